Source: an optimization exercise on an open RTL-to-GDS flow (aim: a short achievable clock period and few clock cycles). Production flows keep margins and buffers that such runs may drop. Where RTL was checked, it was by simulation tests only, not by an equivalence proof against the original. Runs are listed by start time; runs that overlapped did not see each other's results, and the first one shown may already differ from the original design. Some runs may be left out. An edit can pass the tests and still lose a function that they never use. Function not checked in runs 1 and 3: the RTL went through the layout flow alone. Power is estimated from default activity; no workload was simulated.

`design/flow/run.sh`:
```
#!/bin/bash
# synth_recipe.tcl (not shown) runs the flow's synth.tcl, then flattens the netlist and writes it again
# the make line also repeats each setting of config.mk as NAME=value (left out here)
make -C /OpenROAD-flow-scripts/flow DESIGN_CONFIG=/design/flow/config.mk WORK_HOME=/design/flow/orfs CLKGATE_MAP_FILE= SYNTH_SCRIPT=/design/flow/synth_recipe.tcl finish
```
`design/flow/config.mk`:
```
export PLATFORM = sky130hd
export DESIGN_NAME = cpu
export DESIGN_NICKNAME = cpu
export VERILOG_FILES = /design/flow/design.v
export SDC_FILE = /design/flow/constraint.sdc
export NUM_CORES = 4
export LEC_CHECK = 0
export CAP_MARGIN = 20
export CORE_MARGIN = 2
export CORE_UTILIZATION = 40
export SLEW_MARGIN = 20
```
`design/flow/constraint.sdc`:
```
create_clock -name core_clock -period 14.0 [get_ports {clk}]
set_input_delay 2.8000 -clock core_clock [delete_from_list [all_inputs] [get_ports {clk}]]
set_output_delay 2.8000 -clock core_clock [all_outputs]
set_load 0.01 [all_outputs]
```
`design/flow/design.v`:
```
`timescale 1ns / 1ps
module adder
    #(parameter width = 32)
    (input [width-1 : 0] a,
     input [width-1 : 0] b,
     output [width-1 : 0] s
    );
    assign s = a + b;
endmodule
`timescale 1ns / 1ps
module alu 
    #(parameter size = 32)
    (input [size-1:0] a,
    input [size-1:0] b,
    input [3:0] ALUctrl,
    output reg [size-1:0] result,
    output zero
    );    
    assign zero = (result == 0);
    always @(*) begin
        case (ALUctrl)
            4'b0000: result = a & b;
            4'b0001: result = a | b;
            4'b0010: result = a + b;
            4'b0110: result = a - b;
            4'b0111: result = a < b ? 1 : 0;
            4'b1100: result = ~(a | b);
            default: result = 0;
        endcase
    end
endmodule
`timescale 1ns / 1ps
module mux2_1 #(parameter size = 32) (input [size-1:0] a,
    input [size-1:0] b,
    input sel,
    output [size-1:0]out
    );
    assign out = sel ? b : a;
endmodule
`timescale 1ns / 1ps
module mux4_1(
    input [31:0] a, b, c,
    input [1:0] sel,
    output [31:0] out
    );
    assign out = (sel == 2'b10) ? a : (sel == 2'b01) ? b : c;
endmodule
`timescale 1ns / 1ps
module register #(parameter size = 32) (
    input load,
    input clk,
    input rst, clear,
    input [size-1:0] in,
    output reg [size-1:0] out
    );
    always @(posedge clk) begin
        if (rst)
            out <= 0;
        else if (clear)
            out <= 0;
        else if (load)
            out <= in;
    end
endmodule
`timescale 1ns / 1ps
module regfile (input clk,
    input we,
    input [4:0] read1, read2, write1,
    input [31:0] write_data1,
    output [31:0] data_out1, data_out2
    );
    reg [31:0] rf [31:0];
    assign data_out1 = read1 == 0 ? 0 : rf [read1];
    assign data_out2 = read2 == 0 ? 0 : rf [read2];
    always @(negedge clk) begin
        if (we) begin
            rf [write1] <= write_data1;
        end
    end
endmodule
`timescale 1ns / 1ps
module signext(input [31:0] instr,
    output reg [31:0] imm
    );
    always @(*) begin
        if (instr [6:5] == 2'b00) begin
            imm = {{20{instr[31]}}, instr [31:20]};     
        end
        else if (instr [6:5] == 2'b01) begin
            imm = {{20{instr[31]}}, instr [31:25], instr [11:7]};     
        end
        else if (instr [6:2] == 5'b1_1000) begin
            imm = {{20{instr[31]}}, instr [31], instr [7], instr [30:25], instr [11:8]};     
        end
        else if (instr [6:2] == 5'b1_1011 ) begin
            imm = {{12{instr[31]}}, instr [31], instr [19:12], instr [20], instr [30:21]};    
        end
        else
            imm = 32'h0000_0000;    
    end
endmodule
`timescale 1ns / 1ps
module alu_control (
    input [1:0] ALUOp,
    input funct7,   
    input [2:0] funct3,
    output reg [3:0] aluctrl
);
    always @(*) begin
        casez ({ALUOp,funct7,funct3})
            6'b00_????: aluctrl = 4'b0010;   
            6'b10_0000: aluctrl = 4'b0010;   
            6'b10_1000: aluctrl = 4'b0110;   
            6'b10_0111: aluctrl = 4'b0000;   
            6'b10_0110: aluctrl = 4'b0001;   
            default: aluctrl = 4'b0000;
        endcase
    end    
endmodule
module main_control (
    input [6:0] opcode,
    output reg [1:0] ALUOp,
    output reg RegWrite, MemRead, MemWrite, ALUSrc, MemtoReg, Branch, Jump
);
    always @(opcode) begin
        case (opcode)
            7'b011_0011: {ALUOp, RegWrite, MemRead, MemWrite, ALUSrc, MemtoReg, Branch, Jump} = 9'b1_0100_0000;  
            7'b001_0011: {ALUOp, RegWrite, MemRead, MemWrite, ALUSrc, MemtoReg, Branch, Jump} = 9'b0_0100_1000;  
            7'b000_0011: {ALUOp, RegWrite, MemRead, MemWrite, ALUSrc, MemtoReg, Branch, Jump} = 9'b0_0110_1100;  
            7'b010_0011: {ALUOp, RegWrite, MemRead, MemWrite, ALUSrc, MemtoReg, Branch, Jump} = 9'b0_0011_1000;  
            7'b110_0011: {ALUOp, RegWrite, MemRead, MemWrite, ALUSrc, MemtoReg, Branch, Jump} = 9'b0_1000_0010;  
            7'b110_1111: {ALUOp, RegWrite, MemRead, MemWrite, ALUSrc, MemtoReg, Branch, Jump} = 9'b0_1100_0001;  
            default: {ALUOp, RegWrite, MemRead, MemWrite, ALUSrc, MemtoReg, Branch, Jump} = 9'b0_0000_0000;
        endcase
    end
endmodule
module controller(
    input [31:0] instr,
    output [3:0] aluctrl,
    output RegWrite, MemRead, MemWrite, ALUSrc, MemtoReg, Branch, Jump
    );
    wire [1:0] op;
    main_control MainControlUnit(
    .opcode (instr [6:0]),
    .ALUOp (op),
    .RegWrite (RegWrite), .MemRead (MemRead), .MemWrite (MemWrite), .ALUSrc (ALUSrc), .MemtoReg (MemtoReg), .Branch (Branch), .Jump (Jump)
    );
    alu_control  ALUControlUnit(
    .ALUOp (op),
    .funct7 (instr [30]),  
    .funct3 (instr [14:12]),
    .aluctrl (aluctrl)
    ); 
endmodule
`timescale 1ns / 1ps
module branchForwarding (
    input [4:0] rs1, rs2, rd_EX, rd_MEM,
    input RegWrite_EX, MemRead_EX, RegWrite_MEM,
    output [1:0] branch_forwardA, branch_forwardB 
);
    assign branch_forwardA = (RegWrite_EX & !MemRead_EX & (rd_EX != 0) & (rs1 == rd_EX)) ? 2'b10 
                                                                           : (RegWrite_MEM & (rd_MEM != 0) & (rs1 == rd_MEM)) 
                                                                           ? 2'b01 : 2'b00;
    assign branch_forwardB = (RegWrite_EX & !MemRead_EX & (rd_EX != 0) & (rs2 == rd_EX)) ? 2'b10 
                                                                           : (RegWrite_MEM & (rd_MEM != 0) & (rs2 == rd_MEM)) ? 2'b01 : 2'b00;
endmodule
module branchhazardDetection (
    input [4:0] rs1, rs2, rd_ID, rd_EX,
    input Branch, MemRead, 
    output PCWrite, IDWrite, CtrlSrc
);
    assign PCWrite = Branch && (((rd_ID == rs1 || rd_ID == rs2) && (rd_ID != 0)) || (MemRead && (rd_EX == rs1 || rd_EX == rs2) && (rd_EX != 0))) ? 0 : 1;
    assign IDWrite = Branch && (((rd_ID == rs1 || rd_ID == rs2) && (rd_ID != 0)) || (MemRead && (rd_EX == rs1 || rd_EX == rs2) && (rd_EX != 0))) ? 0 : 1;
    assign CtrlSrc = Branch && (((rd_ID == rs1 || rd_ID == rs2) && (rd_ID != 0)) || (MemRead && (rd_EX == rs1 || rd_EX == rs2) && (rd_EX != 0))) ? 1 : 0;    
endmodule
`timescale 1ns / 1ps
module forwarding_unit (
    input [4:0] rs1, rs2, rd_EX, rd_MEM,
    input RegWrite_EX, RegWrite_MEM, 
    output [1:0] forwardA, forwardB
);
    assign forwardA = (RegWrite_EX & (rd_EX != 0) & (rs1 == rd_EX)) ? 2'b10 : (RegWrite_MEM & (rd_MEM != 0) & (rs1 == rd_MEM)) ? 2'b01 : 2'b00;
    assign forwardB = (RegWrite_EX & (rd_EX != 0) & (rs2 == rd_EX)) ? 2'b10 : (RegWrite_MEM & (rd_MEM != 0) & (rs2 == rd_MEM)) ? 2'b01 : 2'b00;
endmodule
module hazardDetection (
    input [4:0] rs1, rs2, rd,
    input MemRead,
    output PCWrite, IDWrite, CtrlSrc
);
    assign PCWrite = (MemRead && (rd == rs1 || rd == rs2)) ? 0 : 1;
    assign IDWrite = (MemRead && (rd == rs1 || rd == rs2)) ? 0 : 1;
    assign CtrlSrc = (MemRead && (rd == rs1 || rd == rs2)) ? 1 : 0;    
endmodule
`timescale 1ns / 1ps
module datapath(
    input clk,rst,
    input RegWrite, ALUSrc, MemtoReg, Branch, Jump, MemRead, MemWrite,
    input [3:0] aluctrl,
    input [31:0] instr, dread_mem,
    output datamem_en, datamem_we,   
    output [31:0] result_EX, instr_addr, rs2_EX, IR_IF    
    );
    wire [31:0] pc_increment4, pc_next, pc_branch, result, rs2;
    wire [31:0] imm, ALUSrca, ALUSrcb, dwrite_regfile;
    wire zero, PCSrc;
    wire [31:0] pc_IF;
    wire [31:0] read1_ID, read2_ID, imm_ID, pc_ID;
    wire [4:0] wdst_ID;
    wire [4:0] wdst_EX;
    wire [31:0] result_MEM, dread_mem_MEM;
    wire [4:0] wdst_MEM;
    wire [10:0] control_ID;
    wire [4:0] control_EX;
    wire [1:0] control_MEM;
    wire [4:0] rs1_ID, rs2_ID;
    wire [1:0] forwardA, forwardB;
    wire [31:0] ina, inb;
    wire PCWriteb, IDWriteb, CtrlSrcb;
    wire [10:0] control_out;
    wire IF_flush, redirect;
    wire [31:0] result_sel;
    wire PCWritea, IDWritea, CtrlSrca;
    wire [31:0] branch_rs1, branch_rs2;
    wire [1:0] branch_forwardA, branch_forwardB;
    mux2_1 mux2(
    .a(pc_increment4),
    .b(pc_branch),
    .sel(redirect),     
    .out(pc_next)
    );
    register pc (
    .clk(clk),
    .load(PCWritea && PCWriteb),
    .rst(rst),
    .clear(1'b0),
    .in(pc_next),
    .out(instr_addr)
    );
    adder #(32) adder1
    (.a(32'b1),
     .b(instr_addr),
     .s(pc_increment4)
    );
    assign redirect = (PCSrc || Jump) && PCWritea && PCWriteb;
    assign IF_flush = redirect;
    register IRIF (
    .clk(clk),
    .load(IDWritea && IDWriteb),
    .rst(rst),
    .clear(IF_flush),
    .in(instr),
    .out(IR_IF)
    );
    register pcIF (
    .clk(clk),
    .load(IDWritea && IDWriteb),
    .rst(rst),
    .clear(1'b0),
    .in(instr_addr),
    .out(pc_IF)
    );
    regfile regfile (
    .clk(clk),
    .we(control_MEM[0]),     
    .read1(IR_IF [19:15]), 
    .read2(IR_IF [24:20]), 
    .write1(wdst_MEM),
    .write_data1(dwrite_regfile),
    .data_out1(ALUSrca), 
    .data_out2(rs2)
    );
    signext signext 
    (.instr(IR_IF),
     .imm(imm)
    );
    branchForwarding branchForwarding(
    .rs1          ( IR_IF [19:15]   ),
    .rs2          ( IR_IF [24:20]   ),
    .rd_EX        ( wdst_EX        ),
    .rd_MEM       ( wdst_MEM       ),
    .RegWrite_EX  ( control_EX[0]  ),
    .MemRead_EX   (control_EX[3]),
    .RegWrite_MEM ( control_MEM[0] ),
    .branch_forwardA     ( branch_forwardA     ),
    .branch_forwardB     ( branch_forwardB     )
    );
    mux4_1 branch_muxA(
    .a   ( result_EX   ),
    .b   ( dwrite_regfile   ),
    .c   (  ALUSrca  ),
    .sel ( branch_forwardA ),
    .out  ( branch_rs1 )
    );
    mux4_1 branch_muxB(
    .a   ( result_EX   ),
    .b   ( dwrite_regfile   ),
    .c   (  rs2  ),
    .sel ( branch_forwardB ),
    .out  ( branch_rs2 )
    );
    branchhazardDetection branchhazardDetection(
    .rs1     ( IR_IF [19:15]     ),
    .rs2     ( IR_IF [24:20]     ),
    .rd_ID   ( wdst_ID   ),
    .rd_EX   ( wdst_EX   ),
    .Branch  (Branch),
    .MemRead ( control_EX[3] ),
    .PCWrite ( PCWritea ),
    .IDWrite ( IDWritea ),
    .CtrlSrc  ( CtrlSrca  )
    );
    assign PCSrc = Branch ? (branch_rs1 - branch_rs2 == 0) : 0;
    adder #(32) adder2   
    (.a(imm),
     .b(pc_IF),
     .s(pc_branch)
    );
    hazardDetection hazardDetection(
    .rs1     ( IR_IF [19:15] ),
    .rs2     ( IR_IF [24:20] ),
    .rd      ( wdst_ID      ),
    .MemRead ( control_ID[3] ),
    .PCWrite ( PCWriteb ),
    .IDWrite ( IDWriteb ),
    .CtrlSrc ( CtrlSrcb  )
    );
    mux2_1 #(11) muxbubble(
    .a({Jump, aluctrl, ALUSrc, Branch, MemRead, MemWrite, MemtoReg, RegWrite}),
    .b(11'b0),
    .sel(CtrlSrca || CtrlSrcb),     
    .out(control_out)
    );
    register read1ID (
    .clk(clk),
    .load(1'b1),
    .rst(rst),
    .clear(1'b0),
    .in(ALUSrca),
    .out(read1_ID)
    );
    register read2ID (
    .clk(clk),
    .load(1'b1),
    .rst(rst),
    .clear(1'b0),
    .in(rs2),
    .out(read2_ID)
    );
    register #(5) wdstID (
    .clk(clk),
    .load(1'b1),
    .rst(rst),
    .clear(Branch),   
    .in(IR_IF [11:7]),
    .out(wdst_ID)
    );
    register immID (
    .clk(clk),
    .load(1'b1),
    .rst(rst),
    .clear(1'b0),
    .in(imm),
    .out(imm_ID)
    );
    register pcID (
    .clk(clk),
    .load(1'b1),
    .rst(rst),
    .clear(1'b0),
    .in(pc_IF),
    .out(pc_ID)
    );
    register #(11) controlID (
    .clk(clk),
    .load(1'b1),
    .rst(rst),
    .clear(1'b0),
    .in(control_out),
    .out(control_ID)
    );
    register #(5) rs1ID (
    .clk(clk),
    .load(1'b1),
    .rst(rst),
    .clear(1'b0),
    .in(IR_IF [19:15]),
    .out(rs1_ID)
    );
    register #(5) rs2ID (
    .clk(clk),
    .load(1'b1),
    .rst(rst),
    .clear(1'b0),
    .in(IR_IF [24:20]),
    .out(rs2_ID)
    );
    mux2_1 mux1(
    .a(inb),
    .b(imm_ID),
    .sel(control_ID[5]),     
    .out(ALUSrcb)
    );
    alu #(32) alu
    (
    .a(ina),
    .b(ALUSrcb),
    .ALUctrl(control_ID[9:6]),    
    .result(result_sel),
    .zero(zero)
    );
    assign result = control_ID[10] ? pc_ID + 1 : result_sel;
    forwarding_unit forwarding_unit(
    .rs1          ( rs1_ID          ),
    .rs2          ( rs2_ID          ),
    .rd_EX        ( wdst_EX        ),
    .rd_MEM       ( wdst_MEM       ),
    .RegWrite_EX  ( control_EX[0]  ),
    .RegWrite_MEM ( control_MEM[0] ),
    .forwardA     ( forwardA     ),
    .forwardB     ( forwardB     )
    );
    mux4_1 muxA(
    .a   ( result_EX   ),
    .b   ( dwrite_regfile   ),
    .c   (  read1_ID  ),
    .sel ( forwardA ),
    .out  ( ina )
    );
    mux4_1 muxB(
    .a   ( result_EX   ),
    .b   ( dwrite_regfile   ),
    .c   (  read2_ID  ),
    .sel ( forwardB ),
    .out  ( inb )
    );
    register resultEX (
    .clk(clk),
    .load(1'b1),
    .rst(rst),
    .clear(1'b0),
    .in(result),
    .out(result_EX)
    );
    register rs2EX (
    .clk(clk),
    .load(1'b1),
    .rst(rst),
    .clear(1'b0),
    .in(inb),        
    .out(rs2_EX)
    );
    register #(5) wdstEX (
    .clk(clk),
    .load(1'b1),
    .rst(rst),
    .clear(1'b0),
    .in(wdst_ID),
    .out(wdst_EX)
    );
    register #(5) controlEX (
    .clk(clk),
    .load(1'b1),
    .rst(rst),
    .clear(1'b0),
    .in(control_ID[4:0]),
    .out(control_EX)
    );
    register resultMEM (
    .clk(clk),
    .load(1'b1),
    .rst(rst),
    .clear(1'b0),
    .in(result_EX),
    .out(result_MEM)
    );
    register #(5) wdstMEM (
    .clk(clk),
    .load(1'b1),
    .rst(rst),
    .clear(1'b0),
    .in(wdst_EX),
    .out(wdst_MEM)
    );
    register dread_memMEM (
    .clk(clk),
    .load(1'b1),
    .rst(rst),
    .clear(1'b0),
    .in(dread_mem),
    .out(dread_mem_MEM)
    );
    assign datamem_en = control_EX[3];
    assign datamem_we = control_EX[2];
    register #(2) controlMEM (
    .clk(clk),
    .load(1'b1),
    .rst(rst),
    .clear(1'b0),
    .in(control_EX[1:0]),
    .out(control_MEM)
    );
    mux2_1 mux3(
    .a(result_MEM),
    .b(dread_mem_MEM),
    .sel(control_MEM[1]),     
    .out(dwrite_regfile)
    );
endmodule
`timescale 1ns / 1ps
module cpu(
    input clk,rst,
    input [31:0] instr, dread_mem,
    output [31:0] result, instr_addr, rs2,
    output instrmem_en,datamem_en, datamem_we
    );
    assign instrmem_en = 1'b1;   
    wire RegWrite, ALUSrc, MemtoReg, Branch, Jump, mem_en, mem_we;
    wire [3:0] aluctrl;
    wire [31:0] IR;
    datapath datapath(
    .clk(clk),
    .rst(rst),
    .RegWrite(RegWrite), 
    .ALUSrc(ALUSrc), 
    .MemtoReg(MemtoReg), 
    .Branch(Branch),
    .Jump(Jump),
    .MemRead(mem_en), 
    .MemWrite(mem_we),
    .aluctrl(aluctrl),
    .instr(instr), 
    .dread_mem(dread_mem),
    .result_EX(result), 
    .instr_addr(instr_addr), 
    .rs2_EX(rs2),
    .IR_IF(IR),
    .datamem_en(datamem_en),
    .datamem_we(datamem_we)
    );
    controller controller(
    .instr(IR),
    .aluctrl(aluctrl),
    .RegWrite(RegWrite), 
    .MemRead(mem_en), 
    .MemWrite(mem_we),     
    .ALUSrc(ALUSrc), 
    .MemtoReg(MemtoReg), 
    .Branch(Branch),
    .Jump(Jump)
    );
endmodule
```
==> results.sh, run 1 <==
export IMPL_drv_slew=0
export IMPL_cp_start_kind="register"
export IMPL_clk_pin_slew_ns=0.06
export IMPL_criticalPathCategory="reg2reg"
export IMPL_syn_cell_area_um2=71500
export IMPL_wl_per_cell_um=26.9
export IMPL_cp_top_family="compound AO/OA/AOI/OAI gates"
export IMPL_cts_resized=0
export IMPL_die_width_um=427
export IMPL_relSlewSlack=0.281
export IMPL_reg2regPathDepth=22
export IMPL_viasPerCell=5.90
export IMPL_synth_top_area_share=0.430
export IMPL_post_route_drc_count=0
export IMPL_max_cap_violations=0
export IMPL_first_iter_violations=5664
export IMPL_clk_path_buf_depth=3
export IMPL_ys_types=90
export IMPL_yosys_area_top_type="edfxtp_1"
export IMPL_hold_path_class="reg2reg"
export IMPL_p_total_mw=11.4
export IMPL_drive_above_1_share=0.167
export IMPL_synthFlopType="edfxtp_1"
export IMPL_cpPeakStageDelay_ns=0.52
export IMPL_crit_fanout=16
export IMPL_dr_pass1_iters=9
export IMPL_num_vias=53200
export IMPL_die_h_um=427
export IMPL_grt_first_pass_wirelength_mm=350
export IMPL_async_reset_ff_frac=0
export IMPL_ys_warn_count=9
export IMPL_grt_ovfl_total=0
export IMPL_crit_required_ns=14.71
export IMPL_path_cells="mux4_2, mux4_2, o211ai_1, nor2_1, a21oi_1, o21ai_0, ha_1, a21oi_1, nor2_1, o21ai_0, nand3_1, a31oi_1, o21ai_0, xor2_1, a2111oi_0, buf_4, nor4b_4, buf_12, or2_1, buf_12, nor3_1, a2111oi_1"
export IMPL_cts_buffers_inserted=154
export IMPL_holdPathStages=1
export IMPL_final_setup_tns_ns=0
export IMPL_cp_end_kind="register"
export IMPL_syn_area_per_cell_um2=13.1
export IMPL_cts_max_level=4
export IMPL_initial_core_util=0.401
export IMPL_fillers=15900
export IMPL_rows=155
export IMPL_port_buffer_count=163
export IMPL_antenna_left=0
export IMPL_dp_cells=7694
export IMPL_worst_hold_slack_ns=0.448
export IMPL_cpMaxStageDelayCell="mux4_2"
export IMPL_ys_top_cells_by_area="edfxtp_1 (43%), mux4_2 (16%), dfxtp_1 (11%)"
export IMPL_synth_edf_count=1024
export IMPL_globalplace_congestion=0.941
export IMPL_grt_max_degree=116
export IMPL_grt_usage=0.263
export IMPL_crit_buf_inv=3
export IMPL_wl_mm=243
export IMPL_clk_latency_ns=0.84
export IMPL_ys_ff_latch=1404
export IMPL_cellLeakagePower_nw=32.7
export IMPL_root_buffer="clkbuf_16"
export IMPL_dp_hpwl_mm=150
export IMPL_final_hold_violation_count=0
export IMPL_status="no timing/DRC/antenna violations"
export IMPL_clock_sinks=1404
export IMPL_crit_top_cell="o21ai_0"
export IMPL_syn_num_nets=5670
export IMPL_syn_inst=5441
export IMPL_worstMarginPinSlew_ns=1.08
export IMPL_nNetsFinal=6752
export IMPL_cts_hold_buf=0
export IMPL_coreArea_um2=178000
export IMPL_cp_arrival_ns=14.02
export IMPL_finalSetupViolations=0
export IMPL_path_depth=22
export IMPL_grt_pass1_vias=54500
export IMPL_antenna_found_initial=1
export IMPL_cts_tree="done"
export IMPL_dieArea_um2=182000
export IMPL_top_level_ports=165
export IMPL_rsz0062_at_grt="false"
export IMPL_ir_worst_vdd_v=0.000138
export IMPL_powerDensity_nw_per_um2=134
export IMPL_final_cells=9009
export IMPL_postCtsSetupRepairBufs=0
export IMPL_clock_skew_ns=0.0668
export IMPL_ys_seq_area_frac=0.537
export IMPL_syn_to_final_growth_pct=19.3
layout by cell type (no fill, tap or decap), types with 21 or more instances in the layout:
master	instances
a221oi_1	39
edfxtp_1	1024
a21oi_2	32
clkinvlp_2	24
inv_1	1169
nand3_1	87
nor3_1	82
xor2_1	54
a211oi_1	25
nor2_1	287
o221ai_1	31
nor2_4	33
a21o_1	47
clkbuf_16	160
dfxtp_1	368
mux2_2	96
o211ai_1	29
nand2b_1	21
xnor2_1	94
nor4_1	42
buf_4	119
nor2b_1	189
o21ai_0	216
mux2i_1	219
clkdlybuf4s50_1	162
ha_1	160
a21oi_1	280
a22oi_1	57
mux4_2	494
a31oi_1	31
o21a_1	60
o22a_1	23
nand2_1	450
o22ai_1	54
registers in the layout, indices dropped and copies added (netlist names), 9 cells and up:
name	cells
datapath.pc.out	32
datapath.IRIF.out	32
datapath.resultMEM.out	32
datapath.immID.out	20
datapath.pcID.out	32
datapath.rs2EX.out	32
datapath.regfile.rf	1024
datapath.controlID.out	9
datapath.read2ID.out	32
datapath.dread_memMEM.out	32
datapath.resultEX.out	32
datapath.read1ID.out	32
datapath.pcIF.out	32
through the flow:
| step | worst slack [ns] | util | instance area (um^2) |
|---|---|---|---|
| global placement | 0.791 | 0.426 | 75900 |
| finish | 0.684 | 0.479 | 85300 |
| global route | 0.156 | 0.479 | 85300 |
| CTS | 0.761 | 0.478 | 85100 |
| detailed placement | 0.707 | 0.427 | 75900 |
| floorplan | 2.04 | - | 71500 |
layout make-up:
cell class | count | area [um^2] | share of cell area
inverters | 136 | 510 | 0.00599
clock inverters | 1137 | 5080 | 0.0596
repair buffers | 297 | 2850 | 0.0334
diodes | 2 | 5.00 | 0.0000587
clock buffers | 172 | 4110 | 0.0482
multi-input cells | 3506 | 31400 | 0.368
well taps | 2355 | 2950 | 0.0346
flip-flops and latches | 1404 | 38400 | 0.450
final timing paths:
| check | from | endpoint | slack [ns] |
|---|---|---|---|
| max | datapath.regfile.rf[14][5]$_DFFE_NP_ | datapath.pc.out[13]$_SDFFE_PP0P_ | 0.68 |
| min reg2reg | datapath.controlID.out[1]$_SDFF_PP0_ | datapath.controlEX.out[1]$_SDFF_PP0_ | 0.45 |
| min | datapath.controlID.out[1]$_SDFF_PP0_ | datapath.controlEX.out[1]$_SDFF_PP0_ | 0.45 |
| max reg2reg | datapath.regfile.rf[14][5]$_DFFE_NP_ | datapath.pc.out[13]$_SDFFE_PP0P_ | 0.68 |
synth_stat cells (87+ instances only):
master,n
mux4_2,494
inv_1,136
nor2b_1,191
edfxtp_1,1024
clkbuf_1,273
ha_1,160
o21ai_0,216
dfxtp_1,380
xnor2_1,94
mux2_2,96
nand2_1,451
mux2i_1,219
nor2_1,319
nand3_1,87
a21oi_1,280
logic make-up (layout without fill, tap and decap cells):
group           after synthesis  count (layout)  share of synthesized area
mux                         809             809                      0.202
other cells                   1               3                  0.0000525
compound gates             1051            1051                     0.0963
fa+ha+maj                   163             163                     0.0289
simple gates               1334            1334                     0.0889
flops                      1404            1404                      0.537
buf+inv                     531            1742                     0.0295
xor+xnor                    148             148                     0.0181
routing by layer:
layer,global-route usage,part of all wire
met4,0.121,0.038
met1,0.327,0.39
met2,0.435,0.49
met5,0,0
met3,0.0596,0.083
where the power goes:
part | switching, mW | internal, mW | leakage (nW)
logic | 0.793 | 0.525 | 12.0
clock network | 2.57 | 2.90 | 8.11
registers | 0.0769 | 4.53 | 12.6
total | 3.44 | 7.95 | 32.7
==> run 2, diff against run 1 <==
==> design/flow/design.v (replaced) <==
module regfile (
    input         clk,
    input         we,
    input  [4:0]  wa,
    input  [31:0] wd,
    input  [31:1] oh1, oh2,
    output [31:0] rd1, rd2
);
    reg [31:0] rf [1:31];
    integer w, r;
    always @(posedge clk)
        for (w = 1; w < 32; w = w + 1)
            if (we && wa == w) rf[w] <= wd;
    reg [31:0] a, b;
    always @(*) begin
        a = 32'd0; b = 32'd0;
        for (r = 1; r < 32; r = r + 1) begin
            a = a | (rf[r] & {32{oh1[r]}});
            b = b | (rf[r] & {32{oh2[r]}});
        end
    end
    assign rd1 = a;
    assign rd2 = b;
endmodule
module controller (
    input  [31:0] instr,
    output        is_r, is_addi, is_lw, is_sw, is_beq, is_jal,
    output        use1, use2, wr, same,
    output        op_sub, op_and, op_or,
    output [31:1] oh1, oh2,
    output [31:0] imm, boff
);
    wire [6:0] op = instr[6:0];
    wire [2:0] f3 = instr[14:12];
    assign is_r    = op == 7'b0110011;
    assign is_addi = op == 7'b0010011;
    assign is_lw   = op == 7'b0000011;
    assign is_sw   = op == 7'b0100011;
    assign is_beq  = op == 7'b1100011;
    assign is_jal  = op == 7'b1101111;
    assign use1 = is_r | is_addi | is_lw | is_sw | is_beq;
    assign use2 = is_r | is_beq;
    assign wr   = (is_r | is_addi | is_lw | is_jal) & (instr[11:7] != 5'd0);
    assign same = instr[19:15] == instr[24:20];
    assign op_sub = is_r & ({instr[30], f3} == 4'b1000);
    assign op_or  = is_r & ({instr[30], f3} == 4'b0110);
    assign op_and = is_r & ({instr[30], f3} != 4'b0000) & ({instr[30], f3} != 4'b1000)
                         & ({instr[30], f3} != 4'b0110);
    genvar i;
    generate
        for (i = 1; i < 32; i = i + 1) begin : g_oh
            assign oh1[i] = instr[19:15] == i;
            assign oh2[i] = instr[24:20] == i;
        end
    endgenerate
    assign imm  = is_sw ? {{20{instr[31]}}, instr[31:25], instr[11:7]}
                        : {{20{instr[31]}}, instr[31:20]};
    assign boff = is_jal ? {{12{instr[31]}}, instr[31], instr[19:12], instr[20], instr[30:21]}
                         : {{20{instr[31]}}, instr[31], instr[7], instr[30:25], instr[11:8]};
endmodule
module datapath (
    input         clk, rst,
    input  [31:0] instr, dread_mem,
    output [31:0] instr_addr, result, rs2,
    output        datamem_en, datamem_we
);
    reg  [31:0] pc_f;
    assign instr_addr = pc_f;
    wire        d_r, d_addi, d_lw, d_sw, d_beq, d_jal, d_use1, d_use2, d_wr, d_same;
    wire        d_sub, d_and, d_or;
    wire [31:1] d_oh1, d_oh2;
    wire [31:0] d_imm, d_boff;
    controller dec (
        .instr(instr),
        .is_r(d_r), .is_addi(d_addi), .is_lw(d_lw), .is_sw(d_sw), .is_beq(d_beq), .is_jal(d_jal),
        .use1(d_use1), .use2(d_use2), .wr(d_wr), .same(d_same),
        .op_sub(d_sub), .op_and(d_and), .op_or(d_or),
        .oh1(d_oh1), .oh2(d_oh2), .imm(d_imm), .boff(d_boff)
    );
    reg        btb_v   [0:15];
    reg [3:0]  btb_tag [0:15];
    reg [7:0]  btb_tgt [0:15];
    wire [3:0] bi = pc_f[3:0];
    wire       btb_hit = btb_v[bi] && btb_tag[bi] == pc_f[7:4];
    wire [31:0] pc_seq = pc_f + 32'd1;
    wire [31:0] pc_pred = btb_hit ? {pc_f[31:8], btb_tgt[bi]} : pc_seq;
    reg         x_v;
    reg         x_r, x_addi, x_lw, x_sw, x_beq, x_jal, x_use1, x_use2, x_wr, x_same;
    reg         x_sub, x_and, x_or;
    reg  [31:1] x_oh1, x_oh2;
    reg  [31:0] x_imm, x_boff, x_pc;
    reg  [4:0]  x_rs1, x_rs2, x_rd;
    reg         m_v, m_lw, m_wr;
    reg  [4:0]  m_rd;
    reg  [31:0] m_res, m_st;
    reg         m_en, m_we;
    assign result     = m_res;
    assign rs2        = m_st;
    assign datamem_en = m_en;
    assign datamem_we = m_we;
    wire [31:0] rf1, rf2;
    wire        rf_we = m_v & m_wr;
    wire [31:0] rf_wd = m_lw ? dread_mem : m_res;
    regfile regfile (
        .clk(clk), .we(rf_we), .wa(m_rd), .wd(rf_wd),
        .oh1(x_oh1), .oh2(x_oh2), .rd1(rf1), .rd2(rf2)
    );
    wire hit1 = m_v & m_wr & (m_rd == x_rs1);
    wire hit2 = m_v & m_wr & (m_rd == x_rs2);
    wire stall = x_v & m_lw & ((x_use1 & hit1) | (x_use2 & hit2));
    wire [31:0] a  = hit1 ? m_res : rf1;
    wire [31:0] b2 = hit2 ? m_res : rf2;
    wire [31:0] b  = x_r ? b2 : x_imm;
    wire [31:0] s_add = a + b;
    wire [31:0] s_sub = a - b;
    wire [31:0] link  = x_pc + 32'd1;
    wire [31:0] x_res = x_jal ? link :
                        x_and ? (a & b) :
                        x_or  ? (a | b) :
                        x_sub ? s_sub : s_add;
    wire [31:0] st_data = (hit2 & m_lw) ? dread_mem : b2;
    wire [31:0] target = x_pc + x_boff;
    wire        taken  = x_jal | (x_beq & (a == b2));
    wire        go     = x_v & ~stall;
    wire        tgt_ok = target == pc_f;
    wire        seq_ok = link == pc_f;
    wire        mispredict = go & (taken ? ~tgt_ok : ~seq_ok);
    wire [31:0] redirect_pc = taken ? target : link;
    wire        btb_wr = go & (x_jal | (x_beq & x_same));
    integer k;
    always @(posedge clk) begin
        if (rst) begin
            pc_f <= 32'd0;
            x_v  <= 1'b0;
            m_v  <= 1'b0;
            m_en <= 1'b0;
            m_we <= 1'b0;
            for (k = 0; k < 16; k = k + 1) btb_v[k] <= 1'b0;
        end else begin
            if (mispredict)  pc_f <= redirect_pc;
            else if (!stall) pc_f <= pc_pred;
            if (mispredict)  x_v <= 1'b0;
            else if (!stall) x_v <= 1'b1;
            m_v  <= go;
            m_en <= go & (x_lw | x_sw);
            m_we <= go & x_sw;
            if (btb_wr) btb_v[x_pc[3:0]] <= 1'b1;
        end
        if (!stall) begin
            x_r <= d_r; x_addi <= d_addi; x_lw <= d_lw; x_sw <= d_sw; x_beq <= d_beq; x_jal <= d_jal;
            x_use1 <= d_use1; x_use2 <= d_use2; x_wr <= d_wr; x_same <= d_same;
            x_sub <= d_sub; x_and <= d_and; x_or <= d_or;
            x_oh1 <= d_oh1; x_oh2 <= d_oh2; x_imm <= d_imm; x_boff <= d_boff;
            x_pc <= pc_f;
            x_rs1 <= instr[19:15]; x_rs2 <= instr[24:20]; x_rd <= instr[11:7];
        end
        if (btb_wr) begin
            btb_tag[x_pc[3:0]] <= x_pc[7:4];
            btb_tgt[x_pc[3:0]] <= target[7:0];
        end
        m_lw  <= x_lw;
        m_wr  <= x_wr;
        m_rd  <= x_rd;
        m_res <= x_res;
        m_st  <= st_data;
    end
endmodule
module cpu(
    input clk,rst,
    input [31:0] instr, dread_mem,
    output [31:0] result, instr_addr, rs2,
    output instrmem_en,datamem_en, datamem_we
    );
    assign instrmem_en = 1'b1;   
    datapath datapath (
        .clk(clk), .rst(rst),
        .instr(instr), .dread_mem(dread_mem),
        .instr_addr(instr_addr), .result(result), .rs2(rs2),
        .datamem_en(datamem_en), .datamem_we(datamem_we)
    );
endmodule
--- a/design/flow/config.mk
+++ b/design/flow/config.mk
@@ -6,4 +6,5 @@
 export NUM_CORES = 4
 export LEC_CHECK = 0
+export ABC_CLOCK_PERIOD_IN_PS = 4000
 export CAP_MARGIN = 20
 export CORE_MARGIN = 2
==> results.sh, run 2 <==
export IMPL_status="no timing/DRC/antenna violations"
export IMPL_r2r_end="datapath.m_res[29]$_DFF_P_"
export IMPL_grt_pass1_vias=51400
export IMPL_fmax_ghz=0.125
export IMPL_dieArea_um2=170000
export IMPL_yosys_area_top_type="edfxtp_1"
export IMPL_die_h_um=412
export IMPL_async_reset_ff_frac=0
export IMPL_clk_latency_ns=0.83
export IMPL_post_route_period_util=0.572
export IMPL_drive_above_1_share=0.125
export IMPL_grt_max_degree=84
export IMPL_regMostFlops="datapath.regfile.rf"
export IMPL_initial_core_util=0.403
export IMPL_dr_pass1_iters=13
export IMPL_clock_skew_ns=0.0503
export IMPL_holdPathStages=0
export IMPL_max_cap_violations=0
export IMPL_ys_top_cells_by_area="edfxtp_1 (60%), a22oi_1 (9.5%), dfxtp_1 (3.8%)"
export IMPL_synth_top_area_share=0.600
export IMPL_ys_seq_area_frac=0.638
export IMPL_synth_most_common_cell="edfxtp_1"
export IMPL_die_width_um=412
export IMPL_first_iter_violations=12100
export IMPL_yosys_top_cells_count="edfxtp_1 (1330), a22oi_1 (838), nor2_1 (385)"
export IMPL_clock_sinks=1457
export IMPL_path_cells="xnor2_1, nand2_2, or3_4, a31oi_1, mux2i_1, nand3_1, nor4_1, inv_1, nor2_1, a21oi_1, xor2_1, ha_1, nand2_1, o31ai_1, a311o_1, a211oi_1, o31ai_1, a311oi_1, or3_1, a31o_2, a21oi_1"
export IMPL_cp_top_family="simple AND/OR/NAND/NOR gates"
export IMPL_relSlewSlack=0.0994
export IMPL_cellLeakagePower_nw=24.5
export IMPL_crit_buf_inv=1
export IMPL_reg2regPathDepth=21
export IMPL_rsz0062_at_grt="false"
export IMPL_syn_inst=4973
export IMPL_final_hold_violation_count=0
export IMPL_ys_ff_latch=1457
export IMPL_mostFrequentLayoutCell="edfxtp_1"
export IMPL_clk_pin_slew_ns=0.06
export IMPL_antenna_found_initial=14
export IMPL_wl_mm=313
export IMPL_largest_reg_flops=992
export IMPL_globalplace_congestion=0.985
export IMPL_nNetsFinal=5265
export IMPL_cp_arrival_ns=8.73
export IMPL_clk_path_buf_depth=3
export IMPL_drv_slew=0
export IMPL_post_route_drc_count=0
export IMPL_syn_num_nets=5118
export IMPL_final_setup_tns_ns=0
export IMPL_criticalPathCategory="reg2reg"
export IMPL_finalSetupViolations=0
export IMPL_ir_worst_vdd_v=0.000127
export IMPL_ys_warn_count=3
export IMPL_cts_max_level=4
export IMPL_layout_common_cells="edfxtp_1 (1330), a22oi_1 (838), nor2_1 (347)"
export IMPL_grt_first_pass_wirelength_mm=421
export IMPL_num_vias=55400
export IMPL_cp_end_kind="register"
export IMPL_synthFlopType="edfxtp_1"
export IMPL_worstMarginPinSlew_ns=1.34
export IMPL_hp_start="datapath.x_rd[3]$_DFFE_PN_"
export IMPL_ys_types=93
export IMPL_fin_crit_ns=8.01
export IMPL_coreArea_um2=165000
export IMPL_powerDensity_nw_per_um2=147
export IMPL_cpMaxStageDelayCell="or3_4"
export IMPL_rr_startpoint="datapath.m_rd[4]$_DFF_P_"
export IMPL_hold_path_class="reg2reg"
export IMPL_root_buffer="clkbuf_16"
export IMPL_p_total_mw=11.3
export IMPL_wl_per_cell_um=42.0
export IMPL_rows=149
export IMPL_viasPerCell=7.43
export IMPL_min_to="datapath.m_rd[3]$_DFF_P_"
export IMPL_synth_edf_count=1330
export IMPL_crit_required_ns=14.72
export IMPL_grt_usage=0.359
export IMPL_syn_to_final_growth_pct=15.2
export IMPL_port_buffer_count=163
export IMPL_postCtsSetupRepairBufs=0
export IMPL_cts_hold_buf=0
export IMPL_cts_buffers_inserted=157
export IMPL_cts_resized=0
export IMPL_dp_hpwl_mm=177
export IMPL_syn_area_per_cell_um2=13.4
export IMPL_top_level_ports=165
export IMPL_cp_start_kind="register"
export IMPL_cpPeakStageDelay_ns=0.89
export IMPL_grt_ovfl_total=0
export IMPL_ff2ff_setup_slack_ns=5.99
export IMPL_antenna_left=0
export IMPL_cts_tree="done"
export IMPL_syn_cell_area_um2=66500
export IMPL_crit_fanout=33
==> run 2: cell types whose count changed in the layout (fill, tap and decap cells not counted), sizes merged, moves of 173 or more <==
cell	delta
mux2i	-195
nand2	-325
inv	-1136
dfxtp	-253
nand4	+202
a21oi	-173
a22oi	+781
nor2b	-174
mux4	-429
edfxtp	+306
==> run 2: area by class of cell <==
type	instances	area (um^2)
multi-input combinational	3118	22900
sequential	1457	42500
clock inverter	89	1120
clock buffer	203	4220
inverter	49	189
antenna	15	37.5
timing repair buffer	337	2960
tap	2189	2740
fill	14500	88300
==> run 2: report_power, final <==
group	leakage, nW	internal, mW	switching (mW)	total (mW)
clock	2.59	2.49	1.85	4.34
combinational	8.53	0.481	1.02	1.51
sequential	13.4	5.21	0.243	5.45
==> run 2: kinds of logic after synthesis <==
family,count (synthesis),share of synthesized area
and+or+nand+nor,1162,0.0874
xor gates and xnor gates,244,0.0347
DFF,1457,0.638
adders and majority gates,79,0.0151
other,1,0.0000564
buffers and inverters,398,0.0233
AOI/OAI and AO/OA,1464,0.162
muxes,168,0.0390
==> run 2: how the worst max path moves through the flow <==
| stage | from | to | slack (ns) | cells past startpoint |
|---|---|---|---|---|
| CTS | datapath.m_rd[1]$_DFF_P_ | datapath.m_res[31]$_DFF_P_ | 6.33 | 22 |
| finish | datapath.m_rd[4]$_DFF_P_ | datapath.m_res[29]$_DFF_P_ | 5.99 | 21 |
| floorplan | datapath.m_rd[1]$_DFF_P_ | register | 7.29 | 14 |
| detailed placement | datapath.m_rd[4]$_DFF_P_ | datapath.m_res[31]$_DFF_P_ | 6.38 | 22 |
| global route | datapath.m_rd[4]$_DFF_P_ | datapath.m_res[29]$_DFF_P_ | 5.83 | 21 |
| global placement | datapath.m_rd[2]$_DFF_P_ | datapath.m_res[31]$_DFF_P_ | 5.95 | 22 |
==> run 2: through the flow <==
step,util,cells,cell area [um^2],worst slack (ns),hold slack [ns]
6_report,0.465,7457,76700,5.99,0.349
5_1_grt,0.465,7442,76600,5.83,0.364
4_1_cts,0.464,7440,76600,6.33,0.351
3_5_place_dp,0.432,7148,71200,6.38,0.338
3_3_place_gp,0.431,7144,71100,5.95,0.332
2_1_floorplan,-,4973,66500,7.29,0.323
==> run 2: per-layer routing <==
metal / global-route usage / share of wire / up-vias
li1: - / - / 20600
met1: 0.433 / 0.34 / 26800
met2: 0.498 / 0.40 / 6040
met3: 0.187 / 0.17 / 2027
met4: 0.236 / 0.092 / 16
met5: 0.00989 / 0.00067 / -
Testbench counts for the RTL of run 2, summed over its fixed seeds: cycles 24,440.
==> run 3, diff against run 2 <==
--- a/design/flow/design.v
+++ b/design/flow/design.v
@@ -78,11 +78,14 @@
         .oh1(d_oh1), .oh2(d_oh2), .imm(d_imm), .boff(d_boff)
     );
-    reg        btb_v   [0:15];
-    reg [3:0]  btb_tag [0:15];
-    reg [7:0]  btb_tgt [0:15];
-    wire [3:0] bi = pc_f[3:0];
-    wire       btb_hit = btb_v[bi] && btb_tag[bi] == pc_f[7:4];
-    wire [31:0] pc_seq = pc_f + 32'd1;
-    wire [31:0] pc_pred = btb_hit ? {pc_f[31:8], btb_tgt[bi]} : pc_seq;
+    wire        f_beq   = instr[6:0] == 7'b1100011;
+    wire        f_taken = (instr[6:0] == 7'b1101111) |
+                          (f_beq & (instr[31] | (instr[19:15] == instr[24:20])));
+    wire [7:0]  f_off   = instr[2] ? instr[28:21] : {instr[28:25], instr[11:8]};
+    wire [7:0]  f_tlo   = pc_f[7:0] + f_off;
+    wire [31:0] pc_seq  = pc_f + 32'd1;
+    wire        fw      = x_v & x_wr;
+    wire        f_f1    = fw & (x_rd == instr[19:15]);
+    wire        f_f2    = fw & (x_rd == instr[24:20]);
+    wire [31:0] pc_pred = f_taken ? {pc_f[31:8], f_tlo} : pc_seq;
     reg         x_v;
     reg         x_r, x_addi, x_lw, x_sw, x_beq, x_jal, x_use1, x_use2, x_wr, x_same;
@@ -91,4 +94,5 @@
     reg  [31:0] x_imm, x_boff, x_pc;
     reg  [4:0]  x_rs1, x_rs2, x_rd;
+    reg         x_f1, x_f2;      
     reg         m_v, m_lw, m_wr;
     reg  [4:0]  m_rd;
@@ -106,9 +110,15 @@
         .oh1(x_oh1), .oh2(x_oh2), .rd1(rf1), .rd2(rf2)
     );
-    wire hit1 = m_v & m_wr & (m_rd == x_rs1);
-    wire hit2 = m_v & m_wr & (m_rd == x_rs2);
-    wire stall = x_v & m_lw & ((x_use1 & hit1) | (x_use2 & hit2));
-    wire [31:0] a  = hit1 ? m_res : rf1;
-    wire [31:0] b2 = hit2 ? m_res : rf2;
+    wire [31:1] x_rs1oh, x_rs2oh;
+    genvar gi;
+    generate
+        for (gi = 1; gi < 32; gi = gi + 1) begin : g_oh
+            assign x_rs1oh[gi] = x_rs1 == gi;
+            assign x_rs2oh[gi] = x_rs2 == gi;
+        end
+    endgenerate
+    wire stall = x_v & m_lw & ((x_use1 & x_f1) | (x_use2 & x_f2));
+    wire [31:0] a  = rf1 | (m_res & {32{x_f1}});
+    wire [31:0] b2 = rf2 | (m_res & {32{x_f2}});
     wire [31:0] b  = x_r ? b2 : x_imm;
     wire [31:0] s_add = a + b;
@@ -119,5 +129,5 @@
                         x_or  ? (a | b) :
                         x_sub ? s_sub : s_add;
-    wire [31:0] st_data = (hit2 & m_lw) ? dread_mem : b2;
+    wire [31:0] st_data = (x_f2 & m_lw) ? dread_mem : b2;
     wire [31:0] target = x_pc + x_boff;
     wire        taken  = x_jal | (x_beq & (a == b2));
@@ -127,6 +137,4 @@
     wire        mispredict = go & (taken ? ~tgt_ok : ~seq_ok);
     wire [31:0] redirect_pc = taken ? target : link;
-    wire        btb_wr = go & (x_jal | (x_beq & x_same));
-    integer k;
     always @(posedge clk) begin
         if (rst) begin
@@ -136,5 +144,4 @@
             m_en <= 1'b0;
             m_we <= 1'b0;
-            for (k = 0; k < 16; k = k + 1) btb_v[k] <= 1'b0;
         end else begin
             if (mispredict)  pc_f <= redirect_pc;
@@ -145,5 +152,15 @@
             m_en <= go & (x_lw | x_sw);
             m_we <= go & x_sw;
-            if (btb_wr) btb_v[x_pc[3:0]] <= 1'b1;
+        end
+        if (stall) begin
+            if (x_f1) x_oh1 <= x_rs1oh;
+            if (x_f2) x_oh2 <= x_rs2oh;
+            x_f1  <= 1'b0;
+            x_f2  <= 1'b0;
+        end else begin
+            x_f1  <= f_f1;
+            x_f2  <= f_f2;
+            x_oh1 <= d_oh1 & ~{31{f_f1}};
+            x_oh2 <= d_oh2 & ~{31{f_f2}};
         end
         if (!stall) begin
@@ -151,11 +168,7 @@
             x_use1 <= d_use1; x_use2 <= d_use2; x_wr <= d_wr; x_same <= d_same;
             x_sub <= d_sub; x_and <= d_and; x_or <= d_or;
-            x_oh1 <= d_oh1; x_oh2 <= d_oh2; x_imm <= d_imm; x_boff <= d_boff;
+            x_imm <= d_imm; x_boff <= d_boff;
             x_pc <= pc_f;
             x_rs1 <= instr[19:15]; x_rs2 <= instr[24:20]; x_rd <= instr[11:7];
-        end
-        if (btb_wr) begin
-            btb_tag[x_pc[3:0]] <= x_pc[7:4];
-            btb_tgt[x_pc[3:0]] <= target[7:0];
         end
         m_lw  <= x_lw;
==> design/flow/flow/run.sh (new file) <==
#!/bin/bash
set -euo pipefail
cd "$(dirname "$0")/.."
bash standard.sh SETUP_SLACK_MARGIN=9.7 finish > make_finish.log 2>&1
==> design/flow/standard.sh (new file) <==
#!/bin/bash
# synth_recipe.tcl (not shown) runs the flow's synth.tcl, then flattens the netlist and writes it again
# the make line also repeats each setting of config.mk as NAME=value (left out here)
make -C /OpenROAD-flow-scripts/flow DESIGN_CONFIG=/design/flow/config.mk WORK_HOME=/design/flow/orfs CLKGATE_MAP_FILE= SYNTH_SCRIPT=/design/flow/synth_recipe.tcl "${@:-finish}"
removed: design/flow/run.sh
==> results.sh, run 3 <==
export IMPL_port_buffer_count=163
export IMPL_ir_worst_vdd_v=0.000138
export IMPL_final_hold_violation_count=0
export IMPL_grt_max_degree=65
export IMPL_mostFrequentLayoutCell="edfxtp_1"
export IMPL_rsz0062_at_grt="true"
export IMPL_clk_pin_slew_ns=0.06
export IMPL_viasPerCell=7.58
export IMPL_hold_path_class="reg2reg"
export IMPL_coreArea_um2=146000
export IMPL_syn_num_nets=4806
export IMPL_rows=140
export IMPL_fin_crit_ns=5.48
export IMPL_ys_seq_area_frac=0.617
export IMPL_clk_path_buf_depth=3
export IMPL_cp_end_kind="register"
export IMPL_syn_cell_area_um2=58800
export IMPL_wl_per_cell_um=43.8
export IMPL_worstMarginPinSlew_ns=1.22
export IMPL_ys_warn_count=3
export IMPL_relSlewSlack=0.189
export IMPL_dieArea_um2=150000
export IMPL_crit_fanout=32
export IMPL_nNetsFinal=5293
export IMPL_synth_most_common_cell="edfxtp_1"
export IMPL_cp_start_kind="register"
export IMPL_dr_pass1_iters=13
export IMPL_globalplace_congestion=0.963
export IMPL_syn_area_per_cell_um2=12.6
export IMPL_layout_common_cells="edfxtp_1 (1137), a22oi_1 (981), buf_4 (355)"
export IMPL_num_vias=54500
export IMPL_clock_skew_ns=0.0626
export IMPL_synth_top_area_share=0.580
export IMPL_die_width_um=388
export IMPL_max_cap_violations=0
export IMPL_cts_max_level=4
export IMPL_cts_hold_buf=0
export IMPL_top_level_ports=165
export IMPL_clk_latency_ns=0.82
export IMPL_ys_top_cells_by_area="edfxtp_1 (58%), a22oi_1 (13%), dfxtp_1 (3.7%)"
export IMPL_hp_start="datapath.x_lw$_DFFE_PN_"
export IMPL_grt_first_pass_wirelength_mm=418
export IMPL_yosys_area_top_type="edfxtp_1"
export IMPL_finalSetupViolations=0
export IMPL_crit_required_ns=14.64
export IMPL_fillers=12400
export IMPL_ys_types=90
export IMPL_synthFlopType="edfxtp_1"
export IMPL_antenna_found_initial=29
export IMPL_root_buffer="clkbuf_16"
export IMPL_dp_slack_ns=7.81
export IMPL_regMostFlops="datapath.regfile.rf"
export IMPL_syn_to_final_growth_pct=25.7
export IMPL_antenna_left=0
export IMPL_wl_mm=315
export IMPL_grt_usage=0.404
export IMPL_drv_slew=0
export IMPL_rr_startpoint="datapath.x_oh2[13]$_DFFE_PP_"
export IMPL_post_route_drc_count=0
export IMPL_cts_buffers_inserted=137
export IMPL_powerDensity_nw_per_um2=139
export IMPL_grt_ovfl_total=0
export IMPL_yosys_top_cells_count="edfxtp_1 (1137), a22oi_1 (1019), clkbuf_1 (303)"
export IMPL_dp_hpwl_mm=163
export IMPL_fmax_ghz=0.183
export IMPL_cts_tree="done"
export IMPL_final_setup_tns_ns=0
export IMPL_setup_ws_ns=8.52
export IMPL_async_reset_ff_frac=0
export IMPL_post_route_period_util=0.391
export IMPL_clock_sinks=1246
export IMPL_criticalPathCategory="reg2reg"
export IMPL_synth_edf_count=1137
export IMPL_cellLeakagePower_nw=25.0
export IMPL_largest_reg_flops=992
export IMPL_drive_above_1_share=0.222
export IMPL_die_h_um=388
export IMPL_status="no timing/DRC/antenna violations"
export IMPL_syn_inst=4656
export IMPL_initial_core_util=0.403
export IMPL_cp_startpoint="datapath.x_oh2[13]$_DFFE_PP_"
export IMPL_cp_arrival_ns=6.11
export IMPL_grt_pass1_vias=50000
export IMPL_first_iter_violations=11500
export IMPL_ys_ff_latch=1246
==> run 3: cell count changes after synthesis, sizes merged, moves of 63 or more <==
cell	before	now
nand4	221	291
a22oi	838	1019
mux4	65	0
nor2	386	199
edfxtp	1330	1137
o22ai	1	64
a222oi	65	0
==> run 3: cell families after synthesis <==
| logic type | count (synthesis) | share of synthesized area |
|---|---|---|
| AO/OA/AOI/OAI | 1582 | 0.194 |
| flip-flops | 1246 | 0.617 |
| AND/OR/NAND/NOR | 1032 | 0.0941 |
| buffers and inverters | 399 | 0.0261 |
| XOR/XNOR | 233 | 0.0361 |
| adder cells (fa/ha/maj) | 84 | 0.0182 |
| multiplexers | 79 | 0.0145 |
| other | 1 | 0.0000637 |
==> run 3: worst max-delay path, stage by stage (launching register included) <==
cell	delay [ns]
edfxtp_1	0.42
buf_12	0.20
a22oi_1	0.22
nand4_1	0.15
nor4_2	0.34
buf_4	0.28
a21o_1	0.17
and4_4	0.24
and4_4	0.26
nand3_4	0.10
nor2_4	0.11
a21oi_2	0.06
xor2_1	0.14
ha_1	0.31
nand2_1	0.07
nor2_2	0.13
nand2_1	0.07
a211o_1	0.29
a31oi_4	0.22
o21ai_2	0.09
a211oi_2	0.25
o31ai_2	0.10
a21oi_2	0.18
nor3_1	0.09
or4_1	0.50
a21oi_1	0.14
o22ai_1	0.08
==> run 3: path summary, 6_finish.rpt <==
path | endpoint | slack [ns] | cells past startpoint
worst max-delay path | datapath.m_res[30]$_DFF_P_ | 8.52 | 26
worst min-delay path | datapath.m_lw$_DFF_P_ | 0.40 | 0
worst max register to register | datapath.m_res[30]$_DFF_P_ | 8.52 | 26
worst min register to register | datapath.m_lw$_DFF_P_ | 0.40 | 0
==> run 3: what timing repair did <==
| action | in CTS | in global routing |
|---|---|---|
| endpoints found under the setup margin | 187 | 94 |
| pin swaps | 94 | 54 |
| resized for setup | 673 | 80 |
| cloned | 30 | 3 |
| buffers inserted | 248 | 50 |
| hold endpoints to repair | 0 | 0 |
==> run 3: layout make-up <==
class	count	area, um^2	share of cell area
Antenna cell	21	52.6	0.000710
Clock inverter	75	952	0.0129
Multi-Input combinational cell	3011	22900	0.309
Sequential cell	1246	36600	0.494
Timing Repair Buffer	675	7220	0.0976
Inverter	72	273	0.00369
Tap cell	1917	2400	0.0324
Clock buffer	173	3670	0.0496
==> run 3: stage by stage <==
step / instance area [um^2] / total power [mW] / instances / utilization / hold slack [ns]
after global routing: 73900 / 10.5 / 7176 / 0.507 / 0.420
after CTS: 73200 / 10.1 / 7115 / 0.501 / 0.403
after floorplan: 59500 / 5.43 / 4656 / - / 0.349
after detailed placement: 63700 / 6.20 / 6589 / 0.437 / 0.384
after global placement: 63700 / 6.19 / 6589 / 0.437 / 0.377
final: 74000 / 10.3 / 7190 / 0.507 / 0.397
==> run 3: power by group <==
group | internal (mW) | total, mW | leakage [nW] | switching [mW]
logic | 0.634 | 1.82 | 11.2 | 1.19
clock network | 2.14 | 3.75 | 2.23 | 1.61
registers | 4.53 | 4.73 | 11.6 | 0.201
total | 7.31 | 10.3 | 25.0 | 3.00
==> run 3: routing by layer <==
metal  wire (um)  GRT usage
met3       57500      0.227
met1      103000      0.475
met4       30300      0.266
met2      123000      0.559
met5         520     0.0258
==> run 4, diff against run 3 <==
==> design/flow/design.v (replaced) <==
module adder (
    input  [31:0] a, b,
    input         cin,
    output [31:0] s
);
    wire [32:0] g0 = {a & b, cin};
    wire [32:0] t0 = {a | b, cin};
    wire [32:0] g1, t1, g2, t2, g3, t3, g4, t4, g5;
    genvar i;
    generate
        for (i = 0; i < 33; i = i + 1) begin : g_tree
            if (i >= 1) begin : l1
                assign g1[i] = g0[i] | (t0[i] & g0[i-1]);
                assign t1[i] = t0[i] & t0[i-1];
            end else begin : l1p
                assign g1[i] = g0[i]; assign t1[i] = t0[i];
            end
            if (i >= 2) begin : l2
                assign g2[i] = g1[i] | (t1[i] & g1[i-2]);
                assign t2[i] = t1[i] & t1[i-2];
            end else begin : l2p
                assign g2[i] = g1[i]; assign t2[i] = t1[i];
            end
            if (i >= 4) begin : l3
                assign g3[i] = g2[i] | (t2[i] & g2[i-4]);
                assign t3[i] = t2[i] & t2[i-4];
            end else begin : l3p
                assign g3[i] = g2[i]; assign t3[i] = t2[i];
            end
            if (i >= 8) begin : l4
                assign g4[i] = g3[i] | (t3[i] & g3[i-8]);
                assign t4[i] = t3[i] & t3[i-8];
            end else begin : l4p
                assign g4[i] = g3[i]; assign t4[i] = t3[i];
            end
            if (i >= 16) begin : l5
                assign g5[i] = g4[i] | (t4[i] & g4[i-16]);
            end else begin : l5p
                assign g5[i] = g4[i];
            end
        end
    endgenerate
    assign s = (a ^ b) ^ g5[31:0];
endmodule
module regfile (
    input         clk,
    input         we,
    input  [4:0]  wa,
    input  [31:0] wd,
    input  [31:1] oh1, oh2,
    output [31:0] rd1, rd2
);
    reg [31:0] rf [1:31];
    integer w, r;
    always @(posedge clk)
        for (w = 1; w < 32; w = w + 1)
            if (we && wa == w) rf[w] <= wd;
    reg [31:0] a, b;
    always @(*) begin
        a = 32'd0; b = 32'd0;
        for (r = 1; r < 32; r = r + 1) begin
            a = a | (rf[r] & {32{oh1[r]}});
            b = b | (rf[r] & {32{oh2[r]}});
        end
    end
    assign rd1 = a;
    assign rd2 = b;
endmodule
module controller (
    input  [31:0] instr,
    output        is_r, is_addi, is_lw, is_sw, is_beq, is_jal,
    output        use1, use2, wr, same,
    output        op_sub, op_and, op_or,
    output [31:1] oh1, oh2,
    output [31:0] imm, boff
);
    wire [6:0] op = instr[6:0];
    wire [2:0] f3 = instr[14:12];
    assign is_r    = op == 7'b0110011;
    assign is_addi = op == 7'b0010011;
    assign is_lw   = op == 7'b0000011;
    assign is_sw   = op == 7'b0100011;
    assign is_beq  = op == 7'b1100011;
    assign is_jal  = op == 7'b1101111;
    assign use1 = is_r | is_addi | is_lw | is_sw | is_beq;
    assign use2 = is_r | is_beq;
    assign wr   = (is_r | is_addi | is_lw | is_jal) & (instr[11:7] != 5'd0);
    assign same = instr[19:15] == instr[24:20];
    assign op_sub = is_r & ({instr[30], f3} == 4'b1000);
    assign op_or  = is_r & ({instr[30], f3} == 4'b0110);
    assign op_and = is_r & ({instr[30], f3} != 4'b0000) & ({instr[30], f3} != 4'b1000)
                         & ({instr[30], f3} != 4'b0110);
    genvar i;
    generate
        for (i = 1; i < 32; i = i + 1) begin : g_oh
            assign oh1[i] = instr[19:15] == i;
            assign oh2[i] = instr[24:20] == i;
        end
    endgenerate
    assign imm  = is_sw ? {{20{instr[31]}}, instr[31:25], instr[11:7]}
                        : {{20{instr[31]}}, instr[31:20]};
    assign boff = is_jal ? {{12{instr[31]}}, instr[31], instr[19:12], instr[20], instr[30:21]}
                         : {{20{instr[31]}}, instr[31], instr[7], instr[30:25], instr[11:8]};
endmodule
module datapath (
    input         clk, rst,
    input  [31:0] instr, dread_mem,
    output [31:0] instr_addr, result, rs2,
    output        datamem_en, datamem_we
);
    reg  [31:0] pc_f;
    reg         d_v;
    reg         d_r, d_lw, d_sw, d_beq, d_jal, d_use1, d_use2, d_wr;
    reg         d_sub, d_and, d_or;
    reg  [31:1] d_oh1, d_oh2;
    reg  [31:0] d_imm, d_boff, d_pc;
    reg  [4:0]  d_rd;
    reg         d_fw1, d_fw2;    
    reg         d_bp1, d_bp2;    
    reg         x_v;
    reg         x_r, x_lw, x_sw, x_beq, x_jal, x_wr;
    reg         x_sub, x_and, x_or;
    reg  [31:0] x_a, x_b, x_imm, x_link, x_tgt;
    reg  [4:0]  x_rd;
    reg         x_f1, x_f2;      
    reg         x_tgt_ok, x_seq_ok;
    reg         m_v, m_lw, m_wr;
    reg  [4:0]  m_rd;
    reg  [31:0] m_res, m_st;
    reg         m_en, m_we;
    assign instr_addr = pc_f;
    assign result     = m_res;
    assign rs2        = m_st;
    assign datamem_en = m_en;
    assign datamem_we = m_we;
    wire        f_r, f_addi, f_lw, f_sw, f_beq, f_jal, f_use1, f_use2, f_wr, f_same;
    wire        f_sub, f_and, f_or;
    wire [31:1] f_oh1, f_oh2;
    wire [31:0] f_imm, f_boff;
    controller dec (
        .instr(instr),
        .is_r(f_r), .is_addi(f_addi), .is_lw(f_lw), .is_sw(f_sw), .is_beq(f_beq), .is_jal(f_jal),
        .use1(f_use1), .use2(f_use2), .wr(f_wr), .same(f_same),
        .op_sub(f_sub), .op_and(f_and), .op_or(f_or),
        .oh1(f_oh1), .oh2(f_oh2), .imm(f_imm), .boff(f_boff)
    );
    wire        f_taken = f_jal | (f_beq & (instr[31] | f_same));
    wire [7:0]  f_off   = instr[2] ? instr[28:21] : {instr[28:25], instr[11:8]};
    wire [7:0]  f_tlo   = pc_f[7:0] + f_off;
    wire [31:0] pc_pred = f_taken ? {pc_f[31:8], f_tlo} : pc_f + 32'd1;
    wire        f_fw1 = d_v & d_wr & (d_rd == instr[19:15]);
    wire        f_fw2 = d_v & d_wr & (d_rd == instr[24:20]);
    wire        f_bp1 = x_v & x_wr & (x_rd == instr[19:15]);
    wire        f_bp2 = x_v & x_wr & (x_rd == instr[24:20]);
    wire [31:0] rf1, rf2;
    wire        rf_we = m_v & m_wr;
    wire [31:0] m_val = m_lw ? dread_mem : m_res;
    regfile regfile (
        .clk(clk), .we(rf_we), .wa(m_rd), .wd(m_val),
        .oh1(d_oh1), .oh2(d_oh2), .rd1(rf1), .rd2(rf2)
    );
    wire [31:0] d_a = d_bp1 ? m_val : rf1;
    wire [31:0] d_b = d_bp2 ? m_val : rf2;
    wire        stall = d_v & x_v & x_lw & ((d_use1 & d_fw1) | (d_use2 & d_fw2));
    wire [31:0] d_link = d_pc + 32'd1;
    wire [31:0] d_tgt  = d_pc + d_boff;
    wire [31:0] a  = x_f1 ? m_res : x_a;
    wire [31:0] b2 = x_f2 ? m_res : x_b;
    wire [31:0] b  = x_r ? b2 : x_imm;
    wire [31:0] s_add, s_sub;
    adder add_u (.a(a), .b(b),  .cin(1'b0), .s(s_add));
    adder sub_u (.a(a), .b(~b), .cin(1'b1), .s(s_sub));
    wire [31:0] x_res = x_jal ? x_link :
                        x_and ? (a & b) :
                        x_or  ? (a | b) :
                        x_sub ? s_sub : s_add;
    wire [31:0] st_data = (x_f2 & m_lw) ? dread_mem : b2;
    wire        taken = x_jal | (x_beq & (a == b2));
    wire        mispredict = x_v & (taken ? ~x_tgt_ok : ~x_seq_ok);
    wire [31:0] redirect_pc = taken ? x_tgt : x_link;
    wire        d_go = d_v & ~stall & ~mispredict;
    always @(posedge clk) begin
        if (rst) begin
            pc_f <= 32'd0;
            d_v  <= 1'b0;
            x_v  <= 1'b0;
            m_v  <= 1'b0;
            m_en <= 1'b0;
            m_we <= 1'b0;
        end else begin
            if (mispredict)  pc_f <= redirect_pc;
            else if (!stall) pc_f <= pc_pred;
            if (mispredict)  d_v <= 1'b0;
            else if (!stall) d_v <= 1'b1;
            x_v  <= d_go;
            m_v  <= x_v;
            m_en <= x_v & (x_lw | x_sw);
            m_we <= x_v & x_sw;
        end
        if (stall) begin
            d_bp1 <= d_fw1;
            d_bp2 <= d_fw2;
            d_fw1 <= 1'b0;
            d_fw2 <= 1'b0;
        end else begin
            d_r <= f_r; d_lw <= f_lw; d_sw <= f_sw; d_beq <= f_beq; d_jal <= f_jal;
            d_use1 <= f_use1; d_use2 <= f_use2; d_wr <= f_wr;
            d_sub <= f_sub; d_and <= f_and; d_or <= f_or;
            d_oh1 <= f_oh1; d_oh2 <= f_oh2; d_imm <= f_imm; d_boff <= f_boff;
            d_pc <= pc_f; d_rd <= instr[11:7];
            d_fw1 <= f_fw1; d_fw2 <= f_fw2; d_bp1 <= f_bp1; d_bp2 <= f_bp2;
        end
        x_r <= d_r; x_lw <= d_lw; x_sw <= d_sw; x_beq <= d_beq; x_jal <= d_jal; x_wr <= d_wr;
        x_sub <= d_sub; x_and <= d_and; x_or <= d_or;
        x_a <= d_a; x_b <= d_b; x_imm <= d_imm; x_link <= d_link; x_tgt <= d_tgt;
        x_rd <= d_rd; x_f1 <= d_fw1; x_f2 <= d_fw2;
        x_tgt_ok <= d_tgt == pc_f;
        x_seq_ok <= d_link == pc_f;
        m_lw  <= x_lw;
        m_wr  <= x_wr;
        m_rd  <= x_rd;
        m_res <= x_res;
        m_st  <= st_data;
    end
endmodule
module cpu(
    input clk,rst,
    input [31:0] instr, dread_mem,
    output [31:0] result, instr_addr, rs2,
    output instrmem_en,datamem_en, datamem_we
    );
    assign instrmem_en = 1'b1;   
    datapath datapath (
        .clk(clk), .rst(rst),
        .instr(instr), .dread_mem(dread_mem),
        .instr_addr(instr_addr), .result(result), .rs2(rs2),
        .datamem_en(datamem_en), .datamem_we(datamem_we)
    );
endmodule
==> results.sh, run 4 <==
export IMPL_top_level_ports=165
export IMPL_hold_path_class="reg2reg"
export IMPL_finish_instance_area_um2=74400
export IMPL_min_to="datapath.x_and$_DFF_P_"
export IMPL_wl_mm=287
export IMPL_post_route_period_util=0.310
export IMPL_port_buffer_count=163
export IMPL_max_cap_violations=0
export IMPL_num_vias=53500
export IMPL_regMostFlops="datapath.regfile.rf"
export IMPL_syn_to_final_growth_pct=15.8
export IMPL_cpMaxStageDelayCell="mux2i_1"
export IMPL_antenna_left=0
export IMPL_grt_pass1_vias=49800
export IMPL_antenna_found_initial=7
export IMPL_status="no timing/DRC/antenna violations"
export IMPL_initial_core_util=0.402
export IMPL_ys_types=86
export IMPL_rows=147
export IMPL_synth_edf_count=1127
export IMPL_ys_seq_area_frac=0.611
export IMPL_viasPerCell=7.16
export IMPL_ff2ff_setup_slack_ns=9.80
export IMPL_cp_top_family="buffers and inverters"
export IMPL_cp_start_kind="primary input"
export IMPL_cts_tree="done"
export IMPL_dp_cells=7160
export IMPL_powerDensity_nw_per_um2=146
export IMPL_clk_pin_slew_ns=0.06
export IMPL_fmax_ghz=0.230
export IMPL_post_route_drc_count=0
export IMPL_final_cells=7478
export IMPL_final_core_util=0.465
export IMPL_coreArea_um2=160000
export IMPL_crit_fanout=31
export IMPL_root_buffer="clkbuf_16"
export IMPL_rsz0062_at_grt="true"
export IMPL_rr_startpoint="datapath.x_f2$_DFF_P_"
export IMPL_setup_ws_ns=9.66
export IMPL_cp_arrival_ns=4.69
export IMPL_largest_reg_flops=992
export IMPL_yosys_top_cells_count="edfxtp_1 (1127), a221oi_1 (325), a22oi_1 (322)"
export IMPL_wl_per_cell_um=38.4
export IMPL_dp_hpwl_mm=168
export IMPL_cts_buffers_inserted=145
export IMPL_first_iter_violations=10400
export IMPL_grt_usage=0.340
export IMPL_crit_buf_inv=2
export IMPL_cellLeakagePower_nw=26.0
export IMPL_die_h_um=405
export IMPL_die_width_um=405
export IMPL_fin_crit_ns=4.34
export IMPL_worstMarginPinSlew_ns=1.32
export IMPL_grt_first_pass_wirelength_mm=390
export IMPL_relSlewSlack=0.112
export IMPL_synthFlopType="edfxtp_1"
export IMPL_grt_max_degree=85
export IMPL_syn_num_nets=5322
export IMPL_holdPathStages=0
export IMPL_clk_latency_ns=0.83
export IMPL_ys_warn_count=3
export IMPL_synth_top_area_share=0.527
export IMPL_async_reset_ff_frac=0
export IMPL_mostFrequentLayoutCell="edfxtp_1"
export IMPL_dpl_cell_area_um2=68700
export IMPL_reg2regPathDepth=14
export IMPL_final_hold_violation_count=0
export IMPL_crit_required_ns=14.35
export IMPL_dieArea_um2=164000
export IMPL_synth_most_common_cell="edfxtp_1"
export IMPL_layout_common_cells="edfxtp_1 (1127), a221oi_1 (324), a22oi_1 (322)"
export IMPL_cp_end_kind="register"
export IMPL_globalplace_congestion=0.962
export IMPL_path_cells="clkdlybuf4s50_1, mux2i_1, inv_1"
export IMPL_cts_hold_buf=0
export IMPL_r2r_end="datapath.m_res[24]$_DFF_P_"
export IMPL_clk_path_buf_depth=3
export IMPL_worst_hold_slack_ns=0.339
export IMPL_nNetsFinal=5499
export IMPL_ys_ff_latch=1397
export IMPL_hp_start="datapath.d_and$_DFFE_PN_"
export IMPL_dp_slack_ns=7.91
export IMPL_clock_skew_ns=0.0503
export IMPL_yosys_area_top_type="edfxtp_1"
export IMPL_dr_pass1_iters=9
export IMPL_p_total_mw=10.9
export IMPL_syn_inst=5087
export IMPL_drv_slew=0
export IMPL_ir_worst_vdd_v=0.000136
export IMPL_finalSetupViolations=0
export IMPL_cts_max_level=4
export IMPL_syn_cell_area_um2=64300
export IMPL_syn_area_per_cell_um2=12.6
export IMPL_criticalPathCategory="in2reg"
export IMPL_final_setup_tns_ns=0
export IMPL_grt_ovfl_total=0
export IMPL_drive_above_1_share=0.125
export IMPL_cpPeakStageDelay_ns=0.76
export IMPL_ys_top_cells_by_area="edfxtp_1 (53%), dfxtp_1 (8.4%), a221oi_1 (4.4%)"
export IMPL_clock_sinks=1397
[run 4: cell type report]
type                            count  area [um^2]
Fill cell                       14300        85600
Sequential cell                  1397        39500
Multi-Input combinational cell   3186        23700
Clock buffer                      192         3960
Timing Repair Buffer              359         3130
Tap cell                         2086         2610
Clock inverter                     71          805
Inverter                          175          662
Antenna cell                       12         30.0
[run 4: power breakdown]
group	switching (mW)	total (mW)	internal (mW)
clock network	1.71	3.96	2.25
logic	1.19	1.71	0.511
registers	0.193	5.23	5.04
total	3.10	10.9	7.80
[run 4: cell families (layout without fill, tap and decap cells)]
family | Yosys count | count (layout) | synth area share
xor+xnor | 240 | 240 | 0.0336
fa+ha+maj | 169 | 169 | 0.0333
other cells | 1 | 13 | 0.0000584
flops | 1397 | 1397 | 0.611
compound gates | 1605 | 1605 | 0.189
buf+inv | 505 | 797 | 0.0308
mux | 150 | 150 | 0.0236
simple gates | 1020 | 1021 | 0.0788
[run 4: what timing repair did]
action / 4_1_cts / 5_1_grt
pin swaps: 9 / 21
endpoints found under the setup margin: 197 / 97
setup buffers: 23 / 17
gates resized for setup: 354 / 86
gates cloned: 3 / 0
[run 4: worst max path at each step]
stage                                                 end  depth (start not counted)                   from  slack (ns)
floorplan                   datapath.pc_f[7]$_SDFFE_PP0P_                         14               instr[2]        8.91
global placement           datapath.pc_f[31]$_SDFFE_PP0P_                         11              instr[19]        7.89
detailed placement         datapath.pc_f[24]$_SDFFE_PP0P_                         11              instr[19]        7.91
CTS                            datapath.m_res[31]$_DFF_P_                         14  datapath.x_f1$_DFF_P_        9.69
global route                datapath.pc_f[7]$_SDFFE_PP0P_                         14               instr[2]        9.55
finish              datapath.regfile.rf[16][11]$_DFFE_PP_                          3          dread_mem[11]        9.66
[run 4: per-layer routing]
metal	wire length, um	track usage	vias to the layer above
met5	58	0	-
met4	19400	0.184	6
met3	48200	0.136	1249
met2	113000	0.456	5277
met1	107000	0.465	26400
li1	-	-	20600
[run 4: worst register-to-register path: stages, from the launching register on]
cell and delay [ns]:
dfxtp_4 0.45, buf_16 0.27, mux2i_1 0.34, a21o_1 0.20, inv_1 0.07, ha_1 0.23
or3_1 0.45, nand3b_1 0.21, or2_2 0.32, a311oi_4 0.34, nor3_1 0.18, o311ai_0 0.46
o221ai_1 0.23, xnor2_1 0.17, o221ai_1 0.11
Testbench counts for the RTL of run 4, summed over its fixed seeds: cycles 24,284.
==> run 5, diff against run 4 <==
--- a/design/flow/design.v
+++ b/design/flow/design.v
@@ -42,4 +42,17 @@
     endgenerate
     assign s = (a ^ b) ^ g5[31:0];
+endmodule
+module alu (
+    input  [31:0] a, b, link,
+    input         sub, op_and, op_or, jal,
+    output        zero
+);
+    wire [31:0] bb = sub ? ~b : b;
+    wire [31:0] c  = {a[30:0] | bb[30:0], sub};
+    wire        z_sum  = &(~(a ^ bb ^ c));
+    wire        z_and  = ~|(a & b);
+    wire        z_or   = ~|(a | b);
+    wire        z_link = ~|link;
+    assign zero = jal ? z_link : op_and ? z_and : op_or ? z_or : z_sum;
 endmodule
 module regfile (
@@ -117,4 +130,5 @@
     reg  [4:0]  d_rd;
     reg         d_fw1, d_fw2;    
+    reg         d_z1, d_z2, d_same;   
     reg         d_bp1, d_bp2;    
     reg         x_v;
@@ -124,5 +138,5 @@
     reg  [4:0]  x_rd;
     reg         x_f1, x_f2;      
-    reg         x_tgt_ok, x_seq_ok;
+    reg         x_tgt_ok, x_seq_ok, x_chk;
     reg         m_v, m_lw, m_wr;
     reg  [4:0]  m_rd;
@@ -165,4 +179,8 @@
     wire [31:0] d_link = d_pc + 32'd1;
     wire [31:0] d_tgt  = d_pc + d_boff;
+    wire        d_tgt_ok = d_tgt == pc_f;
+    wire        d_seq_ok = d_link == pc_f;
+    wire        d_early = d_same | (d_fw1 & d_z2) | (d_fw2 & d_z1);
+    wire        d_chk   = d_v & ~stall & (d_jal | (d_beq & d_early));
     wire [31:0] a  = x_f1 ? m_res : x_a;
     wire [31:0] b2 = x_f2 ? m_res : x_b;
@@ -176,8 +194,18 @@
                         x_sub ? s_sub : s_add;
     wire [31:0] st_data = (x_f2 & m_lw) ? dread_mem : b2;
-    wire        taken = x_jal | (x_beq & (a == b2));
-    wire        mispredict = x_v & (taken ? ~x_tgt_ok : ~x_seq_ok);
-    wire [31:0] redirect_pc = taken ? x_tgt : x_link;
-    wire        d_go = d_v & ~stall & ~mispredict;
+    wire        taken = x_beq & (a == b2);
+    wire        x_mis = x_chk & (taken ? ~x_tgt_ok : ~x_seq_ok);
+    wire [31:0] x_redirect = taken ? x_tgt : x_link;
+    wire        zero_x;
+    alu cmp_u (
+        .a(a), .b(b), .link(x_link),
+        .sub(x_sub), .op_and(x_and), .op_or(x_or), .jal(x_jal), .zero(zero_x)
+    );
+    wire        d_taken = d_jal | d_same | zero_x;
+    wire        d_mis = d_chk & (d_taken ? ~d_tgt_ok : ~d_seq_ok);
+    wire [31:0] d_redirect = d_taken ? d_tgt : d_link;
+    wire        mispredict = x_mis | d_mis;
+    wire [31:0] redirect_pc = x_mis ? x_redirect : d_redirect;
+    wire        d_go = d_v & ~stall & ~x_mis;
     always @(posedge clk) begin
         if (rst) begin
@@ -210,4 +238,5 @@
             d_pc <= pc_f; d_rd <= instr[11:7];
             d_fw1 <= f_fw1; d_fw2 <= f_fw2; d_bp1 <= f_bp1; d_bp2 <= f_bp2;
+            d_z1 <= instr[19:15] == 5'd0; d_z2 <= instr[24:20] == 5'd0; d_same <= f_same;
         end
         x_r <= d_r; x_lw <= d_lw; x_sw <= d_sw; x_beq <= d_beq; x_jal <= d_jal; x_wr <= d_wr;
@@ -215,6 +244,7 @@
         x_a <= d_a; x_b <= d_b; x_imm <= d_imm; x_link <= d_link; x_tgt <= d_tgt;
         x_rd <= d_rd; x_f1 <= d_fw1; x_f2 <= d_fw2;
-        x_tgt_ok <= d_tgt == pc_f;
-        x_seq_ok <= d_link == pc_f;
+        x_tgt_ok <= d_tgt_ok;
+        x_seq_ok <= d_seq_ok;
+        x_chk    <= d_go & d_beq & ~d_early;
         m_lw  <= x_lw;
         m_wr  <= x_wr;
==> results.sh, run 5 <==
export IMPL_status="no timing/DRC/antenna violations"
export IMPL_post_route_drc_count=0
export IMPL_grt_ovfl_total=0
export IMPL_fin_crit_ns=4.49
export IMPL_coreArea_um2=170000
export IMPL_cpMaxStageDelayCell="or4_4"
export IMPL_clock_sinks=1401
export IMPL_synth_edf_count=1130
export IMPL_cts_tree="done"
export IMPL_cpPeakStageDelay_ns=0.59
export IMPL_clk_path_buf_depth=3
export IMPL_drive_above_1_share=0.188
export IMPL_fmax_ghz=0.223
export IMPL_powerDensity_nw_per_um2=137
export IMPL_holdPathStages=0
export IMPL_post_route_period_util=0.321
export IMPL_multi_input_area_um2=29300
export IMPL_max_cap_violations=0
export IMPL_syn_num_nets=6041
export IMPL_crit_buf_inv=6
export IMPL_clk_latency_ns=0.85
export IMPL_synthFlopType="edfxtp_1"
export IMPL_rsz0062_at_grt="true"
export IMPL_globalplace_congestion=0.968
export IMPL_grt_max_degree=74
export IMPL_die_width_um=418
export IMPL_async_reset_ff_frac=0
export IMPL_num_vias=61400
export IMPL_ys_warn_count=3
export IMPL_syn_to_final_growth_pct=21.0
export IMPL_ys_ff_latch=1401
export IMPL_synth_most_common_cell="edfxtp_1"
export IMPL_antenna_left=0
export IMPL_dieArea_um2=175000
export IMPL_dp_hpwl_mm=190
export IMPL_nNetsFinal=6406
export IMPL_ir_worst_vdd_v=0.000115
export IMPL_synth_top_area_share=0.495
export IMPL_initial_core_util=0.404
export IMPL_die_h_um=418
export IMPL_path_cells="buf_12, buf_12, buf_6, mux2i_4, inv_2, ha_4, nor4_4, nand4_1, or4_4, a21oi_2, a21o_2, buf_12, or4b_4, nor4_4, or2_4, or2_4, nor2_4, buf_6, o211ai_1, a41oi_1"
export IMPL_dpl_cell_area_um2=73100
export IMPL_syn_cell_area_um2=68500
export IMPL_cts_hold_buf=0
export IMPL_regMostFlops="datapath.regfile.rf"
export IMPL_worstMarginPinSlew_ns=1.35
export IMPL_area_sequential_um2=39600
export IMPL_cp_top_family="simple AND/OR/NAND/NOR gates"
export IMPL_wl_per_cell_um=39.4
export IMPL_clock_skew_ns=0.0642
export IMPL_dr_pass1_iters=9
export IMPL_antenna_found_initial=20
export IMPL_rows=151
export IMPL_clk_pin_slew_ns=0.07
export IMPL_grt_pass1_vias=57000
export IMPL_wl_mm=335
export IMPL_cellLeakagePower_nw=29.0
export IMPL_syn_inst=5775
export IMPL_cts_buffers_inserted=148
export IMPL_criticalPathCategory="reg2reg"
export IMPL_final_setup_tns_ns=0
export IMPL_cp_start_kind="register"
export IMPL_relSlewSlack=0.0958
export IMPL_cp_end_kind="register"
export IMPL_reg2regPathDepth=20
export IMPL_grt_usage=0.369
export IMPL_grt_first_pass_wirelength_mm=451
export IMPL_viasPerCell=7.24
export IMPL_fillers=15100
export IMPL_largest_reg_flops=992
export IMPL_ys_types=97
export IMPL_cts_max_level=4
export IMPL_cp_arrival_ns=5.22
export IMPL_drv_slew=0
export IMPL_layout_common_cells="edfxtp_1 (1130), buf_4 (350), a22oi_1 (338)"
export IMPL_hold_path_class="reg2reg"
export IMPL_yosys_top_cells_count="edfxtp_1 (1130), a21oi_1 (346), a221oi_1 (344)"
export IMPL_final_hold_violation_count=0
export IMPL_path_depth=20
export IMPL_crit_top_cell="buf_12"
export IMPL_finalSetupViolations=0
export IMPL_crit_fanout=6
export IMPL_syn_area_per_cell_um2=11.9
export IMPL_port_buffer_count=163
export IMPL_finish_instance_area_um2=82900
export IMPL_ys_seq_area_frac=0.575
export IMPL_first_iter_violations=12100
export IMPL_root_buffer="clkbuf_16"
export IMPL_yosys_area_top_type="edfxtp_1"
export IMPL_mostFrequentLayoutCell="edfxtp_1"
export IMPL_crit_required_ns=14.72
export IMPL_top_level_ports=165
export IMPL_ys_top_cells_by_area="edfxtp_1 (50%), dfxtp_1 (7.9%), a221oi_1 (4.4%)"
## run 5: through the flow
stage / power [mW] / instances / utilization / setup slack (ns) / hold WS (ns)
after floorplan: 6.12 / 5775 / - / 8.98 / 0.323
after global placement: 7.03 / 7948 / 0.431 / 7.26 / 0.327
after detailed placement: 7.04 / 7949 / 0.431 / 7.11 / 0.327
after CTS: 11.2 / 8424 / 0.481 / 9.61 / 0.341
after global routing: 11.6 / 8475 / 0.488 / 9.40 / 0.349
final: 11.4 / 8487 / 0.489 / 9.51 / 0.341
## run 5: worst paths after layout
| path | startpoint | endpoint | slack (ns) |
|---|---|---|---|
| min reg2reg | datapath.d_lw$_DFFE_PN_ | datapath.x_lw$_DFF_P_ | 0.34 |
| min | datapath.d_lw$_DFFE_PN_ | datapath.x_lw$_DFF_P_ | 0.34 |
| max | datapath.x_f1$_DFF_P_ | datapath.pc_f[12]$_SDFFE_PP0P_ | 9.51 |
| max reg2reg | datapath.x_f1$_DFF_P_ | datapath.pc_f[12]$_SDFFE_PP0P_ | 9.51 |
## run 5: area by class of cell
class                           count  area share
Tap cell                         2218      0.0335
Clock buffer                      187      0.0490
Multi-Input combinational cell   3772       0.353
Timing Repair inverter              2    0.000181
Sequential cell                  1401       0.478
Antenna cell                       12    0.000362
Clock inverter                     80     0.00993
Timing Repair Buffer              591      0.0658
Inverter                          224      0.0103
## run 5: cell families after synthesis
group                      synth area share
AOI/OAI and AO/OA                     0.199
DFF                                   0.575
and+or+nand+nor                      0.0946
buffers and inverters                0.0340
xor gates and xnor gates             0.0394
adders and majority gates            0.0369
muxes                                0.0214
other                             0.0000547
## run 5: report_power, final
group          switching, mW  internal [mW]  total [mW]
logic                   1.45          0.684        2.13
clock network           1.80           2.23        4.03
registers              0.173           5.04        5.21
total                   3.42           7.95        11.4
## run 5: timing repair
item	CTS	global route
setup buffers	193	48
resized for setup	674	175
pin swaps	81	118
cloned	15	2
endpoints found under the setup margin	198	86
## run 5: per-layer routing
layer  vias up  GRT usage  share of wire
met5         -    0.00194        0.00037
met2      6123      0.499           0.39
met1     30200      0.496           0.36
met3      1417      0.153           0.17
li1      23600          -              -
met4        18      0.200          0.072
Testbench counts for the RTL of run 5, summed over its fixed seeds: cycles 23,559.
==> run 6, diff against run 5 <==
--- a/design/flow/design.v
+++ b/design/flow/design.v
@@ -1,45 +1,27 @@
-module adder (
-    input  [31:0] a, b,
-    input         cin,
-    output [31:0] s
-);
-    wire [32:0] g0 = {a & b, cin};
-    wire [32:0] t0 = {a | b, cin};
-    wire [32:0] g1, t1, g2, t2, g3, t3, g4, t4, g5;
-    genvar i;
+module adder #(parameter W = 32) (
+    input  [W-1:0] a, b,
+    input          cin,
+    output [W-1:0] s
+);
+    localparam L = W <= 2 ? 1 : W <= 4 ? 2 : W <= 8 ? 3 : W <= 16 ? 4 : W <= 32 ? 5 : 6;
+    wire [W:0] g [0:L];
+    wire [W:0] t [0:L];
+    assign g[0] = {a & b, cin};
+    assign t[0] = {a | b, cin};
+    genvar l, i;
     generate
-        for (i = 0; i < 33; i = i + 1) begin : g_tree
-            if (i >= 1) begin : l1
-                assign g1[i] = g0[i] | (t0[i] & g0[i-1]);
-                assign t1[i] = t0[i] & t0[i-1];
-            end else begin : l1p
-                assign g1[i] = g0[i]; assign t1[i] = t0[i];
+        for (l = 0; l < L; l = l + 1) begin : g_lvl
+            for (i = 0; i <= W; i = i + 1) begin : g_bit
+                if (i >= (1 << l)) begin : g_op
+                    assign g[l+1][i] = g[l][i] | (t[l][i] & g[l][i - (1 << l)]);
+                    assign t[l+1][i] = t[l][i] & t[l][i - (1 << l)];
+                end else begin : g_pass
+                    assign g[l+1][i] = g[l][i];
+                    assign t[l+1][i] = t[l][i];
+                end
             end
-            if (i >= 2) begin : l2
-                assign g2[i] = g1[i] | (t1[i] & g1[i-2]);
-                assign t2[i] = t1[i] & t1[i-2];
-            end else begin : l2p
-                assign g2[i] = g1[i]; assign t2[i] = t1[i];
-            end
-            if (i >= 4) begin : l3
-                assign g3[i] = g2[i] | (t2[i] & g2[i-4]);
-                assign t3[i] = t2[i] & t2[i-4];
-            end else begin : l3p
-                assign g3[i] = g2[i]; assign t3[i] = t2[i];
-            end
-            if (i >= 8) begin : l4
-                assign g4[i] = g3[i] | (t3[i] & g3[i-8]);
-                assign t4[i] = t3[i] & t3[i-8];
-            end else begin : l4p
-                assign g4[i] = g3[i]; assign t4[i] = t3[i];
-            end
-            if (i >= 16) begin : l5
-                assign g5[i] = g4[i] | (t4[i] & g4[i-16]);
-            end else begin : l5p
-                assign g5[i] = g4[i];
-            end
         end
     endgenerate
-    assign s = (a ^ b) ^ g5[31:0];
+    assign s = (a ^ b) ^ g[L][W-1:0];
 endmodule
 module alu (
@@ -160,6 +142,8 @@
     );
     wire        f_taken = f_jal | (f_beq & (instr[31] | f_same));
-    wire [7:0]  f_off   = instr[2] ? instr[28:21] : {instr[28:25], instr[11:8]};
-    wire [7:0]  f_tlo   = pc_f[7:0] + f_off;
+    wire [7:0]  f_tj, f_tb;
+    adder #(8) tj_u (.a(pc_f[7:0]), .b(instr[28:21]), .cin(1'b0), .s(f_tj));
+    adder #(8) tb_u (.a(pc_f[7:0]), .b({instr[28:25], instr[11:8]}), .cin(1'b0), .s(f_tb));
+    wire [7:0]  f_tlo   = instr[2] ? f_tj : f_tb;
     wire [31:0] pc_pred = f_taken ? {pc_f[31:8], f_tlo} : pc_f + 32'd1;
     wire        f_fw1 = d_v & d_wr & (d_rd == instr[19:15]);
==> results.sh, run 6 <==
export IMPL_grt_max_degree=97
export IMPL_hp_start="datapath.d_and$_DFFE_PN_"
export IMPL_fillers=14700
export IMPL_synth_top_area_share=0.502
export IMPL_top_level_ports=165
export IMPL_synth_edf_count=1130
export IMPL_regMostFlops="datapath.regfile.rf"
export IMPL_async_reset_ff_frac=0
export IMPL_ys_seq_area_frac=0.582
export IMPL_final_setup_tns_ns=0
export IMPL_layout_common_cells="edfxtp_1 (1130), a22o_1 (326), a221oi_1 (326)"
export IMPL_dr_pass1_iters=9
export IMPL_ys_ff_latch=1401
export IMPL_criticalPathCategory="reg2reg"
export IMPL_dp_slack_ns=6.72
export IMPL_holdPathStages=0
export IMPL_first_iter_violations=11400
export IMPL_ys_types=113
export IMPL_clk_path_buf_depth=3
export IMPL_min_to="datapath.x_and$_DFF_P_"
export IMPL_rows=150
export IMPL_synthFlopType="edfxtp_1"
export IMPL_max_cap_violations=0
export IMPL_final_hold_violation_count=0
export IMPL_drv_slew=0
export IMPL_cp_start_kind="register"
export IMPL_drive_above_1_share=0.184
export IMPL_rr_startpoint="datapath.x_f2$_DFF_P_"
export IMPL_dp_hpwl_mm=192
export IMPL_worstMarginPinSlew_ns=1.24
export IMPL_crit_top_cell="buf_12"
export IMPL_viasPerCell=7.24
export IMPL_syn_inst=5538
export IMPL_syn_to_final_growth_pct=20.5
export IMPL_clock_skew_ns=0.0437
export IMPL_synth_most_common_cell="edfxtp_1"
export IMPL_crit_buf_inv=6
export IMPL_initial_core_util=0.403
export IMPL_grt_first_pass_wirelength_mm=446
export IMPL_grt_pass1_vias=55800
export IMPL_cts_max_level=4
export IMPL_mostFrequentLayoutCell="edfxtp_1"
export IMPL_cellLeakagePower_nw=28.7
export IMPL_crit_required_ns=14.68
export IMPL_yosys_top_cells_count="edfxtp_1 (1130), a221oi_1 (333), a22o_1 (326)"
export IMPL_ir_worst_vdd_v=0.0000895
export IMPL_port_buffer_count=163
export IMPL_syn_cell_area_um2=67600
export IMPL_dieArea_um2=172000
export IMPL_clk_latency_ns=0.83
export IMPL_path_cells="buf_8, buf_12, buf_12, mux2i_2, a21oi_2, xnor2_1, ha_1, xnor2_1, nor4_1, nand4_1, o311ai_4, or4_4, buf_12, buf_4, buf_16, mux2_2, o31ai_2, o22ai_1, a31o_1"
export IMPL_grt_ovfl_total=0
export IMPL_cts_buffers_inserted=151
export IMPL_num_vias=59600
export IMPL_largest_reg_flops=992
export IMPL_post_route_drc_count=0
export IMPL_cpPeakStageDelay_ns=0.49
export IMPL_antenna_found_initial=26
export IMPL_die_width_um=415
export IMPL_r2r_end="datapath.pc_f[21]$_SDFFE_PP0P_"
export IMPL_nNetsFinal=6161
export IMPL_die_h_um=415
export IMPL_status="no timing/DRC/antenna violations"
export IMPL_cp_arrival_ns=5.29
export IMPL_wl_mm=330
export IMPL_clock_sinks=1401
export IMPL_fmax_ghz=0.217
export IMPL_coreArea_um2=168000
export IMPL_cpMaxStageDelayCell="dfxtp_4"
export IMPL_cts_tree="done"
export IMPL_grt_usage=0.369
export IMPL_rsz0062_at_grt="true"
export IMPL_setup_ws_ns=9.39
export IMPL_post_route_period_util=0.329
export IMPL_hold_path_class="reg2reg"
export IMPL_multi_input_area_um2=28300
export IMPL_globalplace_congestion=0.988
export IMPL_root_buffer="clkbuf_16"
export IMPL_area_sequential_um2=39600
export IMPL_cp_end_kind="register"
export IMPL_reg2regPathDepth=19
export IMPL_fin_crit_ns=4.61
export IMPL_syn_area_per_cell_um2=12.2
export IMPL_wl_per_cell_um=40.1
export IMPL_ys_top_cells_by_area="edfxtp_1 (50%), dfxtp_1 (8.0%), a221oi_1 (4.3%)"
export IMPL_cp_top_family="compound AO/OA/AOI/OAI gates"
export IMPL_clk_pin_slew_ns=0.06
export IMPL_crit_fanout=6
export IMPL_syn_num_nets=5818
export IMPL_ff2ff_setup_slack_ns=9.39
export IMPL_powerDensity_nw_per_um2=139
export IMPL_relSlewSlack=0.170
export IMPL_yosys_area_top_type="edfxtp_1"
export IMPL_antenna_left=0
export IMPL_ys_warn_count=5
export IMPL_finalSetupViolations=0
run 6: worst max-delay path by stage:
stage	start	to	slack, ns	cells after the start
floorplan	instr[22]	datapath.pc_f[7]$_SDFFE_PP0P_	9.20	15
global placement	datapath.x_f2$_DFF_P_	datapath.pc_f[18]$_SDFFE_PP0P_	6.80	20
detailed placement	datapath.x_f2$_DFF_P_	datapath.pc_f[18]$_SDFFE_PP0P_	6.72	20
CTS	datapath.x_f2$_DFF_P_	datapath.pc_f[29]$_SDFFE_PP0P_	9.55	22
global route	datapath.x_f2$_DFF_P_	datapath.pc_f[28]$_SDFFE_PP0P_	9.32	23
finish	datapath.x_f2$_DFF_P_	datapath.pc_f[21]$_SDFFE_PP0P_	9.39	19
run 6: power by group:
part           internal, mW  leakage [nW]  total (mW)  switching, mW
sequential             5.03          12.9        5.23          0.204
clock                  2.39          2.49        4.17           1.78
combinational         0.603          13.4        1.92           1.32
total                  8.03          28.7        11.3           3.30
run 6: cell families after synthesis:
kind of cell,count (synthesis),share of synthesized area
adders and majority gates,214,0.0400
buffers and inverters,553,0.0325
xor gates and xnor gates,306,0.0416
DFF,1401,0.582
muxes,171,0.0256
and+or+nand+nor,1153,0.0863
AOI/OAI and AO/OA,1739,0.192
other,1,0.0000555
run 6: layer usage:
layer | global-route usage | part of all wire | up-vias
met3 | 0.164 | 0.18 | 1655
met1 | 0.482 | 0.35 | 29000
met5 | 0.00250 | 0.00085 | -
met2 | 0.501 | 0.39 | 6172
met4 | 0.216 | 0.077 | 32
li1 | - | - | 22700
run 6: stage by stage:
step,hold WS [ns],util,power (mW),std cells,cell area (um^2)
floorplan,0.323,-,6.06,5538,67900
global placement,0.324,0.432,6.94,7751,72400
detailed placement,0.329,0.432,6.95,7751,72400
CTS,0.345,0.482,11.2,8185,80800
global route,0.352,0.486,11.6,8209,81500
finish,0.342,0.486,11.3,8224,81500
run 6: timing repair:
| item | in CTS | in global routing |
|---|---|---|
| pin swaps | 102 | 47 |
| gates cloned | 16 | 0 |
| buffers inserted | 141 | 22 |
| setup endpoints to repair | 165 | 82 |
| hold buffers | 0 | 0 |
| resized for setup | 750 | 109 |
run 6: layout make-up:
type,count,area share
Sequential cell,1401,0.486
Multi-Input combinational cell,3589,0.347
Timing Repair Buffer,539,0.0604
Clock buffer,193,0.0510
Tap cell,2204,0.0338
Clock inverter,84,0.0119
Inverter,198,0.00952
Antenna cell,15,0.000460
Timing Repair inverter,1,0.0000614
run 6: worst reg2reg max path, stage by stage, from the launching register on:
cell,delay [ns]
dfxtp_4,0.49
buf_8,0.18
buf_12,0.13
buf_12,0.13
mux2i_2,0.28
a21oi_2,0.14
xnor2_1,0.15
ha_1,0.31
xnor2_1,0.14
nor4_1,0.29
nand4_1,0.22
o311ai_4,0.48
or4_4,0.23
buf_12,0.12
buf_4,0.13
buf_16,0.12
mux2_2,0.33
o31ai_2,0.27
o22ai_1,0.16
a31o_1,0.21
Testbench counts for the RTL of run 6, summed over its fixed seeds: cycles 23,559.
==> run 7, diff against run 6 <==
--- a/design/flow/design.v
+++ b/design/flow/design.v
@@ -114,4 +114,5 @@
     reg         d_z1, d_z2, d_same;   
     reg         d_bp1, d_bp2;    
+    reg         d_bw1, d_bw2;    
     reg         x_v;
     reg         x_r, x_lw, x_sw, x_beq, x_jal, x_wr;
@@ -125,4 +126,7 @@
     reg  [31:0] m_res, m_st;
     reg         m_en, m_we;
+    reg         w_wr;
+    reg  [4:0]  w_rd;
+    reg  [31:0] w_val;
     assign instr_addr = pc_f;
     assign result     = m_res;
@@ -146,18 +150,20 @@
     adder #(8) tb_u (.a(pc_f[7:0]), .b({instr[28:25], instr[11:8]}), .cin(1'b0), .s(f_tb));
     wire [7:0]  f_tlo   = instr[2] ? f_tj : f_tb;
-    wire [31:0] pc_pred = f_taken ? {pc_f[31:8], f_tlo} : pc_f + 32'd1;
+    wire [31:0] pc_seq  = pc_f + 32'd1;
+    wire [31:0] pc_pred = {pc_seq[31:8], f_taken ? f_tlo : pc_seq[7:0]};
     wire        f_fw1 = d_v & d_wr & (d_rd == instr[19:15]);
     wire        f_fw2 = d_v & d_wr & (d_rd == instr[24:20]);
     wire        f_bp1 = x_v & x_wr & (x_rd == instr[19:15]);
     wire        f_bp2 = x_v & x_wr & (x_rd == instr[24:20]);
+    wire        f_bw1 = m_v & m_wr & (m_rd == instr[19:15]);
+    wire        f_bw2 = m_v & m_wr & (m_rd == instr[24:20]);
     wire [31:0] rf1, rf2;
-    wire        rf_we = m_v & m_wr;
     wire [31:0] m_val = m_lw ? dread_mem : m_res;
     regfile regfile (
-        .clk(clk), .we(rf_we), .wa(m_rd), .wd(m_val),
+        .clk(clk), .we(w_wr), .wa(w_rd), .wd(w_val),
         .oh1(d_oh1), .oh2(d_oh2), .rd1(rf1), .rd2(rf2)
     );
-    wire [31:0] d_a = d_bp1 ? m_val : rf1;
-    wire [31:0] d_b = d_bp2 ? m_val : rf2;
+    wire [31:0] d_a = d_bp1 ? m_val : d_bw1 ? w_val : rf1;
+    wire [31:0] d_b = d_bp2 ? m_val : d_bw2 ? w_val : rf2;
     wire        stall = d_v & x_v & x_lw & ((d_use1 & d_fw1) | (d_use2 & d_fw2));
     wire [31:0] d_link = d_pc + 32'd1;
@@ -180,5 +186,4 @@
     wire        taken = x_beq & (a == b2);
     wire        x_mis = x_chk & (taken ? ~x_tgt_ok : ~x_seq_ok);
-    wire [31:0] x_redirect = taken ? x_tgt : x_link;
     wire        zero_x;
     alu cmp_u (
@@ -188,7 +193,12 @@
     wire        d_taken = d_jal | d_same | zero_x;
     wire        d_mis = d_chk & (d_taken ? ~d_tgt_ok : ~d_seq_ok);
-    wire [31:0] d_redirect = d_taken ? d_tgt : d_link;
     wire        mispredict = x_mis | d_mis;
-    wire [31:0] redirect_pc = x_mis ? x_redirect : d_redirect;
+    wire [31:0] pc_keep = stall ? pc_f : pc_pred;
+    wire [31:0] pc_dt   = (d_chk & ~d_tgt_ok) ? d_tgt  : pc_keep;
+    wire [31:0] pc_dn   = (d_chk & ~d_seq_ok) ? d_link : pc_keep;
+    wire [31:0] pc_d    = (d_jal | d_same | zero_x) ? pc_dt : pc_dn;
+    wire [31:0] pc_xt   = (x_chk & ~x_tgt_ok) ? x_tgt  : pc_d;
+    wire [31:0] pc_xn   = (x_chk & ~x_seq_ok) ? x_link : pc_d;
+    wire [31:0] pc_next = taken ? pc_xt : pc_xn;
     wire        d_go = d_v & ~stall & ~x_mis;
     always @(posedge clk) begin
@@ -197,14 +207,17 @@
             d_v  <= 1'b0;
             x_v  <= 1'b0;
+            x_chk <= 1'b0;
             m_v  <= 1'b0;
+            w_wr <= 1'b0;
             m_en <= 1'b0;
             m_we <= 1'b0;
         end else begin
-            if (mispredict)  pc_f <= redirect_pc;
-            else if (!stall) pc_f <= pc_pred;
+            pc_f <= pc_next;
             if (mispredict)  d_v <= 1'b0;
             else if (!stall) d_v <= 1'b1;
             x_v  <= d_go;
+            x_chk <= d_go & d_beq & ~d_early;
             m_v  <= x_v;
+            w_wr <= m_v & m_wr;
             m_en <= x_v & (x_lw | x_sw);
             m_we <= x_v & x_sw;
@@ -213,4 +226,6 @@
             d_bp1 <= d_fw1;
             d_bp2 <= d_fw2;
+            d_bw1 <= d_bp1;
+            d_bw2 <= d_bp2;
             d_fw1 <= 1'b0;
             d_fw2 <= 1'b0;
@@ -222,4 +237,5 @@
             d_pc <= pc_f; d_rd <= instr[11:7];
             d_fw1 <= f_fw1; d_fw2 <= f_fw2; d_bp1 <= f_bp1; d_bp2 <= f_bp2;
+            d_bw1 <= f_bw1; d_bw2 <= f_bw2;
             d_z1 <= instr[19:15] == 5'd0; d_z2 <= instr[24:20] == 5'd0; d_same <= f_same;
         end
@@ -230,5 +246,4 @@
         x_tgt_ok <= d_tgt_ok;
         x_seq_ok <= d_seq_ok;
-        x_chk    <= d_go & d_beq & ~d_early;
         m_lw  <= x_lw;
         m_wr  <= x_wr;
@@ -236,4 +251,6 @@
         m_res <= x_res;
         m_st  <= st_data;
+        w_rd  <= m_rd;
+        w_val <= m_val;
     end
 endmodule
==> results.sh, run 7 <==
export IMPL_coreArea_um2=172000
export IMPL_grt_max_degree=95
export IMPL_viasPerCell=7.18
export IMPL_largest_reg_flops=992
export IMPL_first_iter_violations=11400
export IMPL_status="no timing/DRC/antenna violations"
export IMPL_initial_core_util=0.403
export IMPL_rows=152
export IMPL_dp_hpwl_mm=190
export IMPL_drive_above_1_share=0.202
export IMPL_mostFrequentLayoutCell="edfxtp_1"
export IMPL_ys_seq_area_frac=0.580
export IMPL_relSlewSlack=0.0494
export IMPL_grt_first_pass_wirelength_mm=447
export IMPL_root_buffer="clkbuf_16"
export IMPL_criticalPathCategory="reg2reg"
export IMPL_post_route_period_util=0.330
export IMPL_die_width_um=420
export IMPL_cts_buffers_inserted=150
export IMPL_regMostFlops="datapath.regfile.rf"
export IMPL_cellLeakagePower_nw=28.9
export IMPL_cts_hold_buf=0
export IMPL_dr_pass1_iters=10
export IMPL_syn_inst=5684
export IMPL_crit_fanout=6
export IMPL_cts_tree="done"
export IMPL_die_h_um=420
export IMPL_holdPathStages=0
export IMPL_synthFlopType="edfxtp_1"
export IMPL_p_total_mw=11.7
export IMPL_antenna_left=0
export IMPL_num_vias=60700
export IMPL_powerDensity_nw_per_um2=139
export IMPL_synth_edf_count=1130
export IMPL_syn_num_nets=5964
export IMPL_nNetsFinal=6285
export IMPL_fin_crit_ns=4.61
export IMPL_layout_common_cells="edfxtp_1 (1130), a22oi_1 (344), buf_4 (332)"
export IMPL_ir_worst_vdd_v=0.000109
export IMPL_clk_latency_ns=0.83
export IMPL_dp_cells=7949
export IMPL_clk_path_buf_depth=3
export IMPL_globalplace_congestion=0.966
export IMPL_hold_path_class="reg2reg"
export IMPL_grt_ovfl_total=0
export IMPL_syn_to_final_growth_pct=21.0
export IMPL_cp_start_kind="register"
export IMPL_ys_types=101
export IMPL_max_cap_violations=0
export IMPL_syn_area_per_cell_um2=12.2
export IMPL_grt_usage=0.365
export IMPL_final_setup_tns_ns=0
export IMPL_crit_required_ns=14.69
export IMPL_syn_cell_area_um2=69200
export IMPL_cp_end_kind="register"
export IMPL_drv_slew=0
export IMPL_rsz0062_at_grt="true"
export IMPL_fmax_ghz=0.217
export IMPL_ys_ff_latch=1441
export IMPL_wl_mm=333
export IMPL_top_level_ports=165
export IMPL_clk_pin_slew_ns=0.06
export IMPL_finalSetupViolations=0
export IMPL_grt_pass1_vias=56200
export IMPL_reg2regPathDepth=23
export IMPL_cts_max_level=4
export IMPL_clock_skew_ns=0.0486
export IMPL_final_hold_violation_count=0
export IMPL_ys_warn_count=5
export IMPL_yosys_top_cells_count="edfxtp_1 (1130), a22oi_1 (346), a221oi_1 (334)"
export IMPL_post_route_drc_count=0
export IMPL_dieArea_um2=176000
export IMPL_final_cells=8457
export IMPL_antenna_found_initial=26
export IMPL_cp_arrival_ns=5.31
export IMPL_port_buffer_count=163
export IMPL_yosys_area_top_type="edfxtp_1"
export IMPL_synth_most_common_cell="edfxtp_1"
export IMPL_ff2ff_setup_slack_ns=9.39
export IMPL_clock_sinks=1441
export IMPL_worst_hold_slack_ns=0.342
export IMPL_worstMarginPinSlew_ns=1.42
export IMPL_synth_top_area_share=0.490
export IMPL_ys_top_cells_by_area="edfxtp_1 (49%), dfxtp_1 (9.0%), a221oi_1 (4.2%)"
export IMPL_wl_per_cell_um=39.4
export IMPL_async_reset_ff_frac=0
## run 7: kinds of logic after synthesis
| group | Yosys count | share of synthesized area |
|---|---|---|
| compound gates | 1847 | 0.200 |
| flops | 1441 | 0.580 |
| simple gates | 1154 | 0.0841 |
| buf+inv | 561 | 0.0313 |
| xor+xnor | 300 | 0.0396 |
| fa+ha+maj | 214 | 0.0391 |
| mux | 166 | 0.0254 |
| other cells | 1 | 0.0000542 |
## run 7: final cells by class
type | count | area [um^2]
fillers | 15100 | 88000
clock buffers | 207 | 4230
well taps | 2310 | 2890
inverters | 183 | 736
multi-input cells | 3682 | 29500
diodes | 13 | 32.5
repair buffers | 545 | 4900
clock inverters | 74 | 1090
repair inverters | 2 | 20.0
flip-flops and latches | 1441 | 40400
## run 7: repair_timing
item / in CTS / in global routing
endpoints found under the setup margin: 162 / 52
gates resized for setup: 693 / 244
gates cloned: 6 / 5
buffers inserted: 123 / 78
pin swaps: 60 / 104
## run 7: per-layer routing
| metal | track usage | share of wire |
|---|---|---|
| met1 | 0.491 | 0.36 |
| met2 | 0.479 | 0.38 |
| met3 | 0.167 | 0.18 |
| met4 | 0.205 | 0.074 |
| met5 | 0.00500 | 0.0011 |
## run 7: where the power goes
| part | switching, mW | total [mW] | internal (mW) |
|---|---|---|---|
| logic | 1.00 | 1.62 | 0.621 |
| clock network | 1.82 | 4.36 | 2.54 |
| registers | 0.524 | 5.69 | 5.16 |
## run 7: worst paths after layout
kind	start	to
max	datapath.x_f2$_DFF_P_	datapath.pc_f[28]$_SDFF_PP0_
min	datapath.d_lw$_DFFE_PN_	datapath.x_lw$_DFF_P_
max reg2reg	datapath.x_f2$_DFF_P_	datapath.pc_f[28]$_SDFF_PP0_
min reg2reg	datapath.d_lw$_DFFE_PN_	datapath.x_lw$_DFF_P_
## run 7: worst max-delay path: stages, from the launching register on
cell       delay (ns)
dfxtp_4          0.37
buf_12           0.13
buf_8            0.13
buf_12           0.11
mux2i_4          0.23
nand2_2          0.09
o21ai_4          0.10
ha_2             0.22
nand4_1          0.30
nor4_2           0.34
nand4_1          0.24
or4_4            0.49
a21oi_4          0.17
a41oi_4          0.08
o21ai_2          0.26
buf_12           0.18
clkinv_16        0.07
buf_4            0.13
buf_6            0.11
a21oi_4          0.17
buf_4            0.19
a21oi_2          0.08
a221oi_2         0.19
o21ai_1          0.10
## run 7: through the flow
step | utilization | cell area [um^2] | setup WS [ns]
CTS | 0.477 | 82000 | 9.52
detailed placement | 0.430 | 73900 | 7.53
floorplan | - | 69400 | 9.24
global placement | 0.430 | 73900 | 7.70
global route | 0.488 | 83800 | 9.38
finish | 0.488 | 83800 | 9.39
Testbench counts for the RTL of run 7, summed over its fixed seeds: cycles 23,559.
==> run 8, diff against run 7 <==
--- a/design/flow/design.v
+++ b/design/flow/design.v
@@ -150,6 +150,5 @@
     adder #(8) tb_u (.a(pc_f[7:0]), .b({instr[28:25], instr[11:8]}), .cin(1'b0), .s(f_tb));
     wire [7:0]  f_tlo   = instr[2] ? f_tj : f_tb;
-    wire [31:0] pc_seq  = pc_f + 32'd1;
-    wire [31:0] pc_pred = {pc_seq[31:8], f_taken ? f_tlo : pc_seq[7:0]};
+    wire [31:0] pc_pred = f_taken ? {pc_f[31:8], f_tlo} : pc_f + 32'd1;
     wire        f_fw1 = d_v & d_wr & (d_rd == instr[19:15]);
     wire        f_fw2 = d_v & d_wr & (d_rd == instr[24:20]);
@@ -186,4 +185,5 @@
     wire        taken = x_beq & (a == b2);
     wire        x_mis = x_chk & (taken ? ~x_tgt_ok : ~x_seq_ok);
+    wire [31:0] x_redirect = taken ? x_tgt : x_link;
     wire        zero_x;
     alu cmp_u (
@@ -193,12 +193,7 @@
     wire        d_taken = d_jal | d_same | zero_x;
     wire        d_mis = d_chk & (d_taken ? ~d_tgt_ok : ~d_seq_ok);
+    wire [31:0] d_redirect = d_taken ? d_tgt : d_link;
     wire        mispredict = x_mis | d_mis;
-    wire [31:0] pc_keep = stall ? pc_f : pc_pred;
-    wire [31:0] pc_dt   = (d_chk & ~d_tgt_ok) ? d_tgt  : pc_keep;
-    wire [31:0] pc_dn   = (d_chk & ~d_seq_ok) ? d_link : pc_keep;
-    wire [31:0] pc_d    = (d_jal | d_same | zero_x) ? pc_dt : pc_dn;
-    wire [31:0] pc_xt   = (x_chk & ~x_tgt_ok) ? x_tgt  : pc_d;
-    wire [31:0] pc_xn   = (x_chk & ~x_seq_ok) ? x_link : pc_d;
-    wire [31:0] pc_next = taken ? pc_xt : pc_xn;
+    wire [31:0] redirect_pc = x_mis ? x_redirect : d_redirect;
     wire        d_go = d_v & ~stall & ~x_mis;
     always @(posedge clk) begin
@@ -213,5 +208,6 @@
             m_we <= 1'b0;
         end else begin
-            pc_f <= pc_next;
+            if (mispredict)  pc_f <= redirect_pc;
+            else if (!stall) pc_f <= pc_pred;
             if (mispredict)  d_v <= 1'b0;
             else if (!stall) d_v <= 1'b1;
==> results.sh, run 8 <==
export IMPL_mostFrequentLayoutCell="edfxtp_1"
export IMPL_fillers=14800
export IMPL_cts_max_level=4
export IMPL_die_h_um=418
export IMPL_syn_to_final_growth_pct=19.9
export IMPL_die_width_um=418
export IMPL_ys_types=107
export IMPL_relSlewSlack=0.0965
export IMPL_ys_seq_area_frac=0.586
export IMPL_hold_path_class="reg2reg"
export IMPL_grt_max_degree=84
export IMPL_powerDensity_nw_per_um2=140
export IMPL_drv_slew=0
export IMPL_cts_buffers_inserted=152
export IMPL_wl_per_cell_um=39.8
export IMPL_cp_startpoint="datapath.x_f2$_DFF_P_"
export IMPL_globalplace_congestion=0.979
export IMPL_largest_reg_flops=992
export IMPL_ys_top_cells_by_area="edfxtp_1 (49%), dfxtp_1 (9.1%), a221oi_1 (4.2%)"
export IMPL_coreArea_um2=170000
export IMPL_dp_hpwl_mm=193
export IMPL_cts_tree="done"
export IMPL_syn_cell_area_um2=68600
export IMPL_ys_ff_latch=1441
export IMPL_final_setup_tns_ns=0
export IMPL_synthFlopType="edfxtp_1"
export IMPL_post_route_period_util=0.354
export IMPL_cellLeakagePower_nw=28.6
export IMPL_nNetsFinal=6155
export IMPL_crit_fanout=12
export IMPL_yosys_top_cells_count="edfxtp_1 (1130), a221oi_1 (326), a22o_1 (324)"
export IMPL_worstMarginPinSlew_ns=1.36
export IMPL_syn_area_per_cell_um2=12.3
export IMPL_ys_warn_count=5
export IMPL_syn_inst=5573
export IMPL_clk_path_buf_depth=3
export IMPL_status="no timing/DRC/antenna violations"
export IMPL_num_vias=59200
export IMPL_rows=151
export IMPL_multi_input_area_um2=28400
export IMPL_async_reset_ff_frac=0
export IMPL_rr_startpoint="datapath.x_f2$_DFF_P_"
export IMPL_yosys_area_top_type="edfxtp_1"
export IMPL_worst_hold_slack_ns=0.356
export IMPL_ir_worst_vdd_v=0.000113
export IMPL_clk_latency_ns=0.85
export IMPL_layout_common_cells="edfxtp_1 (1130), a22o_1 (324), a221oi_1 (323)"
export IMPL_grt_usage=0.361
export IMPL_grt_pass1_vias=54700
export IMPL_viasPerCell=7.18
export IMPL_max_cap_violations=0
export IMPL_finalSetupViolations=0
export IMPL_ff2ff_setup_slack_ns=9.04
export IMPL_dp_slack_ns=7.80
export IMPL_hp_start="datapath.d_imm[0]$_DFFE_PN_"
export IMPL_crit_required_ns=14.71
export IMPL_port_buffer_count=163
export IMPL_clock_skew_ns=0.0505
export IMPL_first_iter_violations=11800
export IMPL_wl_mm=328
export IMPL_grt_ovfl_total=0
export IMPL_syn_num_nets=5853
export IMPL_final_hold_violation_count=0
export IMPL_drive_above_1_share=0.191
export IMPL_clock_sinks=1441
export IMPL_synth_edf_count=1130
export IMPL_top_level_ports=165
export IMPL_fin_crit_ns=4.96
export IMPL_area_sequential_um2=40400
export IMPL_root_buffer="clkbuf_16"
export IMPL_criticalPathCategory="reg2reg"
export IMPL_synth_most_common_cell="edfxtp_1"
export IMPL_initial_core_util=0.404
export IMPL_setup_ws_ns=9.04
export IMPL_antenna_found_initial=24
export IMPL_fmax_ghz=0.202
export IMPL_synth_top_area_share=0.495
export IMPL_cp_start_kind="register"
export IMPL_cp_arrival_ns=5.67
export IMPL_grt_first_pass_wirelength_mm=439
export IMPL_regMostFlops="datapath.regfile.rf"
export IMPL_clk_pin_slew_ns=0.07
export IMPL_cp_end_kind="register"
export IMPL_dieArea_um2=175000
export IMPL_dr_pass1_iters=9
export IMPL_post_route_drc_count=0
export IMPL_rsz0062_at_grt="true"
export IMPL_antenna_left=0
run 8: cell types whose count changed in the layout (fill, tap and decap cells not counted), moves of 12 or more:
| cell | before | now |
|---|---|---|
| diode_2 | 13 | 27 |
| o211ai_1 | 25 | 39 |
| ha_1 | 161 | 175 |
| clkbuf_1 | 37 | 19 |
| o21a_1 | 24 | 7 |
| a21oi_1 | 188 | 215 |
| nand3_1 | 133 | 146 |
| buf_4 | 332 | 295 |
| nor2_1 | 251 | 234 |
| o21ai_1 | 26 | 14 |
| a22oi_1 | 344 | 322 |
| mux2i_1 | 31 | 67 |
| a21oi_2 | 38 | 26 |
run 8: metal layers:
metal | vias up | share of wire | global-route usage
li1 | 22800 | - | -
met1 | 28800 | 0.36 | 0.481
met2 | 6126 | 0.39 | 0.476
met3 | 1443 | 0.17 | 0.157
met4 | 18 | 0.075 | 0.217
met5 | - | 0.00094 | 0.0147
run 8: final cells by class:
type	instances	share of cell area
Tap cell	2218	0.0338
Multi-Input combinational cell	3584	0.346
Inverter	185	0.00863
Clock buffer	193	0.0511
Antenna cell	27	0.000822
Timing Repair Buffer	511	0.0560
Clock inverter	82	0.0128
Sequential cell	1441	0.491
run 8: cell families after synthesis:
| kind of cell | count (synthesis) | synth area share |
|---|---|---|
| flip-flops | 1441 | 0.586 |
| other | 1 | 0.0000547 |
| AND/OR/NAND/NOR | 1119 | 0.0824 |
| AO/OA/AOI/OAI | 1744 | 0.191 |
| XOR/XNOR | 299 | 0.0385 |
| adder cells (fa/ha/maj) | 214 | 0.0395 |
| buffers and inverters | 551 | 0.0313 |
| multiplexers | 204 | 0.0312 |
run 8: timing repair:
| item | 4_1_cts | 5_1_grt |
|---|---|---|
| gates resized for setup | 475 | 282 |
| setup buffers | 78 | 77 |
| endpoints found under the setup margin | 161 | 69 |
| gates cloned | 7 | 5 |
| pin swaps | 42 | 75 |
| hold buffers | 0 | 0 |
run 8: power by group:
group	total [mW]	internal, mW	switching, mW	leakage (nW)
Combinational	1.54	0.567	0.973	12.9
Sequential	5.68	5.17	0.503	13.2
Clock	4.29	2.43	1.85	2.54
Total	11.5	8.17	3.33	28.6
run 8: worst paths after layout:
kind	to	depth (start not counted)
worst min-delay path	datapath.x_imm[0]$_DFF_P_	0
worst min register to register	datapath.x_imm[0]$_DFF_P_	0
worst max-delay path	datapath.pc_f[26]$_SDFFE_PP0P_	23
worst max register to register	datapath.pc_f[26]$_SDFFE_PP0P_	23
run 8: worst max-delay path, stage by stage, from the launching register on:
cell	delay [ns]
dfxtp_4	0.41
buf_12	0.15
buf_16	0.16
buf_16	0.18
mux2i_4	0.31
a21oi_4	0.11
inv_1	0.10
ha_2	0.20
nand4_1	0.24
or4_4	0.49
nor4_2	0.28
a31oi_1	0.09
o32a_1	0.29
o211ai_1	0.19
buf_4	0.16
clkbuf_16	0.18
nor4b_4	0.24
buf_4	0.17
nand4_4	0.13
a21oi_4	0.20
buf_6	0.13
buf_12	0.11
mux2i_1	0.07
a311oi_1	0.23
run 8: stage by stage:
| step | utilization | cell area [um^2] | power (mW) | instances |
|---|---|---|---|---|
| final | 0.484 | 82200 | 11.5 | 8241 |
| after global routing | 0.484 | 82200 | 11.7 | 8215 |
| after CTS | 0.472 | 80200 | 11.3 | 8130 |
| after detailed placement | 0.432 | 73300 | 7.06 | 7770 |
| after global placement | 0.432 | 73300 | 7.05 | 7770 |
| after floorplan | - | 68900 | 6.22 | 5573 |
Testbench counts for the RTL of run 8, summed over its fixed seeds: cycles 23,559.
==> run 9, diff against run 8 <==
--- a/design/flow/design.v
+++ b/design/flow/design.v
@@ -24,4 +24,13 @@
     endgenerate
     assign s = (a ^ b) ^ g[L][W-1:0];
+endmodule
+module sum_eq #(parameter W = 32) (
+    input  [W-1:0] a, b, k,
+    input          cin,
+    output         eq
+);
+    wire [W-1:0] p = a ^ b;
+    wire [W-1:0] c = {(a[W-2:0] & b[W-2:0]) | (p[W-2:0] & ~k[W-2:0]), cin};
+    assign eq = &(~(p ^ k ^ c));
 endmodule
 module alu (
@@ -150,5 +159,6 @@
     adder #(8) tb_u (.a(pc_f[7:0]), .b({instr[28:25], instr[11:8]}), .cin(1'b0), .s(f_tb));
     wire [7:0]  f_tlo   = instr[2] ? f_tj : f_tb;
-    wire [31:0] pc_pred = f_taken ? {pc_f[31:8], f_tlo} : pc_f + 32'd1;
+    wire [31:0] pc_seq  = pc_f + 32'd1;
+    wire [31:0] pc_pred = {pc_seq[31:8], f_taken ? f_tlo : pc_seq[7:0]};
     wire        f_fw1 = d_v & d_wr & (d_rd == instr[19:15]);
     wire        f_fw2 = d_v & d_wr & (d_rd == instr[24:20]);
@@ -168,6 +178,7 @@
     wire [31:0] d_link = d_pc + 32'd1;
     wire [31:0] d_tgt  = d_pc + d_boff;
-    wire        d_tgt_ok = d_tgt == pc_f;
-    wire        d_seq_ok = d_link == pc_f;
+    wire        d_tgt_ok, d_seq_ok;
+    sum_eq tgt_eq (.a(d_pc), .b(d_boff), .cin(1'b0), .k(pc_f), .eq(d_tgt_ok));
+    sum_eq seq_eq (.a(d_pc), .b(32'd0),  .cin(1'b1), .k(pc_f), .eq(d_seq_ok));
     wire        d_early = d_same | (d_fw1 & d_z2) | (d_fw2 & d_z1);
     wire        d_chk   = d_v & ~stall & (d_jal | (d_beq & d_early));
@@ -186,9 +197,14 @@
     wire        x_mis = x_chk & (taken ? ~x_tgt_ok : ~x_seq_ok);
     wire [31:0] x_redirect = taken ? x_tgt : x_link;
-    wire        zero_x;
-    alu cmp_u (
-        .a(a), .b(b), .link(x_link),
-        .sub(x_sub), .op_and(x_and), .op_or(x_or), .jal(x_jal), .zero(zero_x)
-    );
+    wire        z00, z01, z10, z11;
+    alu cmp00 (.a(x_a),   .b(x_r ? x_b   : x_imm), .link(x_link),
+               .sub(x_sub), .op_and(x_and), .op_or(x_or), .jal(x_jal), .zero(z00));
+    alu cmp01 (.a(x_a),   .b(x_r ? m_res : x_imm), .link(x_link),
+               .sub(x_sub), .op_and(x_and), .op_or(x_or), .jal(x_jal), .zero(z01));
+    alu cmp10 (.a(m_res), .b(x_r ? x_b   : x_imm), .link(x_link),
+               .sub(x_sub), .op_and(x_and), .op_or(x_or), .jal(x_jal), .zero(z10));
+    alu cmp11 (.a(m_res), .b(x_r ? m_res : x_imm), .link(x_link),
+               .sub(x_sub), .op_and(x_and), .op_or(x_or), .jal(x_jal), .zero(z11));
+    wire        zero_x = x_f1 ? (x_f2 ? z11 : z10) : (x_f2 ? z01 : z00);
     wire        d_taken = d_jal | d_same | zero_x;
     wire        d_mis = d_chk & (d_taken ? ~d_tgt_ok : ~d_seq_ok);
==> results.sh, run 9 <==
export IMPL_viasPerCell=7.12
export IMPL_post_route_drc_count=0
export IMPL_port_buffer_count=163
export IMPL_layout_common_cells="edfxtp_1 (1130), a22oi_1 (352), a221oi_1 (332)"
export IMPL_criticalPathCategory="reg2reg"
export IMPL_synth_top_area_share=0.463
export IMPL_cp_end_kind="register"
export IMPL_root_buffer="clkbuf_16"
export IMPL_cts_hold_buf=0
export IMPL_fillers=16200
export IMPL_yosys_top_cells_count="edfxtp_1 (1130), a22oi_1 (352), clkbuf_1 (337)"
export IMPL_regMostFlops="datapath.regfile.rf"
export IMPL_pwr_share_seq=0.452
export IMPL_status="no timing/DRC/antenna violations"
export IMPL_crit_required_ns=14.72
export IMPL_synth_most_common_cell="edfxtp_1"
export IMPL_coreArea_um2=182000
export IMPL_first_iter_violations=12200
export IMPL_ys_types=90
export IMPL_syn_inst=6212
export IMPL_clk_path_buf_depth=3
export IMPL_syn_cell_area_um2=73200
export IMPL_async_reset_ff_frac=0
export IMPL_die_h_um=432
export IMPL_dp_hpwl_mm=220
export IMPL_pwr_share_clk=0.342
export IMPL_nNetsFinal=6928
export IMPL_cp_start_kind="register"
export IMPL_grt_first_pass_wirelength_mm=489
export IMPL_fin_crit_ns=4.69
export IMPL_yosys_area_top_type="edfxtp_1"
export IMPL_dp_cells=8586
export IMPL_synth_edf_count=1130
export IMPL_worstMarginPinSlew_ns=1.37
export IMPL_ys_top_cells_by_area="edfxtp_1 (46%), dfxtp_1 (8.5%), ha_1 (5.7%)"
export IMPL_post_route_period_util=0.335
export IMPL_final_hold_violation_count=0
export IMPL_gr_usage_met3=0.153
export IMPL_top_level_ports=165
export IMPL_drive_above_1_share=0.154
export IMPL_cellLeakagePower_nw=30.8
export IMPL_largest_reg_flops=992
export IMPL_grt_max_degree=86
export IMPL_initial_core_util=0.401
export IMPL_busiest_layer="met2"
export IMPL_clk_latency_ns=0.85
export IMPL_p_sw_frac=0.325
export IMPL_cp_arrival_ns=5.41
export IMPL_ys_seq_area_frac=0.548
export IMPL_clock_sinks=1441
export IMPL_clock_skew_ns=0.0608
export IMPL_relSlewSlack=0.0849
export IMPL_p_sw_mw=4.12
export IMPL_use_met1=0.500
export IMPL_cts_tree="done"
export IMPL_wl_mm=364
export IMPL_final_setup_tns_ns=0
export IMPL_finalSetupViolations=0
export IMPL_die_width_um=432
export IMPL_syn_to_final_growth_pct=18.0
export IMPL_crit_fanout=8
export IMPL_dieArea_um2=187000
export IMPL_cts_max_level=4
export IMPL_grt_usage=0.378
export IMPL_powerDensity_nw_per_um2=147
export IMPL_dr_pass1_iters=16
export IMPL_ir_worst_vdd_v=0.000118
export IMPL_wl_per_cell_um=40.3
export IMPL_syn_area_per_cell_um2=11.8
export IMPL_globalplace_congestion=1.06
export IMPL_clk_pin_slew_ns=0.07
export IMPL_drv_slew=0
export IMPL_rsz0062_at_grt="true"
export IMPL_grt_ovfl_total=0
export IMPL_synthFlopType="edfxtp_1"
export IMPL_intPower_mw=8.55
export IMPL_max_cap_violations=0
export IMPL_ys_ff_latch=1441
export IMPL_mostFrequentLayoutCell="edfxtp_1"
export IMPL_ys_warn_count=5
export IMPL_hold_path_class="reg2reg"
export IMPL_rows=157
export IMPL_num_vias=64400
export IMPL_cts_buffers_inserted=155
export IMPL_antenna_found_initial=23
export IMPL_final_cells=9038
export IMPL_combinationalPowerShare=0.206
export IMPL_antenna_left=0
export IMPL_grt_pass1_vias=60500
export IMPL_met2_usage=0.517
export IMPL_syn_num_nets=6647
export IMPL_fmax_ghz=0.213
-- run 9: worst max-delay path: stages (launching register included) --
cell      delay, ns
dfxtp_4        0.36
buf_12         0.15
buf_16         0.14
nor2b_4        0.25
buf_12         0.17
buf_16         0.14
buf_4          0.12
a21oi_2        0.04
xnor2_2        0.17
ha_1           0.23
xor2_1         0.21
nand4_1        0.14
nor4_2         0.35
a31oi_1        0.15
a221oi_2       0.22
nor3_1         0.09
buf_4          0.23
or2_4          0.30
mux2i_4        0.21
buf_12         0.18
buf_12         0.12
buf_16         0.13
a21oi_2        0.12
o21ai_1        0.08
a221oi_1       0.25
-- run 9: per-layer routing --
metal	share of wire	vias up
met5	0.00052	-
met4	0.077	22
met3	0.17	1599
met2	0.39	6338
met1	0.36	31400
li1	-	25000
-- run 9: per-stage QoR --
step | instance area [um^2] | total power, mW | util | hold WS, ns | setup WS (ns)
6_report | 86400 | 12.7 | 0.474 | 0.339 | 9.31
5_1_grt | 86400 | 12.9 | 0.473 | 0.346 | 9.17
4_1_cts | 85700 | 12.5 | 0.470 | 0.340 | 9.45
3_5_place_dp | 78300 | 8.05 | 0.429 | 0.328 | 7.38
3_3_place_gp | 78300 | 8.06 | 0.429 | 0.325 | 7.39
2_1_floorplan | 73400 | 6.71 | - | 0.323 | 9.14
-- run 9: what timing repair did --
item                                    4_1_cts  5_1_grt
buffers inserted                             89       31
pin swaps                                    65       58
endpoints found under the setup margin      164       60
gates cloned                                 14        1
resized for setup                           586       91
-- run 9: worst paths after layout --
path | from | cells after the start | to | slack [ns]
max | datapath.x_r$_DFF_P_ | 24 | datapath.pc_f[18]$_SDFFE_PP0P_ | 9.31
min | datapath.d_imm[2]$_DFFE_PN_ | 0 | datapath.x_imm[2]$_DFF_P_ | 0.34
max reg2reg | datapath.x_r$_DFF_P_ | 24 | datapath.pc_f[18]$_SDFFE_PP0P_ | 9.31
min reg2reg | datapath.d_imm[2]$_DFFE_PN_ | 0 | datapath.x_imm[2]$_DFF_P_ | 0.34
-- run 9: power groups by stage --
stage | clock (mW) | combinational [mW] | sequential (mW)
2_1_floorplan | 0 | 1.14 | 5.57
3_3_place_gp | 0 | 2.24 | 5.82
3_5_place_dp | 0 | 2.22 | 5.83
4_1_cts | 4.33 | 2.44 | 5.69
5_1_grt | 4.51 | 2.66 | 5.75
6_report | 4.33 | 2.61 | 5.73
-- run 9: logic make-up (layout without fill, tap and decap cells) --
logic type / after synthesis / after routing / synth area share
AOI/OAI and AO/OA: 1910 / 1910 / 0.194
DFF: 1441 / 1441 / 0.548
and+or+nand+nor: 1244 / 1244 / 0.0820
buffers and inverters: 661 / 1076 / 0.0355
xor gates and xnor gates: 462 / 462 / 0.0552
adders and majority gates: 369 / 369 / 0.0666
muxes: 124 / 125 / 0.0179
other: 1 / 26 / 0.0000512
-- run 9: cell type report --
class	count	area, um^2	area share
clock inverter	83	1010	0.0117
inverter	259	1030	0.0119
sequential	1441	40400	0.467
clock buffer	209	4330	0.0502
tap	2385	2980	0.0345
antenna	25	62.6	0.000724
timing repair inverter	1	5.00	0.0000579
timing repair buffer	524	5070	0.0586
multi-input combinational	4111	31600	0.365
Testbench counts for the RTL of run 9, summed over its fixed seeds: cycles 23,559.
==> run 10, diff against run 9 <==
--- a/design/flow/design.v
+++ b/design/flow/design.v
@@ -33,17 +33,4 @@
     wire [W-1:0] c = {(a[W-2:0] & b[W-2:0]) | (p[W-2:0] & ~k[W-2:0]), cin};
     assign eq = &(~(p ^ k ^ c));
-endmodule
-module alu (
-    input  [31:0] a, b, link,
-    input         sub, op_and, op_or, jal,
-    output        zero
-);
-    wire [31:0] bb = sub ? ~b : b;
-    wire [31:0] c  = {a[30:0] | bb[30:0], sub};
-    wire        z_sum  = &(~(a ^ bb ^ c));
-    wire        z_and  = ~|(a & b);
-    wire        z_or   = ~|(a | b);
-    wire        z_link = ~|link;
-    assign zero = jal ? z_link : op_and ? z_and : op_or ? z_or : z_sum;
 endmodule
 module regfile (
@@ -121,5 +108,4 @@
     reg  [4:0]  d_rd;
     reg         d_fw1, d_fw2;    
-    reg         d_z1, d_z2, d_same;   
     reg         d_bp1, d_bp2;    
     reg         d_bw1, d_bw2;    
@@ -130,5 +116,5 @@
     reg  [4:0]  x_rd;
     reg         x_f1, x_f2;      
-    reg         x_tgt_ok, x_seq_ok, x_chk;
+    reg         x_tgt_ok, x_seq_ok;
     reg         m_v, m_lw, m_wr;
     reg  [4:0]  m_rd;
@@ -181,6 +167,4 @@
     sum_eq tgt_eq (.a(d_pc), .b(d_boff), .cin(1'b0), .k(pc_f), .eq(d_tgt_ok));
     sum_eq seq_eq (.a(d_pc), .b(32'd0),  .cin(1'b1), .k(pc_f), .eq(d_seq_ok));
-    wire        d_early = d_same | (d_fw1 & d_z2) | (d_fw2 & d_z1);
-    wire        d_chk   = d_v & ~stall & (d_jal | (d_beq & d_early));
     wire [31:0] a  = x_f1 ? m_res : x_a;
     wire [31:0] b2 = x_f2 ? m_res : x_b;
@@ -194,23 +178,9 @@
                         x_sub ? s_sub : s_add;
     wire [31:0] st_data = (x_f2 & m_lw) ? dread_mem : b2;
-    wire        taken = x_beq & (a == b2);
-    wire        x_mis = x_chk & (taken ? ~x_tgt_ok : ~x_seq_ok);
-    wire [31:0] x_redirect = taken ? x_tgt : x_link;
-    wire        z00, z01, z10, z11;
-    alu cmp00 (.a(x_a),   .b(x_r ? x_b   : x_imm), .link(x_link),
-               .sub(x_sub), .op_and(x_and), .op_or(x_or), .jal(x_jal), .zero(z00));
-    alu cmp01 (.a(x_a),   .b(x_r ? m_res : x_imm), .link(x_link),
-               .sub(x_sub), .op_and(x_and), .op_or(x_or), .jal(x_jal), .zero(z01));
-    alu cmp10 (.a(m_res), .b(x_r ? x_b   : x_imm), .link(x_link),
-               .sub(x_sub), .op_and(x_and), .op_or(x_or), .jal(x_jal), .zero(z10));
-    alu cmp11 (.a(m_res), .b(x_r ? m_res : x_imm), .link(x_link),
-               .sub(x_sub), .op_and(x_and), .op_or(x_or), .jal(x_jal), .zero(z11));
-    wire        zero_x = x_f1 ? (x_f2 ? z11 : z10) : (x_f2 ? z01 : z00);
-    wire        d_taken = d_jal | d_same | zero_x;
-    wire        d_mis = d_chk & (d_taken ? ~d_tgt_ok : ~d_seq_ok);
-    wire [31:0] d_redirect = d_taken ? d_tgt : d_link;
-    wire        mispredict = x_mis | d_mis;
-    wire [31:0] redirect_pc = x_mis ? x_redirect : d_redirect;
-    wire        d_go = d_v & ~stall & ~x_mis;
+    wire        eq_x = x_f1 ? (x_f2 | (m_res == x_b)) : (x_f2 ? (x_a == m_res) : (x_a == x_b));
+    wire        taken = x_jal | (x_beq & eq_x);
+    wire        mispredict = x_v & (taken ? ~x_tgt_ok : ~x_seq_ok);
+    wire [31:0] redirect_pc = taken ? x_tgt : x_link;
+    wire        d_go = d_v & ~stall & ~mispredict;
     always @(posedge clk) begin
         if (rst) begin
@@ -218,5 +188,4 @@
             d_v  <= 1'b0;
             x_v  <= 1'b0;
-            x_chk <= 1'b0;
             m_v  <= 1'b0;
             w_wr <= 1'b0;
@@ -229,5 +198,4 @@
             else if (!stall) d_v <= 1'b1;
             x_v  <= d_go;
-            x_chk <= d_go & d_beq & ~d_early;
             m_v  <= x_v;
             w_wr <= m_v & m_wr;
@@ -250,5 +218,4 @@
             d_fw1 <= f_fw1; d_fw2 <= f_fw2; d_bp1 <= f_bp1; d_bp2 <= f_bp2;
             d_bw1 <= f_bw1; d_bw2 <= f_bw2;
-            d_z1 <= instr[19:15] == 5'd0; d_z2 <= instr[24:20] == 5'd0; d_same <= f_same;
         end
         x_r <= d_r; x_lw <= d_lw; x_sw <= d_sw; x_beq <= d_beq; x_jal <= d_jal; x_wr <= d_wr;
==> results.sh, run 10 <==
export IMPL_regMostFlops="datapath.regfile.rf"
export IMPL_cp_startpoint="datapath.m_res[0]$_DFF_P_"
export IMPL_fmax_ghz=0.234
export IMPL_multi_input_area_um2=25200
export IMPL_clock_sinks=1437
export IMPL_crit_required_ns=11.20
export IMPL_rr_startpoint="datapath.x_f2$_DFF_P_"
export IMPL_yosys_top_cells_count="edfxtp_1 (1127), a221oi_1 (325), a22o_1 (321), a22oi_1 (321), dfxtp_1 (310)"
export IMPL_initial_core_util=0.403
export IMPL_dieArea_um2=170000
export IMPL_dp_hpwl_mm=174
export IMPL_top_level_ports=165
export IMPL_crit_buf_inv=1
export IMPL_wl_per_cell_um=38.8
export IMPL_p_total_mw=11.5
export IMPL_post_route_drc_count=0
export IMPL_area_sequential_um2=40200
export IMPL_path_cells="clkdlybuf4s15_2"
export IMPL_cp_end_kind="primary output"
export IMPL_rsz0062_at_grt="true"
export IMPL_syn_num_nets=5508
export IMPL_worstMarginPinSlew_ns=1.34
export IMPL_clk_path_buf_depth=3
export IMPL_powerDensity_nw_per_um2=150
export IMPL_wl_mm=299
export IMPL_ir_worst_vdd_v=0.000118
export IMPL_crit_fanout=5
export IMPL_largest_reg_flops=992
export IMPL_dr_pass1_iters=7
export IMPL_mostFrequentLayoutCell="edfxtp_1"
export IMPL_cpMaxStageDelayCell="dfxtp_4"
export IMPL_nNetsFinal=5682
export IMPL_fillers=14800
export IMPL_grt_pass1_vias=51200
export IMPL_ys_seq_area_frac=0.601
export IMPL_reg2regPathDepth=17
export IMPL_grt_usage=0.342
export IMPL_cts_hold_buf=0
export IMPL_grt_first_pass_wirelength_mm=405
export IMPL_synth_edf_count=1127
export IMPL_cpPeakStageDelay_ns=0.42
export IMPL_clk_latency_ns=0.82
export IMPL_cts_max_level=4
export IMPL_clock_skew_ns=0.0337
export IMPL_cp_top_family="flip-flops"
export IMPL_rows=149
export IMPL_layout_common_cells="edfxtp_1 (1127), a221oi_1 (322), a22oi_1 (321), a22o_1 (321), dfxtp_1 (233)"
export IMPL_cts_buffers_inserted=148
export IMPL_first_iter_violations=10600
export IMPL_final_setup_tns_ns=0
export IMPL_relSlewSlack=0.107
export IMPL_final_hold_violation_count=0
export IMPL_synthFlopType="edfxtp_1"
export IMPL_drive_above_1_share=0.132
export IMPL_async_reset_ff_frac=0
export IMPL_ys_types=67
export IMPL_grt_max_degree=89
export IMPL_num_vias=54300
export IMPL_synth_most_common_cell="edfxtp_1"
export IMPL_viasPerCell=7.05
export IMPL_fin_crit_ns=4.28
export IMPL_cellLeakagePower_nw=26.4
export IMPL_globalplace_congestion=0.954
export IMPL_ys_warn_count=5
export IMPL_ys_ff_latch=1437
export IMPL_ys_top_cells_by_area="edfxtp_1 (51%), dfxtp_1 (9.3%), a221oi_1 (4.3%)"
export IMPL_root_buffer="clkbuf_16"
export IMPL_syn_cell_area_um2=66600
export IMPL_path_depth=1
export IMPL_r2r_end="datapath.m_res[28]$_DFF_P_"
export IMPL_die_h_um=412
export IMPL_antenna_found_initial=26
export IMPL_cts_tree="done"
export IMPL_antenna_left=0
export IMPL_die_width_um=412
export IMPL_port_buffer_count=163
export IMPL_drv_slew=0
export IMPL_syn_to_final_growth_pct=15.6
export IMPL_synth_top_area_share=0.508
export IMPL_cp_start_kind="register"
export IMPL_syn_inst=5197
export IMPL_hp_start="datapath.d_sw$_DFFE_PN_"
export IMPL_status="no timing/DRC/antenna violations"
export IMPL_yosys_area_top_type="edfxtp_1"
export IMPL_ff2ff_setup_slack_ns=9.82
export IMPL_cp_arrival_ns=1.48
export IMPL_finalSetupViolations=0
export IMPL_coreArea_um2=165000
export IMPL_post_route_period_util=0.306
export IMPL_grt_ovfl_total=0
export IMPL_hold_path_class="reg2reg"
export IMPL_syn_area_per_cell_um2=12.8
export IMPL_criticalPathCategory="reg2out"
export IMPL_worst_hold_slack_ns=0.339
export IMPL_max_cap_violations=0
export IMPL_clk_pin_slew_ns=0.06
export IMPL_setup_worst_path_end="result[0]"
run 10: changes by cell type in the layout (fill, tap and decap cells not counted), moves of 36 or more:
cell / before / now
xor2_1: 225 / 89
inv_1: 241 / 173
nor2_1: 264 / 189
nand4_1: 206 / 158
mux2_2: 31 / 87
xnor2_1: 229 / 193
a21oi_1: 246 / 198
ha_1: 323 / 207
buf_4: 294 / 164
nand2_1: 326 / 196
run 10: repair_timing:
item	CTS	global route
pin swaps	5	6
gates resized for setup	304	51
setup endpoints to repair	155	35
cloned	3	0
buffers inserted	9	2
run 10: kinds of logic (layout without fill, tap and decap cells):
group | Yosys count | count (layout) | synth area share
flip-flops | 1437 | 1437 | 0.601
AND/OR/NAND/NOR | 978 | 978 | 0.0736
multiplexers | 138 | 138 | 0.0226
AO/OA/AOI/OAI | 1624 | 1625 | 0.187
buffers and inverters | 492 | 791 | 0.0287
XOR/XNOR | 282 | 282 | 0.0371
adder cells (fa/ha/maj) | 245 | 245 | 0.0500
other | 1 | 18 | 0.0000563
run 10: how the worst min path moves through the flow:
stage / cells past startpoint / slack [ns] / end
3_3_place_gp: 0 / 0.33 / datapath.x_r$_DFF_P_
6_report: 0 / 0.34 / datapath.x_sw$_DFF_P_
2_1_floorplan: 0 / 0.32 / datapath.x_and$_DFF_P_
5_1_grt: 0 / 0.35 / datapath.x_r$_DFF_P_
4_1_cts: 0 / 0.34 / datapath.x_lw$_DFF_P_
3_5_place_dp: 0 / 0.33 / datapath.x_sw$_DFF_P_
run 10: metrics by stage:
step | area, um^2 | worst slack, ns | cells | util
after floorplan | 66700 | 9.26 | 5197 | -
after global placement | 71200 | 8.03 | 7392 | 0.431
after detailed placement | 71200 | 8.12 | 7392 | 0.431
after CTS | 76800 | 9.67 | 7680 | 0.465
after global routing | 77000 | 9.57 | 7688 | 0.466
final | 77000 | 9.72 | 7703 | 0.466
run 10: power breakdown:
| part | total (mW) | switching [mW] | internal, mW |
|---|---|---|---|
| clock | 4.28 | 1.77 | 2.50 |
| combinational | 1.48 | 0.924 | 0.554 |
| sequential | 5.78 | 0.572 | 5.21 |
run 10: cell type report:
class                           instances  share of cell area
Antenna cell                           17            0.000552
Clock buffer                          202              0.0550
Clock inverter                         74              0.0126
Inverter                              179             0.00889
Multi-Input combinational cell       3269               0.327
Sequential cell                      1437               0.522
Tap cell                             2189              0.0356
Timing Repair Buffer                  336              0.0381
run 10: layer usage:
| layer | GRT usage | wire, um | share of wire | up-vias |
|---|---|---|---|---|
| li1 | - | - | - | 21100 |
| met1 | 0.459 | 111000 | 0.37 | 26700 |
| met2 | 0.450 | 114000 | 0.38 | 5317 |
| met3 | 0.165 | 53400 | 0.18 | 1214 |
| met4 | 0.181 | 20400 | 0.068 | 28 |
| met5 | 0 | 208 | 0.00070 | - |
Testbench counts for the RTL of run 10, summed over its fixed seeds: cycles 24,284.
==> run 11, diff against run 10 <==
==> design/flow/flow/run.sh (replaced) <==
#!/bin/bash
set -euo pipefail
cd "$(dirname "$0")/.."
bash standard.sh SETUP_SLACK_MARGIN=10.3 finish > make_finish.log 2>&1
==> results.sh, run 11 <==
export IMPL_status="no timing/DRC/antenna violations"
export IMPL_fmax_ghz=0.237
export IMPL_viasPerCell=7.10
export IMPL_layout_common_cells="edfxtp_1 (1127), a22o_1 (321), a22oi_1 (320), a221oi_1 (320), buf_4 (282)"
export IMPL_first_iter_violations=10800
export IMPL_p_total_mw=11.5
export IMPL_syn_cell_area_um2=66600
export IMPL_dp_hpwl_mm=176
export IMPL_final_cells=7826
export IMPL_crit_required_ns=14.69
export IMPL_relSlewSlack=0.0959
export IMPL_cts_tree="done"
export IMPL_clk_pin_slew_ns=0.06
export IMPL_ys_warn_count=5
export IMPL_ys_top_cells_by_area="edfxtp_1 (51%), dfxtp_1 (9.3%), a221oi_1 (4.3%)"
export IMPL_rows=149
export IMPL_dieArea_um2=170000
export IMPL_dp_slack_ns=8.10
export IMPL_rsz0062_at_grt="true"
export IMPL_ys_seq_area_frac=0.601
export IMPL_regMostFlops="datapath.regfile.rf"
export IMPL_fin_crit_ns=4.22
export IMPL_synthFlopType="edfxtp_1"
export IMPL_antenna_left=0
export IMPL_powerDensity_nw_per_um2=146
export IMPL_cp_start_kind="primary input"
export IMPL_drive_above_1_share=0.180
export IMPL_path_cells="buf_8, buf_12, buf_4, buf_6, xor2_1, nor3_2, a31oi_4, buf_6, o22ai_4, buf_6, nor3_2, a21oi_1, o21bai_1, a2111oi_2"
export IMPL_antenna_found_initial=21
export IMPL_hold_path_class="reg2reg"
export IMPL_num_vias=55600
export IMPL_worstMarginPinSlew_ns=1.35
export IMPL_wl_per_cell_um=38.8
export IMPL_clk_path_buf_depth=3
export IMPL_die_width_um=412
export IMPL_final_hold_violation_count=0
export IMPL_async_reset_ff_frac=0
export IMPL_cpMaxStageDelayCell="a2111oi_2"
export IMPL_ir_worst_vdd_v=0.000124
export IMPL_dp_cells=7402
export IMPL_port_buffer_count=163
export IMPL_syn_num_nets=5508
export IMPL_grt_pass1_vias=51800
export IMPL_synth_top_area_share=0.508
export IMPL_post_route_period_util=0.301
export IMPL_syn_inst=5197
export IMPL_initial_core_util=0.403
export IMPL_cts_max_level=4
export IMPL_nNetsFinal=5813
export IMPL_root_buffer="clkbuf_16"
export IMPL_dr_pass1_iters=10
export IMPL_ys_ff_latch=1437
export IMPL_clk_latency_ns=0.82
export IMPL_finalSetupViolations=0
export IMPL_final_setup_tns_ns=0
export IMPL_max_cap_violations=0
export IMPL_grt_max_degree=88
export IMPL_coreArea_um2=165000
export IMPL_cpPeakStageDelay_ns=0.29
export IMPL_setup_ws_ns=9.78
export IMPL_post_route_drc_count=0
export IMPL_cp_arrival_ns=4.91
export IMPL_clock_skew_ns=0.0270
export IMPL_syn_area_per_cell_um2=12.8
export IMPL_yosys_top_cells_count="edfxtp_1 (1127), a221oi_1 (325), a22o_1 (321), a22oi_1 (321), dfxtp_1 (310)"
export IMPL_top_level_ports=165
export IMPL_largest_reg_flops=992
export IMPL_ys_types=67
export IMPL_grt_ovfl_total=0
export IMPL_yosys_area_top_type="edfxtp_1"
export IMPL_grt_first_pass_wirelength_mm=408
export IMPL_crit_fanout=4
export IMPL_grt_usage=0.346
export IMPL_wl_mm=304
export IMPL_cp_end_kind="register"
export IMPL_mostFrequentLayoutCell="edfxtp_1"
export IMPL_cts_buffers_inserted=148
export IMPL_fillers=14700
export IMPL_die_h_um=412
export IMPL_globalplace_congestion=0.968
export IMPL_synth_edf_count=1127
export IMPL_cellLeakagePower_nw=27.1
export IMPL_syn_to_final_growth_pct=18.0
export IMPL_synth_most_common_cell="edfxtp_1"
export IMPL_crit_top_cell="buf_6"
export IMPL_criticalPathCategory="in2reg"
export IMPL_clock_sinks=1437
export IMPL_drv_slew=0
==> run 11: cell count changes in the layout (fill, tap and decap cells not counted), moves of 9 or more <==
cell,previous run,this run
dlygate4sd2_1,60,7
buf_6,1,100
o21ai_0,160,144
buf_4,164,282
clkdlybuf4s15_2,15,3
ha_1,207,198
clkbuf_1,28,37
clkdlybuf4s15_1,20,0
dfxtp_4,39,58
mux2i_1,46,32
dfxtp_1,233,211
o21ai_1,4,15
==> run 11: power breakdown <==
group / switching, mW / internal [mW] / leakage, nW
Sequential: 0.499 / 5.21 / 13.1
Clock: 1.75 / 2.29 / 2.36
Combinational: 1.06 / 0.694 / 11.6
==> run 11: path summary, 6_finish.rpt <==
check / from / end / slack (ns) / cells past startpoint
max reg2reg: datapath.m_res[0]$_DFF_P_ / datapath.m_res[26]$_DFF_P_ / 10.17 / 20
min: datapath.d_lw$_DFFE_PN_ / datapath.x_lw$_DFF_P_ / 0.34 / 0
max: instr[21] / datapath.pc_f[5]$_SDFFE_PP0P_ / 9.78 / 14
min reg2reg: datapath.d_lw$_DFFE_PN_ / datapath.x_lw$_DFF_P_ / 0.34 / 0
==> run 11: timing repair <==
action | in CTS | in global routing
setup buffers | 98 | 35
hold buffers | 0 | 0
pin swaps | 43 | 53
resized for setup | 817 | 95
gates cloned | 4 | 2
endpoints found under the setup margin | 186 | 152
==> run 11: cells by family after synthesis <==
group / share of synthesized area
other: 0.0000563
AO/OA/AOI/OAI: 0.187
adder cells (fa/ha/maj): 0.0500
AND/OR/NAND/NOR: 0.0736
flip-flops: 0.601
buffers and inverters: 0.0287
XOR/XNOR: 0.0371
multiplexers: 0.0226
==> run 11: stage by stage <==
| step | area (um^2) | utilization | hold WS, ns |
|---|---|---|---|
| finish | 78600 | 0.476 | 0.340 |
| global route | 78600 | 0.476 | 0.352 |
| CTS | 77800 | 0.471 | 0.342 |
| detailed placement | 71400 | 0.432 | 0.327 |
| global placement | 71400 | 0.432 | 0.326 |
| floorplan | 66800 | - | 0.323 |
==> run 11: routing by layer <==
metal,GRT usage,part of all wire
met1,0.463,0.37
met4,0.184,0.071
met2,0.449,0.38
met3,0.173,0.18
met5,0.00933,0.00097
==> run 11: area by class of cell <==
cell class | instances | area, um^2 | area share
multi-input combinational | 3271 | 25800 | 0.328
clock inverter | 70 | 741 | 0.00943
clock buffer | 202 | 4120 | 0.0524
timing repair buffer | 465 | 4180 | 0.0532
inverter | 179 | 692 | 0.00880
antenna | 13 | 32.5 | 0.000414
sequential | 1437 | 40300 | 0.513
tap | 2189 | 2740 | 0.0349
==> run 11: critical path, delay by kind of cell <==
kind,cells,cell delay (ns)
and+or+nand+nor,2,0.30
xor gates and xnor gates,1,0.16
AOI/OAI and AO/OA,5,0.88
buffers and inverters,6,0.77
==> run 12, diff against run 11 <==
==> design/flow/flow/run.sh (replaced) <==
#!/bin/bash
set -euo pipefail
cd "$(dirname "$0")/.."
bash standard.sh SETUP_SLACK_MARGIN=11 finish > make_finish.log 2>&1
==> results.sh, run 12 <==
export IMPL_grt_max_degree=79
export IMPL_crit_fanout=2
export IMPL_cpPeakStageDelay_ns=0.34
export IMPL_fmax_ghz=0.236
export IMPL_synthFlopType="edfxtp_1"
export IMPL_syn_num_nets=5508
export IMPL_cts_max_level=4
export IMPL_final_hold_violation_count=0
export IMPL_largest_reg_flops=992
export IMPL_cp_arrival_ns=4.95
export IMPL_drive_above_1_share=0.250
export IMPL_criticalPathCategory="in2reg"
export IMPL_dpl_cell_area_um2=72700
export IMPL_worstMarginPinSlew_ns=1.27
export IMPL_cts_buffers_inserted=151
export IMPL_dp_cells=7401
export IMPL_pwr_share_clk=0.357
export IMPL_finish_instance_area_um2=83000
export IMPL_num_vias=55700
export IMPL_grt_pass1_vias=52500
export IMPL_wl_per_cell_um=38.6
export IMPL_async_reset_ff_frac=0
export IMPL_cp_end_kind="register"
export IMPL_crit_top_cell="a21oi_1"
export IMPL_synth_xor_area_frac=0.0371
export IMPL_ys_types=67
export IMPL_clk_pin_slew_ns=0.06
export IMPL_nNetsFinal=5956
export IMPL_syn_cell_area_um2=66600
export IMPL_cp_top_family="compound AO/OA/AOI/OAI gates"
export IMPL_synth_edf_count=1127
export IMPL_powerDensity_nw_per_um2=145
export IMPL_clk_latency_ns=0.82
export IMPL_path_cells="buf_8, buf_12, ha_4, inv_2, fa_2, nor2_2, nor2_1, o211ai_1, o31a_1, a21oi_1, o21bai_1, xor2_1, a21oi_1, o211a_1, a2111oi_4"
export IMPL_fin_crit_ns=4.24
export IMPL_ys_top_cells_by_area="edfxtp_1 (51%), dfxtp_1 (9.3%), a221oi_1 (4.3%)"
export IMPL_viasPerCell=6.98
export IMPL_crit_buf_inv=3
export IMPL_grt_first_pass_wirelength_mm=414
export IMPL_synth_most_common_cell="edfxtp_1"
export IMPL_synthMuxAreaShare=0.0226
export IMPL_clock_skew_ns=0.0439
export IMPL_ys_warn_count=5
export IMPL_die_width_um=412
export IMPL_syn_inst=5197
export IMPL_cts_tree="done"
export IMPL_ys_seq_area_frac=0.601
export IMPL_ys_ff_latch=1437
export IMPL_regMostFlops="datapath.regfile.rf"
export IMPL_status="no timing/DRC/antenna violations"
export IMPL_pwr_share_seq=0.474
export IMPL_relSlewSlack=0.148
export IMPL_syn_to_final_growth_pct=24.5
export IMPL_intPower_mw=8.57
export IMPL_crit_required_ns=14.71
export IMPL_drv_slew=0
export IMPL_antenna_left=0
export IMPL_port_buffer_count=163
export IMPL_globalplace_congestion=0.984
export IMPL_finalSetupViolations=0
export IMPL_final_core_util=0.502
export IMPL_yosys_area_share_adder=0.0500
export IMPL_clk_path_buf_depth=3
export IMPL_die_h_um=412
export IMPL_p_sw_mw=3.50
export IMPL_layout_common_cells="edfxtp_1 (1127), buf_4 (361), a22o_1 (321)"
export IMPL_top_level_ports=165
export IMPL_final_setup_tns_ns=0
export IMPL_grt_ovfl_total=0
export IMPL_grt_usage=0.350
export IMPL_final_cells=7977
export IMPL_cellLeakagePower_nw=28.8
export IMPL_initial_core_util=0.403
export IMPL_coreArea_um2=165000
export IMPL_synth_compound_area_frac=0.187
export IMPL_hold_path_class="reg2reg"
export IMPL_synth_top_area_share=0.508
export IMPL_root_buffer="clkbuf_16"
export IMPL_synth_simple_gate_area_frac=0.0736
export IMPL_first_iter_violations=9880
export IMPL_combinationalPowerShare=0.168
export IMPL_mostFrequentLayoutCell="edfxtp_1"
export IMPL_post_route_drc_count=0
export IMPL_syn_area_per_cell_um2=12.8
export IMPL_yosys_area_top_type="edfxtp_1"
export IMPL_rsz0062_at_grt="true"
export IMPL_antenna_found_initial=20
export IMPL_p_sw_frac=0.290
export IMPL_clock_sinks=1437
export IMPL_dr_pass1_iters=8
export IMPL_cp_start_kind="primary input"
export IMPL_max_cap_violations=0
export IMPL_wl_mm=308
export IMPL_yosys_top_cells_count="edfxtp_1 (1127), a221oi_1 (325), a22o_1 (321), a22oi_1 (321), dfxtp_1 (310)"
export IMPL_post_route_period_util=0.303
export IMPL_dieArea_um2=170000
export IMPL_ir_worst_vdd_v=0.000121
export IMPL_synth_top_family_by_area="compound AO/OA/AOI/OAI gates"
export IMPL_cpMaxStageDelayCell="fa_2"
export IMPL_dp_hpwl_mm=178
export IMPL_rows=149
## run 12: path summary, 6_finish.rpt
| path | endpoint | start | slack, ns | cells after the start |
|---|---|---|---|---|
| setup / recovery | datapath.pc_f[6]$_SDFFE_PP0P_ | instr[21] | 9.76 | 15 |
| hold / removal | datapath.x_r$_DFF_P_ | datapath.d_r$_DFFE_PN_ | 0.32 | 0 |
| setup reg to reg | datapath.m_res[28]$_DFF_P_ | datapath.x_f2$_DFF_P_ | 10.20 | 18 |
| hold reg to reg | datapath.x_r$_DFF_P_ | datapath.d_r$_DFFE_PN_ | 0.32 | 0 |
## run 12: power by group through the flow
stage                     Combinational (mW)  Clock, mW  Sequential [mW]
after global placement                  1.51          0             5.84
after global routing                    2.09       4.48             5.76
after CTS                               1.86       4.31             5.70
after detailed placement                1.51          0             5.86
after floorplan                        0.845          0             5.64
final                                   2.03       4.31             5.72
## run 12: routing by layer
metal / track usage / wire length [um]
met1: 0.472 / 114000
met2: 0.467 / 120000
met3: 0.154 / 53500
met4: 0.186 / 20100
met5: 0.00565 / 222
## run 12: final cells by class
type	instances	area, um^2
Fill cell	14200	82200
Sequential cell	1437	40300
Multi-Input combinational cell	3273	28100
Timing Repair Buffer	603	5840
Clock buffer	205	4280
Tap cell	2189	2740
Clock inverter	78	992
Inverter	179	698
Antenna cell	13	32.5
## run 12: worst reg2reg max path, delay by kind of cell, from the launching register on
family / cells / cell delay, ns
compound gates: 6 / 1.35
simple gates: 4 / 0.59
fa+ha+maj: 2 / 0.50
buf+inv: 4 / 0.47
mux: 2 / 0.43
flops: 1 / 0.38
## run 12: kinds of logic (layout without fill, tap and decap cells)
logic type	Yosys count	in the layout
compound gates	1624	1625
flops	1437	1437
simple gates	978	978
buf+inv	492	1065
xor+xnor	282	282
fa+ha+maj	245	245
mux	138	142
other cells	1	14
## run 12: timing repair
item | 4_1_cts | 5_1_grt
hold buffers | 0 | 0
endpoints found under the hold margin | 0 | 0
cloned | 16 | 2
pin swaps | 124 | 111
gates resized for setup | 1005 | 202
setup buffers | 203 | 59
endpoints found under the setup margin | 341 | 311
## run 12: metrics by stage
| stage | setup slack (ns) | power (mW) | hold WS (ns) |
|---|---|---|---|
| 6_report | 9.76 | 12.1 | 0.320 |
| 5_1_grt | 9.59 | 12.3 | 0.343 |
| 4_1_cts | 9.84 | 11.9 | 0.339 |
| 3_5_place_dp | 7.90 | 7.36 | 0.327 |
| 3_3_place_gp | 7.78 | 7.35 | 0.324 |
| 2_1_floorplan | 9.26 | 6.48 | 0.323 |

re-timing with driven ports:
Ports are ideal in the flow. The routed layouts listed here were re-timed in OpenROAD. Step 1: set_driving_cell puts a clkbuf_16 on clk and a buf_2 on each other input, an assumption about the parent block. Step 2 also shifts input and output timing later by t, the mid clock arrival at the registers, as if the neighbouring blocks saw the same clock. Three values: ideal, step 1, step 2; two values: the first two.
| run | t (ns) | setup WS [ns] | worst setup path at the end | cell pins on the clock port's net |
|---|---|---|---|---|
| run 2 | 0.887 | 5.990 / 5.990 / 5.990 | register to register | 1 |
| run 3 | 0.863 | 8.525 / 8.525 / 8.438 | input to register | 1 |
| run 4 | 0.878 | 9.661 / 9.635 / 8.836 | input to register | 1 |
| run 5 | 0.890 | 9.506 / 9.506 / 8.710 | input to register | 1 |
| run 6 | 0.881 | 9.389 / 9.389 / 8.679 | input to register | 1 |
| run 7 | 0.899 | 9.386 / 9.386 / 8.786 | input to register | 1 |
| run 8 | 0.900 | 9.039 / 9.039 / 8.584 | input to register | 1 |
| run 9 | 0.911 | 9.314 / 9.314 / 8.724 | input to register | 1 |
| run 10 | 0.891 | 9.722 / 9.629 / 8.891 | input to register | 1 |
| run 11 | 0.879 | 9.783 / 9.761 / 8.938 | input to register | 1 |
| run 12 | 0.895 | 9.755 / 9.780 / 8.903 | input to register | 1 |
After both steps setup and hold are still met in every run listed. For run 12, which loses most, drivers alone change the setup slack by +0.025 ns; drivers and shift together by -0.852 ns.
